Background: an optimization exercise with open tools, aiming at small area. Do not read the settings as production practice. RTL that was checked went through simulation tests only; none was proved equivalent to the original. Runs are listed by start time; runs that overlapped did not see each other's results, and the first one shown may already differ from the original design. Not every run is shown, and edits may drop behaviour that the tests do not exercise. The RTL of run 11 was laid out without a check of its function.

==> flow/design.v <==
`timescale 1ns / 1ps
module uart_tx (
    input clk,
    input reset,
    input tick,
    input start_trigger,
    input [7:0] data_in,
    output o_tx,
    output o_tx_done
);
    parameter IDLE = 2'b00;
    parameter START = 2'b01;
    parameter DATA = 2'b10;
    parameter STOP = 2'b11;
    reg [7:0] data_in_reg, data_in_next;
    reg [2:0] state, next_state;
    reg tx_reg, tx_next;
    reg tx_done, tx_done_next;
    reg [2:0] data_counter, data_counter_next;
    reg [3:0] tick_count_reg, tick_count_next;
    assign o_tx = tx_reg;
    assign o_tx_done = tx_done;
    always @(posedge clk, posedge reset) begin
        if (reset) begin
            state <= 1'b0;
            tx_reg <= 1'b1;
            tx_done <= 1'b0;
            data_counter <= 3'b000;
            tick_count_reg <= 4'h0;
            data_in_reg <= 0;
        end else begin
            state <= next_state;
            tx_reg <= tx_next;
            tx_done <= tx_done_next;
            data_counter <= data_counter_next;
            tick_count_reg <= tick_count_next;
            data_in_reg <= data_in_next;
        end
    end
    always @(*) begin
        next_state = state;
        tx_next = tx_reg;
        tx_done_next = tx_done;
        data_counter_next = data_counter;
        tick_count_next = tick_count_reg;
        data_in_next = data_in_reg;
        case (state)
            IDLE: begin
                tx_next = 1'b1;
                tx_done_next = 1'b0;
                tick_count_next = 4'h0;
                if (start_trigger) begin
                    next_state = START;
                    data_in_next = data_in;
                end
            end
            START: begin
                tx_done_next = 1'b1;
                tx_next = 1'b0;
                if (tick == 1'b1) begin
                    if (tick_count_reg == 4'hf) begin
                        next_state = DATA;
                        data_counter_next = 3'b000;
                        tick_count_next = 4'h0;
                    end else begin
                        tick_count_next = tick_count_reg + 1;
                    end
                end
            end
            DATA: begin
                tx_next = data_in_reg[data_counter];
                if (tick == 1'b1) begin
                    if (tick_count_reg == 4'hf) begin
                        tick_count_next = 4'h0;
                        if (data_counter == 3'b111) begin
                            next_state = STOP;
                        end else begin
                            next_state = DATA;
                            data_counter_next = data_counter + 1;
                        end
                    end else begin
                        tick_count_next = tick_count_reg + 1;
                    end
                end
            end
            STOP: begin
                tx_next = 1'b1;
                if (tick == 1'b1) begin
                    if (tick_count_reg == 4'hf) begin
                        next_state = IDLE;
                        tick_count_next = 4'h0;
                    end else begin
                        tick_count_next = tick_count_reg + 1;
                    end
                end
            end
        endcase
    end
endmodule
module uart_rx (
    input        clk,
    input        reset,
    input        tick,
    input        rx,
    output       rx_done,
    output [7:0] rx_data
);
    localparam IDLE = 2'b00;
    localparam START = 2'b01;
    localparam DATA = 2'b10;
    localparam STOP = 2'b11;
    reg [1:0] state, next_state;
    reg rx_done_reg, rx_done_next;
    reg [2:0] bit_count_reg, bit_count_next;
    reg [4:0] tick_count_reg, tick_count_next;
    reg [7:0] rx_data_reg, rx_data_next;
    assign rx_done = rx_done_reg;
    assign rx_data = rx_data_reg;
    always @(posedge clk, posedge reset) begin
        if (reset) begin
            state          <= 0;
            rx_done_reg    <= 0;
            rx_data_reg    <= 0;
            bit_count_reg  <= 0;
            tick_count_reg <= 0;
        end else begin
            state          <= next_state;
            rx_done_reg    <= rx_done_next;
            rx_data_reg    <= rx_data_next;
            bit_count_reg  <= bit_count_next;
            tick_count_reg <= tick_count_next;
        end
    end
    always @(*) begin
        next_state = state;
        tick_count_next = tick_count_reg;
        bit_count_next = bit_count_reg;
        rx_data_next = rx_data_reg;
        rx_done_next = rx_done_reg;
        case (state)
            IDLE: begin
                tick_count_next = 0;
                bit_count_next  = 0;
                rx_done_next = 0;
                if (rx == 1'b0) begin
                    next_state = START;
                end
            end
            START: begin
                if (tick == 1'b1) begin
                    if (tick_count_reg == 7) begin
                        next_state = DATA;
                        tick_count_next = 0;
                    end else begin
                        tick_count_next = tick_count_reg + 1;
                    end
                end
            end
            DATA: begin
                if (tick == 1'b1) begin
                    if (tick_count_reg == 15) begin
                        rx_data_next[bit_count_reg] = rx;
                        tick_count_next = 0;
                        if (bit_count_reg == 7) begin
                            next_state = STOP;
                            bit_count_next = 0;
                        end else begin
                            next_state = DATA;
                            bit_count_next = bit_count_reg + 1;
                        end
                    end else begin
                        tick_count_next = tick_count_reg + 1;
                    end
                end
            end
            STOP: begin
                if (tick == 1'b1) begin
                    if (tick_count_reg == 23) begin
                        rx_done_next = 1'b1;
                        next_state = IDLE;
                        tick_count_next = 0;
                    end else begin
                        tick_count_next = tick_count_reg + 1;
                    end
                end
            end
        endcase
    end
endmodule
module baud_tick_gen (
    input  clk,
    input  reset,
    output baud_tick
);
    parameter BAUD_RATE = 115200;
    localparam BAUD_COUNT = (100_000_000 / BAUD_RATE) / 16;
    reg [$clog2(BAUD_COUNT)-1 : 0] count_reg, count_next;
    reg tick_reg, tick_next;
    assign baud_tick = tick_reg;
    always @(posedge clk, posedge reset) begin
        if (reset) begin
            count_reg <= 0;
            tick_reg  <= 0;
        end else begin
            count_reg <= count_next;
            tick_reg  <= tick_next;
        end
    end
    always @(*) begin
        count_next = count_reg;
        tick_next  = tick_reg;
        if (count_reg == BAUD_COUNT - 1) begin
            count_next = 0;
            tick_next  = tick_reg + 1;
        end else begin
            count_next = count_reg + 1;
            tick_next  = 1'b0;
        end
    end
endmodule
`timescale 1ns / 1ps
module fifo (
    input clk,
    input reset,
    input  [7:0] wdata,
    input        wr,
    output       full,
    input        rd,
    output [7:0] rdata,
    output       empty
);
    wire [3:0] waddr, raddr;
    fifo_control_unit U_FIFO_CU(
        .clk(clk),
        .reset(reset),
        .wr(wr),
        .waddr(waddr),
        .full(full),
        .rd(rd),
        .raddr(raddr),
        .empty(empty)
);
    register_file U_REG_FILE(
        .clk(clk),
        .waddr(waddr),
        .wdata(wdata),
        .wr((~full & wr)),
        .raddr(raddr),
        .rdata(rdata)
);
endmodule
module register_file (
    input clk,
    input [3:0] waddr,
    input [7:0] wdata,
    input wr,
    input  [3:0] raddr,
    output [7:0] rdata
);
    reg [7:0] mem[0:15];   
    always @(posedge clk) begin
        if (wr) begin
            mem[waddr] <= wdata;
        end
    end
    assign rdata = mem[raddr];
endmodule
module fifo_control_unit (
    input clk,
    input reset,
    input wr,
    output [3:0] waddr,
    output full,
    input rd,
    output [3:0] raddr,
    output empty
);
    reg full_reg, full_next;
    reg empty_reg, empty_next;
    reg [3:0] wptr_reg, wptr_next;
    reg [3:0] rptr_reg, rptr_next;
    assign full = full_reg;
    assign empty = empty_reg;
    assign waddr = wptr_reg;
    assign raddr = rptr_reg;
    always @(posedge clk, posedge reset) begin
        if (reset) begin
            full_reg  <= 0;
            empty_reg <= 1;
            wptr_reg  <= 0;
            rptr_reg  <= 0;
        end else begin
            full_reg  <= full_next;
            empty_reg <= empty_next;
            wptr_reg  <= wptr_next;
            rptr_reg  <= rptr_next;
        end
    end
    always @(*) begin
        full_next  = full_reg;
        empty_next = empty_reg;
        wptr_next  = wptr_reg;
        rptr_next  = rptr_reg;
        case ({wr,rd})  
            2'b01: begin   
                if (empty_reg == 1'b0) begin
                    rptr_next = rptr_reg + 1;
                    full_next = 1'b0;
                    if (wptr_reg == rptr_next) begin
                        empty_next = 1'b1;
                    end
                end
            end 
            2'b10: begin  
                if (full_reg == 1'b0) begin
                    wptr_next = wptr_reg + 1;
                    empty_next = 1'b0;
                    if (wptr_next == rptr_reg) begin
                        full_next = 1'b1;
                    end
                end
            end
            2'b11: begin
                if (empty_reg == 1'b1) begin   
                    wptr_next = wptr_reg + 1;
                    empty_next = 1'b0;
                end else if (full_reg == 1'b1) begin
                    rptr_next = rptr_reg + 1;
                    full_next = 1'b0;
                end else begin
                    wptr_next = wptr_reg + 1;
                    rptr_next = rptr_reg + 1;
                    empty_next = empty_reg;
                    full_next = full_reg;
                end
            end
            default: begin
                wptr_next = wptr_reg;
                rptr_next = rptr_reg;
                full_next = full_reg;
                empty_next = empty_reg;
            end
        endcase
    end
endmodule
`timescale 1ns / 1ps
module uart_fifo (
    input  clk,
    input  reset,
    input  rx,
    input rd_en,
    output fifo_empty,
    output tx,
    output [7:0]fifo_rx_data
);
    wire w_tick;
    wire w_rx_done;
    wire w_tx_done;
    wire tx_empty;
    wire [7:0] w_rx_data;
    wire [7:0] fifo_tx_data;
    baud_tick_gen TICK_GEN (
        .clk(clk),
        .reset(reset),
        .baud_tick(w_tick)
    );
    uart_rx UART_RX (
        .clk(clk),
        .reset(reset),
        .tick(w_tick),
        .rx(rx),
        .rx_done(w_rx_done),
        .rx_data(w_rx_data)
    );
    fifo FIFO_RX (
        .clk(clk),
        .reset(reset),
        .wdata(w_rx_data),
        .wr(w_rx_done),
        .full(),
        .rd(rd_en),
        .rdata(fifo_rx_data),
        .empty(fifo_empty)
    );
    fifo FIFO_TX (
        .clk(clk),
        .reset(reset),
        .wdata(fifo_rx_data),
        .wr(~fifo_empty & rd_en),
        .full(),
        .rd(~w_tx_done),
        .rdata(fifo_tx_data),
        .empty(tx_empty)
    );
    uart_tx UART_TX (
        .clk(clk),
        .reset(reset),
        .tick(w_tick),
        .start_trigger(~tx_empty),
        .data_in(fifo_tx_data),
        .o_tx(tx),
        .o_tx_done(w_tx_done)
    );
endmodule
module command_to_btn (
    input clk,
    input reset,
    input [7:0] fifo_rx_data,
    input fifo_empty,
    output reg fifo_rd_en,
    output reg run,
    output reg clear,
    output reg hour,
    output reg min,
    output reg sec
);
    reg [3:0] state;
    parameter IDLE = 4'd0, PROCESS = 4'd1, RUN_STATE = 4'd2, CLEAR_STATE = 4'd3,
              HOUR_STATE = 4'd4, MIN_STATE = 4'd5, SEC_STATE = 4'd6, WAIT = 4'd7;
    always @(posedge clk or posedge reset) begin
        if (reset) begin
            state <= IDLE;
            fifo_rd_en <= 0;
            run <= 0;
            clear <= 0;
            hour <= 0;
            min <= 0;
            sec <= 0;
        end else begin
            case (state)
                IDLE: begin
                    if (!fifo_empty) begin
                        fifo_rd_en <= 1;
                        state <= PROCESS;
                    end
                end
                PROCESS: begin
                    fifo_rd_en <= 0;
                    case (fifo_rx_data)
                        8'h52, 8'h72: state <= RUN_STATE;   
                        8'h43, 8'h63: state <= CLEAR_STATE;   
                        8'h48, 8'h68: state <= HOUR_STATE;   
                        8'h4D, 8'h6D: state <= MIN_STATE;   
                        8'h53, 8'h73: state <= SEC_STATE;   
                        default: state <= WAIT;
                    endcase
                end
                RUN_STATE: begin
                    run   <= 1;
                    state <= WAIT;
                end
                CLEAR_STATE: begin
                    clear <= 1;
                    state <= WAIT;
                end
                HOUR_STATE: begin
                    hour  <= 1;
                    state <= WAIT;
                end
                MIN_STATE: begin
                    min   <= 1;
                    state <= WAIT;
                end
                SEC_STATE: begin
                    sec   <= 1;
                    state <= WAIT;
                end
                WAIT: begin
                    run   <= 0;
                    clear <= 0;
                    hour  <= 0;
                    min   <= 0;
                    sec   <= 0;
                    state <= IDLE;
                end
            endcase
        end
    end
endmodule
`timescale 1ns / 1ps
module btn_debounce(
    input clk,
    input reset,
    input i_btn,
    output o_btn
    );
    reg [7:0] q_reg, q_next;     
    reg edge_detect;
    wire btn_debounce;
    reg [1:0] counter;  
    reg r_1khz;
    always @(posedge clk, posedge reset) begin
        if (reset) begin
            counter <= 0;
            r_1khz <=0;
        end else begin
            if (counter == 3) begin   
                counter <= 0;
                r_1khz <= 1'b1;  
            end else begin   
                counter <= counter + 1;
                r_1khz <= 1'b0; 
            end
        end
    end
    always @(posedge clk, posedge reset) begin
        if (reset) begin
            q_reg <= 0;
        end else if (r_1khz) begin
            q_reg <= q_next;
        end
    end
    always @(*) begin
        q_next = {i_btn,q_reg[7:1]} ;    
    end
    assign btn_debounce = &q_reg;
    always @(posedge clk, posedge reset) begin
        if (reset) begin
            edge_detect <= 1'b0;
        end else begin
            edge_detect <= btn_debounce;
        end
    end
    assign o_btn = btn_debounce & (~edge_detect);
endmodule
module Top_stopwatch (
    input clk,
    input reset,
    input btnL,
    input btnR,
    input btnU,
    input btnD,
    input sw_mode,
    input sw_time_mode,
    input w_pc_run,
    input w_pc_clear,
    input w_pc_hour,
    input w_pc_min,
    input w_pc_sec,
    output [3:0] led,
    output [3:0] fnd_comm,
    output [7:0] fnd_font
);
    assign led = (sw_mode)? (sw_time_mode)?4'b1000:4'b0100:(sw_time_mode)?4'b0010:4'b0001;
    wire w_btnL, w_btnR, run, clear;
    wire btn_L, btn_R, btn_U, btn_D;
    wire [6:0] s_msec, s_sec, s_min, s_hour;
    wire [6:0] w_msec, w_sec, w_min, w_hour;
    wire [6:0] o_msec, o_sec, o_min, o_hour;
    btn_debounce U_btn_left (
        .clk  (clk),
        .reset(reset),
        .i_btn(btnL),
        .o_btn(w_btnL)
    );
    btn_debounce U_btn_right (
        .clk  (clk),
        .reset(reset),
        .i_btn(btnR),
        .o_btn(w_btnR)
    );
    btn_debounce U_btn_up (
        .clk  (clk),
        .reset(reset),
        .i_btn(btnU),
        .o_btn(w_btnU)
    );
    btn_debounce U_btn_down (
        .clk  (clk),
        .reset(reset),
        .i_btn(btnD),
        .o_btn(w_btnD)
    );
    assign btn_L = w_btnL | w_pc_run | w_pc_hour;
    assign btn_R = w_btnR | w_pc_clear;
    assign btn_U = w_btnU | w_pc_sec;
    assign btn_D = w_btnD | w_pc_min;
    stopwatch_cu Stopwatch_CU (
        .clk(clk),
        .reset(reset),
        .mode(sw_mode),
        .i_btn_run(btn_L),
        .i_btn_clear(btn_R),
        .o_run(run),
        .o_clear(clear)
    );
    stopwatch_dp Stopwatch_DP (
        .clk  (clk),
        .reset(reset),
        .run  (run),
        .clear(clear),
        .msec (s_msec),
        .sec  (s_sec),
        .min  (s_min),
        .hour (s_hour)
    );
    watch_cu U_Watch_CU (
        .clk(clk),
        .reset(reset),
        .mode(sw_mode),
        .i_btn_sec(btn_U),
        .i_btn_min(btn_D),
        .i_btn_hour(btn_L),
        .o_btn_sec(w_btn_sec),
        .o_btn_min(w_btn_min),
        .o_btn_hour(w_btn_hour)
    );
    watch_dp Watch_DP (
        .clk(clk),
        .reset(reset),
        .btn_sec(w_btn_sec),
        .btn_min(w_btn_min),
        .btn_hour(w_btn_hour),
        .msec(w_msec),
        .sec(w_sec),
        .min(w_min),
        .hour(w_hour)
    );
    mux_2x1_watch U_mux_watch_sw (
        .sel(sw_mode),
        .s_msec(s_msec),
        .s_sec(s_sec),
        .s_min(s_min),
        .s_hour(s_hour),
        .w_msec(w_msec),
        .w_sec(w_sec),
        .w_min(w_min),
        .w_hour(w_hour),
        .o_msec(o_msec),
        .o_sec(o_sec),
        .o_min(o_min),
        .o_hour(o_hour)
    );
    fnd_controller U_Fnd_Ctrl (
        .clk(clk),
        .reset(reset),
        .sw_time_mode(sw_time_mode),
        .msec(o_msec),
        .sec(o_sec),
        .min(o_min),
        .hour(o_hour),
        .fnd_font(fnd_font),
        .fnd_comm(fnd_comm)
    );
endmodule
module mux_2x1_watch (
    input sel,
    input [6:0] s_msec,
    input [6:0] s_sec,
    input [6:0] s_min,
    input [6:0] s_hour,
    input [6:0] w_msec,
    input [6:0] w_sec,
    input [6:0] w_min,
    input [6:0] w_hour,
    output reg [6:0] o_msec,
    output reg [6:0] o_sec,
    output reg [6:0] o_min,
    output reg [6:0] o_hour
);
    always @(*) begin
        case (sel)
            1'b0: begin
                o_msec = s_msec;
                o_sec  = s_sec;
                o_min  = s_min;
                o_hour = s_hour;
            end
            1'b1: begin
                o_msec = w_msec;
                o_sec  = w_sec;
                o_min  = w_min;
                o_hour = w_hour;
            end
        endcase
    end
endmodule
module watch_cu (
    input clk,
    input reset,
    input mode,
    input i_btn_sec,
    input i_btn_min,
    input i_btn_hour,
    output reg o_btn_sec,
    output reg o_btn_min,
    output reg o_btn_hour
);
    parameter WATCH = 2'b00, SEC_UP = 2'b01, MIN_UP = 2'b10, HOUR_UP = 2'b11;
    reg [1:0] state, next;
    always @(posedge clk, posedge reset) begin
        if (reset) begin
            state <= WATCH;
        end else begin
            state <= next;
        end
    end
    always @(*) begin
        next = state;
        case (state)
            WATCH: begin
                if (mode & i_btn_sec) begin
                    next = SEC_UP;
                end else if (mode & i_btn_min) begin
                    next = MIN_UP;
                end else if (mode & i_btn_hour) begin
                    next = HOUR_UP;
                end
            end
            SEC_UP: begin
                if (mode & i_btn_sec == 0) begin
                    next = WATCH;
                end
            end
            MIN_UP: begin
                if (mode & i_btn_min == 0) begin
                    next = WATCH;
                end
            end
            HOUR_UP: begin
                if (mode & i_btn_hour == 0) begin
                    next = WATCH;
                end
            end
            default: next = state;
        endcase
    end
    always @(*) begin
        o_btn_sec  = 0;
        o_btn_min  = 0;
        o_btn_hour = 0;
        case (state)
            WATCH: begin
                o_btn_sec  = 1'b0;
                o_btn_min  = 1'b0;
                o_btn_hour = 1'b0;
            end
            SEC_UP: begin
                o_btn_sec  = 1'b1;
                o_btn_min  = 1'b0;
                o_btn_hour = 1'b0;
            end
            MIN_UP: begin
                o_btn_sec  = 1'b0;
                o_btn_min  = 1'b1;
                o_btn_hour = 1'b0;
            end
            HOUR_UP: begin
                o_btn_sec  = 1'b0;
                o_btn_min  = 1'b0;
                o_btn_hour = 1'b1;
            end
        endcase
    end
endmodule
module watch_dp (
    input clk,
    input reset,
    input btn_sec,
    input btn_min,
    input btn_hour,
    output [6:0] msec,
    output [6:0] sec,
    output [6:0] min,
    output [6:0] hour
);
    wire w_clk_100hz, tick_sec, tick_min;
    clk_div_100 clk_div_100 (
        .clk  (clk),
        .reset(reset),
        .run  (1'b1),
        .clear(1'b0),
        .o_clk(w_clk_100hz)
    );
    time_show #(
        .TICK_COUNT(100),
        .INITIAL_VALUE(0)
    ) time_msec (
        .clk(clk),
        .reset(reset),
        .tick(w_clk_100hz),
        .btn_up(1'b0),
        .o_time(msec),
        .o_tick(tick_msec)
    );
    time_show #(
        .TICK_COUNT(60),
        .INITIAL_VALUE(0)
    ) time_sec (
        .clk(clk),
        .reset(reset),
        .tick(tick_msec),
        .btn_up(btn_sec),
        .o_time(sec),
        .o_tick(tick_sec)
    );
    time_show #(
        .TICK_COUNT(60),
        .INITIAL_VALUE(0)
    ) time_min (
        .clk(clk),
        .reset(reset),
        .tick(tick_sec),
        .btn_up(btn_min),
        .o_time(min),
        .o_tick(tick_min)
    );
    time_show #(
        .TICK_COUNT(24),
        .INITIAL_VALUE(12)
    ) time_hour (
        .clk(clk),
        .reset(reset),
        .tick(tick_min),
        .btn_up(btn_hour),
        .o_time(hour),
        .o_tick()
    );
endmodule
module time_show (
    input clk,
    input reset,
    input tick,
    input btn_up,
    output [6:0] o_time,
    output o_tick
);
    parameter TICK_COUNT = 100, INITIAL_VALUE = 0;
    reg [$clog2(TICK_COUNT)-1:0] count_reg, count_next;
    reg tick_reg, tick_next;
    assign o_time = count_reg;
    assign o_tick = tick_reg;
    always @(posedge clk, posedge reset) begin
        if (reset) begin
            count_reg <= INITIAL_VALUE;
            tick_reg  <= 0;
        end else begin
            count_reg <= count_next;
            tick_reg  <= tick_next;
        end
    end
    always @(*) begin
        count_next = count_reg;
        tick_next  = 1'b0;
        if (btn_up) begin
            count_next = count_reg + 1;
        end
        if (tick) begin
            if (count_reg == TICK_COUNT - 1) begin
                count_next = 0;
                tick_next  = 1'b1;
            end else begin
                count_next = count_reg + 1;
                tick_next  = 1'b0;
            end
        end
        if (count_next >= TICK_COUNT) begin
            count_next = 0;
            tick_next  = 1'b1;
        end
    end
endmodule
module stopwatch_cu (
    input clk,
    input reset,
    input mode,
    input i_btn_run,
    input i_btn_clear,
    output reg o_run,
    output reg o_clear
);
    parameter STOP = 2'b00, RUN = 2'b01, CLEAR = 2'b10;
    reg [1:0] state, next;
    always @(posedge clk, posedge reset) begin
        if (reset) begin
            state <= STOP;
        end else begin
            state <= next;
        end
    end
    always @(*) begin
        next = state;
        case (state)
            STOP: begin
                if (!mode & i_btn_run) begin
                    next = RUN;
                end else if (!mode & i_btn_clear) begin
                    next = CLEAR;
                end
            end
            RUN: begin
                if (!mode & i_btn_run) begin
                    next = STOP;
                end
            end
            CLEAR: begin
                if (!mode & i_btn_clear == 0) begin
                    next = STOP;
                end
            end
            default: next = state;
        endcase
    end
    always @(*) begin
        o_run   = 0;
        o_clear = 0;
        case (state)
            STOP: begin
                o_run   = 1'b0;
                o_clear = 1'b0;
            end
            RUN: begin
                o_run   = 1'b1;
                o_clear = 1'b0;
            end
            CLEAR: begin
                o_clear = 1'b1;
            end
        endcase
    end
endmodule
module stopwatch_dp (
    input clk,
    input reset,
    input run,
    input clear,
    output [6:0] msec,
    output [6:0] sec,
    output [6:0] min,
    output [6:0] hour
);
    wire w_clk_100hz, tick_sec, tick_min;
    clk_div_100 clk_div_100 (
        .clk  (clk),
        .reset(reset),
        .run  (run),
        .clear(clear),
        .o_clk(w_clk_100hz)
    );
    time_counter #(
        .TICK_COUNT(100)
    ) time_counter_msec (
        .clk(clk),
        .reset(reset),
        .tick(w_clk_100hz),
        .clear(clear),
        .o_time(msec),
        .o_tick(tick_msec)
    );
    time_counter #(
        .TICK_COUNT(60)
    ) time_counter_sec (
        .clk(clk),
        .reset(reset),
        .tick(tick_msec),
        .clear(clear),
        .o_time(sec),
        .o_tick(tick_sec)
    );
    time_counter #(
        .TICK_COUNT(60)
    ) time_counter_min (
        .clk(clk),
        .reset(reset),
        .tick(tick_sec),
        .clear(clear),
        .o_time(min),
        .o_tick(tick_min)
    );
    time_counter #(
        .TICK_COUNT(24)
    ) time_counter_hour (
        .clk(clk),
        .reset(reset),
        .tick(tick_min),
        .clear(clear),
        .o_time(hour),
        .o_tick()
    );
endmodule
module time_counter (
    input clk,
    input reset,
    input tick,
    input clear,
    output [6:0] o_time,
    output o_tick
);
    parameter TICK_COUNT = 100;
    reg [$clog2(TICK_COUNT)-1:0] count_reg, count_next;
    reg tick_reg, tick_next;
    assign o_time = count_reg;
    assign o_tick = tick_reg;
    always @(posedge clk, posedge reset) begin
        if (reset) begin
            count_reg <= 0;
            tick_reg  <= 0;
        end else begin
            count_reg <= count_next;
            tick_reg  <= tick_next;
        end
    end
    always @(*) begin
        count_next = count_reg;
        tick_next  = 1'b0;
        if (clear) begin
            count_next = 0;
        end else if (tick) begin
            if (count_reg == TICK_COUNT - 1) begin
                count_next = 0;
                tick_next  = 1'b1;
            end else begin
                count_next = count_reg + 1;
                tick_next  = 1'b0;
            end
        end
    end
endmodule
module clk_div_100 (
    input  clk,
    input  reset,
    input  run,
    input  clear,
    output o_clk
);
    parameter FCOUNT = 4;   
    reg [$clog2(FCOUNT)-1:0] count_reg, count_next;
    reg clk_reg, clk_next;
    assign o_clk = clk_reg;
    always @(posedge clk, posedge reset) begin
        if (reset) begin
            count_reg <= 0;
            clk_reg   <= 0;
        end else begin
            count_reg <= count_next;
            clk_reg   <= clk_next;
        end
    end
    always @(*) begin
        count_next = count_reg;
        clk_next   = clk_reg;
        if (clear == 1'b1) begin
            count_next = 0;
            clk_next   = 0;
        end else if (run == 1'b1) begin
            if (count_reg == FCOUNT - 1) begin
                count_next = 0;
                clk_next   = 1'b1;
            end else begin
                count_next = count_reg + 1;
                clk_next   = 1'b0;
            end
        end
    end
endmodule
`timescale 1ns / 1ps
module fnd_controller (
    input clk,
    input reset,
    input sw_time_mode,
    input [6:0] msec,
    input [6:0] sec,
    input [6:0] min,
    input [6:0] hour,
    output [7:0] fnd_font,
    output [3:0] fnd_comm
);
    wire [3:0]  w_bcd, w_bcd1, w_bcd2, w_dot,
                w_digit_msec_1, w_digit_msec_10, 
                w_digit_sec_1, w_digit_sec_10,
                w_digit_min_1, w_digit_min_10,
                w_digit_hour_1, w_digit_hour_10;
    wire [2:0] w_seg_sel;
    wire w_clk_100hz;
    clk_divider U_Clk_Divider (
        .clk  (clk),
        .reset(reset),
        .o_clk(w_clk_100hz)
    );
    counter_8 U_Counter_8 (
        .clk  (clk),
        .en   (w_clk_100hz),
        .reset(reset),
        .o_sel(w_seg_sel)
    );
    decoder_3x8 U_decoder_3x8 (
        .seg_sel (w_seg_sel),
        .seg_comm(fnd_comm)
    );
    digit_splitter U_Msec_ds (
        .bcd(msec),
        .digit_1(w_digit_msec_1),
        .digit_10(w_digit_msec_10)
    );
    digit_splitter U_sec_ds (
        .bcd(sec),
        .digit_1(w_digit_sec_1),
        .digit_10(w_digit_sec_10)
    );
    digit_splitter U_min_ds (
        .bcd(min),
        .digit_1(w_digit_min_1),
        .digit_10(w_digit_min_10)
    );
    digit_splitter U_hour_ds (
        .bcd(hour),
        .digit_1(w_digit_hour_1),
        .digit_10(w_digit_hour_10)
    );
    comparator_msec U_Comp_dot (
        .msec(msec),
        .dot (w_dot)
    );
    mux_8x1 U_Mux_8x1_msec_sec (
        .sel(w_seg_sel),
        .x_0(w_digit_msec_1),
        .x_1(w_digit_msec_10),
        .x_2(w_digit_sec_1),
        .x_3(w_digit_sec_10),
        .x_4(4'ha),
        .x_5(4'ha),
        .x_6(w_dot),
        .x_7(4'ha),
        .y  (w_bcd1)
    );
    mux_8x1 U_Mux_8x1_min_hour (
        .sel(w_seg_sel),
        .x_0(w_digit_min_1),
        .x_1(w_digit_min_10),
        .x_2(w_digit_hour_1),
        .x_3(w_digit_hour_10),
        .x_4(4'ha),
        .x_5(4'ha),
        .x_6(w_dot),
        .x_7(4'ha),
        .y  (w_bcd2)
    );
    mux_2x1 U_mux_2x1 (
        .sel(sw_time_mode),
        .x_0(w_bcd1),
        .x_1(w_bcd2),
        .y  (w_bcd)
    );
    bcdtoseg U_bcdtoseg (
        .bcd(w_bcd),     
        .seg(fnd_font)
    );
endmodule
module clk_divider (
    input  clk,
    input  reset,
    output o_clk
);
    parameter FCOUNT = 16;   
    reg [$clog2(FCOUNT)-1:0] r_counter;
    reg r_clk;
    assign o_clk = r_clk;
    always @(posedge clk, posedge reset) begin
        if (reset) begin  
            r_counter <= 0;   
            r_clk <= 1'b0;
        end else begin
            if (r_counter == FCOUNT - 1) begin
                r_counter <= 0;
                r_clk <= 1'b1;   
            end else begin
                r_counter <= r_counter + 1;
                r_clk <= 1'b0;   
            end
        end
    end
endmodule
module comparator_msec (
    input  [6:0] msec,
    output [3:0] dot
);
    assign dot = (msec < 50) ? 4'hf : 4'ha;
endmodule
module counter_8 (
    input        clk,
    input        en,
    input        reset,
    output [3:0] o_sel
);
    reg [3:0] r_counter;
    assign o_sel = r_counter;
    always @(posedge clk, posedge reset) begin
        if (reset) begin
            r_counter <= 0;
        end else if (en) begin
            r_counter <= r_counter + 1;
        end
    end
endmodule
module digit_splitter (
    input  [6:0] bcd,
    output [3:0] digit_1,
    output [3:0] digit_10
);
    assign digit_1  = bcd % 10;   
    assign digit_10 = bcd / 10 % 10;   
endmodule
module decoder_3x8 (
    input [2:0] seg_sel,
    output reg [3:0] seg_comm
);
    always @(seg_sel) begin
        case (seg_sel)
            3'b000:  seg_comm = 4'b1110;
            3'b001:  seg_comm = 4'b1101;
            3'b010:  seg_comm = 4'b1011;
            3'b011:  seg_comm = 4'b0111;
            3'b100:  seg_comm = 4'b1110;
            3'b101:  seg_comm = 4'b1101;
            3'b110:  seg_comm = 4'b1011;
            3'b111:  seg_comm = 4'b0111;
            default: seg_comm = 4'b1110;
        endcase
    end
endmodule
module mux_8x1 (
    input [2:0] sel,
    input [3:0] x_0,
    input [3:0] x_1,
    input [3:0] x_2,
    input [3:0] x_3,
    input [3:0] x_4,
    input [3:0] x_5,
    input [3:0] x_6,
    input [3:0] x_7,
    output reg [3:0] y
);
    always @(*) begin
        case (sel)
            3'b000:  y = x_0;
            3'b001:  y = x_1;
            3'b010:  y = x_2;
            3'b011:  y = x_3;
            3'b100:  y = x_4;
            3'b101:  y = x_5;
            3'b110:  y = x_6;
            3'b111:  y = x_7;
            default: y = 4'bx;
        endcase
    end
endmodule
module mux_2x1 (
    input sel,
    input [3:0] x_0,
    input [3:0] x_1,
    output reg [3:0] y
);
    always @(*) begin
        case (sel)
            1'b0: y = x_0;
            1'b1: y = x_1;
            default: y = 4'bx;
        endcase
    end
endmodule
module bcdtoseg (
    input [3:0] bcd,   
    output reg [7:0] seg
);
    always @(bcd) begin
        case (bcd)
            4'h0: seg = 8'hc0;
            4'h1: seg = 8'hF9;
            4'h2: seg = 8'hA4;
            4'h3: seg = 8'hB0;
            4'h4: seg = 8'h99;
            4'h5: seg = 8'h92;
            4'h6: seg = 8'h82;
            4'h7: seg = 8'hf8;
            4'h8: seg = 8'h80;
            4'h9: seg = 8'h90;
            4'hf: seg = 8'h7f;  
            default: seg = 8'hff;  
        endcase
    end
endmodule
`timescale 1ns / 1ps
module Top_project (
    input clk,
    input reset,
    input [1:0] sw,
    input btnL,
    btnR,
    btnU,
    btnD,
    input rx,
    output tx,
    output [3:0] led,
    output [3:0] fnd_comm,
    output [7:0] fnd_font
);
    wire [7:0] fifo_rx_data;
    wire fifo_empty, fifo_rd_en;
    wire run, clear, hour, min, sec;
    uart_fifo UART_FIFO (
        .clk(clk),
        .reset(reset),
        .rx(rx),
        .tx(tx),
        .fifo_rx_data(fifo_rx_data),
        .fifo_empty(fifo_empty),
        .rd_en(fifo_rd_en)
    );
    command_to_btn CMD_PROC (
        .clk(clk),
        .reset(reset),
        .fifo_rx_data(fifo_rx_data),
        .fifo_empty(fifo_empty),
        .fifo_rd_en(fifo_rd_en),
        .run(run),
        .clear(clear),
        .hour(hour),
        .min(min),
        .sec(sec)
    );
    Top_stopwatch STOPWATCH (
        .clk(clk),
        .reset(reset),
        .btnL(btnL),
        .btnR(btnR),
        .btnU(btnU),
        .btnD(btnD),
        .sw_mode(sw[1]),
        .sw_time_mode(sw[0]),
        .w_pc_run(run),
        .w_pc_clear(clear),
        .w_pc_hour(hour),
        .w_pc_min(min),
        .w_pc_sec(sec),
        .led(led),
        .fnd_comm(fnd_comm),
        .fnd_font(fnd_font)
    );
endmodule
==> flow/run.sh <==
#!/bin/bash
# synth_recipe.tcl (not shown) runs the flow's synth.tcl, then flattens the netlist and writes it again
# the make line also repeats each setting of config.mk as NAME=value (left out here)
make -C /OpenROAD-flow-scripts/flow DESIGN_CONFIG=/design/flow/config.mk WORK_HOME=/design/flow/orfs CLKGATE_MAP_FILE= SYNTH_SCRIPT=/design/flow/synth_recipe.tcl finish
==> flow/config.mk <==
export PLATFORM = sky130hd
export DESIGN_NAME = Top_project
export DESIGN_NICKNAME = Top_project
export VERILOG_FILES = /design/flow/design.v
export SDC_FILE = /design/flow/constraint.sdc
export NUM_CORES = 4
export LEC_CHECK = 0
export CAP_MARGIN = 20
export CORE_MARGIN = 2
export CORE_UTILIZATION = 40
export SLEW_MARGIN = 20
==> flow/constraint.sdc <==
create_clock -name core_clock -period 12.0 [get_ports {clk}]
set_input_delay 2.4000 -clock core_clock [delete_from_list [all_inputs] [get_ports {clk}]]
set_output_delay 2.4000 -clock core_clock [all_outputs]
set_load 0.01 [all_outputs]
==> qor.yml, run 1 <==
outcome:
  status: "timing/DRC/antenna clean"
synth:
  ys_types: 90
  syn_area_mm2: 0.0220
  synthesis.nets: 1748
  synth-seq-cells: 450
  syn-instance-count: 1664
  synth_edf_count: 256
  seq_area_frac_synth: 0.571
  yosys_warnings: 31
  synth_flop_cell: "edfxtp_1"
  syn_avg_cell_area_um2: 13.2
  async_flop_share: 0.431
cells_and_area:
  final_layout_size_suffix_gt1_frac: 0.162
  final_nets: 1760
  synthToLayoutAreaGrowth_pct: 11.9
  diodes: 0
  final_util: 0.455
  reg_top3: "UART_FIFO.FIFO_RX.U_REG_FILE.mem: 128 flops, UART_FIFO.FIFO_TX.U_REG_FILE.mem: 128 flops"
cts:
  htree_levels: 2
  clk_pin_slew_ps: 50
  cts_tree: "yes"
  cts.sinks: 450
  cts_buffer_depth: 3
  root_buffer: "clkbuf_16"
  cts_setup_buffers: 0
  postCtsHoldBufs: 0
  clock_latency_ps: 590
  cts_resized: 0
  numCtsBuffers: 47
die:
  die_w_um: 238
  num_rows: 85
  core_area_mm2: 0.0540
  die_y_um: 238
  initial_core_util: 0.406
  io_pins: 26
  dieArea_mm2: 0.0568
place:
  dp_hpwl_um: 29900
  io_buffers: 25
  place_congestion: 0.863
grt:
  antenna_found_initial: 0
  track_usage: 0.161
  grt_pass1_vias: 13270
  grt.overflow.total: 0
  grt_first_pass_wirelength_um: 72900
  grt_max_degree: 115
detailed_routing:
  via_per_inst: 5.55
  wl_um: 44600
  wl_per_cell_um: 18.5
  vias: 13382
  drcViolationCount: 0
  drtIter0Drc: 968
  first_pass_iters: 5
  antenna_left: 0
setup_path:
  worstPathCellList: "buf_2 -> mux4_2 -> or2_2 -> ha_1 -> nor2b_1 -> o21ai_0 -> a31oi_1 -> o21ai_2 -> a221oi_2 -> o221ai_2 -> a211o_1 -> o2111ai_1 -> ha_1 -> inv_1 -> or4_1 -> o21ai_1 -> clkdlybuf4s50_1"
  cpPeakStageDelay_ps: 780
  cp_top_family: "compound AO/OA/AOI/OAI gates"
  rr_worst_depth: 9
  crit_type: "in2out"
  crit_slowest_cell: "mux4_2"
  crit_path_frequent_cell: "ha_1"
  critPathBufInv: 3
  arrival_ps: 8020
  rrSetupSlack_ps: 8700
  start_kind: "primary input"
  worstPathRequired_ps: 9600
  end_kind: "output port"
  r2r-start: "UART_FIFO.FIFO_RX.U_FIFO_CU.rptr_reg[0]$_DFFE_PP0P_"
  worstReg2RegEnd: "CMD_PROC.state[0]$_DFFE_PP0P_"
  crit_fanout: 26
job:
  drv_cap: 0
worst_hold_path:
  whs_path_depth: 1
  hold_class: "reg2reg"
  whs_endpoint: "STOPWATCH.U_btn_left.counter[0]$_DFF_PP0_"
  worstHoldStart: "STOPWATCH.U_btn_left.counter[0]$_DFF_PP0_"
sta:
  setup_viol: 0
  max_freq_ghz: 0.0960
  timing.final.crit_share: 0.868
  tightest_slew_ps: 1070
  rsz0062_at_grt: "no"
  period_minus_slack_ps: 10420
  slew_headroom: 0.276
  clock_skew_ps: 27.5
  hold_viol: 0
  drv_slew: 0
  final.setup.tns_ps: 0
## cell usage after synthesis, types with 11 or more instances
| cell type | n | share of area |
|---|---|---|
| a21o_1 | 15 | 0.0051 |
| ha_1 | 75 | 0.043 |
| o21ai_0 | 70 | 0.016 |
| nor2_1 | 129 | 0.022 |
| xnor2_1 | 33 | 0.013 |
| dfrtp_1 | 189 | 0.22 |
| edfxtp_1 | 256 | 0.35 |
| mux4_2 | 90 | 0.092 |
| and2_1 | 24 | 0.0068 |
| nand3_1 | 38 | 0.0087 |
| xor2_1 | 26 | 0.010 |
| nand4_1 | 25 | 0.0071 |
| nor3_1 | 35 | 0.0080 |
| nor2b_1 | 16 | 0.0046 |
| nand2_1 | 123 | 0.021 |
| mux2i_1 | 43 | 0.020 |
| buf_1 | 12 | 0.0021 |
| clkbuf_1 | 44 | 0.0075 |
| mux2_2 | 62 | 0.032 |
| a21oi_1 | 64 | 0.015 |
| nand2b_1 | 18 | 0.0051 |
| nor3b_1 | 11 | 0.0038 |
| inv_1 | 63 | 0.011 |
## metrics by stage
stage	hold WS [ps]	setup slack, ps	std cells	cell area [um^2]
4_1_cts	425	1550	2411	24600
5_1_grt	447	1060	2411	24600
2_1_floorplan	403	2850	1664	22000
3_5_place_dp	418	1570	2323	22900
3_3_place_gp	413	1710	2323	22900
6_report	423	1580	2411	24600
## layout make-up
type,count,area [um^2]
clock buffers,70,1470
clock inverters,18,241
fillers,4805,29500
inverters,65,251
multi-input cells,1079,8880
flip-flops and latches,450,12600
well taps,696,871
repair buffers,33,309
## how the worst max path moves through the flow
stage | startpoint | to | cells past startpoint | slack, ps
3_5_place_dp | sw[1] | fnd_font[2] | 17 | 1570
4_1_cts | sw[1] | fnd_font[2] | 17 | 1550
6_report | sw[1] | fnd_font[2] | 17 | 1580
5_1_grt | sw[1] | fnd_font[2] | 17 | 1060
2_1_floorplan | sw[1] | fnd_font[2] | 19 | 2850
3_3_place_gp | sw[1] | fnd_font[2] | 17 | 1710
## worst reg2reg max path, stage by stage (launching register included)
cell     delay, ps
dfrtp_2        330
buf_4          570
mux4_2         680
mux4_2         670
nor2b_1        250
nand3_1        190
nor3_1         230
nand2_1         70
o21ai_0         80
a22oi_1        100
## logic make-up (layout without fill, tap and decap cells)
logic type / count (synthesis) / count (layout) / share of synthesized area
compound gates: 284 / 284 / 0.0894
xor+xnor: 59 / 59 / 0.0235
fa+ha+maj: 77 / 77 / 0.0436
buf+inv: 135 / 186 / 0.0252
flops: 450 / 450 / 0.571
mux: 196 / 196 / 0.144
simple gates: 463 / 463 / 0.103
## layout by cell type (no fill, tap or decap), types with 7 or more instances in the layout
| cell | Yosys | routed |
|---|---|---|
| edfxtp_1 | 256 | 256 |
| dfrtp_1 | 189 | 187 |
| nor2_1 | 129 | 129 |
| nand2_1 | 123 | 123 |
| mux4_2 | 90 | 90 |
| ha_1 | 75 | 75 |
| o21ai_0 | 70 | 70 |
| a21oi_1 | 64 | 64 |
| inv_1 | 63 | 62 |
| mux2_2 | 62 | 62 |
| clkbuf_16 | 0 | 50 |
| mux2i_1 | 43 | 43 |
| nand3_1 | 38 | 38 |
| xnor2_1 | 33 | 33 |
| nor3_1 | 35 | 31 |
| xor2_1 | 26 | 26 |
| nand4_1 | 25 | 25 |
| and2_1 | 24 | 24 |
| clkdlybuf4s50_1 | 0 | 24 |
| nand2b_1 | 18 | 18 |
| nor2b_1 | 16 | 16 |
| a21o_1 | 15 | 15 |
| clkbuf_8 | 0 | 14 |
| nor3b_1 | 11 | 11 |
| o211ai_1 | 9 | 9 |
| o22ai_1 | 9 | 9 |
| a22o_1 | 8 | 8 |
| a311oi_1 | 8 | 8 |
| nand3b_1 | 7 | 7 |
| a31oi_1 | 7 | 7 |
| and3_1 | 7 | 7 |
| o31ai_1 | 7 | 7 |
| o221ai_1 | 7 | 7 |
| clkinv_2 | 0 | 7 |
| buf_4 | 2 | 7 |
## routing by layer
layer  vias up  global-route usage  share of wire
met1      6737               0.228           0.47
met4         0              0.0445          0.020
met3        62              0.0219          0.041
met2       264               0.260           0.47
met5         -                   0              0
li1       6319                   -              -
Power of run 1 is not shown: the default activity estimate is doubtful for this run.
==> inputs of run 2 (changes only) <==
==> flow/design.v (replaced) <==
`timescale 1ns / 1ps
module Top_project (
    input clk,
    input reset,
    input [1:0] sw,
    input btnL,
    btnR,
    btnU,
    btnD,
    input rx,
    output tx,
    output [3:0] led,
    output [3:0] fnd_comm,
    output [7:0] fnd_font
);
    wire mode = sw[1];
    assign led = mode ? (sw[0] ? 4'b1000 : 4'b0100) : (sw[0] ? 4'b0010 : 4'b0001);
    reg started;
    reg [6:0] cp;
    always @(posedge clk, posedge reset) begin
        if (reset) begin
            started <= 1'b0;
            cp <= 7'd0;
        end else begin
            started <= 1'b1;
            if (started) cp <= cp + 7'd1;
        end
    end
    wire t4 = &cp[1:0];
    wire [2:0] sel = cp[6:4];
    reg [5:0] bc;
    always @(posedge clk, posedge reset) begin
        if (reset) bc <= 6'd0;
        else if (bc == 6'd53) bc <= 6'd0;
        else bc <= bc + 6'd1;
    end
    wire tick = started & (bc == 6'd0);
    reg [7:0] rn;
    reg [7:0] rdata;
    wire r_idle = (rn[7:4] == 4'd0) & ~rn[3];
    wire r_end = tick & (rn == 8'd167);
    wire r_sample = tick & (rn[3:0] == 4'hf) & (rn[7:4] != 4'd0) & (rn[7:4] <= 4'd8);
    always @(posedge clk, posedge reset) begin
        if (reset) rn <= 8'd0;
        else if (r_idle) begin
            if (!rx) rn <= 8'd8;
        end else if (r_end) rn <= 8'd0;
        else if (tick) rn <= rn + 8'd1;
    end
    always @(posedge clk) begin
        if (r_sample) rdata <= {rx, rdata[7:1]};
    end
    reg rf;
    always @(posedge clk, posedge reset) begin
        if (reset) rf <= 1'b0;
        else if (r_end) rf <= 1'b1;
        else if (tick) rf <= 1'b0;
    end
    wire t_load = rf & (bc == 6'd4);
    wire c_pulse = rf & (bc == 6'd5);
    reg [7:0] tn;
    reg [7:0] tdata;
    reg tx_reg;
    wire [3:0] th = tn[7:4];
    wire t_idle = th[3] & th[1];
    always @(posedge clk, posedge reset) begin
        if (reset) begin
            tn <= 8'd160;
            tx_reg <= 1'b1;
        end else begin
            if (t_load) tn <= 8'd0;
            else if (tick & ~t_idle) tn <= tn + 8'd1;
            tx_reg <= (th[3] & (th[1] | th[0])) | ((th != 4'd0) & tdata[0]);
        end
    end
    always @(posedge clk) begin
        if (t_load) tdata <= rdata;
        else if (tick & (tn[3:0] == 4'hf) & (th != 4'd0)) tdata <= {1'b0, tdata[7:1]};
    end
    assign tx = tx_reg;
    wire cmd_hi = (rdata[7:6] == 2'b01);
    wire [3:0] cl = rdata[3:0];
    wire c_L = c_pulse & cmd_hi & ((rdata[4] & cl == 4'h2) | (~rdata[4] & cl == 4'h8));
    wire c_R = c_pulse & cmd_hi & ~rdata[4] & (cl == 4'h3);
    wire c_U = c_pulse & cmd_hi & rdata[4] & (cl == 4'h3);
    wire c_D = c_pulse & cmd_hi & ~rdata[4] & (cl == 4'hd);
    wire d_L, d_R, d_U, d_D;
    debounce U_dL (.clk(clk), .reset(reset), .t4(t4), .i_btn(btnL), .o_btn(d_L));
    debounce U_dR (.clk(clk), .reset(reset), .t4(t4), .i_btn(btnR), .o_btn(d_R));
    debounce U_dU (.clk(clk), .reset(reset), .t4(t4), .i_btn(btnU), .o_btn(d_U));
    debounce U_dD (.clk(clk), .reset(reset), .t4(t4), .i_btn(btnD), .o_btn(d_D));
    wire b_L = d_L | c_L;
    wire b_R = d_R | c_R;
    wire b_U = d_U | c_U;
    wire b_D = d_D | c_D;
    reg s_run, s_clr;
    always @(posedge clk, posedge reset) begin
        if (reset) begin
            s_run <= 1'b0;
            s_clr <= 1'b0;
        end else if (!mode) begin
            if (s_run) begin
                if (b_L) s_run <= 1'b0;
            end else if (s_clr) begin
                if (!b_R) s_clr <= 1'b0;
            end else if (b_L) s_run <= 1'b1;
            else if (b_R) s_clr <= 1'b1;
        end
    end
    reg [1:0] sd;
    reg s_tick;
    always @(posedge clk, posedge reset) begin
        if (reset) begin
            sd <= 2'd0;
            s_tick <= 1'b0;
        end else if (s_clr) begin
            sd <= 2'd0;
            s_tick <= 1'b0;
        end else if (s_run) begin
            sd <= sd + 2'd1;
            s_tick <= &sd;
        end
    end
    wire [3:0] s_ms1, s_ms10, s_s1, s_m1, s_h1;
    wire [2:0] s_s10, s_m10;
    wire [1:0] s_h10;
    wire s_c0, s_c1, s_c2;
    bcd_cnt #(.T(9), .WT(4), .TT(9)) S_MS (.clk(clk), .reset(reset), .clr(s_clr), .inc(s_tick),
        .ones(s_ms1), .tens(s_ms10), .carry(s_c0));
    bcd_cnt #(.T(9), .WT(3), .TT(5)) S_S (.clk(clk), .reset(reset), .clr(s_clr), .inc(s_c0),
        .ones(s_s1), .tens(s_s10), .carry(s_c1));
    bcd_cnt #(.T(9), .WT(3), .TT(5)) S_M (.clk(clk), .reset(reset), .clr(s_clr), .inc(s_c1),
        .ones(s_m1), .tens(s_m10), .carry(s_c2));
    bcd_cnt #(.T(3), .WT(2), .TT(2)) S_H (.clk(clk), .reset(reset), .clr(s_clr), .inc(s_c2),
        .ones(s_h1), .tens(s_h10), .carry());
    reg [1:0] ws;
    always @(posedge clk, posedge reset) begin
        if (reset) ws <= 2'd0;
        else if (mode) begin
            case (ws)
                2'd0: ws <= b_U ? 2'd1 : b_D ? 2'd2 : b_L ? 2'd3 : 2'd0;
                2'd1: if (!b_U) ws <= 2'd0;
                2'd2: if (!b_D) ws <= 2'd0;
                2'd3: if (!b_L) ws <= 2'd0;
            endcase
        end
    end
    wire [3:0] w_ms1, w_ms10, w_s1, w_m1, w_h1;
    wire [2:0] w_s10, w_m10;
    wire [1:0] w_h10;
    wire w_c0, w_c1, w_c2;
    bcd_cnt #(.T(9), .WT(4), .TT(9)) W_MS (.clk(clk), .reset(reset), .clr(1'b0), .inc(t4),
        .ones(w_ms1), .tens(w_ms10), .carry(w_c0));
    bcd_cnt #(.T(9), .WT(3), .TT(5)) W_S (.clk(clk), .reset(reset), .clr(1'b0),
        .inc(w_c0 | (ws == 2'd1)), .ones(w_s1), .tens(w_s10), .carry(w_c1));
    bcd_cnt #(.T(9), .WT(3), .TT(5)) W_M (.clk(clk), .reset(reset), .clr(1'b0),
        .inc(w_c1 | (ws == 2'd2)), .ones(w_m1), .tens(w_m10), .carry(w_c2));
    bcd_cnt #(.T(3), .WT(2), .TT(2), .R1(2), .R10(1)) W_H (.clk(clk), .reset(reset), .clr(1'b0),
        .inc(w_c2 | (ws == 2'd3)), .ones(w_h1), .tens(w_h10), .carry());
    assign fnd_comm = ~(4'b0001 << sel[1:0]);
    wire [3:0] ms1 = mode ? w_ms1 : s_ms1;
    wire [3:0] ms10 = mode ? w_ms10 : s_ms10;
    wire [3:0] s1 = mode ? w_s1 : s_s1;
    wire [2:0] s10 = mode ? w_s10 : s_s10;
    wire [3:0] m1 = mode ? w_m1 : s_m1;
    wire [2:0] m10 = mode ? w_m10 : s_m10;
    wire [3:0] h1 = mode ? w_h1 : s_h1;
    wire [1:0] h10 = mode ? w_h10 : s_h10;
    reg [3:0] digit;
    always @(*) begin
        case ({sw[0], sel[1:0]})
            3'd0: digit = ms1;
            3'd1: digit = ms10;
            3'd2: digit = s1;
            3'd3: digit = {1'b0, s10};
            3'd4: digit = m1;
            3'd5: digit = m10;
            3'd6: digit = h1;
            default: digit = {2'b00, h10};
        endcase
    end
    reg [6:0] seg;
    always @(*) begin
        case (digit)
            4'd0: seg = 7'h40;
            4'd1: seg = 7'h79;
            4'd2: seg = 7'h24;
            4'd3: seg = 7'h30;
            4'd4: seg = 7'h19;
            4'd5: seg = 7'h12;
            4'd6: seg = 7'h02;
            4'd7: seg = 7'h78;
            4'd8: seg = 7'h00;
            default: seg = 7'h10;
        endcase
    end
    wire dot = (sel[1:0] == 2'd2) & (ms10 < 4'd5);
    assign fnd_font = sel[2] ? {~dot, 7'h7f} : {1'b1, seg};
endmodule
module debounce (
    input clk,
    input reset,
    input t4,
    input i_btn,
    output o_btn
);
    reg [3:0] n;
    always @(posedge clk, posedge reset) begin
        if (reset) n <= 4'd0;
        else if (n == 4'd8) n <= 4'd9;
        else if (t4) begin
            if (!i_btn) n <= 4'd0;
            else if (n != 4'd9) n <= n + 4'd1;
        end
    end
    assign o_btn = (n == 4'd8);
endmodule
module bcd_cnt #(
    parameter T = 9,
    parameter WT = 4,
    parameter TT = 9,
    parameter R1 = 0,
    parameter R10 = 0
) (
    input clk,
    input reset,
    input clr,
    input inc,
    output reg [3:0] ones,
    output [WT-1:0] tens,
    output reg carry
);
    reg [WT-1:0] t;
    assign tens = t;
    wire top = (t == TT) & (ones == T);
    always @(posedge clk, posedge reset) begin
        if (reset) begin
            ones <= R1;
            t <= R10;
            carry <= 1'b0;
        end else if (clr) begin
            ones <= 4'd0;
            t <= 0;
            carry <= 1'b0;
        end else begin
            carry <= inc & top;
            if (inc) begin
                if (top) begin
                    ones <= 4'd0;
                    t <= 0;
                end else if (ones == 4'd9) begin
                    ones <= 4'd0;
                    t <= t + 1'b1;
                end else ones <= ones + 4'd1;
            end
        end
    end
endmodule
==> qor.yml, run 2 <==
place:
  io_buffers: 25  # unchanged
  place_congestion: 0.828  # was 0.863
  dp_hpwl_um: 10800  # was 29,900 um
die:
  die_w_um: 143  # was 238 um
  num_rows: 50  # was 85
  io_pins: 26  # unchanged
  dieArea_mm2: 0.0204  # was 0.0568 mm^2
  initial_core_util: 0.410  # was 0.406
  die_y_um: 143  # was 238 um
  core_area_mm2: 0.0188  # was 0.0540 mm^2
sta:
  hold_viol: 0  # unchanged
  tightest_slew_ps: 1030  # was 1070 ps
  final.setup.tns_ps: 0  # unchanged
  max_freq_ghz: 0.128  # was 0.0960 GHz
  rsz0062_at_grt: "no"  # unchanged
  setup_viol: 0  # unchanged
  slew_headroom: 0.307  # was 0.276
  drv_slew: 0  # unchanged
  clock_skew_ps: 8.76  # was 27.5 ps
  timing.final.crit_share: 0.649  # was 0.868
  period_minus_slack_ps: 7790  # was 10,420 ps
detailed_routing:
  vias: 5716  # was 13,382
  wl_per_cell_um: 13.9  # was 18.5 um
  wl_um: 15300  # was 44,600 um
  antenna_left: 0  # unchanged
  first_pass_iters: 5  # unchanged
  drcViolationCount: 0  # unchanged
  drtIter0Drc: 274  # was 968
  via_per_inst: 5.21  # was 5.55
cts:
  root_buffer: "clkbuf_16"  # unchanged
  cts_resized: 0  # unchanged
  numCtsBuffers: 17  # was 47
  postCtsHoldBufs: 0  # unchanged
  cts_tree: "yes"  # unchanged
  clock_latency_ps: 410  # was 590 ps
  cts_buffer_depth: 2  # was 3
  cts.sinks: 133  # was 450
  htree_levels: 4  # was 2
  cts_setup_buffers: 0  # unchanged
  clk_pin_slew_ps: 50  # about the same
cells_and_area:
  final.fill_count: 1771  # was 4,805
  final_cell_mix: "112 x dfrtp_1, 91 x nor2_1, 85 x nand2_1, 49 x o21ai_0, 49 x ha_1"  # was 256 x edfxtp_1, 187 x dfrtp_1, 129 x nor2_1, 123 x nand2_1, 90 x mux4_2
  final_nets: 884  # was 1,760
  layout_commonest_cell: "dfrtp_1"  # was edfxtp_1
  diodes: 0  # unchanged
  synthToLayoutAreaGrowth_pct: 12.3  # was 11.9%
  final_layout_size_suffix_gt1_frac: 0.0729  # was 0.162
setup_path:
  arrival_ps: 5390  # was 8020 ps
  worstPathRequired_ps: 9600  # about the same
  rrSetupSlack_ps: 9420  # was 8700 ps
  crit_path_start: "sw[0]"  # was sw[1]
  start_kind: "primary input"  # unchanged
  crit_type: "in2out"  # unchanged
  worstReg2RegEnd: "rdata[2]$_DFFE_PP_"  # was CMD_PROC.state[0]$_DFFE_PP0P_
  rr_worst_depth: 5  # was 9
  crit_fanout: 22  # was 26
  end_kind: "output port"  # unchanged
  r2r-start: "bc[0]$_DFF_PP0_"  # was UART_FIFO.FIFO_RX.U_FIFO_CU.rptr_reg[0]$_DFFE_PP0P_
synth:
  yosysTopAreaCell: "dfrtp_1"  # was edfxtp_1
  synthesis.nets: 857  # was 1,748
  seq_area_frac_synth: 0.442  # was 0.571
  synth_mux_area_frac: 0.0614  # was 0.144
  ys_types: 75  # was 90
  synth_area_leaders: "dfrtp_1 36%, ha_1 7.9%, edfxtp_1 6.2%"  # was edfxtp_1 35%, dfrtp_1 22%, mux4_2 9.2%
  synth_fa_ha_area_frac: 0.0794  # was 0.0436
  yosysMostFrequentCell: "dfrtp_1"  # was edfxtp_1
  synth_xor_area_frac: 0.0261  # was 0.0235
  syn_area_mm2: 0.00773  # was 0.0220 mm^2
  yosys_warnings: 6  # was 31
  synthSimpleGateAreaFrac: 0.213  # was 0.103
  synth_compound_area_frac: 0.137  # was 0.0894
  synth-seq-cells: 133  # was 450
  synth_edf_count: 16  # was 256
  syn-instance-count: 799  # was 1,664
  synth_common_cells: "112 x dfrtp_1, 91 x nor2_1, 85 x nand2_1"  # was 256 x edfxtp_1, 189 x dfrtp_1, 129 x nor2_1
  async_flop_share: 0.880  # was 0.431
  synth_flop_cell: "dfrtp_1"  # was edfxtp_1
  synth_top_family_by_area: "simple AND/OR/NAND/NOR gates"  # was multiplexers
  syn_avg_cell_area_um2: 9.67  # was 13.2 um^2
  synth_top_area_frac: 0.363  # was 0.350
grt:
  grt_pass1_vias: 5483  # was 13,270
  track_usage: 0.162  # was 0.161
  grt_max_degree: 65  # was 115
  antenna_found_initial: 0  # unchanged
  grt_first_pass_wirelength_um: 26400  # was 72,900 um
  grt.overflow.total: 0  # unchanged
worst_hold_path:
  whs_endpoint: "rdata[4]$_DFFE_PP_"  # was STOPWATCH.U_btn_left.counter[0]$_DFF_PP0_
  hold_class: "reg2reg"  # unchanged
  worstHoldStart: "rdata[5]$_DFFE_PP_"  # was STOPWATCH.U_btn_left.counter[0]$_DFF_PP0_
  whs_path_depth: 0  # was 1
outcome:
  status: "timing/DRC/antenna clean"  # unchanged
job:
  drv_cap: 0  # unchanged
## run 2: through the flow
| step | setup WS [ps] | hold slack, ps | instance area [um^2] | cells | utilization |
|---|---|---|---|---|---|
| after floorplan | 5420 | 422 | 7730 | 799 | - |
| after global placement | 4240 | 444 | 8160 | 1067 | 0.433 |
| after detailed placement | 4200 | 446 | 8160 | 1067 | 0.433 |
| after CTS | 4190 | 459 | 8680 | 1097 | 0.461 |
| after global routing | 4020 | 488 | 8680 | 1097 | 0.461 |
| final | 4210 | 457 | 8680 | 1097 | 0.461 |
## run 2: area by class of cell
class / instances / area, um^2 / share of cell area
flip-flops and latches: 133 / 3410 / 0.394
inverters: 40 / 153 / 0.0176
multi-input cells: 606 / 4000 / 0.460
clock buffers: 26 / 499 / 0.0575
well taps: 260 / 325 / 0.0375
repair buffers: 28 / 268 / 0.0309
clock inverters: 4 / 22.5 / 0.00260
## run 2: worst max path at each step
stage / to / slack [ps] / cells past startpoint
floorplan: fnd_font[3] / 5420 / 10
global placement: fnd_font[3] / 4240 / 10
detailed placement: fnd_font[3] / 4200 / 10
CTS: fnd_font[3] / 4190 / 10
global route: fnd_font[3] / 4020 / 10
finish: fnd_font[3] / 4210 / 10
## run 2: worst max-delay path: stages
cell and delay (ps):
clkdlybuf4s50_1 460, buf_4 260, mux4_2 540, nor2b_4 150, o41ai_4 440, inv_1 120, ha_1 220, nor3_1 220
a211oi_2 100, clkdlybuf4s50_1 480
## run 2: kinds of logic after synthesis
family	count (synthesis)
compound gates	163
xor+xnor	23
fa+ha+maj	49
buf+inv	60
flops	133
mux	38
other cells	1
simple gates	332
## run 2: per-layer routing
metal | track usage | part of all wire | vias to the layer above
met5 | 0 | 0 | -
li1 | - | - | 2872
met2 | 0.265 | 0.47 | 76
met1 | 0.216 | 0.48 | 2751
met4 | 0.0479 | 0.013 | 0
met3 | 0.0379 | 0.035 | 17
Power of run 2 is not shown: the default activity estimate is doubtful for this run.
==> inputs of run 3 (changes only) <==
==> flow/design.v (replaced) <==
`timescale 1ns / 1ps
module Top_project (
    input clk,
    input reset,
    input [1:0] sw,
    input btnL,
    btnR,
    btnU,
    btnD,
    input rx,
    output tx,
    output [3:0] led,
    output [3:0] fnd_comm,
    output [7:0] fnd_font
);
    wire mode = sw[1];
    assign led = {mode & sw[0], mode & ~sw[0], ~mode & sw[0], ~mode & ~sw[0]};
    reg started;
    reg [1:0] cq;
    always @(posedge clk, posedge reset) begin
        if (reset) begin
            started <= 1'b0;
            cq <= 2'd0;
        end else begin
            started <= 1'b1;
            cq <= {cq[1] ^ (started & cq[0]), cq[0] ^ started};
        end
    end
    wire t4 = cq[1] & cq[0];
    wire [3:0] w_ms1, w_ms10;
    wire w_ms1_wrap = t4 & w_ms1[3] & w_ms1[0];
    wire w_c0_next = w_ms1_wrap & w_ms10[3] & w_ms10[0];
    digit10 W_MS1 (.clk(clk), .reset(reset), .clr(1'b0), .e(t4), .q(w_ms1));
    digit10 W_MS10 (.clk(clk), .reset(reset), .clr(1'b0), .e(w_ms1_wrap), .q(w_ms10));
    wire t16 = t4 & w_ms1[0] & (w_ms1[1] ^ w_ms10[0]);
    reg [2:0] sel;
    always @(posedge clk, posedge reset) begin
        if (reset) sel <= 3'd0;
        else sel <= {sel[2] ^ (t16 & sel[1] & sel[0]), sel[1] ^ (t16 & sel[0]), sel[0] ^ t16};
    end
    reg [5:0] bc;
    wire bc_top = bc[5] & bc[4] & bc[2] & bc[0];   
    always @(posedge clk, posedge reset) begin
        if (reset) bc <= 6'd0;
        else if (bc_top) bc <= 6'd0;
        else bc <= bc + 6'd1;
    end
    wire bc_lo0 = ~bc[5] & ~bc[4] & ~bc[3];
    wire tick = started & bc_lo0 & ~bc[2] & ~bc[1] & ~bc[0];
    wire bc4 = bc_lo0 & bc[2] & ~bc[1] & ~bc[0];
    wire bc5 = bc_lo0 & bc[2] & ~bc[1] & bc[0];
    reg [3:0] rh, rl;
    reg [7:0] rdata;
    wire r_idle = ~rl[3] & (rh == 4'd0);
    wire r_end = tick & rh[3] & rh[1] & ~rl[3] & rl[2] & rl[1] & rl[0];
    wire rl15 = &rl;
    wire r_sample = tick & rl15 & (rh[3] ? ~rh[1] & ~rh[0] : (rh[2] | rh[1] | rh[0]));
    always @(posedge clk, posedge reset) begin
        if (reset) begin
            rh <= 4'd0;
            rl <= 4'd0;
        end else if (r_idle) begin
            rl[3] <= ~rx;
        end else if (r_end) begin
            rh <= 4'd0;
            rl <= 4'd0;
        end else if (tick) begin
            rl <= rl + 4'd1;
            if (rl15) rh <= rh + 4'd1;
        end
    end
    always @(posedge clk) begin
        if (r_sample) rdata <= {rx, rdata[7:1]};
    end
    reg [3:0] th, tl;
    reg [7:0] tdata;
    reg tx_reg;
    wire t_idle = th[3] & th[1];
    wire t_load = th[3] & th[1] & th[0] & bc4;
    wire c_pulse = (th == 4'd0) & (tl == 4'd0) & bc5;
    wire tl15 = &tl;
    always @(posedge clk, posedge reset) begin
        if (reset) begin
            th <= 4'd10;
            tl <= 4'd0;
            tx_reg <= 1'b1;
        end else begin
            if (r_end) begin
                th <= 4'd11;
                tl <= 4'd0;
            end else if (t_load) begin
                th <= 4'd0;
            end else if (tick & ~t_idle) begin
                tl <= tl + 4'd1;
                if (tl15) th <= th + 4'd1;
            end
            tx_reg <= (th[3] & (th[1] | th[0])) | ((th != 4'd0) & tdata[0]);
        end
    end
    always @(posedge clk) begin
        if (t_load) tdata <= rdata;
        else if (tick & tl15 & (th != 4'd0)) tdata <= {1'b0, tdata[7:1]};
    end
    assign tx = tx_reg;
    wire c_v = c_pulse & ~rdata[7] & rdata[6];
    wire c_L = c_v & ((rdata[4] & rdata[3:0] == 4'h2) | (~rdata[4] & rdata[3:0] == 4'h8));
    wire c_R = c_v & ~rdata[4] & (rdata[3:0] == 4'h3);
    wire c_U = c_v & rdata[4] & (rdata[3:0] == 4'h3);
    wire c_D = c_v & ~rdata[4] & (rdata[3:0] == 4'hd);
    wire d_L, d_R, d_U, d_D;
    debounce U_dL (.clk(clk), .reset(reset), .t4(t4), .i_btn(btnL), .o_btn(d_L));
    debounce U_dR (.clk(clk), .reset(reset), .t4(t4), .i_btn(btnR), .o_btn(d_R));
    debounce U_dU (.clk(clk), .reset(reset), .t4(t4), .i_btn(btnU), .o_btn(d_U));
    debounce U_dD (.clk(clk), .reset(reset), .t4(t4), .i_btn(btnD), .o_btn(d_D));
    wire b_L = d_L | c_L;
    wire b_R = d_R | c_R;
    wire b_U = d_U | c_U;
    wire b_D = d_D | c_D;
    reg s_run, s_clr;
    always @(posedge clk, posedge reset) begin
        if (reset) begin
            s_run <= 1'b0;
            s_clr <= 1'b0;
        end else if (!mode) begin
            s_run <= s_run ? ~b_L : (~s_clr & b_L);
            s_clr <= s_clr ? b_R : (~s_run & ~b_L & b_R);
        end
    end
    reg [1:0] sd;
    reg s_tick;
    always @(posedge clk, posedge reset) begin
        if (reset) begin
            sd <= 2'd0;
            s_tick <= 1'b0;
        end else begin
            sd <= {~s_clr & (sd[1] ^ (s_run & sd[0])), ~s_clr & (sd[0] ^ s_run)};
            s_tick <= ~s_clr & (s_run ? sd[1] & sd[0] : s_tick);
        end
    end
    wire [3:0] s_ms1, s_ms10, s_s1, s_m1, s_h1;
    wire [2:0] s_s10, s_m10;
    wire [1:0] s_h10;
    reg s_c0, s_c1, s_c2;
    wire s_ms1_wrap = s_tick & s_ms1[3] & s_ms1[0];
    wire s_s1_wrap = s_c0 & s_s1[3] & s_s1[0];
    wire s_m1_wrap = s_c1 & s_m1[3] & s_m1[0];
    digit10 S_MS1 (.clk(clk), .reset(reset), .clr(s_clr), .e(s_tick), .q(s_ms1));
    digit10 S_MS10 (.clk(clk), .reset(reset), .clr(s_clr), .e(s_ms1_wrap), .q(s_ms10));
    digit10 S_S1 (.clk(clk), .reset(reset), .clr(s_clr), .e(s_c0), .q(s_s1));
    digit6 S_S10 (.clk(clk), .reset(reset), .clr(s_clr), .e(s_s1_wrap), .q(s_s10));
    digit10 S_M1 (.clk(clk), .reset(reset), .clr(s_clr), .e(s_c1), .q(s_m1));
    digit6 S_M10 (.clk(clk), .reset(reset), .clr(s_clr), .e(s_m1_wrap), .q(s_m10));
    hours #(.R1(4'd0), .R10(2'd0)) S_H (.clk(clk), .reset(reset), .clr(s_clr), .e(s_c2),
        .ones(s_h1), .tens(s_h10));
    always @(posedge clk, posedge reset) begin
        if (reset) begin
            s_c0 <= 1'b0;
            s_c1 <= 1'b0;
            s_c2 <= 1'b0;
        end else begin
            s_c0 <= ~s_clr & s_ms1_wrap & s_ms10[3] & s_ms10[0];
            s_c1 <= ~s_clr & s_s1_wrap & s_s10[2] & s_s10[0];
            s_c2 <= ~s_clr & s_m1_wrap & s_m10[2] & s_m10[0];
        end
    end
    reg [1:0] ws;
    always @(posedge clk, posedge reset) begin
        if (reset) ws <= 2'd0;
        else if (mode) begin
            case (ws)
                2'd0: ws <= b_U ? 2'd1 : b_D ? 2'd2 : b_L ? 2'd3 : 2'd0;
                2'd1: if (!b_U) ws <= 2'd0;
                2'd2: if (!b_D) ws <= 2'd0;
                2'd3: if (!b_L) ws <= 2'd0;
            endcase
        end
    end
    wire [3:0] w_s1, w_m1, w_h1;
    wire [2:0] w_s10, w_m10;
    wire [1:0] w_h10;
    reg w_c0, w_c1, w_c2;
    wire w_s_e = w_c0 | (~ws[1] & ws[0]);
    wire w_m_e = w_c1 | (ws[1] & ~ws[0]);
    wire w_h_e = w_c2 | (ws[1] & ws[0]);
    wire w_s1_wrap = w_s_e & w_s1[3] & w_s1[0];
    wire w_m1_wrap = w_m_e & w_m1[3] & w_m1[0];
    digit10 W_S1 (.clk(clk), .reset(reset), .clr(1'b0), .e(w_s_e), .q(w_s1));
    digit6 W_S10 (.clk(clk), .reset(reset), .clr(1'b0), .e(w_s1_wrap), .q(w_s10));
    digit10 W_M1 (.clk(clk), .reset(reset), .clr(1'b0), .e(w_m_e), .q(w_m1));
    digit6 W_M10 (.clk(clk), .reset(reset), .clr(1'b0), .e(w_m1_wrap), .q(w_m10));
    hours #(.R1(4'd2), .R10(2'd1)) W_H (.clk(clk), .reset(reset), .clr(1'b0), .e(w_h_e),
        .ones(w_h1), .tens(w_h10));
    always @(posedge clk, posedge reset) begin
        if (reset) begin
            w_c0 <= 1'b0;
            w_c1 <= 1'b0;
            w_c2 <= 1'b0;
        end else begin
            w_c0 <= w_c0_next;
            w_c1 <= w_s1_wrap & w_s10[2] & w_s10[0];
            w_c2 <= w_m1_wrap & w_m10[2] & w_m10[0];
        end
    end
    assign fnd_comm = {~(sel[1] & sel[0]), ~(sel[1] & ~sel[0]), ~(~sel[1] & sel[0]), ~(~sel[1] & ~sel[0])};
    wire [3:0] ms1 = mode ? w_ms1 : s_ms1;
    wire [3:0] ms10 = mode ? w_ms10 : s_ms10;
    wire [3:0] s1 = mode ? w_s1 : s_s1;
    wire [2:0] s10 = mode ? w_s10 : s_s10;
    wire [3:0] m1 = mode ? w_m1 : s_m1;
    wire [2:0] m10 = mode ? w_m10 : s_m10;
    wire [3:0] h1 = mode ? w_h1 : s_h1;
    wire [1:0] h10 = mode ? w_h10 : s_h10;
    reg [3:0] d;
    always @(*) begin
        case ({sw[0], sel[1:0]})
            3'd0: d = ms1;
            3'd1: d = ms10;
            3'd2: d = s1;
            3'd3: d = {1'b0, s10};
            3'd4: d = m1;
            3'd5: d = {1'b0, m10};
            3'd6: d = h1;
            default: d = {2'b00, h10};
        endcase
    end
    wire [6:0] seg;
    assign seg[0] = (d[2] & ~d[1] & ~d[0]) | (~d[3] & ~d[2] & ~d[1] & d[0]);
    assign seg[1] = (d[2] & ~d[1] & d[0]) | (d[2] & d[1] & ~d[0]);
    assign seg[2] = ~d[2] & d[1] & ~d[0];
    assign seg[3] = (d[2] & ~d[1] & ~d[0]) | (d[2] & d[1] & d[0]) | (~d[3] & ~d[2] & ~d[1] & d[0]);
    assign seg[4] = d[0] | (d[2] & ~d[1]);
    assign seg[5] = (d[1] & d[0]) | (~d[2] & d[1]) | (~d[3] & ~d[2] & d[0]);
    assign seg[6] = (d[2] & d[1] & d[0]) | (~d[3] & ~d[2] & ~d[1]);
    wire lt50 = ~ms10[3] & ~(ms10[2] & (ms10[1] | ms10[0]));
    wire dot = sel[2] & sel[1] & ~sel[0] & lt50;
    assign fnd_font = {~dot, seg | {7{sel[2]}}};
endmodule
module debounce (
    input clk,
    input reset,
    input t4,
    input i_btn,
    output o_btn
);
    reg [3:0] n;
    wire s1 = t4 & i_btn;
    wire s0 = t4 & ~i_btn;
    always @(posedge clk, posedge reset) begin
        if (reset) n <= 4'd0;
        else if (n[3]) n <= {~s0, 2'b00, ~s0};
        else n <= {s1 & n[2] & n[1] & n[0],
                   t4 ? s1 & (n[2] ^ (n[1] & n[0])) : n[2],
                   t4 ? s1 & (n[1] ^ n[0]) : n[1],
                   t4 ? s1 & ~n[0] : n[0]};
    end
    assign o_btn = n[3] & ~n[0];
endmodule
module digit10 (
    input clk,
    input reset,
    input clr,
    input e,
    output reg [3:0] q
);
    always @(posedge clk, posedge reset) begin
        if (reset) q <= 4'd0;
        else q <= {4{~clr}} & {q[3] ^ (e & q[0] & (q[3] | (q[2] & q[1]))),
                              q[2] ^ (e & q[1] & q[0]),
                              q[1] ^ (e & q[0] & ~q[3]),
                              q[0] ^ e};
    end
endmodule
module digit6 (
    input clk,
    input reset,
    input clr,
    input e,
    output reg [2:0] q
);
    always @(posedge clk, posedge reset) begin
        if (reset) q <= 3'd0;
        else q <= {3{~clr}} & {q[2] ^ (e & q[0] & (q[2] | q[1])),
                              q[1] ^ (e & q[0] & ~q[2]),
                              q[0] ^ e};
    end
endmodule
module hours #(
    parameter [3:0] R1 = 4'd0,
    parameter [1:0] R10 = 2'd0
) (
    input clk,
    input reset,
    input clr,
    input e,
    output reg [3:0] ones,
    output reg [1:0] tens
);
    wire o9 = ones[3] & ones[0];
    wire top = tens[1] & ones[1] & ones[0];
    always @(posedge clk, posedge reset) begin
        if (reset) begin
            ones <= R1;
            tens <= R10;
        end else begin
            ones <= {4{~clr}} & {ones[3] ^ (e & ones[0] & (ones[3] | (ones[2] & ones[1]))),
                                 ones[2] ^ (e & ones[1] & ones[0] & ~tens[1]),
                                 ones[1] ^ (e & ones[0] & ~ones[3]),
                                 ones[0] ^ e};
            tens <= {2{~clr}} & {tens[1] ^ (e & ((o9 & tens[0]) | top)),
                                 tens[0] ^ (e & o9)};
        end
    end
endmodule
==> qor.yml, run 3 <==
outcome:
  status: "timing/DRC/antenna clean"  # unchanged
setup_path:
  crit_fanout: 35  # was 22
  arrival_ps: 5320  # was 5390 ps
  worstReg2RegEnd: "th[3]$_DFFE_PP1P_"  # was rdata[2]$_DFFE_PP_
  r2r-start: "bc[3]$_DFF_PP0_"  # was bc[0]$_DFF_PP0_
  rrSetupSlack_ps: 9480  # was 9420 ps
  crit_end: "fnd_font[3]"  # unchanged
  worstPathRequired_ps: 9600  # about the same
  rr_worst_depth: 5  # unchanged
  end_kind: "output port"  # unchanged
  crit_path_start: "sw[1]"  # was sw[0]
  start_kind: "primary input"  # unchanged
  crit_type: "in2out"  # unchanged
synth:
  yosys_warnings: 6  # unchanged
  yosysMostFrequentCell: "dfrtp_1"  # unchanged
  yosysTopAreaCell: "dfrtp_1"  # unchanged
  ys_types: 73  # was 75
  syn-instance-count: 612  # was 799
  synth_edf_count: 16  # unchanged
  syn_area_mm2: 0.00665  # was 0.00773 mm^2
  syn_avg_cell_area_um2: 10.9  # was 9.67 um^2
  synth-seq-cells: 130  # was 133
  async_flop_share: 0.877  # was 0.880
  synth_common_cells: "109 x dfrtp_1, 53 x nor2_1, 34 x o21ai_0"  # was 112 x dfrtp_1, 91 x nor2_1, 85 x nand2_1
  synthesis.nets: 650  # was 857
  synth_area_leaders: "dfrtp_1 41%, edfxtp_1 7.2%, ha_1 5.5%"  # was dfrtp_1 36%, ha_1 7.9%, edfxtp_1 6.2%
  synth_top_area_frac: 0.410  # was 0.363
  synth_flop_cell: "dfrtp_1"  # unchanged
  seq_area_frac_synth: 0.502  # was 0.442
cts:
  postCtsHoldBufs: 0  # unchanged
  htree_levels: 4  # unchanged
  cts_tree: "yes"  # unchanged
  root_buffer: "clkbuf_16"  # unchanged
  clock_latency_ps: 420  # was 410 ps
  cts_resized: 0  # unchanged
  cts.sinks: 130  # was 133
  cts_buffer_depth: 2  # unchanged
  cts_setup_buffers: 0  # unchanged
  clk_pin_slew_ps: 50  # about the same
  numCtsBuffers: 17  # unchanged
grt:
  track_usage: 0.161  # was 0.162
  grt_first_pass_wirelength_um: 22700  # was 26,400 um
  grt_max_degree: 67  # was 65
  grt_pass1_vias: 4561  # was 5,483
  grt.overflow.total: 0  # unchanged
  antenna_found_initial: 0  # unchanged
sta:
  final.setup.tns_ps: 0  # unchanged
  max_freq_ghz: 0.129  # was 0.128 GHz
  period_minus_slack_ps: 7720  # was 7790 ps
  tightest_slew_ps: 848  # was 1030 ps
  rsz0062_at_grt: "no"  # unchanged
  clock_skew_ps: 10.3  # was 8.76 ps
  timing.final.crit_share: 0.644  # was 0.649
  drv_slew: 0  # unchanged
  slew_headroom: 0.431  # was 0.307
  hold_viol: 0  # unchanged
  setup_viol: 0  # unchanged
detailed_routing:
  antenna_left: 0  # unchanged
  wl_um: 13200  # was 15,300 um
  drtIter0Drc: 297  # was 274
  first_pass_iters: 4  # was 5
  vias: 4531  # was 5,716
  wl_per_cell_um: 15.2  # was 13.9 um
  via_per_inst: 5.21  # about the same
  drcViolationCount: 0  # unchanged
die:
  dieArea_mm2: 0.0177  # was 0.0204 mm^2
  die_w_um: 133  # was 143 um
  num_rows: 47  # was 50
  initial_core_util: 0.405  # was 0.410
  io_pins: 26  # unchanged
  core_area_mm2: 0.0164  # was 0.0188 mm^2
  die_y_um: 133  # was 143 um
cells_and_area:
  synthToLayoutAreaGrowth_pct: 15.4  # was 12.3%
  final_nets: 676  # was 884
  diodes: 0  # unchanged
  final.fill_count: 1501  # was 1,771
  final_util: 0.468  # was 0.461
  final_layout_size_suffix_gt1_frac: 0.122  # was 0.0729
  layout_commonest_cell: "dfrtp_1"  # unchanged
  reg_top3: "rdata: 8 flops, tdata: 8 flops, bc: 6 flops"
  final_cell_mix: "108 x dfrtp_1, 53 x nor2_1, 34 x o21ai_0, 30 x nand2_1, 30 x a21oi_1"  # was 112 x dfrtp_1, 91 x nor2_1, 85 x nand2_1, 49 x o21ai_0, 49 x ha_1
job:
  drv_cap: 0  # unchanged
place:
  io_buffers: 25  # unchanged
  dp_hpwl_um: 9130  # was 10,800 um
  place_congestion: 0.818  # was 0.828
worst_hold_path:
  hold_class: "reg2reg"  # unchanged
  worstHoldStart: "rdata[5]$_DFFE_PP_"  # unchanged
==> run 3: cell type report <==
type	count	area (um^2)	area share
clock buffers	25	485	0.0633
inverters	22	85.1	0.0111
multi-input cells	439	3110	0.405
flip-flops and latches	130	3340	0.435
well taps	220	275	0.0359
clock inverters	6	105	0.0137
repair buffers	28	273	0.0356
==> run 3: how the worst min path moves through the flow <==
stage | slack [ps] | depth (start not counted) | endpoint
2_1_floorplan | 420 | 0 | rdata[4]$_DFFE_PP_
3_3_place_gp | 450 | 0 | rdata[4]$_DFFE_PP_
3_5_place_dp | 440 | 0 | rdata[4]$_DFFE_PP_
4_1_cts | 460 | 0 | rdata[4]$_DFFE_PP_
5_1_grt | 470 | 0 | rdata[4]$_DFFE_PP_
6_report | 460 | 0 | rdata[4]$_DFFE_PP_
==> run 3: worst max-delay path, stage by stage <==
cell and delay (ps):
clkdlybuf4s50_1 450, buf_4 390, mux2_2 390, a222oi_1 330
o211a_1 310, o21a_1 230, a2bb2oi_1 80, o21ai_0 150
clkdlybuf4s50_1 560
==> run 3: routing by layer <==
layer  up-vias  routed length [um]  global-route usage
met5         -                   0                   0
met1      2223                6160               0.209
met4         0                 177              0.0615
li1       2224                   -                   -
met3        12                 438              0.0464
met2        72                6420               0.257
==> run 3: kinds of logic (layout without fill, tap and decap cells) <==
kind of cell	after synthesis	after routing	synth area share
AND/OR/NAND/NOR	226	226	0.191
other	1	1	0.000564
adder cells (fa/ha/maj)	29	29	0.0546
flip-flops	130	130	0.502
AO/OA/AOI/OAI	106	106	0.103
XOR/XNOR	45	45	0.0593
buffers and inverters	43	81	0.0301
multiplexers	32	32	0.0591
==> run 3: through the flow <==
| step | hold slack (ps) | instance area, um^2 | instances | setup WS [ps] |
|---|---|---|---|---|
| after floorplan | 420 | 6650 | 612 | 5590 |
| after global placement | 446 | 7080 | 839 | 4330 |
| after detailed placement | 444 | 7080 | 839 | 4290 |
| after CTS | 457 | 7670 | 870 | 4280 |
| after global routing | 471 | 7670 | 870 | 4060 |
| final | 458 | 7670 | 870 | 4280 |
Power of run 3 is not shown: the default activity estimate is doubtful for this run.
==> inputs of run 4 (changes only) <==
--- a/flow/config.mk
+++ b/flow/config.mk
@@ -10,2 +10,4 @@
 export CORE_UTILIZATION = 40
+export CTS_BUF_LIST = sky130_fd_sc_hd__clkbuf_4
+export CTS_CLUSTER_SIZE = 40
 export SLEW_MARGIN = 20
==> qor.yml, run 4 <==
die:
  core_area_mm2: 0.0164  # unchanged
  die_w_um: 133  # unchanged
  num_rows: 47  # unchanged
  io_pins: 26  # unchanged
  dieArea_mm2: 0.0177  # unchanged
  die_y_um: 133  # unchanged
  initial_core_util: 0.405  # unchanged
detailed_routing:
  wl_per_cell_um: 14.9  # was 15.2 um
  wl_um: 13000  # was 13,200 um
  antenna_left: 0  # unchanged
  drcViolationCount: 0  # unchanged
  via_per_inst: 5.24  # was 5.21
  vias: 4556  # was 4,531
  first_pass_iters: 4  # unchanged
  drtIter0Drc: 315  # was 297
sta:
  period_minus_slack_ps: 7720  # about the same
  hold_viol: 0  # unchanged
  rsz0062_at_grt: "no"  # unchanged
  drv_slew: 0  # unchanged
  tightest_slew_ps: 852  # was 848 ps
  hold_slack_ps: 467  # was 458 ps
  timing.final.crit_share: 0.644  # about the same
  slew_headroom: 0.429  # was 0.431
  setup_viol: 0  # unchanged
  clock_skew_ps: 20.3  # was 10.3 ps
  max_freq_ghz: 0.129  # about the same
  final.setup.tns_ps: 0  # unchanged
synth:
  syn-instance-count: 612  # unchanged
  yosysTopAreaCell: "dfrtp_1"  # unchanged
  async_flop_share: 0.877  # unchanged
  ys_types: 73  # unchanged
  yosysMostFrequentCell: "dfrtp_1"  # unchanged
  synth_common_cells: "109 x dfrtp_1, 53 x nor2_1, 34 x o21ai_0"  # unchanged
  synth_top_area_frac: 0.410  # unchanged
  synth_top_family_by_area: "simple AND/OR/NAND/NOR gates"  # unchanged
  synth_fa_ha_area_frac: 0.0546  # unchanged
  synth_area_leaders: "dfrtp_1 41%, edfxtp_1 7.2%, ha_1 5.5%"  # unchanged
  syn_avg_cell_area_um2: 10.9  # unchanged
  syn_area_mm2: 0.00665  # unchanged
  synth-seq-cells: 130  # unchanged
  synth_mux_area_frac: 0.0591  # unchanged
  yosys_warnings: 6  # unchanged
  synth_xor_area_frac: 0.0593  # unchanged
  synth_edf_count: 16  # unchanged
  synth_compound_area_frac: 0.103  # unchanged
  synthSimpleGateAreaFrac: 0.191  # unchanged
  synth_flop_cell: "dfrtp_1"  # unchanged
  synthesis.nets: 650  # unchanged
  seq_area_frac_synth: 0.502  # unchanged
worst_hold_path:
  hold_class: "reg2reg"  # unchanged
  whs_endpoint: "rdata[4]$_DFFE_PP_"  # unchanged
  worstHoldStart: "rdata[5]$_DFFE_PP_"  # unchanged
  whs_path_depth: 0  # unchanged
cts:
  htree_levels: 4  # unchanged
  clock_latency_ps: 510  # was 420 ps
  clk_pin_slew_ps: 110  # was 50 ps
  numCtsBuffers: 17  # unchanged
  cts.sinks: 130  # unchanged
  cts_resized: 0  # unchanged
  cts_tree: "yes"  # unchanged
  cts_buffer_depth: 2  # unchanged
  postCtsHoldBufs: 0  # unchanged
  cts_setup_buffers: 0  # unchanged
  root_buffer: "clkbuf_4"  # was clkbuf_16
cells_and_area:
  multi_input_area_mm2: 0.00311  # unchanged
  final.fill_count: 1534  # was 1,501
  layout_commonest_cell: "dfrtp_1"  # unchanged
  reg_top3: "rdata: 8 flops, tdata: 8 flops, bc: 6 flops"  # unchanged
  final_layout_size_suffix_gt1_frac: 0.125  # was 0.122
  final_cell_mix: "108 x dfrtp_1, 53 x nor2_1, 34 x o21ai_0, 30 x nand2_1, 30 x a21oi_1"  # unchanged
  diodes: 0  # unchanged
  synthToLayoutAreaGrowth_pct: 10.8  # was 15.4%
  seq_area_mm2: 0.00334  # unchanged
  final_nets: 676  # unchanged
setup_path:
  rrSetupSlack_ps: 9470  # was 9480 ps
  rr_worst_depth: 5  # unchanged
  crit_type: "in2out"  # unchanged
  end_kind: "output port"  # unchanged
  cpPeakStageDelay_ps: 560  # about the same
  r2r-start: "bc[3]$_DFF_PP0_"  # unchanged
  start_kind: "primary input"  # unchanged
  worstPathRequired_ps: 9600  # about the same
  arrival_ps: 5320  # about the same
  crit_fanout: 35  # unchanged
  crit_path_frequent_cell: "clkdlybuf4s50_1"  # unchanged
  crit_slowest_cell: "clkdlybuf4s50_1"  # unchanged
  worstPathCellList: "clkdlybuf4s50_1 -> buf_4 -> mux2_2 -> a222oi_1 -> o211a_1 -> o21a_1 -> a2bb2oi_1 -> o21ai_0 -> clkdlybuf4s50_1"  # unchanged
  worstReg2RegEnd: "th[3]$_DFFE_PP1P_"  # unchanged
grt:
  grt_max_degree: 67  # unchanged
  grt.overflow.total: 0  # unchanged
  track_usage: 0.158  # was 0.161
  antenna_found_initial: 0  # unchanged
  grt_first_pass_wirelength_um: 22300  # was 22,700 um
  grt_pass1_vias: 4540  # was 4,561
outcome:
  status: "timing/DRC/antenna clean"  # unchanged
place:
  place_congestion: 0.818  # unchanged
  io_buffers: 25  # unchanged
  dp_hpwl_um: 9130  # unchanged
job:
  drv_cap: 0  # unchanged
==> run 4: cell counts after synthesis <==
No cell type changed its count.
==> run 4: critical path, delay by kind of cell <==
family,cells,cell delay (ps)
multiplexers,1,390
buffers and inverters,3,1400
AO/OA/AOI/OAI,5,1110
==> run 4: cell families (layout without fill, tap and decap cells) <==
group,after synthesis,after routing
AO/OA/AOI/OAI,106,106
XOR/XNOR,45,45
adder cells (fa/ha/maj),29,29
buffers and inverters,43,81
flip-flops,130,130
multiplexers,32,32
other,1,1
AND/OR/NAND/NOR,226,226
==> run 4: worst max path at each step <==
stage	startpoint	slack [ps]	to
4_1_cts	sw[1]	4270	fnd_font[3]
2_1_floorplan	sw[1]	5590	fnd_font[3]
6_report	sw[1]	4280	fnd_font[3]
3_5_place_dp	sw[1]	4290	fnd_font[3]
5_1_grt	sw[1]	4060	fnd_font[3]
3_3_place_gp	sw[1]	4330	fnd_font[3]
==> run 4: stage by stage <==
stage	util	worst slack (ps)	cell area [um^2]	cells
after floorplan	-	5590	6650	612
after global placement	0.432	4330	7080	839
after detailed placement	0.432	4290	7080	839
after CTS	0.449	4270	7360	870
after global routing	0.449	4060	7360	870
final	0.449	4280	7360	870
==> run 4: layer usage <==
metal	global-route usage	vias to the layer above	routed length, um
li1	-	2226	-
met5	0	-	0
met2	0.252	66	6220
met4	0.0573	0	226
met1	0.207	2244	6070
met3	0.0444	20	455
==> run 4: cell type report <==
class,instances,share of cell area
Clock inverter,9,0.0158
Multi-Input combinational cell,439,0.422
Timing Repair Buffer,28,0.0370
Inverter,22,0.0116
Tap cell,220,0.0374
Clock buffer,22,0.0224
Sequential cell,130,0.454
Power of run 4 is not shown: the default activity estimate is doubtful for this run.
==> inputs of run 5 (changes only) <==
==> flow/flow/run.sh (new file) <==
#!/bin/bash
# Standard layout flow, unchanged.
bash standard.sh > standard.log 2>&1
==> flow/standard.sh (new file) <==
#!/bin/bash
# synth_recipe.tcl (not shown) runs the flow's synth.tcl, then flattens the netlist and writes it again
# the make line also repeats each setting of config.mk as NAME=value (left out here)
make -C /OpenROAD-flow-scripts/flow DESIGN_CONFIG=/design/flow/config.mk WORK_HOME=/design/flow/orfs CLKGATE_MAP_FILE= SYNTH_SCRIPT=/design/flow/synth_recipe.tcl "${@:-finish}"
--- a/flow/config.mk
+++ b/flow/config.mk
@@ -10,4 +10,2 @@
 export CORE_UTILIZATION = 40
-export CTS_BUF_LIST = sky130_fd_sc_hd__clkbuf_4
-export CTS_CLUSTER_SIZE = 40
 export SLEW_MARGIN = 20
removed: flow/run.sh
==> qor.yml, run 5 <==
outcome:
  status: "timing/DRC/antenna clean"  # unchanged
place:
  dp_hpwl_um: 9130  # unchanged
  place_congestion: 0.818  # unchanged
  io_buffers: 25  # unchanged
sta:
  setup_viol: 0  # unchanged
  rsz0062_at_grt: "no"  # unchanged
  period_minus_slack_ps: 7720  # about the same
  tightest_slew_ps: 848  # was 852 ps
  timing.final.crit_share: 0.644  # about the same
  drv_slew: 0  # unchanged
  slew_headroom: 0.431  # was 0.429
  clock_skew_ps: 10.3  # was 20.3 ps
  max_freq_ghz: 0.129  # about the same
  final.setup.tns_ps: 0  # unchanged
  hold_viol: 0  # unchanged
setup_path:
  crit_fanout: 35  # unchanged
  rr_worst_depth: 5  # unchanged
  worstPathRequired_ps: 9600  # about the same
  start_kind: "primary input"  # unchanged
  worstReg2RegEnd: "th[3]$_DFFE_PP1P_"  # unchanged
  end_kind: "output port"  # unchanged
  arrival_ps: 5320  # about the same
  r2r-start: "bc[3]$_DFF_PP0_"  # unchanged
  crit_type: "in2out"  # unchanged
  rrSetupSlack_ps: 9480  # was 9470 ps
detailed_routing:
  antenna_left: 0  # unchanged
  drcViolationCount: 0  # unchanged
  vias: 4531  # was 4,556
  wl_per_cell_um: 15.2  # was 14.9 um
  wl_um: 13200  # was 13,000 um
  drtIter0Drc: 297  # was 315
  via_per_inst: 5.21  # was 5.24
  first_pass_iters: 4  # unchanged
synth:
  syn_area_mm2: 0.00665  # unchanged
  synthesis.nets: 650  # unchanged
  yosysMostFrequentCell: "dfrtp_1"  # unchanged
  synth-seq-cells: 130  # unchanged
  syn-instance-count: 612  # unchanged
  yosys_warnings: 6  # unchanged
  synth_edf_count: 16  # unchanged
  synth_top_area_frac: 0.410  # unchanged
  yosysTopAreaCell: "dfrtp_1"  # unchanged
  seq_area_frac_synth: 0.502  # unchanged
  ys_types: 73  # unchanged
  synth_area_leaders: "dfrtp_1 41%, edfxtp_1 7.2%, ha_1 5.5%"  # unchanged
  synth_common_cells: "109 x dfrtp_1, 53 x nor2_1, 34 x o21ai_0"  # unchanged
  synth_flop_cell: "dfrtp_1"  # unchanged
  async_flop_share: 0.877  # unchanged
  syn_avg_cell_area_um2: 10.9  # unchanged
job:
  drv_cap: 0  # unchanged
die:
  initial_core_util: 0.405  # unchanged
  die_y_um: 133  # unchanged
  die_w_um: 133  # unchanged
  num_rows: 47  # unchanged
  dieArea_mm2: 0.0177  # unchanged
  core_area_mm2: 0.0164  # unchanged
  io_pins: 26  # unchanged
cts:
  cts_tree: "yes"  # unchanged
  root_buffer: "clkbuf_16"  # was clkbuf_4
  clock_latency_ps: 420  # was 510 ps
  cts.sinks: 130  # unchanged
  cts_buffer_depth: 2  # unchanged
  clk_pin_slew_ps: 50  # was 110 ps
  htree_levels: 4  # unchanged
  cts_resized: 0  # unchanged
  postCtsHoldBufs: 0  # unchanged
  numCtsBuffers: 17  # unchanged
  cts_setup_buffers: 0  # unchanged
cells_and_area:
  layout_commonest_cell: "dfrtp_1"  # unchanged
  final_layout_size_suffix_gt1_frac: 0.122  # was 0.125
  final_cell_mix: "108 x dfrtp_1, 53 x nor2_1, 34 x o21ai_0, 30 x nand2_1, 30 x a21oi_1"  # unchanged
  final.fill_count: 1501  # was 1,534
  diodes: 0  # unchanged
  synthToLayoutAreaGrowth_pct: 15.4  # was 10.8%
  reg_top3: "rdata: 8 flops, tdata: 8 flops, bc: 6 flops"  # unchanged
  final_nets: 676  # unchanged
grt:
  grt_max_degree: 67  # unchanged
  track_usage: 0.161  # was 0.158
  antenna_found_initial: 0  # unchanged
  grt_pass1_vias: 4561  # was 4,540
  grt_first_pass_wirelength_um: 22700  # was 22,300 um
  grt.overflow.total: 0  # unchanged
worst_hold_path:
  whs_path_depth: 0  # unchanged
  worstHoldStart: "rdata[5]$_DFFE_PP_"  # unchanged
  whs_endpoint: "rdata[4]$_DFFE_PP_"  # unchanged
  hold_class: "reg2reg"  # unchanged
-- run 5: changes by cell type in the layout (fill, tap and decap cells not counted) --
cell	previous run	this run
clkbuf_1	0	5
clkbuf_16	0	17
clkbuf_4	22	0
clkbuf_8	0	3
clkinv_1	3	0
-- run 5: area by class of cell --
class                   count  area [um^2]  share of cell area
repair buffers             28          273              0.0356
clock inverters             6          105              0.0137
well taps                 220          275              0.0359
inverters                  22         85.1              0.0111
clock buffers              25          485              0.0633
flip-flops and latches    130         3340               0.435
multi-input cells         439         3110               0.405
-- run 5: critical path, cell delays in order --
cell             delay, ps
clkdlybuf4s50_1        450
buf_4                  390
mux2_2                 390
a222oi_1               330
o211a_1                310
o21a_1                 230
a2bb2oi_1               80
o21ai_0                150
clkdlybuf4s50_1        560
-- run 5: worst max-delay path by stage --
| stage | from | to | slack, ps | depth (start not counted) |
|---|---|---|---|---|
| 2_1_floorplan | sw[1] | fnd_font[3] | 5590 | 8 |
| 3_3_place_gp | sw[1] | fnd_font[3] | 4330 | 9 |
| 3_5_place_dp | sw[1] | fnd_font[3] | 4290 | 9 |
| 4_1_cts | sw[1] | fnd_font[3] | 4280 | 9 |
| 5_1_grt | sw[1] | fnd_font[3] | 4060 | 9 |
| 6_report | sw[1] | fnd_font[3] | 4280 | 9 |
-- run 5: cell families (layout without fill, tap and decap cells) --
group | Yosys count | after routing | share of synthesized area
AO/OA/AOI/OAI | 106 | 106 | 0.103
XOR/XNOR | 45 | 45 | 0.0593
adder cells (fa/ha/maj) | 29 | 29 | 0.0546
buffers and inverters | 43 | 81 | 0.0301
flip-flops | 130 | 130 | 0.502
multiplexers | 32 | 32 | 0.0591
other | 1 | 1 | 0.000564
AND/OR/NAND/NOR | 226 | 226 | 0.191
-- run 5: metrics by stage --
step / hold WS [ps] / area [um^2] / util / cells / setup slack (ps)
3_3_place_gp: 446 / 7080 / 0.432 / 839 / 4330
4_1_cts: 457 / 7670 / 0.468 / 870 / 4280
2_1_floorplan: 420 / 6650 / - / 612 / 5590
6_report: 458 / 7670 / 0.468 / 870 / 4280
3_5_place_dp: 444 / 7080 / 0.432 / 839 / 4290
5_1_grt: 471 / 7670 / 0.468 / 870 / 4060
-- run 5: metal layers --
| metal | global-route usage | wire length, um |
|---|---|---|
| met5 | 0 | 0 |
| met4 | 0.0615 | 177 |
| met3 | 0.0464 | 438 |
| met2 | 0.257 | 6420 |
| met1 | 0.209 | 6160 |
Power of run 5 is not shown: the default activity estimate is doubtful for this run.
==> inputs of run 6 (changes only) <==
--- a/flow/design.v
+++ b/flow/design.v
@@ -51,2 +51,3 @@
     wire bc5 = bc_lo0 & bc[2] & ~bc[1] & bc[0];
+    wire bc1 = bc_lo0 & ~bc[2] & ~bc[1] & bc[0];
     reg [3:0] rh, rl;
@@ -75,3 +76,3 @@
     reg [3:0] th, tl;
-    reg [7:0] tdata;
+    reg [2:0] tp;
     reg tx_reg;
@@ -79,4 +80,6 @@
     wire t_load = th[3] & th[1] & th[0] & bc4;
-    wire c_pulse = (th == 4'd0) & (tl == 4'd0) & bc5;
-    wire tl15 = &tl;
+    wire tl0 = (tl == 4'd0);
+    wire c_pulse = (th == 4'd0) & tl0 & bc5;
+    wire t_data = (th != 4'd0) & ~(th[3] & (th[1] | th[0]));   
+    wire t_read = bc1 & tl0 & t_data;
     always @(posedge clk, posedge reset) begin
@@ -84,15 +87,8 @@
             th <= 4'd10;
-            tl <= 4'd0;
             tx_reg <= 1'b1;
         end else begin
-            if (r_end) begin
-                th <= 4'd11;
-                tl <= 4'd0;
-            end else if (t_load) begin
-                th <= 4'd0;
-            end else if (tick & ~t_idle) begin
-                tl <= tl + 4'd1;
-                if (tl15) th <= th + 4'd1;
-            end
-            tx_reg <= (th[3] & (th[1] | th[0])) | ((th != 4'd0) & tdata[0]);
+            if (r_end) th <= 4'd11;
+            else if (t_load) th <= 4'd0;
+            else if (tick & ~t_idle & (&tl)) th <= th + 4'd1;
+            if ((bc1 & tl0) | c_pulse) tx_reg <= (th[3] & (th[1] | th[0])) | ((th != 4'd0) & rdata[tp]);
         end
@@ -100,4 +96,7 @@
     always @(posedge clk) begin
-        if (t_load) tdata <= rdata;
-        else if (tick & tl15 & (th != 4'd0)) tdata <= {1'b0, tdata[7:1]};
+        if (r_end) tl <= 4'd0;
+        else if (tick & ~t_idle) tl <= tl + 4'd1;
+        if (r_end) tp <= 3'd0;
+        else if (t_read) tp <= tp + 3'd1;
+        else if (r_sample) tp <= tp - 3'd1;
     end
@@ -204,23 +203,13 @@
     assign fnd_comm = {~(sel[1] & sel[0]), ~(sel[1] & ~sel[0]), ~(~sel[1] & sel[0]), ~(~sel[1] & ~sel[0])};
-    wire [3:0] ms1 = mode ? w_ms1 : s_ms1;
     wire [3:0] ms10 = mode ? w_ms10 : s_ms10;
-    wire [3:0] s1 = mode ? w_s1 : s_s1;
-    wire [2:0] s10 = mode ? w_s10 : s_s10;
-    wire [3:0] m1 = mode ? w_m1 : s_m1;
-    wire [2:0] m10 = mode ? w_m10 : s_m10;
-    wire [3:0] h1 = mode ? w_h1 : s_h1;
-    wire [1:0] h10 = mode ? w_h10 : s_h10;
-    reg [3:0] d;
+    reg [3:0] a0, a1, b0, b1;
     always @(*) begin
-        case ({sw[0], sel[1:0]})
-            3'd0: d = ms1;
-            3'd1: d = ms10;
-            3'd2: d = s1;
-            3'd3: d = {1'b0, s10};
-            3'd4: d = m1;
-            3'd5: d = {1'b0, m10};
-            3'd6: d = h1;
-            default: d = {2'b00, h10};
+        case (sel[1:0])
+            2'd0: begin a0 = s_ms1; a1 = s_m1; b0 = w_ms1; b1 = w_m1; end
+            2'd1: begin a0 = s_ms10; a1 = {1'b0, s_m10}; b0 = w_ms10; b1 = {1'b0, w_m10}; end
+            2'd2: begin a0 = s_s1; a1 = s_h1; b0 = w_s1; b1 = w_h1; end
+            default: begin a0 = {1'b0, s_s10}; a1 = {2'b00, s_h10}; b0 = {1'b0, w_s10}; b1 = {2'b00, w_h10}; end
         endcase
     end
+    wire [3:0] d = mode ? (sw[0] ? b1 : b0) : (sw[0] ? a1 : a0);
     wire [6:0] seg;
==> flow/flow/run.sh (replaced) <==
#!/bin/bash
# The standard layout flow (standard.sh, unchanged synthesis), with:
# - port buffers of the smallest buffer cell,
# - a clock tree of clkbuf_4 without dummy loads,
# - downsizing of non-critical cells after global routing.
bash standard.sh \
  "BUFFER_PORTS_ARGS=-buffer_cell sky130_fd_sc_hd__buf_1" \
  "CTS_ARGS=-sink_clustering_enable -repair_clock_nets -buf_list sky130_fd_sc_hd__clkbuf_4 -dont_use_dummy_load" \
  "RECOVER_POWER=100" \
  finish > standard.log 2>&1
==> qor.yml, run 6 <==
synth:
  async_flop_share: 0.880  # was 0.877
  synth_xor_area_frac: 0.0597  # was 0.0593
  synth_edf_count: 8  # was 16
  synth_top_area_frac: 0.407  # was 0.410
  synth_top_family_by_area: "simple AND/OR/NAND/NOR gates"  # unchanged
  synth-seq-cells: 125  # was 130
  yosysMostFrequentCell: "dfrtp_1"  # unchanged
  synth_common_cells: "105 x dfrtp_1, 59 x nor2_1, 40 x o21ai_0"  # was 109 x dfrtp_1, 53 x nor2_1, 34 x o21ai_0
  synth_mux_area_frac: 0.0562  # was 0.0591
  synth_area_leaders: "dfrtp_1 41%, ha_1 5.6%, xnor2_1 4.1%"  # was dfrtp_1 41%, edfxtp_1 7.2%, ha_1 5.5%
  ys_types: 65  # was 73
  seq_area_frac_synth: 0.486  # was 0.502
  synth_compound_area_frac: 0.113  # was 0.103
  syn_area_mm2: 0.00646  # was 0.00665 mm^2
  synth_fa_ha_area_frac: 0.0593  # was 0.0546
  synthSimpleGateAreaFrac: 0.196  # was 0.191
  yosys_warnings: 6  # unchanged
  yosysTopAreaCell: "dfrtp_1"  # unchanged
  syn_avg_cell_area_um2: 10.3  # was 10.9 um^2
  synth_flop_cell: "dfrtp_1"  # unchanged
  syn-instance-count: 626  # was 612
  synthesis.nets: 665  # was 650
cts:
  cts_resized: 0  # unchanged
  numCtsBuffers: 17  # unchanged
  clock_latency_ps: 520  # was 420 ps
  postCtsHoldBufs: 0  # unchanged
  htree_levels: 4  # unchanged
  cts_setup_buffers: 0  # unchanged
  root_buffer: "clkbuf_4"  # was clkbuf_16
  clk_pin_slew_ps: 90  # was 50 ps
  cts_tree: "yes"  # unchanged
  cts_buffer_depth: 2  # unchanged
  cts.sinks: 125  # was 130
die:
  die_w_um: 131  # was 133 um
  core_area_mm2: 0.0158  # was 0.0164 mm^2
  initial_core_util: 0.408  # was 0.405
  die_y_um: 131  # was 133 um
  num_rows: 46  # was 47
  io_pins: 26  # unchanged
  dieArea_mm2: 0.0172  # was 0.0177 mm^2
cells_and_area:
  largest_register_ffs: 8
  synthToLayoutAreaGrowth_pct: 5.68  # was 15.4%
  final_nets: 693  # was 676
  final.fill_count: 1535  # was 1,501
  final_layout_size_suffix_gt1_frac: 0.0644  # was 0.122
  seq_area_mm2: 0.00314  # was 0.00334 mm^2
  final_cell_mix: "105 x dfrtp_1, 59 x nor2_1, 41 x o21ai_0, 37 x nand2_1, 36 x a21oi_1"  # was 108 x dfrtp_1, 53 x nor2_1, 34 x o21ai_0, 30 x nand2_1, 30 x a21oi_1
  diodes: 0  # unchanged
  reg_top3: "rdata: 8 flops, bc: 6 flops"  # was rdata: 8 flops, tdata: 8 flops, bc: 6 flops
  layout_commonest_cell: "dfrtp_1"  # unchanged
  largest_register: "rdata"
  multi_input_area_mm2: 0.00307  # was 0.00311 mm^2
setup_path:
  crit_fanout: 15  # was 35
  worstPathRequired_ps: 9600  # about the same
  arrival_ps: 4690  # was 5320 ps
  crit_type: "in2out"  # unchanged
  end_kind: "output port"  # unchanged
  start_kind: "primary input"  # unchanged
sta:
  setup_viol: 0  # unchanged
  slew_headroom: -1.26  # was 0.431
  timing.final.crit_share: 0.591  # was 0.644
  max_freq_ghz: 0.141  # was 0.129 GHz
  hold_viol: 0  # unchanged
  final.setup.tns_ps: 0  # unchanged
  period_minus_slack_ps: 7090  # was 7720 ps
  drv_slew: 124  # was 0
  clock_skew_ps: 28.3  # was 10.3 ps
  tightest_slew_ps: 3380  # was 848 ps
  rsz0062_at_grt: "no"  # unchanged
place:
  io_buffers: 25  # unchanged
  place_congestion: 0.818  # about the same
  dp_hpwl_um: 9310  # was 9130 um
detailed_routing:
  antenna_left: 0  # unchanged
  drcViolationCount: 0  # unchanged
  drtIter0Drc: 233  # was 297
  vias: 4598  # was 4,531
  via_per_inst: 5.30  # was 5.21
  wl_per_cell_um: 14.9  # was 15.2 um
  first_pass_iters: 4  # unchanged
  wl_um: 12900  # was 13,200 um
worst_hold_path:
  hold_class: "reg2reg"  # unchanged
job:
  drv_cap: 3  # was 0
grt:
  antenna_found_initial: 0  # unchanged
  grt_max_degree: 66  # was 67
  grt_use_met3: 0.0471  # was 0.0464
  grt_first_pass_wirelength_um: 21900  # was 22,700 um
  track_usage: 0.163  # was 0.161
  grt_use_met1: 0.202  # was 0.209
  grt.met2_usage: 0.273  # was 0.257
  grt_pass1_vias: 4696  # was 4,561
  grt.overflow.total: 0  # unchanged
  busiest_layer: "met2"  # unchanged
outcome:
  violations: "capacitance limit, slew limit"
  status: "finished with violations"  # was timing/DRC/antenna clean
-- run 6: cells by family (layout without fill, tap and decap cells) --
logic type / count (synthesis) / in the layout
multiplexers: 28 / 28
XOR/XNOR: 44 / 44
flip-flops: 125 / 125
other: 1 / 1
adder cells (fa/ha/maj): 30 / 30
AO/OA/AOI/OAI: 119 / 119
AND/OR/NAND/NOR: 230 / 230
buffers and inverters: 49 / 75
-- run 6: area by class of cell --
class | instances | share of cell area
sequential | 125 | 0.460
inverter | 32 | 0.0178
multi-input combinational | 452 | 0.450
tap | 216 | 0.0396
clock buffer | 17 | 0.0187
timing repair buffer | 26 | 0.0143
-- run 6: stage by stage --
| step | area (um^2) | cells | utilization | hold WS [ps] | setup WS [ps] |
|---|---|---|---|---|---|
| 2_1_floorplan | 6460 | 626 | - | 421 | 5540 |
| 3_3_place_gp | 6760 | 851 | 0.427 | 450 | 5000 |
| 3_5_place_dp | 6760 | 851 | 0.427 | 452 | 4940 |
| 4_1_cts | 6890 | 868 | 0.435 | 470 | 4930 |
| 5_1_grt | 6830 | 868 | 0.431 | 481 | 4640 |
| 6_report | 6830 | 868 | 0.431 | 469 | 4910 |
-- run 6: critical path, stage by stage --
cell      delay, ps
clkbuf_1        550
inv_1           260
nand2_1         190
o221ai_1        170
o22ai_1         430
mux2_2          390
o21ai_0         130
buf_1           170
-- run 6: final timing paths --
check / slack, ps / end / depth (start not counted) / from
max in group asynchronous: 5680 / W_H.tens[1]$_DFF_PP0_ / 3 / reset
min in group asynchronous: 2400 / bc[3]$_DFF_PP0_ / 2 / reset
hold reg to reg: 470 / cq[1]$_DFF_PP0_ / 1 / cq[1]$_DFF_PP0_
setup reg to reg: 8420 / tp[1]$_SDFFE_PP0P_ / 6 / bc[4]$_DFF_PP0_
hold / removal: 470 / cq[1]$_DFF_PP0_ / 1 / cq[1]$_DFF_PP0_
setup / recovery: 4910 / fnd_font[0] / 8 / sw[0]
-- run 6: metal layers --
metal | part of all wire | wire length (um) | up-vias
li1 | - | - | 2258
met1 | 0.46 | 5870 | 2254
met2 | 0.50 | 6390 | 70
met3 | 0.035 | 450 | 16
met4 | 0.014 | 182 | 0
met5 | 0 | 0 | -
Power of run 6 is not shown: the default activity estimate is doubtful for this run.
==> inputs of run 7 (changes only) <==
==> flow/run.sh (new file) <==
#!/bin/bash
# synth_recipe.tcl (not shown) runs the flow's synth.tcl, then flattens the netlist and writes it again
# the make line also repeats each setting of config.mk as NAME=value (left out here)
make -C /OpenROAD-flow-scripts/flow DESIGN_CONFIG=/design/flow/config.mk WORK_HOME=/design/flow/orfs CLKGATE_MAP_FILE= SYNTH_SCRIPT=/design/flow/synth_recipe.tcl finish
--- a/flow/config.mk
+++ b/flow/config.mk
@@ -10,2 +10,3 @@
 export CORE_UTILIZATION = 40
+export CTS_BUF_LIST = sky130_fd_sc_hd__clkbuf_4
 export SLEW_MARGIN = 20
removed: flow/flow/run.sh
removed: flow/standard.sh
==> qor.yml, run 7 <==
outcome:
  status: "timing/DRC/antenna clean"  # was finished with violations
setup_path:
  rrSetupSlack_ps: 9330  # was 8420 ps
  start_kind: "primary input"  # unchanged
  arrival_ps: 5460  # was 4690 ps
  crit_type: "in2out"  # unchanged
  worstPathRequired_ps: 9600  # about the same
  end_kind: "output port"  # unchanged
  crit_fanout: 26  # was 15
synth:
  synth_top_area_frac: 0.407  # unchanged
  syn-instance-count: 626  # unchanged
  yosysMostFrequentCell: "dfrtp_1"  # unchanged
  synth_area_leaders: "dfrtp_1 41%, ha_1 5.6%, xnor2_1 4.1%"  # unchanged
  synth_flop_cell: "dfrtp_1"  # unchanged
  syn_avg_cell_area_um2: 10.3  # unchanged
  yosys_warnings: 6  # unchanged
  synth_edf_count: 8  # unchanged
  synth_common_cells: "105 x dfrtp_1, 59 x nor2_1, 40 x o21ai_0"  # unchanged
  synth-seq-cells: 125  # unchanged
  synthesis.nets: 665  # unchanged
  yosysTopAreaCell: "dfrtp_1"  # unchanged
  syn_area_mm2: 0.00646  # unchanged
  seq_area_frac_synth: 0.486  # unchanged
  async_flop_share: 0.880  # unchanged
  ys_types: 65  # unchanged
cells_and_area:
  reg_top3: "rdata: 8 flops, bc: 6 flops"  # unchanged
  largest_register_ffs: 8  # unchanged
  multi_input_area_mm2: 0.00314  # was 0.00307 mm^2
  largest_register: "rdata"  # unchanged
  seq_area_mm2: 0.00314  # about the same
  synthToLayoutAreaGrowth_pct: 11.8  # was 5.68%
  final_layout_size_suffix_gt1_frac: 0.0943  # was 0.0644
  final_cell_mix: "104 x dfrtp_1, 59 x nor2_1, 40 x o21ai_0, 37 x nand2_1, 36 x a21oi_1"  # was 105 x dfrtp_1, 59 x nor2_1, 41 x o21ai_0, 37 x nand2_1, 36 x a21oi_1
  final.fill_count: 1508  # was 1,535
  stdcell_count: 885  # was 868
  stdcell_area_mm2: 0.00722  # was 0.00683 mm^2
  final_nets: 694  # was 693
  layout_commonest_cell: "dfrtp_1"  # unchanged
sta:
  final.setup.tns_ps: 0  # unchanged
  max_freq_ghz: 0.127  # was 0.141 GHz
  hold_viol: 0  # unchanged
  hold_slack_ps: 473  # was 469 ps
  tightest_slew_ps: 941  # was 3380 ps
  rsz0062_at_grt: "no"  # unchanged
  setup_viol: 0  # unchanged
  timing.final.crit_share: 0.655  # was 0.591
  drv_slew: 0  # was 124
  period_minus_slack_ps: 7860  # was 7090 ps
  slew_headroom: 0.373  # was -1.26
  clock_skew_ps: 16.2  # was 28.3 ps
detailed_routing:
  drtIter0Drc: 241  # was 233
  first_pass_iters: 4  # unchanged
  vias: 4597  # was 4,598
  via_per_inst: 5.19  # was 5.30
  wl_per_cell_um: 14.8  # was 14.9 um
  antenna_left: 0  # unchanged
  drcViolationCount: 0  # unchanged
  wl_um: 13100  # was 12,900 um
die:
  core_area_mm2: 0.0158  # unchanged
  die_y_um: 131  # unchanged
  initial_core_util: 0.408  # unchanged
  dieArea_mm2: 0.0172  # unchanged
  num_rows: 46  # unchanged
  io_pins: 26  # unchanged
  die_w_um: 131  # unchanged
cts:
  clk_pin_slew_ps: 100  # was 90 ps
  numCtsBuffers: 17  # unchanged
  postCtsHoldBufs: 0  # unchanged
  root_buffer: "clkbuf_4"  # unchanged
  cts.sinks: 125  # unchanged
  cts_setup_buffers: 0  # unchanged
  htree_levels: 4  # unchanged
  clock_latency_ps: 540  # was 520 ps
  cts_resized: 0  # unchanged
  cts_buffer_depth: 2  # unchanged
  cts_tree: "yes"  # unchanged
grt:
  grt_max_degree: 75  # was 66
  track_usage: 0.168  # was 0.163
  grt_pass1_vias: 4603  # was 4,696
  grt.overflow.total: 0  # unchanged
  antenna_found_initial: 1  # was 0
  grt_first_pass_wirelength_um: 22200  # was 21,900 um
place:
  placed_cell_area_mm2: 0.00693  # was 0.00676 mm^2
  dp_cells: 852  # was 851
  dp_hpwl_um: 9270  # was 9310 um
  place_congestion: 0.809  # was 0.818
  io_buffers: 25  # unchanged
worst_hold_path:
  hold_class: "reg2reg"  # unchanged
job:
  drv_cap: 0  # was 3
[run 7: layout make-up]
class	instances	area share
clock inverters	11	0.0172
well taps	216	0.0374
flip-flops and latches	125	0.435
multi-input cells	452	0.435
clock buffers	21	0.0218
inverters	32	0.0170
diodes	1	0.000347
repair buffers	27	0.0367
[run 7: critical path, stage by stage]
cell             delay (ps)
clkdlybuf4s50_1         850
nor3b_1                 350
o21ai_0                 190
o221ai_1                170
o22ai_1                 420
mux2_2                  390
o21ai_0                 130
clkdlybuf4s50_1         550
[run 7: metal layers]
metal,GRT usage,routed length [um],up-vias
li1,-,-,2273
met1,0.211,5980,2255
met2,0.283,6470,58
met3,0.0455,467,11
met4,0.0519,157,0
met5,0,0,-
[run 7: final timing paths]
check | startpoint | end | cells past startpoint
min in group asynchronous | reset | bc[3]$_DFF_PP0_ | 2
max in group asynchronous | reset | s_clr$_DFFE_PP0N_ | 3
worst min register to register | rdata[5]$_DFFE_PP_ | rdata[4]$_DFFE_PP_ | 0
worst min-delay path | rdata[5]$_DFFE_PP_ | rdata[4]$_DFFE_PP_ | 0
worst max register to register | bc[4]$_DFF_PP0_ | tp[2]$_SDFFE_PP0P_ | 8
worst max-delay path | sw[1] | fnd_font[0] | 8
[run 7: through the flow]
stage | utilization | setup WS [ps]
2_1_floorplan | - | 5540
3_3_place_gp | 0.438 | 4240
3_5_place_dp | 0.438 | 4150
4_1_cts | 0.455 | 4130
5_1_grt | 0.456 | 3920
6_report | 0.456 | 4140
[run 7: cell families after synthesis]
family / share of synthesized area
flops: 0.486
xor+xnor: 0.0597
simple gates: 0.196
compound gates: 0.113
other cells: 0.000581
buf+inv: 0.0296
mux: 0.0562
fa+ha+maj: 0.0593
Power of run 7 is not shown: the default activity estimate is doubtful for this run.
==> inputs of run 8 (changes only) <==
==> flow/flow/run.sh (new file) <==
#!/bin/bash
# The standard layout flow (standard.sh, unchanged synthesis), with:
# - port buffers of the smallest buffer cell,
# - a clock tree of clkbuf_4 without dummy loads.
bash standard.sh \
  "BUFFER_PORTS_ARGS=-buffer_cell sky130_fd_sc_hd__buf_1" \
  "CTS_ARGS=-sink_clustering_enable -repair_clock_nets -buf_list sky130_fd_sc_hd__clkbuf_4 -dont_use_dummy_load" \
  finish > standard.log 2>&1
==> flow/standard.sh (new file) <==
#!/bin/bash
# synth_recipe.tcl (not shown) runs the flow's synth.tcl, then flattens the netlist and writes it again
# the make line also repeats each setting of config.mk as NAME=value (left out here)
make -C /OpenROAD-flow-scripts/flow DESIGN_CONFIG=/design/flow/config.mk WORK_HOME=/design/flow/orfs CLKGATE_MAP_FILE= SYNTH_SCRIPT=/design/flow/synth_recipe.tcl "${@:-finish}"
--- a/flow/config.mk
+++ b/flow/config.mk
@@ -10,3 +10,2 @@
 export CORE_UTILIZATION = 40
-export CTS_BUF_LIST = sky130_fd_sc_hd__clkbuf_4
 export SLEW_MARGIN = 20
removed: flow/run.sh
==> qor.yml, run 8 <==
outcome:
  status: "timing/DRC/antenna clean"  # unchanged
cells_and_area:
  largest_register: "rdata"  # unchanged
  final_nets: 693  # was 694
  largest_register_ffs: 8  # unchanged
  layout_commonest_cell: "dfrtp_1"  # unchanged
  diodes: 0  # was 1
  reg_top3: "rdata: 8 flops, bc: 6 flops"  # unchanged
  final_cell_mix: "104 x dfrtp_1, 59 x nor2_1, 40 x o21ai_0, 37 x nand2_1, 36 x a21oi_1"  # unchanged
  stdcell_area_mm2: 0.00690  # was 0.00722 mm^2
  synthToLayoutAreaGrowth_pct: 6.82  # was 11.8%
  final_layout_size_suffix_gt1_frac: 0.0798  # was 0.0943
  final.fill_count: 1522  # was 1,508
setup_path:
  crit_path_frequent_cell: "buf_1"
  worstPathRequired_ps: 9600  # about the same
  cp_top_family: "buffers and inverters"  # unchanged
  crit_type: "in2out"  # unchanged
  crit_fanout: 15  # was 26
  critPathBufInv: 3  # was 2
  crit_slowest_cell: "buf_1"  # was clkdlybuf4s50_1
  arrival_ps: 4690  # was 5460 ps
  end_kind: "output port"  # unchanged
  worstPathCellList: "buf_1 -> inv_1 -> nand2_1 -> o221ai_1 -> o22ai_1 -> mux2_2 -> o21ai_0 -> buf_1"  # was clkdlybuf4s50_1 -> nor3b_1 -> o21ai_0 -> o221ai_1 -> o22ai_1 -> mux2_2 -> o21ai_0 -> clkdlybuf4s50_1
  rrSetupSlack_ps: 9350  # was 9330 ps
  cpPeakStageDelay_ps: 540  # was 850 ps
  start_kind: "primary input"  # unchanged
synth:
  synth_flop_cell: "dfrtp_1"  # unchanged
  synthesis.nets: 665  # unchanged
  yosys_warnings: 6  # unchanged
  synth-seq-cells: 125  # unchanged
  synth_common_cells: "105 x dfrtp_1, 59 x nor2_1, 40 x o21ai_0"  # unchanged
  synth_area_leaders: "dfrtp_1 41%, ha_1 5.6%, xnor2_1 4.1%"  # unchanged
  seq_area_frac_synth: 0.486  # unchanged
  ys_types: 65  # unchanged
  syn-instance-count: 626  # unchanged
  yosysMostFrequentCell: "dfrtp_1"  # unchanged
  syn_area_mm2: 0.00646  # unchanged
  synth_edf_count: 8  # unchanged
  synth_top_area_frac: 0.407  # unchanged
  syn_avg_cell_area_um2: 10.3  # unchanged
  async_flop_share: 0.880  # unchanged
  yosysTopAreaCell: "dfrtp_1"  # unchanged
sta:
  final.setup.tns_ps: 0  # unchanged
  timing.final.crit_share: 0.591  # was 0.655
  tightest_slew_ps: 999  # was 941 ps
  setup_ws_ps: 4910  # was 4140 ps
  drv_slew: 0  # unchanged
  hold_viol: 0  # unchanged
  rsz0062_at_grt: "no"  # unchanged
  period_minus_slack_ps: 7090  # was 7860 ps
  max_freq_ghz: 0.141  # was 0.127 GHz
  slew_headroom: 0.334  # was 0.373
  setup_viol: 0  # unchanged
  clock_skew_ps: 30.6  # was 16.2 ps
cts:
  cts_buffer_depth: 2  # unchanged
  clk_pin_slew_ps: 90  # was 100 ps
  cts_resized: 0  # unchanged
  cts_setup_buffers: 0  # unchanged
  clock_latency_ps: 520  # was 540 ps
  cts_tree: "yes"  # unchanged
  htree_levels: 4  # unchanged
  root_buffer: "clkbuf_4"  # unchanged
  cts.sinks: 125  # unchanged
  postCtsHoldBufs: 0  # unchanged
  numCtsBuffers: 17  # unchanged
place:
  placed_cell_area_mm2: 0.00676  # was 0.00693 mm^2
  dp_hpwl_um: 9310  # was 9270 um
  place_congestion: 0.818  # was 0.809
  io_buffers: 25  # unchanged
  pre_cts_ws_ps: 4940  # was 4150 ps
job:
  drv_cap: 0  # unchanged
grt:
  grt_max_degree: 66  # was 75
  grt_first_pass_wirelength_um: 21900  # was 22,200 um
  antenna_found_initial: 0  # was 1
  track_usage: 0.163  # was 0.168
  grt_pass1_vias: 4696  # was 4,603
  grt.overflow.total: 0  # unchanged
detailed_routing:
  first_pass_iters: 4  # unchanged
  drcViolationCount: 0  # unchanged
  drtIter0Drc: 244  # was 241
  via_per_inst: 5.31  # was 5.19
  wl_um: 12900  # was 13,100 um
  vias: 4607  # was 4,597
  antenna_left: 0  # unchanged
  wl_per_cell_um: 14.8  # about the same
die:
  die_w_um: 131  # unchanged
  die_y_um: 131  # unchanged
  core_area_mm2: 0.0158  # unchanged
  num_rows: 46  # unchanged
  io_pins: 26  # unchanged
  dieArea_mm2: 0.0172  # unchanged
  initial_core_util: 0.408  # unchanged
worst_hold_path:
  hold_class: "reg2reg"  # unchanged
-- run 8: cell counts after synthesis --
Identical to the previous run, type by type.
-- run 8: path summary, 6_finish.rpt --
path / start / end / cells after the start
setup / recovery: sw[0] / fnd_font[0] / 8
hold / removal: cq[1]$_DFF_PP0_ / cq[1]$_DFF_PP0_ / 1
setup reg to reg: bc[4]$_DFF_PP0_ / tp[2]$_SDFFE_PP0P_ / 8
hold reg to reg: cq[1]$_DFF_PP0_ / cq[1]$_DFF_PP0_ / 1
max in group asynchronous: reset / U_dL.n[1]$_DFFE_PP0P_ / 3
min in group asynchronous: reset / bc[3]$_DFF_PP0_ / 2
-- run 8: cell families after synthesis --
kind of cell,Yosys count,share of synthesized area
buffers and inverters,49,0.0296
and+or+nand+nor,230,0.196
muxes,28,0.0562
DFF,125,0.486
adders and majority gates,30,0.0593
xor gates and xnor gates,44,0.0597
AOI/OAI and AO/OA,119,0.113
other,1,0.000581
-- run 8: stage by stage --
step                hold WS (ps)   util  std cells
floorplan                    421      -        626
global placement             450  0.427        851
detailed placement           452  0.427        851
CTS                          470  0.435        868
global route                 481  0.436        868
finish                       469  0.436        868
-- run 8: cell type report --
type | instances | area, um^2 | share of cell area
clock buffers | 17 | 128 | 0.0185
inverters | 32 | 123 | 0.0178
multi-input cells | 452 | 3140 | 0.455
flip-flops and latches | 125 | 3140 | 0.455
well taps | 216 | 270 | 0.0392
repair buffers | 26 | 101 | 0.0147
-- run 8: per-layer routing --
metal  part of all wire  up-vias  track usage
li1                   -     2258            -
met4              0.016        0       0.0588
met1               0.45     2246        0.202
met5                  0        -            0
met3              0.037       18       0.0471
met2               0.50       85        0.273
Power of run 8 is not shown: the default activity estimate is doubtful for this run.
==> inputs of run 9 (changes only) <==
--- a/flow/design.v
+++ b/flow/design.v
@@ -16,13 +16,9 @@
     wire mode = sw[1];
+    reg [5:0] bc;
     assign led = {mode & sw[0], mode & ~sw[0], ~mode & sw[0], ~mode & ~sw[0]};
-    reg started;
     reg [1:0] cq;
-    always @(posedge clk, posedge reset) begin
-        if (reset) begin
-            started <= 1'b0;
-            cq <= 2'd0;
-        end else begin
-            started <= 1'b1;
-            cq <= {cq[1] ^ (started & cq[0]), cq[0] ^ started};
-        end
+    wire first = (cq == 2'd0) & (bc == 6'd0);
+    always @(posedge clk, posedge reset) begin
+        if (reset) cq <= 2'd0;
+        else cq <= {cq[1] ^ (~first & cq[0]), cq[0] ^ ~first};
     end
@@ -40,3 +36,2 @@
     end
-    reg [5:0] bc;
     wire bc_top = bc[5] & bc[4] & bc[2] & bc[0];   
@@ -48,3 +43,3 @@
     wire bc_lo0 = ~bc[5] & ~bc[4] & ~bc[3];
-    wire tick = started & bc_lo0 & ~bc[2] & ~bc[1] & ~bc[0];
+    wire tick = (cq != 2'd0) & bc_lo0 & ~bc[2] & ~bc[1] & ~bc[0];
     wire bc4 = bc_lo0 & bc[2] & ~bc[1] & ~bc[0];
==> flow/flow/run.sh (replaced) <==
#!/bin/bash
# The standard layout flow (standard.sh, unchanged synthesis), with port
# buffers of the smallest buffer cell and a custom clock tree.
bash standard.sh \
  "BUFFER_PORTS_ARGS=-buffer_cell sky130_fd_sc_hd__buf_1" \
  "CTS_ARGS=-sink_clustering_enable -repair_clock_nets -buf_list sky130_fd_sc_hd__clkbuf_8 -sink_clustering_size 30 -sink_clustering_max_diameter 150 -dont_use_dummy_load" \
  finish > standard.log 2>&1
==> qor.yml, run 9 <==
cts:
  root_buffer: "clkbuf_8"  # was clkbuf_4
  cts_setup_buffers: 0  # unchanged
  cts_buffer_depth: 2  # unchanged
  clock_latency_ps: 430  # was 520 ps
  cts_tree: "yes"  # unchanged
  htree_levels: 4  # unchanged
  clk_pin_slew_ps: 60  # was 90 ps
  numCtsBuffers: 17  # unchanged
  cts_resized: 0  # unchanged
  cts.sinks: 124  # was 125
  postCtsHoldBufs: 0  # unchanged
place:
  dp_cells: 856  # was 851
  dp_hpwl_um: 9640  # was 9310 um
  place_congestion: 0.840  # was 0.818
  io_buffers: 25  # unchanged
  placed_cell_area_mm2: 0.00678  # was 0.00676 mm^2
job:
  drv_cap: 0  # unchanged
synth:
  synth_common_cells: "104 x dfrtp_1, 47 x nor2_1, 44 x nand3_1"  # was 105 x dfrtp_1, 59 x nor2_1, 40 x o21ai_0
  synth_edf_count: 8  # unchanged
  syn_area_mm2: 0.00649  # was 0.00646 mm^2
  ys_types: 68  # was 65
  async_flop_share: 0.879  # was 0.880
  yosysMostFrequentCell: "dfrtp_1"  # unchanged
  synthesis.nets: 674  # was 665
  yosys_warnings: 6  # unchanged
  synth_top_area_frac: 0.401  # was 0.407
  syn_avg_cell_area_um2: 10.3  # about the same
  synth_flop_cell: "dfrtp_1"  # unchanged
  synth_area_leaders: "dfrtp_1 40%, ha_1 6.0%, edfxtp_1 3.7%"  # was dfrtp_1 41%, ha_1 5.6%, xnor2_1 4.1%
  yosysTopAreaCell: "dfrtp_1"  # unchanged
  synth-seq-cells: 124  # was 125
  syn-instance-count: 633  # was 626
  seq_area_frac_synth: 0.480  # was 0.486
detailed_routing:
  antenna_left: 0  # unchanged
  drtIter0Drc: 279  # was 244
  vias: 4715  # was 4,607
  wl_per_cell_um: 15.4  # was 14.8 um
  via_per_inst: 5.40  # was 5.31
  drcViolationCount: 0  # unchanged
  wl_um: 13400  # was 12,900 um
  first_pass_iters: 4  # unchanged
cells_and_area:
  synthToLayoutAreaGrowth_pct: 8.08  # was 6.82%
  largest_register: "rdata"  # unchanged
  layout_commonest_cell: "dfrtp_1"  # unchanged
  final_layout_size_suffix_gt1_frac: 0.0852  # was 0.0798
  diodes: 0  # unchanged
  reg_top3: "rdata: 8 flops, bc: 6 flops"  # unchanged
  final_nets: 700  # was 693
  largest_register_ffs: 8  # unchanged
  stdcell_area_mm2: 0.00702  # was 0.00690 mm^2
  stdcell_count: 873  # was 868
  final.fill_count: 1517  # was 1,522
  final_cell_mix: "103 x dfrtp_1, 47 x nor2_1, 44 x nand3_1, 41 x o21ai_0, 39 x a21oi_1"  # was 104 x dfrtp_1, 59 x nor2_1, 40 x o21ai_0, 37 x nand2_1, 36 x a21oi_1
grt:
  track_usage: 0.163  # about the same
  antenna_found_initial: 0  # unchanged
  grt_first_pass_wirelength_um: 22800  # was 21,900 um
  grt_max_degree: 75  # was 66
  grt.overflow.total: 0  # unchanged
  grt_pass1_vias: 4706  # was 4,696
sta:
  clock_skew_ps: 20.5  # was 30.6 ps
  rsz0062_at_grt: "no"  # unchanged
  max_freq_ghz: 0.139  # was 0.141 GHz
  drv_slew: 0  # unchanged
  setup_viol: 0  # unchanged
  slew_headroom: 0.346  # was 0.334
  period_minus_slack_ps: 7190  # was 7090 ps
  final.setup.tns_ps: 0  # unchanged
  hold_viol: 0  # unchanged
  timing.final.crit_share: 0.600  # was 0.591
  tightest_slew_ps: 981  # was 999 ps
setup_path:
  worstPathRequired_ps: 9600  # about the same
  end_kind: "output port"  # unchanged
  rrSetupSlack_ps: 9130  # was 9350 ps
  arrival_ps: 4790  # was 4690 ps
  worstReg2RegEnd: "tp[1]$_SDFFE_PP0P_"  # was tp[2]$_SDFFE_PP0P_
  rr_worst_depth: 6  # was 8
  crit_path_start: "sw[1]"  # was sw[0]
  start_kind: "primary input"  # unchanged
  crit_type: "in2out"  # unchanged
  crit_fanout: 21  # was 15
  r2r-start: "bc[3]$_DFF_PP0_"  # was bc[4]$_DFF_PP0_
die:
  die_w_um: 131  # about the same
  num_rows: 46  # unchanged
  io_pins: 26  # unchanged
  core_area_mm2: 0.0159  # was 0.0158 mm^2
  initial_core_util: 0.409  # was 0.408
  dieArea_mm2: 0.0173  # was 0.0172 mm^2
  die_y_um: 131  # about the same
worst_hold_path:
  whs_path_depth: 0  # was 1
  whs_endpoint: "rdata[5]$_DFFE_PP_"  # was cq[1]$_DFF_PP0_
  hold_class: "reg2reg"  # unchanged
  worstHoldStart: "rdata[6]$_DFFE_PP_"  # was cq[1]$_DFF_PP0_
outcome:
  status: "timing/DRC/antenna clean"  # unchanged
[run 9: cell types whose count changed after synthesis, sizes merged, moves of 5 or more]
cell    change
nand4b      -5
nand3      +12
mux2i       -9
inv         +5
nor2       -12
nor3        +7
[run 9: cell type report]
type                            count  area (um^2)  share of cell area
Tap cell                          216          270              0.0385
Timing Repair Buffer               27          109              0.0155
Inverter                           38          145              0.0207
Clock buffer                       17          234              0.0334
Sequential cell                   124         3120               0.444
Multi-Input combinational cell    451         3140               0.448
[run 9: worst max-delay path, cell delays in order]
cell	delay, ps
buf_1	710
nor2b_1	280
a221oi_1	350
o22ai_1	130
o21ai_1	440
a31oi_1	190
o31ai_1	110
buf_1	180
[run 9: cell families after synthesis]
logic type               synth area share
AO/OA/AOI/OAI                       0.122
XOR/XNOR                           0.0553
adder cells (fa/ha/maj)            0.0628
buffers and inverters              0.0366
flip-flops                          0.480
multiplexers                       0.0524
AND/OR/NAND/NOR                     0.191
[run 9: per-layer routing]
metal,GRT usage,routed length (um),vias up,part of all wire
met5,0,0,-,0
met4,0.0574,246,0,0.018
met3,0.0478,430,17,0.032
met2,0.271,6530,84,0.49
met1,0.202,6200,2337,0.46
li1,-,-,2277,-
[run 9: metrics by stage]
stage	worst slack, ps	util	hold slack (ps)
3_5_place_dp	4830	0.427	454
5_1_grt	4600	0.442	493
3_3_place_gp	4970	0.427	438
2_1_floorplan	5790	-	421
6_report	4810	0.442	472
4_1_cts	4810	0.441	471
[run 9: worst max path at each step]
stage	slack, ps	cells after the start	endpoint
2_1_floorplan	5790	6	fnd_font[3]
3_3_place_gp	4970	8	fnd_font[1]
3_5_place_dp	4830	8	fnd_font[1]
4_1_cts	4810	8	fnd_font[1]
5_1_grt	4600	8	fnd_font[6]
6_report	4810	8	fnd_font[6]
Power of run 9 is not shown: the default activity estimate is doubtful for this run.
==> inputs of run 10 (changes only) <==
==> flow/flow/run.sh (replaced) <==
#!/bin/bash
# The standard layout flow (standard.sh, unchanged synthesis), with:
# - port buffers of the smallest buffer cell,
# - a clock tree of clkbuf_4 without dummy loads.
bash standard.sh \
  "BUFFER_PORTS_ARGS=-buffer_cell sky130_fd_sc_hd__buf_1" \
  "CTS_ARGS=-sink_clustering_enable -repair_clock_nets -buf_list sky130_fd_sc_hd__clkbuf_4 -dont_use_dummy_load" \
  finish > standard.log 2>&1
==> qor.yml, run 10 <==
synth:
  synth_compound_area_frac: 0.122  # unchanged
  synth_top_family_by_area: "simple AND/OR/NAND/NOR gates"  # unchanged
  synthSimpleGateAreaFrac: 0.191  # unchanged
  yosysTopAreaCell: "dfrtp_1"  # unchanged
  synth-seq-cells: 124  # unchanged
  synth_top_area_frac: 0.401  # unchanged
  syn_area_mm2: 0.00649  # unchanged
  yosysMostFrequentCell: "dfrtp_1"  # unchanged
  synth_flop_cell: "dfrtp_1"  # unchanged
  seq_area_frac_synth: 0.480  # unchanged
  yosys_warnings: 6  # unchanged
  ys_types: 68  # unchanged
  synthesis.nets: 674  # unchanged
  synth_edf_count: 8  # unchanged
  synth_xor_area_frac: 0.0553  # unchanged
  synth_fa_ha_area_frac: 0.0628  # unchanged
  synth_mux_area_frac: 0.0524  # unchanged
  syn_avg_cell_area_um2: 10.3  # unchanged
  synth_common_cells: "104 x dfrtp_1, 47 x nor2_1, 44 x nand3_1"  # unchanged
  syn-instance-count: 633  # unchanged
  synth_area_leaders: "dfrtp_1 40%, ha_1 6.0%, edfxtp_1 3.7%"  # unchanged
  async_flop_share: 0.879  # unchanged
grt:
  grt_max_degree: 75  # unchanged
  grt.overflow.total: 0  # unchanged
  antenna_found_initial: 1  # was 0
  track_usage: 0.161  # was 0.163
  grt_pass1_vias: 4725  # was 4,706
  grt_first_pass_wirelength_um: 22700  # was 22,800 um
detailed_routing:
  drtIter0Drc: 213  # was 279
  antenna_left: 0  # unchanged
  first_pass_iters: 4  # unchanged
  via_per_inst: 5.37  # was 5.40
  wl_per_cell_um: 15.3  # was 15.4 um
  vias: 4697  # was 4,715
  drcViolationCount: 0  # unchanged
  wl_um: 13400  # about the same
setup_path:
  arrival_ps: 4810  # was 4790 ps
  rr_worst_depth: 6  # unchanged
  cpPeakStageDelay_ps: 720  # was 710 ps
  crit_type: "in2out"  # unchanged
  worstPathRequired_ps: 9600  # about the same
  crit_slowest_cell: "buf_1"  # unchanged
  worstPathCellList: "buf_1 -> nor2b_1 -> a221oi_1 -> o22ai_1 -> o21ai_1 -> a31oi_1 -> o31ai_1 -> buf_1"  # unchanged
  crit_path_frequent_cell: "buf_1"  # unchanged
  start_kind: "primary input"  # unchanged
  crit_fanout: 21  # unchanged
  end_kind: "output port"  # unchanged
cells_and_area:
  final_util: 0.435  # was 0.442
  largest_register_ffs: 8  # unchanged
  stdcell_count: 874  # was 873
  final_layout_size_suffix_gt1_frac: 0.0852  # unchanged
  final_nets: 700  # unchanged
  largest_register: "rdata"  # unchanged
  layout_commonest_cell: "dfrtp_1"  # unchanged
  synthToLayoutAreaGrowth_pct: 6.48  # was 8.08%
  final_cell_mix: "103 x dfrtp_1, 47 x nor2_1, 44 x nand3_1, 41 x o21ai_0, 39 x a21oi_1"  # unchanged
  reg_top3: "rdata: 8 flops, bc: 6 flops"  # unchanged
sta:
  drv_slew: 0  # unchanged
  timing.final.crit_share: 0.601  # was 0.600
  hold_viol: 0  # unchanged
  clock_skew_ps: 37.9  # was 20.5 ps
  max_freq_ghz: 0.139  # about the same
  period_minus_slack_ps: 7210  # was 7190 ps
  tightest_slew_ps: 1010  # was 981 ps
  setup_ws_ps: 4790  # was 4810 ps
  rsz0062_at_grt: "no"  # unchanged
  setup_viol: 0  # unchanged
  final.setup.tns_ps: 0  # unchanged
  slew_headroom: 0.330  # was 0.346
place:
  pre_cts_ws_ps: 4830  # unchanged
  dp_hpwl_um: 9640  # unchanged
  place_congestion: 0.840  # unchanged
  io_buffers: 25  # unchanged
  dp_cells: 856  # unchanged
worst_hold_path:
  hold_class: "reg2reg"  # unchanged
  whs_path_depth: 1  # was 0
cts:
  cts_setup_buffers: 0  # unchanged
  clock_latency_ps: 520  # was 430 ps
  htree_levels: 4  # unchanged
  numCtsBuffers: 17  # unchanged
  cts_buffer_depth: 2  # unchanged
  cts_resized: 0  # unchanged
  root_buffer: "clkbuf_4"  # was clkbuf_8
  clk_pin_slew_ps: 110  # was 60 ps
  cts_tree: "yes"  # unchanged
  cts.sinks: 124  # unchanged
  postCtsHoldBufs: 0  # unchanged
die:
  dieArea_mm2: 0.0173  # unchanged
  die_w_um: 131  # unchanged
  die_y_um: 131  # unchanged
  io_pins: 26  # unchanged
  core_area_mm2: 0.0159  # unchanged
  num_rows: 46  # unchanged
  initial_core_util: 0.409  # unchanged
outcome:
  status: "timing/DRC/antenna clean"  # unchanged
job:
  drv_cap: 0  # unchanged
-- run 10: path summary, 6_finish.rpt --
path                                    endpoint  slack [ps]                 from
setup / recovery                     fnd_font[6]        4790                sw[1]
hold / removal             U_dD.n[2]$_DFFE_PP0P_         480  U_dD.n[3]$_DFF_PP0_
setup reg to reg              tp[1]$_SDFFE_PP0P_        9140      bc[3]$_DFF_PP0_
hold reg to reg            U_dD.n[2]$_DFFE_PP0P_         480  U_dD.n[3]$_DFF_PP0_
max in group asynchronous      s_clr$_DFFE_PP0N_        8760                reset
min in group asynchronous    U_dR.n[3]$_DFF_PP0_        1890                reset
-- run 10: kinds of logic (layout without fill, tap and decap cells) --
logic type	count (synthesis)	after routing
simple gates	229	229
compound gates	125	125
flops	124	124
buf+inv	58	82
xor+xnor	41	41
fa+ha+maj	32	32
mux	24	24
other cells	0	1
-- run 10: per-layer routing --
metal,up-vias,global-route usage,share of wire
li1,2283,-,-
met1,2329,0.202,0.46
met2,70,0.271,0.49
met3,15,0.0386,0.033
met4,0,0.0610,0.019
met5,-,0,0
-- run 10: worst max-delay path: cells and delay by family --
kind / cells / cell delay, ps
simple gates: 1 / 280
buf+inv: 2 / 900
compound gates: 5 / 1230
-- run 10: per-stage QoR --
step           area (um^2)  hold WS [ps]
3_5_place_dp          6780           454
3_3_place_gp          6780           438
6_report              6910           478
5_1_grt               6910           493
2_1_floorplan         6490           421
4_1_cts               6910           481
-- run 10: area by class of cell --
class                   instances  area, um^2
diodes                          1        2.50
clock buffers                  17         128
fillers                      1535        8970
inverters                      38         145
multi-input cells             451        3140
flip-flops and latches        124        3120
well taps                     216         270
repair buffers                 27         109
Power of run 10 is not shown: the default activity estimate is doubtful for this run.
==> inputs of run 11 (changes only) <==
--- a/flow/design.v
+++ b/flow/design.v
@@ -90,5 +90,8 @@
     end
+    always @(posedge clk, posedge reset) begin
+        if (reset) tl <= 4'd0;
+        else if (r_end) tl <= 4'd0;
+        else if (tick & ~t_idle) tl <= tl + 4'd1;
+    end
     always @(posedge clk) begin
-        if (r_end) tl <= 4'd0;
-        else if (tick & ~t_idle) tl <= tl + 4'd1;
         if (r_end) tp <= 3'd0;
==> flow/flow/run.sh (replaced) <==
#!/bin/bash
# The standard layout flow (standard.sh, unchanged synthesis), with port
# buffers of the smallest buffer cell and a custom clock tree.
bash standard.sh \
  "BUFFER_PORTS_ARGS=-buffer_cell sky130_fd_sc_hd__buf_1" \
  "CTS_ARGS=-sink_clustering_enable -repair_clock_nets -buf_list sky130_fd_sc_hd__clkbuf_4 -dont_use_dummy_load" \
  finish > standard.log 2>&1
--- a/flow/config.mk
+++ b/flow/config.mk
@@ -9,3 +9,3 @@
 export CORE_MARGIN = 2
-export CORE_UTILIZATION = 40
+export CORE_UTILIZATION = 70
 export SLEW_MARGIN = 20
==> qor.yml, run 11 <==
outcome:
  status: "timing/DRC/antenna clean"  # unchanged
cells_and_area:
  largest_register_ffs: 8  # unchanged
  largest_register: "rdata"  # unchanged
  stdcell_count: 762  # was 874
  final_cell_mix: "107 x dfrtp_1, 57 x nor2_1, 37 x a21oi_1, 37 x inv_1"  # was 103 x dfrtp_1, 47 x nor2_1, 44 x nand3_1, 41 x o21ai_0, 39 x a21oi_1
  layout_commonest_cell: "dfrtp_1"  # unchanged
  diodes: 0  # was 1
  final_layout_size_suffix_gt1_frac: 0.0845  # was 0.0852
  reg_top3: "rdata: 8 flops, bc: 6 flops"  # unchanged
  synthToLayoutAreaGrowth_pct: 4.46  # was 6.48%
  final_nets: 694  # was 700
  final_util: 0.746  # was 0.435
detailed_routing:
  wl_per_cell_um: 16.4  # was 15.3 um
  wl_um: 12500  # was 13,400 um
  antenna_left: 0  # unchanged
  via_per_inst: 6.07  # was 5.37
  first_pass_iters: 5  # was 4
  drtIter0Drc: 207  # was 213
  drcViolationCount: 0  # unchanged
  vias: 4629  # was 4,697
cts:
  cts_tree: "yes"  # unchanged
  htree_levels: 4  # unchanged
  cts.sinks: 124  # unchanged
  cts_resized: 0  # unchanged
  numCtsBuffers: 17  # unchanged
  root_buffer: "clkbuf_4"  # unchanged
  clock_latency_ps: 520  # about the same
  postCtsHoldBufs: 0  # unchanged
  cts_setup_buffers: 0  # unchanged
  clk_pin_slew_ps: 70  # was 110 ps
  cts_buffer_depth: 2  # unchanged
synth:
  syn-instance-count: 624  # was 633
  ys_types: 71  # was 68
  seq_area_frac_synth: 0.482  # was 0.480
  syn_area_mm2: 0.00651  # was 0.00649 mm^2
  yosysTopAreaCell: "dfrtp_1"  # unchanged
  synthesis.nets: 665  # was 674
  synth_flop_cell: "dfrtp_1"  # unchanged
  syn_avg_cell_area_um2: 10.4  # was 10.3 um^2
  async_flop_share: 0.911  # was 0.879
  yosys_warnings: 6  # unchanged
  synth_common_cells: "108 x dfrtp_1, 57 x nor2_1, 38 x inv_1"  # was 104 x dfrtp_1, 47 x nor2_1, 44 x nand3_1
  synth_area_leaders: "dfrtp_1 42%, ha_1 6.0%, xnor2_1 3.9%"  # was dfrtp_1 40%, ha_1 6.0%, edfxtp_1 3.7%
  synth_edf_count: 8  # unchanged
  yosysMostFrequentCell: "dfrtp_1"  # unchanged
  synth-seq-cells: 124  # unchanged
  synth_top_area_frac: 0.415  # was 0.401
die:
  die_w_um: 100  # was 131 um
  core_area_mm2: 0.00911  # was 0.0159 mm^2
  initial_core_util: 0.715  # was 0.409
  num_rows: 35  # was 46
  io_pins: 26  # unchanged
  dieArea_mm2: 0.0101  # was 0.0173 mm^2
  die_y_um: 100  # was 131 um
worst_hold_path:
  hold_class: "reg2reg"  # unchanged
sta:
  max_freq_ghz: 0.142  # was 0.139 GHz
  setup_ws_ps: 4970  # was 4790 ps
  period_minus_slack_ps: 7030  # was 7210 ps
  final.setup.tns_ps: 0  # unchanged
  clock_skew_ps: 43.0  # was 37.9 ps
  hold_viol: 0  # unchanged
  rsz0062_at_grt: "no"  # unchanged
  setup_viol: 0  # unchanged
  tightest_slew_ps: 1070  # was 1010 ps
  timing.final.crit_share: 0.586  # was 0.601
  slew_headroom: 0.284  # was 0.330
  drv_slew: 0  # unchanged
setup_path:
  cp_top_family: "buffers and inverters"  # was compound AO/OA/AOI/OAI gates
  crit_slowest_cell: "buf_1"  # unchanged
  cpPeakStageDelay_ps: 600  # was 720 ps
  critPathBufInv: 4  # was 2
  crit_type: "in2out"  # unchanged
  arrival_ps: 4630  # was 4810 ps
  end_kind: "output port"  # unchanged
  start_kind: "primary input"  # unchanged
  worstPathRequired_ps: 9600  # about the same
  crit_fanout: 18  # was 21
  worstPathCellList: "buf_1 -> or2_2 -> inv_1 -> o211a_1 -> a211o_1 -> o22ai_1 -> inv_1 -> o211ai_1 -> buf_1"  # was buf_1 -> nor2b_1 -> a221oi_1 -> o22ai_1 -> o21ai_1 -> a31oi_1 -> o31ai_1 -> buf_1
grt:
  track_usage: 0.267  # was 0.161
  grt_pass1_vias: 4403  # was 4,725
  grt_max_degree: 63  # was 75
  antenna_found_initial: 0  # was 1
  grt.overflow.total: 0  # unchanged
  grt_first_pass_wirelength_um: 20900  # was 22,700 um
place:
  pre_cts_ws_ps: 5040  # was 4830 ps
  place_congestion: 0.840  # about the same
  dp_cells: 745  # was 856
  io_buffers: 25  # unchanged
  dp_hpwl_um: 8750  # was 9640 um
job:
  drv_cap: 0  # unchanged
run 11: worst reg2reg max path, stage by stage, from the launching register on:
cell and delay, ps:
dfrtp_1 410, inv_1 110, ha_1 160, nor3b_1 350, nor4b_1 690, a32oi_1 410
or4_1 500, nand2_1 70
run 11: through the flow:
stage	hold slack [ps]	area, um^2
floorplan	421	6510
global placement	437	6670
detailed placement	438	6670
CTS	455	6800
global route	465	6800
finish	453	6800
run 11: final cells by class:
| class | instances | area [um^2] |
|---|---|---|
| multi-input combinational | 445 | 3140 |
| sequential | 124 | 3140 |
| inverter | 38 | 145 |
| tap | 111 | 139 |
| timing repair buffer | 27 | 109 |
| clock buffer | 17 | 128 |
| fill | 675 | 2310 |
run 11: final timing paths:
path | slack, ps | depth (start not counted) | to | start
setup / recovery | 4970 | 9 | fnd_font[5] | sw[1]
hold / removal | 450 | 0 | rdata[4]$_DFFE_PP_ | rdata[5]$_DFFE_PP_
setup reg to reg | 9230 | 7 | s_run$_DFFE_PP0N_ | th[0]$_DFFE_PP0P_
hold reg to reg | 450 | 0 | rdata[4]$_DFFE_PP_ | rdata[5]$_DFFE_PP_
max in group asynchronous | 8760 | 3 | s_clr$_DFFE_PP0N_ | reset
min in group asynchronous | 1950 | 2 | w_c2$_DFF_PP0_ | reset
run 11: kinds of logic after synthesis:
logic type / Yosys count / synth area share
AO/OA/AOI/OAI: 114 / 0.113
flip-flops: 124 / 0.482
AND/OR/NAND/NOR: 229 / 0.191
XOR/XNOR: 43 / 0.0579
adder cells (fa/ha/maj): 32 / 0.0627
buffers and inverters: 55 / 0.0356
multiplexers: 27 / 0.0584
run 11: layer usage:
metal	wire length [um]	vias up	global-route usage
li1	-	2246	-
met1	6020	2284	0.384
met2	5830	80	0.411
met3	482	19	0.0592
met4	173	0	0.0780
met5	0	-	0
Power of run 11 is not shown: the default activity estimate is doubtful for this run.
==> inputs of run 12 (changes only) <==
--- a/flow/design.v
+++ b/flow/design.v
@@ -19,3 +19,4 @@
     reg [1:0] cq;
-    wire first = (cq == 2'd0) & (bc == 6'd0);
+    wire bc0 = ~bc[4] & ~bc[3] & ~bc[2] & ~bc[1] & ~bc[0];
+    wire first = (cq == 2'd0) & bc0;
     always @(posedge clk, posedge reset) begin
@@ -36,16 +37,17 @@
     end
-    wire bc_top = bc[5] & bc[4] & bc[2] & bc[0];   
+    wire bc_wrap = ~bc[5] & bc[4] & bc[3] & ~bc[2] & ~bc[1] & bc[0];   
     always @(posedge clk, posedge reset) begin
         if (reset) bc <= 6'd0;
-        else if (bc_top) bc <= 6'd0;
-        else bc <= bc + 6'd1;
+        else bc <= {6{~bc_wrap}} & {bc[4:0], ~(bc[5] ^ bc[4])};
     end
-    wire bc_lo0 = ~bc[5] & ~bc[4] & ~bc[3];
-    wire tick = (cq != 2'd0) & bc_lo0 & ~bc[2] & ~bc[1] & ~bc[0];
-    wire bc4 = bc_lo0 & bc[2] & ~bc[1] & ~bc[0];
-    wire bc5 = bc_lo0 & bc[2] & ~bc[1] & bc[0];
-    wire bc1 = bc_lo0 & ~bc[2] & ~bc[1] & bc[0];
-    reg [3:0] rh, rl;
+    wire tick = (cq != 2'd0) & bc0;
+    wire bc1 = ~bc[5] & ~bc[4] & ~bc[3] & ~bc[2] & ~bc[1] & bc[0];
+    wire bc4 = ~bc[5] & ~bc[4] & bc[3] & bc[2] & bc[1] & bc[0];
+    wire bc5 = bc[4] & bc[3] & bc[2] & bc[1] & bc[0];
+    reg [3:0] rh;
+    reg rl3;
+    reg [2:0] rlo;
+    wire [3:0] rl = {rl3, rlo};
     reg [7:0] rdata;
-    wire r_idle = ~rl[3] & (rh == 4'd0);
+    wire r_idle = ~rl3 & (rh == 4'd0);
     wire r_end = tick & rh[3] & rh[1] & ~rl[3] & rl[2] & rl[1] & rl[0];
@@ -56,10 +58,10 @@
             rh <= 4'd0;
-            rl <= 4'd0;
+            rl3 <= 1'b0;
         end else if (r_idle) begin
-            rl[3] <= ~rx;
+            rl3 <= ~rx;
         end else if (r_end) begin
             rh <= 4'd0;
-            rl <= 4'd0;
+            rl3 <= 1'b0;
         end else if (tick) begin
-            rl <= rl + 4'd1;
+            rl3 <= rl3 ^ (&rlo);
             if (rl15) rh <= rh + 4'd1;
@@ -67,2 +69,6 @@
     end
+    always @(posedge clk) begin
+        if (r_idle | r_end) rlo <= 3'd0;
+        else if (tick) rlo <= rlo + 3'd1;
+    end
     always @(posedge clk) begin
==> flow/flow/run.sh (replaced) <==
#!/bin/bash
# The standard layout flow (standard.sh, unchanged synthesis), with:
# - port buffers of the smallest buffer cell,
# - a clock tree of clkbuf_4 without dummy loads.
bash standard.sh \
  "BUFFER_PORTS_ARGS=-buffer_cell sky130_fd_sc_hd__buf_1" \
  "CTS_ARGS=-sink_clustering_enable -repair_clock_nets -buf_list sky130_fd_sc_hd__clkbuf_4 -dont_use_dummy_load" \
  finish > standard.log 2>&1
--- a/flow/config.mk
+++ b/flow/config.mk
@@ -9,3 +9,3 @@
 export CORE_MARGIN = 2
-export CORE_UTILIZATION = 70
+export CORE_UTILIZATION = 40
 export SLEW_MARGIN = 20
==> qor.yml, run 12 <==
die:
  initial_core_util: 0.408  # was 0.715
  io_pins: 26  # unchanged
  core_area_mm2: 0.0159  # was 0.00911 mm^2
  die_y_um: 131  # was 100 um
  die_w_um: 131  # was 100 um
  dieArea_mm2: 0.0172  # was 0.0101 mm^2
  num_rows: 46  # was 35
synth:
  syn-instance-count: 616  # was 624
  syn_avg_cell_area_um2: 10.5  # was 10.4 um^2
  async_flop_share: 0.887  # was 0.911
  synth_edf_count: 8  # unchanged
  yosysTopAreaCell: "dfrtp_1"  # unchanged
  synth-seq-cells: 124  # unchanged
  synth_top_area_frac: 0.406  # was 0.415
  syn_area_mm2: 0.00648  # was 0.00651 mm^2
  synth_area_leaders: "dfrtp_1 41%, ha_1 6.2%, xnor2_1 4.1%"  # was dfrtp_1 42%, ha_1 6.0%, xnor2_1 3.9%
  synth_common_cells: "105 x dfrtp_1, 50 x nor2_1, 44 x inv_1"  # was 108 x dfrtp_1, 57 x nor2_1, 38 x inv_1
  seq_area_frac_synth: 0.481  # was 0.482
  synthesis.nets: 658  # was 665
  ys_types: 68  # was 71
  synth_flop_cell: "dfrtp_1"  # unchanged
  yosys_warnings: 6  # unchanged
  yosysMostFrequentCell: "dfrtp_1"  # unchanged
cts:
  cts.sinks: 124  # unchanged
  root_buffer: "clkbuf_4"  # unchanged
  htree_levels: 4  # unchanged
  cts_resized: 0  # unchanged
  numCtsBuffers: 17  # unchanged
  clock_latency_ps: 520  # about the same
  cts_setup_buffers: 0  # unchanged
  clk_pin_slew_ps: 90  # was 70 ps
  cts_tree: "yes"  # unchanged
  cts_buffer_depth: 2  # unchanged
  postCtsHoldBufs: 0  # unchanged
cells_and_area:
  final_util: 0.435  # was 0.746
  reg_top3: "rdata: 8 flops, bc: 6 flops"  # unchanged
  diodes: 0  # unchanged
  largest_register_ffs: 8  # unchanged
  final_layout_size_suffix_gt1_frac: 0.0950  # was 0.0845
  final_nets: 686  # was 694
  largest_register: "rdata"  # unchanged
  synthToLayoutAreaGrowth_pct: 6.78  # was 4.46%
  stdcell_count: 858  # was 762
  layout_commonest_cell: "dfrtp_1"  # unchanged
  final_cell_mix: "105 x dfrtp_1, 50 x nor2_1, 43 x inv_1, 38 x a21oi_1, 32 x ha_1"  # was 107 x dfrtp_1, 57 x nor2_1, 37 x a21oi_1, 37 x inv_1
place:
  dp_hpwl_um: 8860  # was 8750 um
  dp_cells: 841  # was 745
  place_congestion: 0.837  # was 0.840
  io_buffers: 25  # unchanged
setup_path:
  crit_type: "in2out"  # unchanged
  arrival_ps: 4270  # was 4630 ps
  worstPathRequired_ps: 9600  # about the same
  end_kind: "output port"  # unchanged
  start_kind: "primary input"  # unchanged
  crit_fanout: 25  # was 18
detailed_routing:
  wl_um: 12600  # was 12,500 um
  via_per_inst: 5.24  # was 6.07
  drcViolationCount: 0  # unchanged
  antenna_left: 0  # unchanged
  drtIter0Drc: 334  # was 207
  first_pass_iters: 5  # unchanged
  vias: 4496  # was 4,629
  wl_per_cell_um: 14.7  # was 16.4 um
sta:
  hold_viol: 0  # unchanged
  drv_slew: 0  # unchanged
  clock_skew_ps: 32.0  # was 43.0 ps
  slew_headroom: 0.451  # was 0.284
  timing.final.crit_share: 0.556  # was 0.586
  period_minus_slack_ps: 6670  # was 7030 ps
  setup_viol: 0  # unchanged
  rsz0062_at_grt: "no"  # unchanged
  final.setup.tns_ps: 0  # unchanged
  max_freq_ghz: 0.150  # was 0.142 GHz
  tightest_slew_ps: 812  # was 1070 ps
grt:
  grt.overflow.total: 0  # unchanged
  track_usage: 0.156  # was 0.267
  antenna_found_initial: 0  # unchanged
  grt_first_pass_wirelength_um: 21800  # was 20,900 um
  grt_pass1_vias: 4555  # was 4,403
  grt_max_degree: 84  # was 63
worst_hold_path:
  hold_class: "reg2reg"  # unchanged
outcome:
  status: "timing/DRC/antenna clean"  # unchanged
job:
  drv_cap: 0  # unchanged
## run 12: cell types whose count changed after synthesis, moves of 4 or more
cell     before  now
a21o_1        3    8
nand4_1       6   10
nand3_1      35   30
nor2_1       57   50
inv_1        38   44
o21ai_0      35   28
## run 12: final timing paths
kind	startpoint	to	slack [ps]	cells past startpoint
hold reg to reg	bc[1]$_DFF_PP0_	bc[2]$_DFF_PP0_	460	0
setup / recovery	sw[1]	fnd_font[3]	5330	7
max in group asynchronous	reset	S_S1.q[2]$_DFF_PP0_	9070	3
setup reg to reg	tl[0]$_DFFE_PP0P_	tp[2]$_SDFFE_PP0P_	9560	8
hold / removal	bc[1]$_DFF_PP0_	bc[2]$_DFF_PP0_	460	0
min in group asynchronous	reset	tl[2]$_DFFE_PP0P_	1850	2
## run 12: through the flow
| step | setup WS, ps | area [um^2] | hold slack [ps] |
|---|---|---|---|
| 2_1_floorplan | 5810 | 6480 | 421 |
| 5_1_grt | 5160 | 6920 | 485 |
| 3_5_place_dp | 4910 | 6790 | 444 |
| 3_3_place_gp | 4930 | 6790 | 425 |
| 6_report | 5330 | 6920 | 463 |
| 4_1_cts | 4900 | 6910 | 465 |
## run 12: worst max-delay path, stage by stage
cell,delay [ps]
clkbuf_2,390
mux4_2,560
nor2_1,150
o22a_2,230
nor2_1,80
o32a_1,330
buf_1,130
## run 12: area by class of cell
type | instances | area, um^2
Inverter | 44 | 168
Tap cell | 216 | 270
Multi-Input combinational cell | 428 | 3100
Clock buffer | 17 | 128
Fill cell | 1545 | 8970
Timing Repair Buffer | 29 | 129
Sequential cell | 124 | 3120
## run 12: metal layers
metal / GRT usage / share of wire / routed length (um) / vias to the layer above
li1: - / - / - / 2217
met1: 0.200 / 0.47 / 5930 / 2193
met2: 0.255 / 0.48 / 6030 / 73
met3: 0.0428 / 0.034 / 429 / 13
met4: 0.0531 / 0.015 / 190 / 0
met5: 0 / 0 / 0 / -
## run 12: kinds of logic (layout without fill, tap and decap cells)
kind of cell | count (synthesis) | after routing | synth area share
fa+ha+maj | 33 | 33 | 0.0649
flops | 124 | 124 | 0.481
simple gates | 210 | 210 | 0.180
mux | 31 | 31 | 0.0637
compound gates | 112 | 112 | 0.114
buf+inv | 64 | 90 | 0.0394
xor+xnor | 42 | 42 | 0.0568
Power of run 12 is not shown: the default activity estimate is doubtful for this run.
==> inputs of run 13 (changes only) <==
--- a/flow/flow/run.sh
+++ b/flow/flow/run.sh
@@ -3,5 +3,10 @@
 # - port buffers of the smallest buffer cell,
+# - logic cells sized down before the placement's repair_design
+#   (flow/downsize.tcl), which sizes up again wherever limits need it,
 # - a clock tree of clkbuf_4 without dummy loads.
+# ORFS writes each step's log under orfs/logs; make's output goes to
+# standard.log.
 bash standard.sh \
   "BUFFER_PORTS_ARGS=-buffer_cell sky130_fd_sc_hd__buf_1" \
+  "PRE_RESIZE_TCL=$PWD/flow/downsize.tcl" \
   "CTS_ARGS=-sink_clustering_enable -repair_clock_nets -buf_list sky130_fd_sc_hd__clkbuf_4 -dont_use_dummy_load" \
==> flow/flow/downsize.tcl (new file) <==
# Run by the place_resized step before its repair_design (PRE_RESIZE_TCL).
# Swaps each logic cell that synthesis sized up for the smallest cell of the
# same function (same name but the drive-strength suffix). repair_design,
# which follows in the step, sizes cells back up or buffers wherever a
# slew, capacitance or fanout limit needs it. Registers are not touched.
set downsize_map [dict create \
  sky130_fd_sc_hd__a2111o_2 sky130_fd_sc_hd__a2111o_1 \
  sky130_fd_sc_hd__a2111o_4 sky130_fd_sc_hd__a2111o_1 \
  sky130_fd_sc_hd__a2111oi_1 sky130_fd_sc_hd__a2111oi_0 \
  sky130_fd_sc_hd__a2111oi_2 sky130_fd_sc_hd__a2111oi_0 \
  sky130_fd_sc_hd__a2111oi_4 sky130_fd_sc_hd__a2111oi_0 \
  sky130_fd_sc_hd__a211o_2 sky130_fd_sc_hd__a211o_1 \
  sky130_fd_sc_hd__a211o_4 sky130_fd_sc_hd__a211o_1 \
  sky130_fd_sc_hd__a211oi_2 sky130_fd_sc_hd__a211oi_1 \
  sky130_fd_sc_hd__a211oi_4 sky130_fd_sc_hd__a211oi_1 \
  sky130_fd_sc_hd__a21bo_4 sky130_fd_sc_hd__a21bo_1 \
  sky130_fd_sc_hd__a21boi_2 sky130_fd_sc_hd__a21boi_0 \
  sky130_fd_sc_hd__a21boi_4 sky130_fd_sc_hd__a21boi_0 \
  sky130_fd_sc_hd__a21o_2 sky130_fd_sc_hd__a21o_1 \
  sky130_fd_sc_hd__a21o_4 sky130_fd_sc_hd__a21o_1 \
  sky130_fd_sc_hd__a21oi_2 sky130_fd_sc_hd__a21oi_1 \
  sky130_fd_sc_hd__a21oi_4 sky130_fd_sc_hd__a21oi_1 \
  sky130_fd_sc_hd__a221o_2 sky130_fd_sc_hd__a221o_1 \
  sky130_fd_sc_hd__a221o_4 sky130_fd_sc_hd__a221o_1 \
  sky130_fd_sc_hd__a221oi_2 sky130_fd_sc_hd__a221oi_1 \
  sky130_fd_sc_hd__a221oi_4 sky130_fd_sc_hd__a221oi_1 \
  sky130_fd_sc_hd__a22o_2 sky130_fd_sc_hd__a22o_1 \
  sky130_fd_sc_hd__a22o_4 sky130_fd_sc_hd__a22o_1 \
  sky130_fd_sc_hd__a22oi_2 sky130_fd_sc_hd__a22oi_1 \
  sky130_fd_sc_hd__a22oi_4 sky130_fd_sc_hd__a22oi_1 \
  sky130_fd_sc_hd__a2bb2o_2 sky130_fd_sc_hd__a2bb2o_1 \
  sky130_fd_sc_hd__a2bb2o_4 sky130_fd_sc_hd__a2bb2o_1 \
  sky130_fd_sc_hd__a2bb2oi_2 sky130_fd_sc_hd__a2bb2oi_1 \
  sky130_fd_sc_hd__a2bb2oi_4 sky130_fd_sc_hd__a2bb2oi_1 \
  sky130_fd_sc_hd__a311o_2 sky130_fd_sc_hd__a311o_1 \
  sky130_fd_sc_hd__a311o_4 sky130_fd_sc_hd__a311o_1 \
  sky130_fd_sc_hd__a311oi_2 sky130_fd_sc_hd__a311oi_1 \
  sky130_fd_sc_hd__a311oi_4 sky130_fd_sc_hd__a311oi_1 \
  sky130_fd_sc_hd__a31o_4 sky130_fd_sc_hd__a31o_1 \
  sky130_fd_sc_hd__a31oi_2 sky130_fd_sc_hd__a31oi_1 \
  sky130_fd_sc_hd__a31oi_4 sky130_fd_sc_hd__a31oi_1 \
  sky130_fd_sc_hd__a32o_2 sky130_fd_sc_hd__a32o_1 \
  sky130_fd_sc_hd__a32o_4 sky130_fd_sc_hd__a32o_1 \
  sky130_fd_sc_hd__a32oi_2 sky130_fd_sc_hd__a32oi_1 \
  sky130_fd_sc_hd__a32oi_4 sky130_fd_sc_hd__a32oi_1 \
  sky130_fd_sc_hd__a41o_2 sky130_fd_sc_hd__a41o_1 \
  sky130_fd_sc_hd__a41o_4 sky130_fd_sc_hd__a41o_1 \
  sky130_fd_sc_hd__a41oi_2 sky130_fd_sc_hd__a41oi_1 \
  sky130_fd_sc_hd__a41oi_4 sky130_fd_sc_hd__a41oi_1 \
  sky130_fd_sc_hd__and2_2 sky130_fd_sc_hd__and2_0 \
  sky130_fd_sc_hd__and2_4 sky130_fd_sc_hd__and2_0 \
  sky130_fd_sc_hd__and2b_2 sky130_fd_sc_hd__and2b_1 \
  sky130_fd_sc_hd__and2b_4 sky130_fd_sc_hd__and2b_1 \
  sky130_fd_sc_hd__and3_2 sky130_fd_sc_hd__and3_1 \
  sky130_fd_sc_hd__and3_4 sky130_fd_sc_hd__and3_1 \
  sky130_fd_sc_hd__and3b_2 sky130_fd_sc_hd__and3b_1 \
  sky130_fd_sc_hd__and3b_4 sky130_fd_sc_hd__and3b_1 \
  sky130_fd_sc_hd__and4_2 sky130_fd_sc_hd__and4_1 \
  sky130_fd_sc_hd__and4_4 sky130_fd_sc_hd__and4_1 \
  sky130_fd_sc_hd__and4b_2 sky130_fd_sc_hd__and4b_1 \
  sky130_fd_sc_hd__and4b_4 sky130_fd_sc_hd__and4b_1 \
  sky130_fd_sc_hd__and4bb_4 sky130_fd_sc_hd__and4bb_1 \
  sky130_fd_sc_hd__buf_12 sky130_fd_sc_hd__buf_1 \
  sky130_fd_sc_hd__buf_16 sky130_fd_sc_hd__buf_1 \
  sky130_fd_sc_hd__buf_2 sky130_fd_sc_hd__buf_1 \
  sky130_fd_sc_hd__buf_4 sky130_fd_sc_hd__buf_1 \
  sky130_fd_sc_hd__buf_6 sky130_fd_sc_hd__buf_1 \
  sky130_fd_sc_hd__buf_8 sky130_fd_sc_hd__buf_1 \
  sky130_fd_sc_hd__bufbuf_16 sky130_fd_sc_hd__bufbuf_8 \
  sky130_fd_sc_hd__bufinv_16 sky130_fd_sc_hd__bufinv_8 \
  sky130_fd_sc_hd__ebufn_2 sky130_fd_sc_hd__ebufn_1 \
  sky130_fd_sc_hd__ebufn_4 sky130_fd_sc_hd__ebufn_1 \
  sky130_fd_sc_hd__ebufn_8 sky130_fd_sc_hd__ebufn_1 \
  sky130_fd_sc_hd__einvn_1 sky130_fd_sc_hd__einvn_0 \
  sky130_fd_sc_hd__einvn_2 sky130_fd_sc_hd__einvn_0 \
  sky130_fd_sc_hd__einvn_4 sky130_fd_sc_hd__einvn_0 \
  sky130_fd_sc_hd__einvn_8 sky130_fd_sc_hd__einvn_0 \
  sky130_fd_sc_hd__einvp_2 sky130_fd_sc_hd__einvp_1 \
  sky130_fd_sc_hd__einvp_4 sky130_fd_sc_hd__einvp_1 \
  sky130_fd_sc_hd__einvp_8 sky130_fd_sc_hd__einvp_1 \
  sky130_fd_sc_hd__fa_2 sky130_fd_sc_hd__fa_1 \
  sky130_fd_sc_hd__fa_4 sky130_fd_sc_hd__fa_1 \
  sky130_fd_sc_hd__ha_2 sky130_fd_sc_hd__ha_1 \
  sky130_fd_sc_hd__ha_4 sky130_fd_sc_hd__ha_1 \
  sky130_fd_sc_hd__inv_12 sky130_fd_sc_hd__inv_1 \
  sky130_fd_sc_hd__inv_16 sky130_fd_sc_hd__inv_1 \
  sky130_fd_sc_hd__inv_4 sky130_fd_sc_hd__inv_1 \
  sky130_fd_sc_hd__inv_6 sky130_fd_sc_hd__inv_1 \
  sky130_fd_sc_hd__inv_8 sky130_fd_sc_hd__inv_1 \
  sky130_fd_sc_hd__maj3_2 sky130_fd_sc_hd__maj3_1 \
  sky130_fd_sc_hd__maj3_4 sky130_fd_sc_hd__maj3_1 \
  sky130_fd_sc_hd__mux2_4 sky130_fd_sc_hd__mux2_1 \
  sky130_fd_sc_hd__mux2_8 sky130_fd_sc_hd__mux2_1 \
  sky130_fd_sc_hd__mux2i_2 sky130_fd_sc_hd__mux2i_1 \
  sky130_fd_sc_hd__mux2i_4 sky130_fd_sc_hd__mux2i_1 \
  sky130_fd_sc_hd__mux4_1 sky130_fd_sc_hd__mux4_2 \
  sky130_fd_sc_hd__mux4_4 sky130_fd_sc_hd__mux4_2 \
  sky130_fd_sc_hd__nand2_2 sky130_fd_sc_hd__nand2_1 \
  sky130_fd_sc_hd__nand2_4 sky130_fd_sc_hd__nand2_1 \
  sky130_fd_sc_hd__nand2_8 sky130_fd_sc_hd__nand2_1 \
  sky130_fd_sc_hd__nand2b_2 sky130_fd_sc_hd__nand2b_1 \
  sky130_fd_sc_hd__nand2b_4 sky130_fd_sc_hd__nand2b_1 \
  sky130_fd_sc_hd__nand3_2 sky130_fd_sc_hd__nand3_1 \
  sky130_fd_sc_hd__nand3_4 sky130_fd_sc_hd__nand3_1 \
  sky130_fd_sc_hd__nand3b_2 sky130_fd_sc_hd__nand3b_1 \
  sky130_fd_sc_hd__nand3b_4 sky130_fd_sc_hd__nand3b_1 \
  sky130_fd_sc_hd__nand4_2 sky130_fd_sc_hd__nand4_1 \
  sky130_fd_sc_hd__nand4_4 sky130_fd_sc_hd__nand4_1 \
  sky130_fd_sc_hd__nand4b_2 sky130_fd_sc_hd__nand4b_1 \
  sky130_fd_sc_hd__nand4b_4 sky130_fd_sc_hd__nand4b_1 \
  sky130_fd_sc_hd__nand4bb_2 sky130_fd_sc_hd__nand4bb_1 \
  sky130_fd_sc_hd__nand4bb_4 sky130_fd_sc_hd__nand4bb_1 \
  sky130_fd_sc_hd__nor2_2 sky130_fd_sc_hd__nor2_1 \
  sky130_fd_sc_hd__nor2_4 sky130_fd_sc_hd__nor2_1 \
  sky130_fd_sc_hd__nor2_8 sky130_fd_sc_hd__nor2_1 \
  sky130_fd_sc_hd__nor2b_2 sky130_fd_sc_hd__nor2b_1 \
  sky130_fd_sc_hd__nor2b_4 sky130_fd_sc_hd__nor2b_1 \
  sky130_fd_sc_hd__nor3_2 sky130_fd_sc_hd__nor3_1 \
  sky130_fd_sc_hd__nor3_4 sky130_fd_sc_hd__nor3_1 \
  sky130_fd_sc_hd__nor3b_2 sky130_fd_sc_hd__nor3b_1 \
  sky130_fd_sc_hd__nor3b_4 sky130_fd_sc_hd__nor3b_1 \
  sky130_fd_sc_hd__nor4_2 sky130_fd_sc_hd__nor4_1 \
  sky130_fd_sc_hd__nor4_4 sky130_fd_sc_hd__nor4_1 \
  sky130_fd_sc_hd__nor4b_2 sky130_fd_sc_hd__nor4b_1 \
  sky130_fd_sc_hd__nor4b_4 sky130_fd_sc_hd__nor4b_1 \
  sky130_fd_sc_hd__nor4bb_2 sky130_fd_sc_hd__nor4bb_1 \
  sky130_fd_sc_hd__nor4bb_4 sky130_fd_sc_hd__nor4bb_1 \
  sky130_fd_sc_hd__o2111a_2 sky130_fd_sc_hd__o2111a_1 \
  sky130_fd_sc_hd__o2111a_4 sky130_fd_sc_hd__o2111a_1 \
  sky130_fd_sc_hd__o2111ai_2 sky130_fd_sc_hd__o2111ai_1 \
  sky130_fd_sc_hd__o2111ai_4 sky130_fd_sc_hd__o2111ai_1 \
  sky130_fd_sc_hd__o211a_4 sky130_fd_sc_hd__o211a_1 \
  sky130_fd_sc_hd__o211ai_2 sky130_fd_sc_hd__o211ai_1 \
  sky130_fd_sc_hd__o211ai_4 sky130_fd_sc_hd__o211ai_1 \
  sky130_fd_sc_hd__o21a_2 sky130_fd_sc_hd__o21a_1 \
  sky130_fd_sc_hd__o21a_4 sky130_fd_sc_hd__o21a_1 \
  sky130_fd_sc_hd__o21ai_2 sky130_fd_sc_hd__o21ai_0 \
  sky130_fd_sc_hd__o21ai_4 sky130_fd_sc_hd__o21ai_0 \
  sky130_fd_sc_hd__o21ba_4 sky130_fd_sc_hd__o21ba_1 \
  sky130_fd_sc_hd__o21bai_2 sky130_fd_sc_hd__o21bai_1 \
  sky130_fd_sc_hd__o21bai_4 sky130_fd_sc_hd__o21bai_1 \
  sky130_fd_sc_hd__o221a_4 sky130_fd_sc_hd__o221a_1 \
  sky130_fd_sc_hd__o221ai_2 sky130_fd_sc_hd__o221ai_1 \
  sky130_fd_sc_hd__o221ai_4 sky130_fd_sc_hd__o221ai_1 \
  sky130_fd_sc_hd__o22a_2 sky130_fd_sc_hd__o22a_1 \
  sky130_fd_sc_hd__o22a_4 sky130_fd_sc_hd__o22a_1 \
  sky130_fd_sc_hd__o22ai_2 sky130_fd_sc_hd__o22ai_1 \
  sky130_fd_sc_hd__o22ai_4 sky130_fd_sc_hd__o22ai_1 \
  sky130_fd_sc_hd__o2bb2a_2 sky130_fd_sc_hd__o2bb2a_1 \
  sky130_fd_sc_hd__o2bb2a_4 sky130_fd_sc_hd__o2bb2a_1 \
  sky130_fd_sc_hd__o2bb2ai_2 sky130_fd_sc_hd__o2bb2ai_1 \
  sky130_fd_sc_hd__o2bb2ai_4 sky130_fd_sc_hd__o2bb2ai_1 \
  sky130_fd_sc_hd__o311a_2 sky130_fd_sc_hd__o311a_1 \
  sky130_fd_sc_hd__o311a_4 sky130_fd_sc_hd__o311a_1 \
  sky130_fd_sc_hd__o311ai_2 sky130_fd_sc_hd__o311ai_0 \
  sky130_fd_sc_hd__o311ai_4 sky130_fd_sc_hd__o311ai_0 \
  sky130_fd_sc_hd__o31a_2 sky130_fd_sc_hd__o31a_1 \
  sky130_fd_sc_hd__o31a_4 sky130_fd_sc_hd__o31a_1 \
  sky130_fd_sc_hd__o31ai_2 sky130_fd_sc_hd__o31ai_1 \
  sky130_fd_sc_hd__o31ai_4 sky130_fd_sc_hd__o31ai_1 \
  sky130_fd_sc_hd__o32a_2 sky130_fd_sc_hd__o32a_1 \
  sky130_fd_sc_hd__o32a_4 sky130_fd_sc_hd__o32a_1 \
  sky130_fd_sc_hd__o32ai_2 sky130_fd_sc_hd__o32ai_1 \
  sky130_fd_sc_hd__o32ai_4 sky130_fd_sc_hd__o32ai_1 \
  sky130_fd_sc_hd__o41a_2 sky130_fd_sc_hd__o41a_1 \
  sky130_fd_sc_hd__o41a_4 sky130_fd_sc_hd__o41a_1 \
  sky130_fd_sc_hd__o41ai_2 sky130_fd_sc_hd__o41ai_1 \
  sky130_fd_sc_hd__o41ai_4 sky130_fd_sc_hd__o41ai_1 \
  sky130_fd_sc_hd__or2_4 sky130_fd_sc_hd__or2_0 \
  sky130_fd_sc_hd__or2b_2 sky130_fd_sc_hd__or2b_1 \
  sky130_fd_sc_hd__or2b_4 sky130_fd_sc_hd__or2b_1 \
  sky130_fd_sc_hd__or3_2 sky130_fd_sc_hd__or3_1 \
  sky130_fd_sc_hd__or3_4 sky130_fd_sc_hd__or3_1 \
  sky130_fd_sc_hd__or3b_4 sky130_fd_sc_hd__or3b_1 \
  sky130_fd_sc_hd__or4_2 sky130_fd_sc_hd__or4_1 \
  sky130_fd_sc_hd__or4_4 sky130_fd_sc_hd__or4_1 \
  sky130_fd_sc_hd__or4b_4 sky130_fd_sc_hd__or4b_1 \
  sky130_fd_sc_hd__or4bb_2 sky130_fd_sc_hd__or4bb_1 \
  sky130_fd_sc_hd__or4bb_4 sky130_fd_sc_hd__or4bb_1 \
  sky130_fd_sc_hd__sedfxbp_2 sky130_fd_sc_hd__sedfxbp_1 \
  sky130_fd_sc_hd__sedfxtp_2 sky130_fd_sc_hd__sedfxtp_1 \
  sky130_fd_sc_hd__sedfxtp_4 sky130_fd_sc_hd__sedfxtp_1 \
  sky130_fd_sc_hd__xnor2_2 sky130_fd_sc_hd__xnor2_1 \
  sky130_fd_sc_hd__xnor2_4 sky130_fd_sc_hd__xnor2_1 \
  sky130_fd_sc_hd__xnor3_2 sky130_fd_sc_hd__xnor3_1 \
  sky130_fd_sc_hd__xnor3_4 sky130_fd_sc_hd__xnor3_1 \
  sky130_fd_sc_hd__xor2_2 sky130_fd_sc_hd__xor2_1 \
  sky130_fd_sc_hd__xor2_4 sky130_fd_sc_hd__xor2_1 \
  sky130_fd_sc_hd__xor3_2 sky130_fd_sc_hd__xor3_1 \
  sky130_fd_sc_hd__xor3_4 sky130_fd_sc_hd__xor3_1 \
]
set n_downsized 0
foreach inst [[ord::get_db_block] getInsts] {
  set master [[$inst getMaster] getName]
  if { [dict exists $downsize_map $master] } {
    replace_cell [$inst getName] [dict get $downsize_map $master]
    incr n_downsized
  }
}
puts "downsize: replaced $n_downsized instances with smaller cells of the same function"
==> qor.yml, run 13 <==
cts:
  cts_buffer_depth: 2  # unchanged
  clk_pin_slew_ps: 100  # was 90 ps
  clock_latency_ps: 530  # was 520 ps
  htree_levels: 4  # unchanged
  cts_setup_buffers: 0  # unchanged
  postCtsHoldBufs: 0  # unchanged
  cts_tree: "yes"  # unchanged
  cts_resized: 0  # unchanged
  root_buffer: "clkbuf_4"  # unchanged
  numCtsBuffers: 17  # unchanged
  cts.sinks: 124  # unchanged
detailed_routing:
  wl_per_cell_um: 14.7  # about the same
  antenna_left: 0  # unchanged
  via_per_inst: 5.23  # was 5.24
  drtIter0Drc: 208  # was 334
  wl_um: 12600  # about the same
  first_pass_iters: 5  # unchanged
  drcViolationCount: 0  # unchanged
  vias: 4506  # was 4,496
cells_and_area:
  final_cell_mix: "105 x dfrtp_1, 50 x nor2_1, 43 x inv_1, 38 x a21oi_1, 32 x ha_1"  # unchanged
  layout_commonest_cell: "dfrtp_1"  # unchanged
  largest_register_ffs: 8  # unchanged
  synthToLayoutAreaGrowth_pct: 6.32  # was 6.78%
  diodes: 0  # unchanged
  final_layout_size_suffix_gt1_frac: 0.0822  # was 0.0950
  final_nets: 689  # was 686
  largest_register: "rdata"  # unchanged
  reg_top3: "rdata: 8 flops, bc: 6 flops"  # unchanged
synth:
  synth_area_leaders: "dfrtp_1 41%, ha_1 6.2%, xnor2_1 4.1%"  # unchanged
  ys_types: 68  # unchanged
  synth-seq-cells: 124  # unchanged
  synthesis.nets: 658  # unchanged
  synth_common_cells: "105 x dfrtp_1, 50 x nor2_1, 44 x inv_1"  # unchanged
  synth_top_area_frac: 0.406  # unchanged
  yosys_warnings: 6  # unchanged
  async_flop_share: 0.887  # unchanged
  yosysMostFrequentCell: "dfrtp_1"  # unchanged
  synth_flop_cell: "dfrtp_1"  # unchanged
  syn_area_mm2: 0.00648  # unchanged
  seq_area_frac_synth: 0.481  # unchanged
  syn_avg_cell_area_um2: 10.5  # unchanged
  yosysTopAreaCell: "dfrtp_1"  # unchanged
  syn-instance-count: 616  # unchanged
  synth_edf_count: 8  # unchanged
setup_path:
  end_kind: "output port"  # unchanged
  rrSetupSlack_ps: 9300  # was 9560 ps
  arrival_ps: 4360  # was 4270 ps
  rr_worst_depth: 5  # was 8
  crit_fanout: 25  # unchanged
  worstReg2RegEnd: "rh[0]$_DFFE_PP0P_"  # was tp[2]$_SDFFE_PP0P_
  start_kind: "primary input"  # unchanged
  r2r-start: "bc[3]$_DFF_PP0_"  # was tl[0]$_DFFE_PP0P_
  crit_path_start: "sw[1]"  # unchanged
  crit_type: "in2out"  # unchanged
  worstPathRequired_ps: 9600  # about the same
worst_hold_path:
  worstHoldStart: "bc[2]$_DFF_PP0_"  # was bc[1]$_DFF_PP0_
  whs_path_depth: 0  # unchanged
  hold_class: "reg2reg"  # unchanged
  whs_endpoint: "bc[3]$_DFF_PP0_"  # was bc[2]$_DFF_PP0_
sta:
  rsz0062_at_grt: "no"  # unchanged
  max_freq_ghz: 0.148  # was 0.150 GHz
  tightest_slew_ps: 1000  # was 812 ps
  setup_viol: 0  # unchanged
  slew_headroom: 0.329  # was 0.451
  timing.final.crit_share: 0.563  # was 0.556
  clock_skew_ps: 23.5  # was 32.0 ps
  drv_slew: 0  # unchanged
  period_minus_slack_ps: 6760  # was 6670 ps
  final.setup.tns_ps: 0  # unchanged
  hold_viol: 0  # unchanged
die:
  die_w_um: 131  # unchanged
  die_y_um: 131  # unchanged
  dieArea_mm2: 0.0172  # unchanged
  core_area_mm2: 0.0159  # unchanged
  io_pins: 26  # unchanged
  num_rows: 46  # unchanged
  initial_core_util: 0.408  # unchanged
grt:
  grt_max_degree: 35  # was 84
  antenna_found_initial: 0  # unchanged
  grt_pass1_vias: 4573  # was 4,555
  track_usage: 0.155  # was 0.156
  grt_first_pass_wirelength_um: 21600  # was 21,800 um
  grt.overflow.total: 0  # unchanged
place:
  io_buffers: 25  # unchanged
  dp_hpwl_um: 9050  # was 8860 um
  place_congestion: 0.837  # unchanged
job:
  drv_cap: 0  # unchanged
outcome:
  status: "timing/DRC/antenna clean"  # unchanged
[run 13: cell counts after synthesis]
Identical to the previous run, type by type.
[run 13: worst max-delay path by stage]
stage / to / slack, ps / cells past startpoint
final: fnd_font[3] / 5240 / 7
after global routing: fnd_font[0] / 4990 / 8
after CTS: fnd_font[3] / 4800 / 7
after detailed placement: fnd_font[3] / 4830 / 7
after global placement: fnd_font[3] / 4930 / 7
after floorplan: fnd_font[3] / 5810 / 6
[run 13: critical path: stages]
cell and delay [ps]:
clkbuf_2 410, mux4_2 570, nor2_1 140, o22a_1 270, nor2_1 90, o32a_1 330, buf_1 130
[run 13: cell families (layout without fill, tap and decap cells)]
group | after synthesis | after routing | synth area share
simple gates | 210 | 210 | 0.180
flops | 124 | 124 | 0.481
compound gates | 112 | 112 | 0.114
buf+inv | 64 | 93 | 0.0394
xor+xnor | 42 | 42 | 0.0568
fa+ha+maj | 33 | 33 | 0.0649
mux | 31 | 31 | 0.0637
[run 13: final cells by class]
type / count / area [um^2]
Tap cell: 216 / 270
Clock buffer: 17 / 128
Timing Repair Buffer: 32 / 175
Fill cell: 1554 / 9000
Multi-Input combinational cell: 428 / 3030
Sequential cell: 124 / 3120
Inverter: 44 / 165
[run 13: layer usage]
metal  GRT usage  share of wire
met5           0              0
met4      0.0525          0.010
met1       0.195           0.47
met2       0.256           0.48
met3      0.0444          0.038
[run 13: stage by stage]
step                       util  worst slack (ps)  hold WS [ps]  instances  area, um^2
after CTS                 0.433              4800           464        861        6890
after global placement    0.427              4930           425        841        6790
after floorplan               -              5810           421        616        6480
final                     0.434              5240           461        861        6890
after detailed placement  0.425              4830           430        844        6760
after global routing      0.434              4990           490        861        6890
Power of run 13 is not shown: the default activity estimate is doubtful for this run.
==> inputs of run 14 (changes only) <==
--- a/flow/design.v
+++ b/flow/design.v
@@ -77,3 +77,3 @@
     reg [3:0] th, tl;
-    reg [2:0] tp;
+    wire [2:0] tp = th[2:0] - {rh[2:1], rh[0] | (rh == 4'd0)};
     reg tx_reg;
@@ -83,4 +83,2 @@
     wire c_pulse = (th == 4'd0) & tl0 & bc5;
-    wire t_data = (th != 4'd0) & ~(th[3] & (th[1] | th[0]));   
-    wire t_read = bc1 & tl0 & t_data;
     always @(posedge clk, posedge reset) begin
@@ -101,7 +99,2 @@
     end
-    always @(posedge clk) begin
-        if (r_end) tp <= 3'd0;
-        else if (t_read) tp <= tp + 3'd1;
-        else if (r_sample) tp <= tp - 3'd1;
-    end
     assign tx = tx_reg;
==> qor.yml, run 14 <==
die:
  num_rows: 46  # unchanged
  core_area_mm2: 0.0157  # was 0.0159 mm^2
  initial_core_util: 0.404  # was 0.408
  io_pins: 26  # unchanged
  die_y_um: 130  # was 131 um
  die_w_um: 130  # was 131 um
  dieArea_mm2: 0.0169  # was 0.0172 mm^2
cts:
  cts_buffer_depth: 2  # unchanged
  numCtsBuffers: 17  # unchanged
  cts.sinks: 121  # was 124
  cts_tree: "yes"  # unchanged
  htree_levels: 4  # unchanged
  root_buffer: "clkbuf_4"  # unchanged
  clk_pin_slew_ps: 90  # was 100 ps
  clock_latency_ps: 520  # was 530 ps
  cts_setup_buffers: 0  # unchanged
  postCtsHoldBufs: 0  # unchanged
  cts_resized: 0  # unchanged
synth:
  syn_area_mm2: 0.00635  # was 0.00648 mm^2
  yosysTopAreaCell: "dfrtp_1"  # unchanged
  seq_area_frac_synth: 0.482  # was 0.481
  synthesis.nets: 644  # was 658
  ys_types: 64  # was 68
  syn-instance-count: 601  # was 616
  synth_top_area_frac: 0.414  # was 0.406
  async_flop_share: 0.909  # was 0.887
  yosysMostFrequentCell: "dfrtp_1"  # unchanged
  synth_edf_count: 8  # unchanged
  synth_common_cells: "105 x dfrtp_1, 52 x nor2_1, 35 x inv_1, 35 x nand3_1"  # was 105 x dfrtp_1, 50 x nor2_1, 44 x inv_1
  synth-seq-cells: 121  # was 124
  syn_avg_cell_area_um2: 10.6  # was 10.5 um^2
  synth_area_leaders: "dfrtp_1 41%, ha_1 6.5%, xnor2_1 4.0%"  # was dfrtp_1 41%, ha_1 6.2%, xnor2_1 4.1%
  yosys_warnings: 6  # unchanged
  synth_flop_cell: "dfrtp_1"  # unchanged
setup_path:
  worstPathRequired_ps: 9600  # about the same
  r2r-start: "rh[1]$_DFFE_PP0P_"  # was bc[3]$_DFF_PP0_
  crit_path_start: "sw[1]"  # unchanged
  crit_type: "in2out"  # unchanged
  start_kind: "primary input"  # unchanged
  crit_fanout: 21  # was 25
  end_kind: "output port"  # unchanged
  arrival_ps: 4880  # was 4360 ps
sta:
  drv_slew: 0  # unchanged
  tightest_slew_ps: 1080  # was 1000 ps
  setup_viol: 0  # unchanged
  max_freq_ghz: 0.137  # was 0.148 GHz
  setup_ws_ps: 4720  # was 5240 ps
  clock_skew_ps: 38.6  # was 23.5 ps
  rsz0062_at_grt: "no"  # unchanged
  slew_headroom: 0.277  # was 0.329
  final.setup.tns_ps: 0  # unchanged
  period_minus_slack_ps: 7280  # was 6760 ps
  timing.final.crit_share: 0.607  # was 0.563
  hold_viol: 0  # unchanged
worst_hold_path:
  worstHoldStart: "bc[2]$_DFF_PP0_"  # unchanged
  hold_class: "reg2reg"  # unchanged
grt:
  grt_first_pass_wirelength_um: 21500  # was 21,600 um
  grt_use_met3: 0.0422  # was 0.0444
  grt_pass1_vias: 4381  # was 4,573
  antenna_found_initial: 0  # unchanged
  busiest_layer: "met2"  # unchanged
  track_usage: 0.163  # was 0.155
  grt_max_degree: 53  # was 35
  grt_use_met1: 0.213  # was 0.195
  grt.met2_usage: 0.262  # was 0.256
  grt.overflow.total: 0  # unchanged
detailed_routing:
  first_pass_iters: 4  # was 5
  wl_per_cell_um: 15.1  # was 14.7 um
  via_per_inst: 5.30  # was 5.23
  antenna_left: 0  # unchanged
  drtIter0Drc: 311  # was 208
  wl_um: 12700  # was 12,600 um
  drcViolationCount: 0  # unchanged
  vias: 4463  # was 4,506
outcome:
  status: "timing/DRC/antenna clean"  # unchanged
cells_and_area:
  seq_area_mm2: 0.00306  # was 0.00312 mm^2
  final_layout_size_suffix_gt1_frac: 0.0671  # was 0.0822
  layout_commonest_cell: "dfrtp_1"  # unchanged
  final_cell_mix: "104 x dfrtp_1, 52 x nor2_1, 36 x nand3_1, 34 x inv_1, 33 x a21oi_1"  # was 105 x dfrtp_1, 50 x nor2_1, 43 x inv_1, 38 x a21oi_1, 32 x ha_1
  diodes: 0  # unchanged
  final.fill_count: 1504  # was 1,554
  largest_register: "rdata"  # unchanged
  synthToLayoutAreaGrowth_pct: 5.67  # was 6.32%
  final_nets: 671  # was 689
  final_util: 0.427  # was 0.434
  largest_register_ffs: 8  # unchanged
  reg_top3: "rdata: 8 flops, bc: 6 flops"  # unchanged
  multi_input_area_mm2: 0.00300  # was 0.00303 mm^2
place:
  dp_hpwl_um: 9180  # was 9050 um
  io_buffers: 25  # unchanged
  place_congestion: 0.812  # was 0.837
  pre_cts_ws_ps: 4710  # was 4830 ps
job:
  drv_cap: 0  # unchanged
## run 14: cell count changes in the layout (fill, tap and decap cells not counted), moves of 4 or more
cell	previous run	this run
nand3_1	30	36
o21a_1	0	5
mux2_1	2	7
mux2i_1	12	8
inv_1	43	34
mux2_2	10	4
a21oi_1	38	33
or2_2	4	0
nand2_1	20	26
## run 14: layer usage
| metal | vias up | part of all wire | wire length (um) |
|---|---|---|---|
| met5 | - | 0 | 0 |
| met4 | 0 | 0.013 | 170 |
| met3 | 10 | 0.030 | 380 |
| met2 | 58 | 0.48 | 6030 |
| met1 | 2235 | 0.48 | 6100 |
| li1 | 2160 | - | - |
## run 14: cell type report
cell class | count | share of cell area
tap | 216 | 0.0403
multi-input combinational | 425 | 0.446
clock buffer | 17 | 0.0190
timing repair buffer | 27 | 0.0177
sequential | 121 | 0.456
inverter | 36 | 0.0205
## run 14: logic make-up (layout without fill, tap and decap cells)
group | Yosys count | count (layout) | share of synthesized area
and+or+nand+nor | 214 | 214 | 0.186
DFF | 121 | 121 | 0.482
AOI/OAI and AO/OA | 107 | 107 | 0.108
buffers and inverters | 55 | 80 | 0.0351
xor gates and xnor gates | 42 | 42 | 0.0579
adders and majority gates | 34 | 34 | 0.0682
muxes | 28 | 28 | 0.0640
## run 14: path summary, 6_finish.rpt
path / endpoint / slack [ps] / cells past startpoint
setup reg to reg: tx_reg$_DFFE_PP1P_ / 8630 / 11
setup / recovery: fnd_font[0] / 4720 / 8
min in group asynchronous: U_dL.n[1]$_DFFE_PP0P_ / 1980 / 2
max in group asynchronous: W_M1.q[1]$_DFF_PP0_ / 8690 / 4
hold / removal: bc[3]$_DFF_PP0_ / 420 / 0
hold reg to reg: bc[3]$_DFF_PP0_ / 420 / 0
## run 14: critical path, cell delays in order
cell and delay (ps):
buf_1 650, inv_1 250, mux4_2 400, nor2_1 40, o21ai_1 440, mux2_2 410, o21bai_1 120, buf_1 170
## run 14: stage by stage
stage | instance area (um^2) | std cells | hold slack, ps
2_1_floorplan | 6350 | 601 | 421
3_3_place_gp | 6640 | 824 | 409
3_5_place_dp | 6580 | 825 | 412
4_1_cts | 6710 | 842 | 417
5_1_grt | 6710 | 842 | 447
6_report | 6710 | 842 | 421
Power of run 14 is not shown: the default activity estimate is doubtful for this run.
==> inputs of run 15 (changes only) <==
--- a/flow/design.v
+++ b/flow/design.v
@@ -201,12 +201,15 @@
     wire [3:0] ms10 = mode ? w_ms10 : s_ms10;
-    reg [3:0] a0, a1, b0, b1;
-    always @(*) begin
-        case (sel[1:0])
-            2'd0: begin a0 = s_ms1; a1 = s_m1; b0 = w_ms1; b1 = w_m1; end
-            2'd1: begin a0 = s_ms10; a1 = {1'b0, s_m10}; b0 = w_ms10; b1 = {1'b0, w_m10}; end
-            2'd2: begin a0 = s_s1; a1 = s_h1; b0 = w_s1; b1 = w_h1; end
-            default: begin a0 = {1'b0, s_s10}; a1 = {2'b00, s_h10}; b0 = {1'b0, w_s10}; b1 = {2'b00, w_h10}; end
-        endcase
-    end
-    wire [3:0] d = mode ? (sw[0] ? b1 : b0) : (sw[0] ? a1 : a0);
+    wire [3:0] z0 = mode ? w_ms1 : s_ms1;
+    wire [3:0] z1 = ms10;
+    wire [3:0] z2 = mode ? w_s1 : s_s1;
+    wire [2:0] z3 = mode ? w_s10 : s_s10;
+    wire [3:0] z4 = mode ? w_m1 : s_m1;
+    wire [2:0] z5 = mode ? w_m10 : s_m10;
+    wire [3:0] z6 = mode ? w_h1 : s_h1;
+    wire [1:0] z7 = mode ? w_h10 : s_h10;
+    wire [3:0] p0 = sel[1] ? z2 : z0;
+    wire [3:0] p1 = sel[1] ? {1'b0, z3} : z1;
+    wire [3:0] q0 = sel[1] ? z6 : z4;
+    wire [3:0] q1 = sel[1] ? {2'b00, z7} : {1'b0, z5};
+    wire [3:0] d = sw[0] ? (sel[0] ? q1 : q0) : (sel[0] ? p1 : p0);
     wire [6:0] seg;
--- a/flow/flow/run.sh
+++ b/flow/flow/run.sh
@@ -11,3 +11,3 @@
   "PRE_RESIZE_TCL=$PWD/flow/downsize.tcl" \
-  "CTS_ARGS=-sink_clustering_enable -repair_clock_nets -buf_list sky130_fd_sc_hd__clkbuf_4 -dont_use_dummy_load" \
+  "CTS_ARGS=-repair_clock_nets -buf_list sky130_fd_sc_hd__clkbuf_4 -dont_use_dummy_load" \
   finish > standard.log 2>&1
==> qor.yml, run 15 <==
die:
  dieArea_mm2: 0.0168  # was 0.0169 mm^2
  num_rows: 45  # was 46
  core_area_mm2: 0.0153  # was 0.0157 mm^2
  io_pins: 26  # unchanged
  die_y_um: 130  # about the same
  initial_core_util: 0.413  # was 0.404
  die_w_um: 130  # about the same
synth:
  syn_avg_cell_area_um2: 10.8  # was 10.6 um^2
  async_flop_share: 0.909  # unchanged
  ys_types: 71  # was 64
  yosysTopAreaCell: "dfrtp_1"  # unchanged
  synth_area_leaders: "dfrtp_1 42%, ha_1 6.5%, mux4_2 4.3%"  # was dfrtp_1 41%, ha_1 6.5%, xnor2_1 4.0%
  synthesis.nets: 629  # was 644
  synth_flop_cell: "dfrtp_1"  # unchanged
  synth_common_cells: "105 x dfrtp_1, 48 x nor2_1, 35 x a21oi_1, 35 x inv_1"  # was 105 x dfrtp_1, 52 x nor2_1, 35 x inv_1, 35 x nand3_1
  synth-seq-cells: 121  # unchanged
  syn_area_mm2: 0.00633  # was 0.00635 mm^2
  yosysMostFrequentCell: "dfrtp_1"  # unchanged
  syn-instance-count: 586  # was 601
  synth_top_area_frac: 0.415  # was 0.414
  yosys_warnings: 6  # unchanged
  synth_edf_count: 8  # unchanged
  seq_area_frac_synth: 0.484  # was 0.482
cells_and_area:
  synthToLayoutAreaGrowth_pct: 6.03  # was 5.67%
  final_cell_mix: "105 x dfrtp_1, 48 x nor2_1, 36 x a21oi_1, 34 x inv_1, 34 x nand3_1"  # was 104 x dfrtp_1, 52 x nor2_1, 36 x nand3_1, 34 x inv_1, 33 x a21oi_1
  final_layout_size_suffix_gt1_frac: 0.0717  # was 0.0671
  largest_register: "rdata"  # unchanged
  largest_register_ffs: 8  # unchanged
  final_nets: 659  # was 671
  layout_commonest_cell: "dfrtp_1"  # unchanged
  reg_top3: "rdata: 8 flops, bc: 6 flops"  # unchanged
job:
  drv_cap: 0  # unchanged
detailed_routing:
  drcViolationCount: 0  # unchanged
  antenna_left: 0  # unchanged
  first_pass_iters: 5  # was 4
  wl_um: 12600  # was 12,700 um
  wl_per_cell_um: 15.3  # was 15.1 um
  drtIter0Drc: 221  # was 311
  vias: 4353  # was 4,463
  via_per_inst: 5.27  # was 5.30
setup_path:
  crit_fanout: 28  # was 21
  rr_worst_depth: 4  # was 11
  worstPathRequired_ps: 9600  # about the same
  crit_path_start: "sw[1]"  # unchanged
  crit_type: "in2out"  # unchanged
  rrSetupSlack_ps: 8660  # was 8630 ps
  cpPeakStageDelay_ps: 570  # was 650 ps
  end_kind: "output port"  # unchanged
  crit_path_frequent_cell: "buf_1"  # unchanged
  worstReg2RegEnd: "rdata[3]$_DFFE_PP_"  # was tx_reg$_DFFE_PP1P_
  cp_top_family: "compound AO/OA/AOI/OAI gates"  # was buffers and inverters
  r2r-start: "bc[3]$_DFF_PP0_"  # was rh[1]$_DFFE_PP0P_
  path_depth: 8  # unchanged
  worstPathCellList: "buf_1 -> buf_2 -> mux4_2 -> o22ai_1 -> o32ai_1 -> a2111oi_0 -> o31a_1 -> buf_1"  # was buf_1 -> inv_1 -> mux4_2 -> nor2_1 -> o21ai_1 -> mux2_2 -> o21bai_1 -> buf_1
  critPathBufInv: 3  # unchanged
  arrival_ps: 4900  # was 4880 ps
  start_kind: "primary input"  # unchanged
  crit_slowest_cell: "mux4_2"  # was buf_1
  crit_end: "fnd_font[3]"  # was fnd_font[0]
sta:
  slew_headroom: 0.331  # was 0.277
  clock_skew_ps: 28.2  # was 38.6 ps
  period_minus_slack_ps: 7300  # was 7280 ps
  tightest_slew_ps: 996  # was 1080 ps
  max_freq_ghz: 0.137  # about the same
  hold_viol: 0  # unchanged
  drv_slew: 0  # unchanged
  final.setup.tns_ps: 0  # unchanged
  rsz0062_at_grt: "no"  # unchanged
  timing.final.crit_share: 0.608  # was 0.607
  setup_viol: 0  # unchanged
cts:
  cts_buffer_depth: 2  # unchanged
  clk_pin_slew_ps: 100  # was 90 ps
  htree_levels: 4  # unchanged
  clock_latency_ps: 520  # about the same
  cts.sinks: 121  # unchanged
  cts_resized: 0  # unchanged
  cts_setup_buffers: 0  # unchanged
  cts_tree: "yes"  # unchanged
  root_buffer: "clkbuf_4"  # unchanged
  numCtsBuffers: 17  # unchanged
  postCtsHoldBufs: 0  # unchanged
place:
  io_buffers: 25  # unchanged
  place_congestion: 0.843  # was 0.812
  dp_hpwl_um: 9160  # was 9180 um
worst_hold_path:
  whs_path_depth: 0  # unchanged
  hold_class: "reg2reg"  # unchanged
grt:
  grt.overflow.total: 0  # unchanged
  grt_first_pass_wirelength_um: 21300  # was 21,500 um
  antenna_found_initial: 1  # was 0
  grt_max_degree: 59  # was 53
  grt_pass1_vias: 4348  # was 4,381
  track_usage: 0.164  # was 0.163
outcome:
  status: "timing/DRC/antenna clean"  # unchanged
==> run 15: changes by cell type after synthesis, sizes merged, moves of 3 or more <==
| cell | before | now |
|---|---|---|
| nor2 | 52 | 48 |
| o21a | 5 | 1 |
| mux2 | 11 | 0 |
| mux4 | 9 | 12 |
| nand2 | 26 | 21 |
| o21ai | 33 | 30 |
| a21oi | 33 | 36 |
| mux2i | 8 | 12 |
==> run 15: how the worst min path moves through the flow <==
stage | start | endpoint | slack [ps]
finish | bc[1]$_DFF_PP0_ | bc[2]$_DFF_PP0_ | 390
global route | bc[1]$_DFF_PP0_ | bc[2]$_DFF_PP0_ | 420
CTS | bc[1]$_DFF_PP0_ | bc[2]$_DFF_PP0_ | 400
detailed placement | bc[2]$_DFF_PP0_ | bc[3]$_DFF_PP0_ | 400
global placement | bc[1]$_DFF_PP0_ | bc[2]$_DFF_PP0_ | 400
floorplan | rdata[5]$_DFFE_PP_ | rdata[4]$_DFFE_PP_ | 420
==> run 15: metrics by stage <==
stage               instances  hold slack (ps)   util  worst slack, ps  cell area [um^2]
floorplan                 586              421      -             5440              6330
global placement          806              404  0.432             5080              6620
detailed placement        808              402  0.429             4730              6560
CTS                       825              395  0.437             4730              6690
global route              826              424  0.438             4460              6710
finish                    826              390  0.438             4700              6710
==> run 15: worst register-to-register path: stages (launching register included) <==
cell and delay [ps]:
dfrtp_1 440, or4_1 600, nor3_1 790, nand3_1 460, a311oi_2 690
==> run 15: per-layer routing <==
layer	GRT usage	vias to the layer above	wire length (um)
met5	0	-	0
met1	0.205	2123	5680
met3	0.0422	23	490
met4	0.0696	0	283
met2	0.271	71	6180
li1	-	2136	-
==> run 15: final cells by class <==
type	count	area [um^2]
antenna	1	2.50
clock buffer	17	128
sequential	121	3060
fill	1484	8610
tap	211	264
multi-input combinational	411	2960
timing repair buffer	30	156
inverter	35	134
==> run 15: logic make-up after synthesis <==
logic type | after synthesis | share of synthesized area
xor gates and xnor gates | 41 | 0.0568
adders and majority gates | 34 | 0.0684
buffers and inverters | 54 | 0.0348
and+or+nand+nor | 201 | 0.177
DFF | 121 | 0.484
AOI/OAI and AO/OA | 111 | 0.118
muxes | 24 | 0.0617
Power of run 15 is not shown: the default activity estimate is doubtful for this run.
==> inputs of run 16 (changes only) <==
--- a/flow/design.v
+++ b/flow/design.v
@@ -28,5 +28,5 @@
     wire w_ms1_wrap = t4 & w_ms1[3] & w_ms1[0];
-    wire w_c0_next = w_ms1_wrap & w_ms10[3] & w_ms10[0];
+    wire w_c0 = w_ms10[3] & w_ms10[1];   
     digit10 W_MS1 (.clk(clk), .reset(reset), .clr(1'b0), .e(t4), .q(w_ms1));
-    digit10 W_MS10 (.clk(clk), .reset(reset), .clr(1'b0), .e(w_ms1_wrap), .q(w_ms10));
+    tens10 W_MS10 (.clk(clk), .reset(reset), .clr(1'b0), .e(w_ms1_wrap), .q(w_ms10));
     wire t16 = t4 & w_ms1[0] & (w_ms1[1] ^ w_ms10[0]);
@@ -138,3 +138,5 @@
     wire [1:0] s_h10;
-    reg s_c0, s_c1, s_c2;
+    wire s_c0 = s_ms10[3] & s_ms10[1];
+    wire s_c1 = s_s10[2] & s_s10[1];
+    wire s_c2 = s_m10[2] & s_m10[1];
     wire s_ms1_wrap = s_tick & s_ms1[3] & s_ms1[0];
@@ -143,20 +145,9 @@
     digit10 S_MS1 (.clk(clk), .reset(reset), .clr(s_clr), .e(s_tick), .q(s_ms1));
-    digit10 S_MS10 (.clk(clk), .reset(reset), .clr(s_clr), .e(s_ms1_wrap), .q(s_ms10));
+    tens10 S_MS10 (.clk(clk), .reset(reset), .clr(s_clr), .e(s_ms1_wrap), .q(s_ms10));
     digit10 S_S1 (.clk(clk), .reset(reset), .clr(s_clr), .e(s_c0), .q(s_s1));
-    digit6 S_S10 (.clk(clk), .reset(reset), .clr(s_clr), .e(s_s1_wrap), .q(s_s10));
+    tens6 S_S10 (.clk(clk), .reset(reset), .clr(s_clr), .e(s_s1_wrap), .q(s_s10));
     digit10 S_M1 (.clk(clk), .reset(reset), .clr(s_clr), .e(s_c1), .q(s_m1));
-    digit6 S_M10 (.clk(clk), .reset(reset), .clr(s_clr), .e(s_m1_wrap), .q(s_m10));
+    tens6 S_M10 (.clk(clk), .reset(reset), .clr(s_clr), .e(s_m1_wrap), .q(s_m10));
     hours #(.R1(4'd0), .R10(2'd0)) S_H (.clk(clk), .reset(reset), .clr(s_clr), .e(s_c2),
         .ones(s_h1), .tens(s_h10));
-    always @(posedge clk, posedge reset) begin
-        if (reset) begin
-            s_c0 <= 1'b0;
-            s_c1 <= 1'b0;
-            s_c2 <= 1'b0;
-        end else begin
-            s_c0 <= ~s_clr & s_ms1_wrap & s_ms10[3] & s_ms10[0];
-            s_c1 <= ~s_clr & s_s1_wrap & s_s10[2] & s_s10[0];
-            s_c2 <= ~s_clr & s_m1_wrap & s_m10[2] & s_m10[0];
-        end
-    end
     reg [1:0] ws;
@@ -176,3 +167,4 @@
     wire [1:0] w_h10;
-    reg w_c0, w_c1, w_c2;
+    wire w_c1 = w_s10[2] & w_s10[1];
+    wire w_c2 = w_m10[2] & w_m10[1];
     wire w_s_e = w_c0 | (~ws[1] & ws[0]);
@@ -183,18 +175,7 @@
     digit10 W_S1 (.clk(clk), .reset(reset), .clr(1'b0), .e(w_s_e), .q(w_s1));
-    digit6 W_S10 (.clk(clk), .reset(reset), .clr(1'b0), .e(w_s1_wrap), .q(w_s10));
+    tens6 W_S10 (.clk(clk), .reset(reset), .clr(1'b0), .e(w_s1_wrap), .q(w_s10));
     digit10 W_M1 (.clk(clk), .reset(reset), .clr(1'b0), .e(w_m_e), .q(w_m1));
-    digit6 W_M10 (.clk(clk), .reset(reset), .clr(1'b0), .e(w_m1_wrap), .q(w_m10));
+    tens6 W_M10 (.clk(clk), .reset(reset), .clr(1'b0), .e(w_m1_wrap), .q(w_m10));
     hours #(.R1(4'd2), .R10(2'd1)) W_H (.clk(clk), .reset(reset), .clr(1'b0), .e(w_h_e),
         .ones(w_h1), .tens(w_h10));
-    always @(posedge clk, posedge reset) begin
-        if (reset) begin
-            w_c0 <= 1'b0;
-            w_c1 <= 1'b0;
-            w_c2 <= 1'b0;
-        end else begin
-            w_c0 <= w_c0_next;
-            w_c1 <= w_s1_wrap & w_s10[2] & w_s10[0];
-            w_c2 <= w_m1_wrap & w_m10[2] & w_m10[0];
-        end
-    end
     assign fnd_comm = {~(sel[1] & sel[0]), ~(sel[1] & ~sel[0]), ~(~sel[1] & sel[0]), ~(~sel[1] & ~sel[0])};
@@ -205,4 +186,6 @@
     wire [2:0] z3 = mode ? w_s10 : s_s10;
+    wire z3x = z3[2] & z3[1];
     wire [3:0] z4 = mode ? w_m1 : s_m1;
     wire [2:0] z5 = mode ? w_m10 : s_m10;
+    wire z5x = z5[2] & z5[1];
     wire [3:0] z6 = mode ? w_h1 : s_h1;
@@ -210,5 +193,5 @@
     wire [3:0] p0 = sel[1] ? z2 : z0;
-    wire [3:0] p1 = sel[1] ? {1'b0, z3} : z1;
+    wire [3:0] p1 = sel[1] ? {z3x, z3} : z1;
     wire [3:0] q0 = sel[1] ? z6 : z4;
-    wire [3:0] q1 = sel[1] ? {2'b00, z7} : {1'b0, z5};
+    wire [3:0] q1 = sel[1] ? {2'b00, z7} : {z5x, z5};
     wire [3:0] d = sw[0] ? (sel[0] ? q1 : q0) : (sel[0] ? p1 : p0);
@@ -216,9 +199,9 @@
     assign seg[0] = (d[2] & ~d[1] & ~d[0]) | (~d[3] & ~d[2] & ~d[1] & d[0]);
-    assign seg[1] = (d[2] & ~d[1] & d[0]) | (d[2] & d[1] & ~d[0]);
-    assign seg[2] = ~d[2] & d[1] & ~d[0];
+    assign seg[1] = (d[2] & ~d[1] & d[0]) | (~d[3] & d[2] & d[1] & ~d[0]);
+    assign seg[2] = ~d[3] & ~d[2] & d[1] & ~d[0];
     assign seg[3] = (d[2] & ~d[1] & ~d[0]) | (d[2] & d[1] & d[0]) | (~d[3] & ~d[2] & ~d[1] & d[0]);
     assign seg[4] = d[0] | (d[2] & ~d[1]);
-    assign seg[5] = (d[1] & d[0]) | (~d[2] & d[1]) | (~d[3] & ~d[2] & d[0]);
-    assign seg[6] = (d[2] & d[1] & d[0]) | (~d[3] & ~d[2] & ~d[1]);
-    wire lt50 = ~ms10[3] & ~(ms10[2] & (ms10[1] | ms10[0]));
+    assign seg[5] = ~((~d[1] & ~d[0]) | (d[2] & ~d[0]) | (d[2] & ~d[1]) | d[3]);
+    assign seg[6] = (d[2] & d[1] & d[0]) | (~d[3] & ~d[2] & ~d[1]) | (d[3] & d[1]);
+    wire lt50 = ~((ms10[3] & ~ms10[1]) | (ms10[2] & (ms10[1] | ms10[0])));   
     wire dot = sel[2] & sel[1] & ~sel[0] & lt50;
@@ -261,3 +244,19 @@
 endmodule
-module digit6 (
+module tens10 (
+    input clk,
+    input reset,
+    input clr,
+    input e,
+    output reg [3:0] q
+);
+    wire p = q[3] & q[1];
+    always @(posedge clk, posedge reset) begin
+        if (reset) q <= 4'd0;
+        else q <= {4{~clr & ~p}} & {q[3] ^ (e & q[2] & q[1] & q[0]),
+                                   q[2] ^ (e & q[1] & q[0]),
+                                   q[1] ^ (e & q[0]),
+                                   q[0] ^ e};
+    end
+endmodule
+module tens6 (
     input clk,
@@ -268,7 +267,8 @@
 );
+    wire p = q[2] & q[1];
     always @(posedge clk, posedge reset) begin
         if (reset) q <= 3'd0;
-        else q <= {3{~clr}} & {q[2] ^ (e & q[0] & (q[2] | q[1])),
-                              q[1] ^ (e & q[0] & ~q[2]),
-                              q[0] ^ e};
+        else q <= {3{~clr & ~p}} & {q[2] ^ (e & q[1] & q[0]),
+                                   q[1] ^ (e & q[0]),
+                                   q[0] ^ e};
     end
--- a/flow/flow/run.sh
+++ b/flow/flow/run.sh
@@ -11,3 +11,3 @@
   "PRE_RESIZE_TCL=$PWD/flow/downsize.tcl" \
-  "CTS_ARGS=-repair_clock_nets -buf_list sky130_fd_sc_hd__clkbuf_4 -dont_use_dummy_load" \
+  "CTS_ARGS=-sink_clustering_enable -repair_clock_nets -buf_list sky130_fd_sc_hd__clkbuf_4 -dont_use_dummy_load" \
   finish > standard.log 2>&1
==> qor.yml, run 16 <==
cts:
  cts_buffer_depth: 2  # unchanged
  cts_tree: "yes"  # unchanged
  htree_levels: 4  # unchanged
  clock_latency_ps: 510  # was 520 ps
  postCtsHoldBufs: 0  # unchanged
  clk_pin_slew_ps: 100  # about the same
  root_buffer: "clkbuf_4"  # unchanged
  cts_resized: 0  # unchanged
  cts.sinks: 115  # was 121
  numCtsBuffers: 17  # unchanged
  cts_setup_buffers: 0  # unchanged
sta:
  period_minus_slack_ps: 7340  # was 7300 ps
  tightest_slew_ps: 1060  # was 996 ps
  setup_viol: 0  # unchanged
  slew_headroom: 0.295  # was 0.331
  drv_slew: 0  # unchanged
  timing.final.crit_share: 0.612  # was 0.608
  max_freq_ghz: 0.136  # was 0.137 GHz
  final.setup.tns_ps: 0  # unchanged
  clock_skew_ps: 25.9  # was 28.2 ps
  hold_viol: 0  # unchanged
  rsz0062_at_grt: "no"  # unchanged
cells_and_area:
  synthToLayoutAreaGrowth_pct: 6.20  # was 6.03%
  reg_top3: "rdata: 8 flops, bc: 6 flops"  # unchanged
  stdcell_count: 819  # was 826
  final_layout_size_suffix_gt1_frac: 0.0810  # was 0.0717
  final_nets: 675  # was 659
  final_cell_mix: "98 x dfrtp_1, 51 x nor2_1, 41 x inv_1, 39 x a21oi_1, 34 x o21ai_0"  # was 105 x dfrtp_1, 48 x nor2_1, 36 x a21oi_1, 34 x inv_1, 34 x nand3_1
  stdcell_area_mm2: 0.00661  # was 0.00671 mm^2
  largest_register: "rdata"  # unchanged
  layout_commonest_cell: "dfrtp_1"  # unchanged
  largest_register_ffs: 8  # unchanged
setup_path:
  crit_fanout: 30  # was 28
  critPathBufInv: 2  # was 3
  end_kind: "output port"  # unchanged
  worstPathRequired_ps: 9600  # about the same
  crit_slowest_cell: "mux4_2"  # unchanged
  cp_top_family: "buffers and inverters"  # was compound AO/OA/AOI/OAI gates
  worstPathCellList: "clkbuf_2 -> mux4_2 -> nor2b_1 -> o32ai_1 -> and2_1 -> nor2b_1 -> o32a_1 -> buf_1"  # was buf_1 -> buf_2 -> mux4_2 -> o22ai_1 -> o32ai_1 -> a2111oi_0 -> o31a_1 -> buf_1
  crit_type: "in2out"  # unchanged
  start_kind: "primary input"  # unchanged
  crit_path_frequent_cell: "nor2b_1"  # was buf_1
  arrival_ps: 4940  # was 4900 ps
  cpPeakStageDelay_ps: 580  # was 570 ps
detailed_routing:
  drcViolationCount: 0  # unchanged
  via_per_inst: 5.40  # was 5.27
  wl_per_cell_um: 14.9  # was 15.3 um
  wl_um: 12200  # was 12,600 um
  antenna_left: 0  # unchanged
  drtIter0Drc: 213  # was 221
  vias: 4424  # was 4,353
  first_pass_iters: 4  # was 5
synth:
  async_flop_share: 0.904  # was 0.909
  yosysTopAreaCell: "dfrtp_1"  # unchanged
  synth_edf_count: 8  # unchanged
  yosys_warnings: 7  # was 6
  synth_common_cells: "99 x dfrtp_1, 51 x nor2_1, 42 x inv_1"  # was 105 x dfrtp_1, 48 x nor2_1, 35 x a21oi_1, 35 x inv_1
  ys_types: 62  # was 71
  synth_flop_cell: "dfrtp_1"  # unchanged
  synth-seq-cells: 115  # was 121
  syn_avg_cell_area_um2: 10.3  # was 10.8 um^2
  synth_area_leaders: "dfrtp_1 40%, ha_1 6.6%, mux4_2 4.0%"  # was dfrtp_1 42%, ha_1 6.5%, mux4_2 4.3%
  syn_area_mm2: 0.00622  # was 0.00633 mm^2
  yosysMostFrequentCell: "dfrtp_1"  # unchanged
  synth_top_area_frac: 0.398  # was 0.415
  syn-instance-count: 603  # was 586
  seq_area_frac_synth: 0.468  # was 0.484
  synthesis.nets: 646  # was 629
grt:
  grt_max_degree: 35  # was 59
  grt_pass1_vias: 4305  # was 4,348
  antenna_found_initial: 1  # unchanged
  grt.overflow.total: 0  # unchanged
  track_usage: 0.156  # was 0.164
  grt_first_pass_wirelength_um: 20400  # was 21,300 um
die:
  initial_core_util: 0.409  # was 0.413
  num_rows: 45  # unchanged
  die_w_um: 129  # was 130 um
  core_area_mm2: 0.0152  # was 0.0153 mm^2
  dieArea_mm2: 0.0166  # was 0.0168 mm^2
  io_pins: 26  # unchanged
  die_y_um: 129  # was 130 um
job:
  drv_cap: 0  # unchanged
outcome:
  status: "timing/DRC/antenna clean"  # unchanged
place:
  placed_cell_area_mm2: 0.00647  # was 0.00656 mm^2
  dp_cells: 801  # was 808
  io_buffers: 25  # unchanged
  place_congestion: 0.822  # was 0.843
  dp_hpwl_um: 8940  # was 9160 um
worst_hold_path:
  hold_class: "reg2reg"  # unchanged
[run 16: changes by cell type after synthesis, sizes merged, moves of 4 or more]
cell / previous run / this run
nand4: 5 / 10
o21ai: 30 / 35
nor2b: 23 / 15
mux2i: 12 / 19
dfrtp: 105 / 99
inv: 35 / 42
a21o: 5 / 1
and2: 4 / 9
nand2: 21 / 30
xnor2: 29 / 23
[run 16: cell type report]
| cell class | instances | area [um^2] |
|---|---|---|
| antenna | 1 | 2.50 |
| clock buffer | 17 | 128 |
| fill | 1457 | 8600 |
| inverter | 42 | 158 |
| multi-input combinational | 427 | 3000 |
| sequential | 115 | 2910 |
| tap | 188 | 235 |
| timing repair buffer | 29 | 168 |
[run 16: path summary, 6_finish.rpt]
kind / startpoint / to / slack [ps] / depth (start not counted)
worst max register to register: bc[3]$_DFF_PP0_ / rdata[2]$_DFFE_PP_ / 8570 / 4
worst min register to register: bc[2]$_DFF_PP0_ / bc[3]$_DFF_PP0_ / 420 / 0
max in group asynchronous: reset / S_MS10.q[2]$_DFF_PP0_ / 9060 / 5
worst max-delay path: sw[1] / fnd_font[3] / 4660 / 8
min in group asynchronous: reset / bc[5]$_DFF_PP0_ / 1840 / 2
worst min-delay path: bc[2]$_DFF_PP0_ / bc[3]$_DFF_PP0_ / 420 / 0
[run 16: kinds of logic after synthesis]
family                   Yosys count  synth area share
AO/OA/AOI/OAI                    112             0.112
XOR/XNOR                          33            0.0465
adder cells (fa/ha/maj)           34            0.0696
buffers and inverters             61            0.0418
flip-flops                       115             0.468
multiplexers                      33            0.0758
AND/OR/NAND/NOR                  215             0.187
[run 16: per-stage QoR]
step	hold slack, ps	setup WS [ps]	utilization
2_1_floorplan	421	5660	-
3_3_place_gp	409	4730	0.425
3_5_place_dp	401	4670	0.426
4_1_cts	423	4640	0.434
5_1_grt	426	4410	0.434
6_report	424	4660	0.434
[run 16: per-layer routing]
metal  part of all wire  global-route usage  wire length (um)  vias to the layer above
met5                  0                   0                 0                        -
met4              0.017              0.0684               204                        0
met3              0.033              0.0457               402                       12
met2               0.48               0.254              5890                       64
met1               0.47               0.194              5730                     2158
li1                   -                   -                 -                     2190
Power of run 16 is not shown: the default activity estimate is doubtful for this run.
==> inputs of run 17 (changes only) <==
--- a/flow/design.v
+++ b/flow/design.v
@@ -51,9 +51,9 @@
     reg [7:0] rdata;
-    wire r_idle = ~rl3 & (rh == 4'd0);
-    wire r_end = tick & rh[3] & rh[1] & ~rl[3] & rl[2] & rl[1] & rl[0];
+    wire r_idle = ~rh[3] & rh[2] & ~rl3;
+    wire r_end = tick & ~rh[3] & ~rh[2] & rh[0] & ~rl[3] & rl[2] & rl[1] & rl[0];
     wire rl15 = &rl;
-    wire r_sample = tick & rl15 & (rh[3] ? ~rh[1] & ~rh[0] : (rh[2] | rh[1] | rh[0]));
+    wire r_sample = tick & rl15 & rh[3];
     always @(posedge clk, posedge reset) begin
         if (reset) begin
-            rh <= 4'd0;
+            rh <= 4'd7;
             rl3 <= 1'b0;
@@ -62,3 +62,3 @@
         end else if (r_end) begin
-            rh <= 4'd0;
+            rh <= 4'd7;
             rl3 <= 1'b0;
@@ -77,17 +77,17 @@
     reg [3:0] th, tl;
-    wire [2:0] tp = th[2:0] - {rh[2:1], rh[0] | (rh == 4'd0)};
+    wire [2:0] tp = th[2:0] - (rh[2:0] & {3{rh[3]}});
     reg tx_reg;
-    wire t_idle = th[3] & th[1];
-    wire t_load = th[3] & th[1] & th[0] & bc4;
+    wire t_idle = ~th[3] & ~th[2] & th[0];
+    wire t_load = ~th[3] & ~th[2] & th[1] & bc4;
     wire tl0 = (tl == 4'd0);
-    wire c_pulse = (th == 4'd0) & tl0 & bc5;
+    wire c_pulse = ~th[3] & th[2] & tl0 & bc5;
     always @(posedge clk, posedge reset) begin
         if (reset) begin
-            th <= 4'd10;
+            th <= 4'd1;
             tx_reg <= 1'b1;
         end else begin
-            if (r_end) th <= 4'd11;
-            else if (t_load) th <= 4'd0;
+            if (r_end) th <= 4'd3;
+            else if (t_load) th <= 4'd7;
             else if (tick & ~t_idle & (&tl)) th <= th + 4'd1;
-            if ((bc1 & tl0) | c_pulse) tx_reg <= (th[3] & (th[1] | th[0])) | ((th != 4'd0) & rdata[tp]);
+            if ((bc1 & tl0) | c_pulse) tx_reg <= th[3] ? rdata[tp] : ~th[2];
         end
==> qor.yml, run 17 <==
sta:
  timing.final.crit_share: 0.617  # was 0.612
  setup_viol: 0  # unchanged
  rsz0062_at_grt: "no"  # unchanged
  period_minus_slack_ps: 7400  # was 7340 ps
  hold_viol: 0  # unchanged
  tightest_slew_ps: 908  # was 1060 ps
  max_freq_ghz: 0.135  # was 0.136 GHz
  clock_skew_ps: 25.4  # was 25.9 ps
  drv_slew: 0  # unchanged
  final.setup.tns_ps: 0  # unchanged
  slew_headroom: 0.390  # was 0.295
synth:
  synth_top_area_frac: 0.395  # was 0.398
  yosysMostFrequentCell: "dfrtp_1"  # unchanged
  synth_area_leaders: "dfrtp_1 39%, ha_1 6.3%, mux4_2 4.4%"  # was dfrtp_1 40%, ha_1 6.6%, mux4_2 4.0%
  syn-instance-count: 583  # was 603
  ys_types: 58  # was 62
  synth_flop_cell: "dfrtp_1"  # unchanged
  synth_common_cells: "97 x dfrtp_1, 44 x nor2_1, 35 x inv_1"  # was 99 x dfrtp_1, 51 x nor2_1, 42 x inv_1
  synth-seq-cells: 115  # unchanged
  yosysTopAreaCell: "dfrtp_1"  # unchanged
  seq_area_frac_synth: 0.474  # was 0.468
  syn_avg_cell_area_um2: 10.5  # was 10.3 um^2
  synth_edf_count: 8  # unchanged
  yosys_warnings: 7  # unchanged
  synthesis.nets: 624  # was 646
  syn_area_mm2: 0.00615  # was 0.00622 mm^2
  async_flop_share: 0.904  # unchanged
die:
  dieArea_mm2: 0.0164  # was 0.0166 mm^2
  die_y_um: 128  # was 129 um
  die_w_um: 128  # was 129 um
  num_rows: 45  # unchanged
  core_area_mm2: 0.0151  # was 0.0152 mm^2
  io_pins: 26  # unchanged
  initial_core_util: 0.407  # was 0.409
cells_and_area:
  synthToLayoutAreaGrowth_pct: 6.39  # was 6.20%
  final_cell_mix: "96 x dfrtp_1, 44 x nor2_1, 35 x inv_1, 33 x a21oi_1, 30 x ha_1"  # was 98 x dfrtp_1, 51 x nor2_1, 41 x inv_1, 39 x a21oi_1, 34 x o21ai_0
  final_nets: 650  # was 675
  largest_register: "rdata"  # unchanged
  layout_commonest_cell: "dfrtp_1"  # unchanged
  multi_input_area_mm2: 0.00299  # was 0.00300 mm^2
  final_layout_size_suffix_gt1_frac: 0.0824  # was 0.0810
  reg_top3: "rdata: 8 flops, bc: 6 flops"  # unchanged
  final.fill_count: 1448  # was 1,457
  largest_register_ffs: 8  # unchanged
  seq_area_mm2: 0.00291  # about the same
  final_util: 0.433  # was 0.434
cts:
  cts_buffer_depth: 2  # unchanged
  postCtsHoldBufs: 0  # unchanged
  cts.sinks: 115  # unchanged
  htree_levels: 4  # unchanged
  cts_tree: "yes"  # unchanged
  clk_pin_slew_ps: 90  # was 100 ps
  root_buffer: "clkbuf_4"  # unchanged
  cts_setup_buffers: 0  # unchanged
  numCtsBuffers: 17  # unchanged
  clock_latency_ps: 510  # about the same
  cts_resized: 0  # unchanged
job:
  drv_cap: 0  # unchanged
detailed_routing:
  wl_per_cell_um: 15.0  # was 14.9 um
  drcViolationCount: 0  # unchanged
  first_pass_iters: 5  # was 4
  wl_um: 11900  # was 12,200 um
  antenna_left: 0  # unchanged
  via_per_inst: 5.39  # was 5.40
  drtIter0Drc: 246  # was 213
  vias: 4291  # was 4,424
grt:
  track_usage: 0.158  # was 0.156
  grt_first_pass_wirelength_um: 20400  # about the same
  grt.overflow.total: 0  # unchanged
  grt_pass1_vias: 4372  # was 4,305
  antenna_found_initial: 0  # was 1
  grt_max_degree: 35  # unchanged
worst_hold_path:
  whs_path_depth: 0  # unchanged
  hold_class: "reg2reg"  # unchanged
setup_path:
  start_kind: "primary input"  # unchanged
  end_kind: "output port"  # unchanged
  rrSetupSlack_ps: 9000  # was 8570 ps
  arrival_ps: 5000  # was 4940 ps
  worstPathRequired_ps: 9600  # about the same
  rr_worst_depth: 4  # unchanged
  crit_type: "in2out"  # unchanged
  crit_fanout: 33  # was 30
outcome:
  status: "timing/DRC/antenna clean"  # unchanged
place:
  io_buffers: 25  # unchanged
  dp_hpwl_um: 8740  # was 8940 um
  place_congestion: 0.845  # was 0.822
==> run 17: changes by cell type after synthesis, moves of 3 or more <==
cell / before / now
buf_1: 0 / 3
inv_1: 42 / 35
nand3_1: 33 / 28
a22oi_1: 3 / 0
mux2i_1: 19 / 24
buf_6: 3 / 0
o21ai_0: 34 / 25
a21oi_1: 39 / 33
o21bai_1: 0 / 5
nor2_1: 51 / 44
and2_1: 9 / 12
and4_1: 0 / 3
==> run 17: per-stage QoR <==
step,hold WS [ps],area (um^2),setup slack (ps),std cells
6_report,430,6540,4600,796
5_1_grt,469,6540,4280,795
4_1_cts,436,6530,4560,795
3_5_place_dp,413,6400,4570,778
3_3_place_gp,412,6400,4650,776
2_1_floorplan,421,6150,5390,583
==> run 17: cell families (layout without fill, tap and decap cells) <==
| kind of cell | after synthesis | count (layout) | share of synthesized area |
|---|---|---|---|
| muxes | 39 | 39 | 0.0886 |
| xor gates and xnor gates | 35 | 35 | 0.0499 |
| adders and majority gates | 32 | 32 | 0.0664 |
| AOI/OAI and AO/OA | 103 | 103 | 0.109 |
| DFF | 115 | 115 | 0.474 |
| buffers and inverters | 56 | 80 | 0.0360 |
| and+or+nand+nor | 203 | 203 | 0.177 |
| other | 0 | 1 | 0 |
==> run 17: final timing paths <==
kind / startpoint / end
worst max-delay path: sw[1] / fnd_font[3]
worst min-delay path: bc[2]$_DFF_PP0_ / bc[3]$_DFF_PP0_
worst max register to register: bc[3]$_DFF_PP0_ / rdata[3]$_DFFE_PP_
worst min register to register: bc[2]$_DFF_PP0_ / bc[3]$_DFF_PP0_
max in group asynchronous: reset / W_MS1.q[3]$_DFF_PP0_
min in group asynchronous: reset / rh[3]$_DFFE_PP0P_
==> run 17: metal layers <==
layer | up-vias | GRT usage | share of wire
met5 | - | 0 | 0
met4 | 0 | 0.0575 | 0.012
met3 | 10 | 0.0447 | 0.032
met2 | 50 | 0.260 | 0.49
met1 | 2119 | 0.200 | 0.47
li1 | 2112 | - | -
==> run 17: layout make-up <==
cell class	count	share of cell area
antenna	1	0.000383
tap	188	0.0360
inverter	35	0.0201
clock buffer	17	0.0195
multi-input combinational	412	0.457
sequential	115	0.445
timing repair buffer	28	0.0214
==> run 17: critical path, cell delays in order <==
cell and delay (ps):
clkbuf_2 660, mux4_2 580, and2_1 170, o32ai_1 470, and2b_1 280, mux2i_1 90
a31oi_1 180, buf_1 170
Power of run 17 is not shown: the default activity estimate is doubtful for this run.
==> inputs of run 18 (changes only) <==
--- a/flow/config.mk
+++ b/flow/config.mk
@@ -7,5 +7,5 @@
 export LEC_CHECK = 0
-export CAP_MARGIN = 20
+export CAP_MARGIN = 0
 export CORE_MARGIN = 2
 export CORE_UTILIZATION = 40
-export SLEW_MARGIN = 20
+export SLEW_MARGIN = 0
==> qor.yml, run 18 <==
outcome:
  status: "timing/DRC/antenna clean"  # unchanged
place:
  dp_hpwl_um: 8690  # was 8740 um
  io_buffers: 25  # unchanged
  place_congestion: 0.845  # unchanged
  placed_cell_area_mm2: 0.00640  # about the same
setup_path:
  r2r-start: "bc[3]$_DFF_PP0_"  # unchanged
  crit_slowest_cell: "clkbuf_2"  # unchanged
  worstPathCellList: "clkbuf_2 -> mux4_2 -> and2_1 -> o32ai_1 -> and2b_1 -> mux2i_1 -> a31oi_1 -> buf_1"  # unchanged
  rrSetupSlack_ps: 9000  # about the same
  crit_fanout: 33  # unchanged
  worstReg2RegEnd: "rdata[6]$_DFFE_PP_"  # was rdata[3]$_DFFE_PP_
  worstPathRequired_ps: 9600  # about the same
  start_kind: "primary input"  # unchanged
  crit_type: "in2out"  # unchanged
  crit_end: "fnd_font[3]"  # unchanged
  arrival_ps: 5040  # was 5000 ps
  rr_worst_depth: 4  # unchanged
  cpPeakStageDelay_ps: 680  # was 660 ps
  end_kind: "output port"  # unchanged
  crit_path_start: "sw[1]"  # unchanged
cells_and_area:
  final_cell_mix: "97 x dfrtp_1, 44 x nor2_1, 35 x inv_1, 33 x a21oi_1, 31 x ha_1"  # was 96 x dfrtp_1, 44 x nor2_1, 35 x inv_1, 33 x a21oi_1, 30 x ha_1
  stdcell_area_mm2: 0.00653  # was 0.00654 mm^2
  final_layout_size_suffix_gt1_frac: 0.0789  # was 0.0824
  layout_commonest_cell: "dfrtp_1"  # unchanged
  largest_register_ffs: 8  # unchanged
  final.fill_count: 1422  # was 1,448
  diodes: 0  # was 1
  final_nets: 651  # was 650
  synthToLayoutAreaGrowth_pct: 6.29  # was 6.39%
  reg_top3: "rdata: 8 flops, bc: 6 flops"  # unchanged
  largest_register: "rdata"  # unchanged
synth:
  yosysTopAreaCell: "dfrtp_1"  # unchanged
  syn_avg_cell_area_um2: 10.5  # unchanged
  yosysMostFrequentCell: "dfrtp_1"  # unchanged
  synth_top_area_frac: 0.395  # unchanged
  synth_common_cells: "97 x dfrtp_1, 44 x nor2_1, 35 x inv_1"  # unchanged
  synth_flop_cell: "dfrtp_1"  # unchanged
  syn_area_mm2: 0.00615  # unchanged
  synthesis.nets: 624  # unchanged
  syn-instance-count: 583  # unchanged
  async_flop_share: 0.904  # unchanged
  synth_area_leaders: "dfrtp_1 39%, ha_1 6.3%, mux4_2 4.4%"  # unchanged
  synth_edf_count: 8  # unchanged
  yosys_warnings: 7  # unchanged
  seq_area_frac_synth: 0.474  # unchanged
  ys_types: 58  # unchanged
  synth-seq-cells: 115  # unchanged
cts:
  htree_levels: 4  # unchanged
  root_buffer: "clkbuf_4"  # unchanged
  numCtsBuffers: 17  # unchanged
  cts_tree: "yes"  # unchanged
  postCtsHoldBufs: 0  # unchanged
  cts.sinks: 115  # unchanged
  cts_buffer_depth: 2  # unchanged
  cts_resized: 0  # unchanged
  clock_latency_ps: 520  # was 510 ps
  clk_pin_slew_ps: 100  # was 90 ps
  cts_setup_buffers: 0  # unchanged
sta:
  rsz0062_at_grt: "no"  # unchanged
  period_minus_slack_ps: 7440  # was 7400 ps
  hold_viol: 0  # unchanged
  tightest_slew_ps: 1130  # was 908 ps
  setup_viol: 0  # unchanged
  max_freq_ghz: 0.134  # was 0.135 GHz
  clock_skew_ps: 30.4  # was 25.4 ps
  slew_headroom: 0.247  # was 0.390
  final.setup.tns_ps: 0  # unchanged
  drv_slew: 0  # unchanged
  timing.final.crit_share: 0.620  # was 0.617
die:
  die_y_um: 128  # unchanged
  io_pins: 26  # unchanged
  num_rows: 45  # unchanged
  initial_core_util: 0.407  # unchanged
  core_area_mm2: 0.0151  # unchanged
  die_w_um: 128  # unchanged
  dieArea_mm2: 0.0164  # unchanged
detailed_routing:
  drtIter0Drc: 241  # was 246
  wl_per_cell_um: 15.1  # was 15.0 um
  vias: 4324  # was 4,291
  antenna_left: 0  # unchanged
  wl_um: 12100  # was 11,900 um
  first_pass_iters: 4  # was 5
  drcViolationCount: 0  # unchanged
  via_per_inst: 5.43  # was 5.39
grt:
  track_usage: 0.158  # about the same
  antenna_found_initial: 0  # unchanged
  grt.overflow.total: 0  # unchanged
  grt_pass1_vias: 4360  # was 4,372
  grt_first_pass_wirelength_um: 20800  # was 20,400 um
  grt_max_degree: 37  # was 35
job:
  drv_cap: 0  # unchanged
worst_hold_path:
  hold_class: "reg2reg"  # unchanged
run 18: cell counts after synthesis:
Identical to the previous run, type by type.
run 18: worst min-delay path by stage:
stage,startpoint,to,slack (ps),cells after the start
2_1_floorplan,rdata[5]$_DFFE_PP_,rdata[4]$_DFFE_PP_,420,0
3_3_place_gp,bc[2]$_DFF_PP0_,bc[3]$_DFF_PP0_,410,0
3_5_place_dp,bc[2]$_DFF_PP0_,bc[3]$_DFF_PP0_,410,0
4_1_cts,bc[1]$_DFF_PP0_,bc[2]$_DFF_PP0_,440,0
5_1_grt,bc[2]$_DFF_PP0_,bc[3]$_DFF_PP0_,470,0
6_report,bc[1]$_DFF_PP0_,bc[2]$_DFF_PP0_,440,0
run 18: area by class of cell:
class	instances	area [um^2]	area share
clock buffers	17	128	0.0195
inverters	35	131	0.0201
multi-input cells	412	2980	0.456
flip-flops and latches	115	2910	0.446
well taps	188	235	0.0360
repair buffers	29	145	0.0222
run 18: critical path, delay by kind of cell:
family	cells	cell delay [ps]
AO/OA/AOI/OAI	2	670
multiplexers	2	670
buffers and inverters	2	850
AND/OR/NAND/NOR	2	450
run 18: cells by family after synthesis:
| group | synth area share |
|---|---|
| AO/OA/AOI/OAI | 0.109 |
| AND/OR/NAND/NOR | 0.177 |
| XOR/XNOR | 0.0499 |
| adder cells (fa/ha/maj) | 0.0664 |
| buffers and inverters | 0.0360 |
| multiplexers | 0.0886 |
| flip-flops | 0.474 |
run 18: routing by layer:
layer	wire (um)	track usage	vias up
li1	-	-	2123
met1	5750	0.205	2111
met2	5660	0.259	73
met3	431	0.0430	17
met4	214	0.0511	0
met5	0	0	-
run 18: through the flow:
stage	hold WS [ps]	cells	worst slack (ps)	utilization
5_1_grt	472	796	4280	0.433
3_5_place_dp	409	778	4590	0.424
6_report	441	796	4560	0.433
3_3_place_gp	412	776	4650	0.424
4_1_cts	440	795	4570	0.433
2_1_floorplan	421	583	5390	-
Power of run 18 is not shown: the default activity estimate is doubtful for this run.
==> inputs of run 19 (changes only) <==
--- a/flow/flow/downsize.tcl
+++ b/flow/flow/downsize.tcl
@@ -200 +200,11 @@
 puts "downsize: replaced $n_downsized instances with smaller cells of the same function"
+
+# Let this step's repair_design buffer with small buffers only.
+set big_buffers {}
+foreach cell [get_lib_cells {sky130_fd_sc_hd__buf_* sky130_fd_sc_hd__clkbuf_* sky130_fd_sc_hd__bufbuf_* sky130_fd_sc_hd__clkdlybuf4s* sky130_fd_sc_hd__dlygate* sky130_fd_sc_hd__dlymetal*}] {
+  if { [get_property $cell area] > 7.6 } {
+    lappend big_buffers $cell
+  }
+}
+set_dont_use $big_buffers
+puts "downsize: [llength $big_buffers] large buffer cells not used by this step"
--- a/flow/config.mk
+++ b/flow/config.mk
@@ -7,5 +7,5 @@
 export LEC_CHECK = 0
-export CAP_MARGIN = 0
+export CAP_MARGIN = 20
 export CORE_MARGIN = 2
 export CORE_UTILIZATION = 40
-export SLEW_MARGIN = 0
+export SLEW_MARGIN = 20
==> qor.yml, run 19 <==
place:
  dp_hpwl_um: 8650  # was 8690 um
  dp_cells: 778  # unchanged
  place_congestion: 0.845  # unchanged
  io_buffers: 25  # unchanged
cells_and_area:
  largest_register: "rdata"  # unchanged
  diodes: 0  # unchanged
  final_cell_mix: "96 x dfrtp_1, 44 x nor2_1, 35 x inv_1, 33 x a21oi_1, 30 x ha_1"  # was 97 x dfrtp_1, 44 x nor2_1, 35 x inv_1, 33 x a21oi_1, 31 x ha_1
  stdcell_count: 796  # unchanged
  final.fill_count: 1407  # was 1,422
  final_layout_size_suffix_gt1_frac: 0.0822  # was 0.0789
  reg_top3: "rdata: 8 flops, bc: 6 flops"  # unchanged
  synthToLayoutAreaGrowth_pct: 5.94  # was 6.29%
  final_nets: 651  # unchanged
  layout_commonest_cell: "dfrtp_1"  # unchanged
  largest_register_ffs: 8  # unchanged
grt:
  grt.overflow.total: 0  # unchanged
  grt_use_met3: 0.0497  # was 0.0430
  busiest_layer: "met2"  # unchanged
  grt_pass1_vias: 4395  # was 4,360
  antenna_found_initial: 0  # unchanged
  grt_max_degree: 35  # was 37
  grt_use_met1: 0.207  # was 0.205
  grt.met2_usage: 0.260  # was 0.259
  track_usage: 0.161  # was 0.158
  grt_first_pass_wirelength_um: 20900  # was 20,800 um
synth:
  synth_top_area_frac: 0.395  # unchanged
  ys_types: 58  # unchanged
  async_flop_share: 0.904  # unchanged
  yosysTopAreaCell: "dfrtp_1"  # unchanged
  synth-seq-cells: 115  # unchanged
  yosys_warnings: 7  # unchanged
  synth_flop_cell: "dfrtp_1"  # unchanged
  synthSimpleGateAreaFrac: 0.177  # unchanged
  yosysMostFrequentCell: "dfrtp_1"  # unchanged
  synth_fa_ha_area_frac: 0.0664  # unchanged
  synth_edf_count: 8  # unchanged
  syn_avg_cell_area_um2: 10.5  # unchanged
  synth_xor_area_frac: 0.0499  # unchanged
  synth_compound_area_frac: 0.109  # unchanged
  synth_top_family_by_area: "simple AND/OR/NAND/NOR gates"  # unchanged
  seq_area_frac_synth: 0.474  # unchanged
  synth_area_leaders: "dfrtp_1 39%, ha_1 6.3%, mux4_2 4.4%"  # unchanged
  synth_mux_area_frac: 0.0886  # unchanged
  synth_common_cells: "97 x dfrtp_1, 44 x nor2_1, 35 x inv_1"  # unchanged
  syn_area_mm2: 0.00615  # unchanged
  synthesis.nets: 624  # unchanged
  syn-instance-count: 583  # unchanged
worst_hold_path:
  hold_class: "reg2reg"  # unchanged
  worstHoldStart: "bc[2]$_DFF_PP0_"  # was bc[1]$_DFF_PP0_
  whs_path_depth: 0  # unchanged
  whs_endpoint: "bc[3]$_DFF_PP0_"  # was bc[2]$_DFF_PP0_
setup_path:
  start_kind: "primary input"  # unchanged
  crit_slowest_cell: "clkbuf_2"  # unchanged
  worstPathRequired_ps: 9600  # about the same
  cpPeakStageDelay_ps: 670  # was 680 ps
  arrival_ps: 5060  # was 5040 ps
  worstReg2RegEnd: "rdata[4]$_DFFE_PP_"  # was rdata[6]$_DFFE_PP_
  crit_fanout: 33  # unchanged
  cp_top_family: "buffers and inverters"  # unchanged
  r2r-start: "bc[3]$_DFF_PP0_"  # unchanged
  rr_worst_depth: 4  # unchanged
  rrSetupSlack_ps: 8990  # was 9000 ps
  critPathBufInv: 2  # unchanged
  crit_type: "in2out"  # unchanged
  worstPathCellList: "clkbuf_2 -> mux4_2 -> and2_1 -> o32ai_1 -> and2b_1 -> mux2i_1 -> a31oi_1 -> buf_1"  # unchanged
  end_kind: "output port"  # unchanged
detailed_routing:
  via_per_inst: 5.44  # was 5.43
  wl_per_cell_um: 15.1  # about the same
  wl_um: 12000  # was 12,100 um
  antenna_left: 0  # unchanged
  vias: 4328  # was 4,324
  first_pass_iters: 5  # was 4
  drcViolationCount: 0  # unchanged
  drtIter0Drc: 317  # was 241
cts:
  htree_levels: 4  # unchanged
  postCtsHoldBufs: 0  # unchanged
  cts.sinks: 115  # unchanged
  numCtsBuffers: 17  # unchanged
  cts_buffer_depth: 2  # unchanged
  cts_resized: 0  # unchanged
  cts_tree: "yes"  # unchanged
  clock_latency_ps: 510  # was 520 ps
  cts_setup_buffers: 0  # unchanged
  root_buffer: "clkbuf_4"  # unchanged
  clk_pin_slew_ps: 100  # about the same
die:
  dieArea_mm2: 0.0164  # unchanged
  core_area_mm2: 0.0151  # unchanged
  io_pins: 26  # unchanged
  initial_core_util: 0.407  # unchanged
  die_y_um: 128  # unchanged
  num_rows: 45  # unchanged
  die_w_um: 128  # unchanged
sta:
  final.setup.tns_ps: 0  # unchanged
  timing.final.crit_share: 0.622  # was 0.620
  hold_slack_ps: 403  # was 441 ps
  setup_viol: 0  # unchanged
  slew_headroom: 0.383  # was 0.247
  hold_viol: 0  # unchanged
  drv_slew: 0  # unchanged
  period_minus_slack_ps: 7460  # was 7440 ps
  rsz0062_at_grt: "no"  # unchanged
  clock_skew_ps: 33.5  # was 30.4 ps
  tightest_slew_ps: 918  # was 1130 ps
  max_freq_ghz: 0.134  # about the same
outcome:
  status: "timing/DRC/antenna clean"  # unchanged
job:
  drv_cap: 0  # unchanged
run 19: layout make-up:
type | count | area [um^2] | area share
clock buffer | 17 | 128 | 0.0196
inverter | 35 | 131 | 0.0202
sequential | 115 | 2910 | 0.447
tap | 188 | 235 | 0.0361
timing repair buffer | 29 | 120 | 0.0184
multi-input combinational | 412 | 2980 | 0.458
run 19: per-layer routing:
metal | routed length (um) | part of all wire
met2 | 5750 | 0.48
met3 | 468 | 0.039
met5 | 0 | 0
met4 | 127 | 0.011
met1 | 5680 | 0.47
run 19: metrics by stage:
step	util	setup WS, ps	cell area [um^2]
floorplan	-	5390	6150
global route	0.432	4240	6510
detailed placement	0.422	4560	6370
global placement	0.424	4650	6400
finish	0.432	4540	6510
CTS	0.431	4560	6500
run 19: worst max path at each step:
stage             endpoint  slack (ps)  start  cells after the start
6_report       fnd_font[3]        4540  sw[1]                      8
5_1_grt        fnd_font[3]        4240  sw[1]                      8
4_1_cts        fnd_font[3]        4560  sw[1]                      8
3_5_place_dp   fnd_font[3]        4560  sw[1]                      8
3_3_place_gp   fnd_font[3]        4650  sw[1]                      8
2_1_floorplan  fnd_font[3]        5390  sw[1]                      9
run 19: cells by family (layout without fill, tap and decap cells):
family          Yosys count  in the layout
mux                      39             39
fa+ha+maj                32             32
simple gates            203            203
compound gates          103            103
flops                   115            115
buf+inv                  56             81
xor+xnor                 35             35
Power of run 19 is not shown: the default activity estimate is doubtful for this run.
==> inputs of run 20 (changes only) <==
==> flow/flow/run.sh (replaced) <==
#!/bin/bash
# The standard layout flow (standard.sh, with its synthesis unchanged), with:
# - port buffers of the smallest buffer cell,
# - logic cells sized down before placement's repair_design, which then
#   buffers with small buffers only and sizes up wherever a limit needs it
#   (flow/downsize.tcl, generated by gen/make_downsize.py plus a dont_use
#   list of the large buffers for that step),
# - a clock tree of clkbuf_4 without dummy loads.
# ORFS writes each step's full log under orfs/logs/; make's own output goes
# to standard.log.
bash standard.sh \
  "BUFFER_PORTS_ARGS=-buffer_cell sky130_fd_sc_hd__buf_1" \
  "PRE_RESIZE_TCL=$PWD/flow/downsize.tcl" \
  "CTS_ARGS=-sink_clustering_enable -repair_clock_nets -buf_list sky130_fd_sc_hd__clkbuf_4 -dont_use_dummy_load" \
  finish > standard.log 2>&1
==> qor.yml, run 20 <==
outcome:
  status: "timing/DRC/antenna clean"  # unchanged
sta:
  hold_viol: 0  # unchanged
  setup_viol: 0  # unchanged
  rsz0062_at_grt: "no"  # unchanged
  final.setup.tns_ps: 0  # unchanged
  max_freq_ghz: 0.134  # unchanged
  period_minus_slack_ps: 7460  # unchanged
  setup_ws_ps: 4540  # unchanged
  drv_slew: 0  # unchanged
  tightest_slew_ps: 918  # unchanged
  clock_skew_ps: 33.5  # unchanged
  slew_headroom: 0.383  # unchanged
  timing.final.crit_share: 0.622  # unchanged
cts:
  cts_setup_buffers: 0  # unchanged
  root_buffer: "clkbuf_4"  # unchanged
  clock_latency_ps: 510  # about the same
  postCtsHoldBufs: 0  # unchanged
  cts.sinks: 115  # unchanged
  htree_levels: 4  # unchanged
  cts_tree: "yes"  # unchanged
  cts_buffer_depth: 2  # unchanged
  numCtsBuffers: 17  # unchanged
  clk_pin_slew_ps: 100  # about the same
  cts_resized: 0  # unchanged
detailed_routing:
  drcViolationCount: 0  # unchanged
  vias: 4328  # unchanged
  wl_um: 12000  # unchanged
  antenna_left: 0  # unchanged
  drtIter0Drc: 317  # unchanged
  via_per_inst: 5.44  # unchanged
  first_pass_iters: 5  # unchanged
  wl_per_cell_um: 15.1  # unchanged
synth:
  syn_area_mm2: 0.00615  # unchanged
  synth_flop_cell: "dfrtp_1"  # unchanged
  synth_area_leaders: "dfrtp_1 39%, ha_1 6.3%, mux4_2 4.4%"  # unchanged
  synthesis.nets: 624  # unchanged
  yosys_warnings: 7  # unchanged
  syn_avg_cell_area_um2: 10.5  # unchanged
  seq_area_frac_synth: 0.474  # unchanged
  synth_common_cells: "97 x dfrtp_1, 44 x nor2_1, 35 x inv_1"  # unchanged
  synth_top_area_frac: 0.395  # unchanged
  ys_types: 58  # unchanged
  yosysTopAreaCell: "dfrtp_1"  # unchanged
  synth-seq-cells: 115  # unchanged
  yosysMostFrequentCell: "dfrtp_1"  # unchanged
  async_flop_share: 0.904  # unchanged
  syn-instance-count: 583  # unchanged
  synth_edf_count: 8  # unchanged
setup_path:
  cpPeakStageDelay_ps: 670  # about the same
  crit_slowest_cell: "clkbuf_2"  # unchanged
  worstReg2RegEnd: "rdata[4]$_DFFE_PP_"  # unchanged
  arrival_ps: 5060  # about the same
  rr_worst_depth: 4  # unchanged
  r2r-start: "bc[3]$_DFF_PP0_"  # unchanged
  crit_fanout: 33  # unchanged
  crit_path_start: "sw[1]"  # unchanged
  start_kind: "primary input"  # unchanged
  worstPathRequired_ps: 9600  # about the same
  end_kind: "output port"  # unchanged
  worstPathCellList: "clkbuf_2 -> mux4_2 -> and2_1 -> o32ai_1 -> and2b_1 -> mux2i_1 -> a31oi_1 -> buf_1"  # unchanged
  rrSetupSlack_ps: 8990  # about the same
  crit_type: "in2out"  # unchanged
die:
  die_y_um: 128  # unchanged
  dieArea_mm2: 0.0164  # unchanged
  initial_core_util: 0.407  # unchanged
  die_w_um: 128  # unchanged
  io_pins: 26  # unchanged
  core_area_mm2: 0.0151  # unchanged
  num_rows: 45  # unchanged
worst_hold_path:
  whs_endpoint: "bc[3]$_DFF_PP0_"  # unchanged
  hold_class: "reg2reg"  # unchanged
  worstHoldStart: "bc[2]$_DFF_PP0_"  # unchanged
  whs_path_depth: 0  # unchanged
grt:
  grt.met2_usage: 0.260  # unchanged
  grt_pass1_vias: 4395  # unchanged
  grt_use_met3: 0.0497  # unchanged
  grt.overflow.total: 0  # unchanged
  grt_use_met1: 0.207  # unchanged
  grt_first_pass_wirelength_um: 20900  # unchanged
  busiest_layer: "met2"  # unchanged
  grt_max_degree: 35  # unchanged
  track_usage: 0.161  # unchanged
  antenna_found_initial: 0  # unchanged
cells_and_area:
  synthToLayoutAreaGrowth_pct: 5.94  # unchanged
  largest_register_ffs: 8  # unchanged
  final_layout_size_suffix_gt1_frac: 0.0822  # unchanged
  diodes: 0  # unchanged
  layout_commonest_cell: "dfrtp_1"  # unchanged
  final_nets: 651  # unchanged
  largest_register: "rdata"  # unchanged
  final_cell_mix: "96 x dfrtp_1, 44 x nor2_1, 35 x inv_1, 33 x a21oi_1, 30 x ha_1"  # unchanged
  reg_top3: "rdata: 8 flops, bc: 6 flops"  # unchanged
place:
  pre_cts_ws_ps: 4560  # unchanged
  dp_hpwl_um: 8650  # unchanged
  place_congestion: 0.845  # unchanged
  io_buffers: 25  # unchanged
job:
  drv_cap: 0  # unchanged
-- run 20: cell counts after synthesis --
Identical to the previous run, type by type.
-- run 20: logic make-up after synthesis --
family                   Yosys count  synth area share
AO/OA/AOI/OAI                    103             0.109
XOR/XNOR                          35            0.0499
adder cells (fa/ha/maj)           32            0.0664
buffers and inverters             56            0.0360
flip-flops                       115             0.474
multiplexers                      39            0.0886
AND/OR/NAND/NOR                  203             0.177
-- run 20: layout make-up --
| cell class | instances | area (um^2) |
|---|---|---|
| fill | 1407 | 8580 |
| multi-input combinational | 412 | 2980 |
| sequential | 115 | 2910 |
| tap | 188 | 235 |
| inverter | 35 | 131 |
| clock buffer | 17 | 128 |
| timing repair buffer | 29 | 120 |
-- run 20: metrics by stage --
step	hold WS, ps	util	cells	instance area [um^2]
after detailed placement	402	0.422	778	6370
after CTS	403	0.431	795	6500
final	403	0.432	796	6510
after floorplan	421	-	583	6150
after global placement	412	0.424	776	6400
after global routing	436	0.432	796	6510
-- run 20: critical path, delay by kind of cell --
kind / cells / cell delay (ps)
buffers and inverters: 2 / 830
AO/OA/AOI/OAI: 2 / 690
multiplexers: 2 / 670
AND/OR/NAND/NOR: 2 / 460
-- run 20: worst max path at each step --
stage / cells past startpoint / to
floorplan: 9 / fnd_font[3]
global placement: 8 / fnd_font[3]
detailed placement: 8 / fnd_font[3]
CTS: 8 / fnd_font[3]
global route: 8 / fnd_font[3]
finish: 8 / fnd_font[3]
-- run 20: routing by layer --
metal,wire length (um),vias to the layer above
met2,5750,86
met4,127,0
met5,0,-
met3,468,12
li1,-,2115
met1,5680,2115
Power of run 20 is not shown: the default activity estimate is doubtful for this run.
==> inputs of run 21 (changes only) <==
--- a/flow/flow/run.sh
+++ b/flow/flow/run.sh
@@ -13,3 +13,3 @@
   "PRE_RESIZE_TCL=$PWD/flow/downsize.tcl" \
-  "CTS_ARGS=-sink_clustering_enable -repair_clock_nets -buf_list sky130_fd_sc_hd__clkbuf_4 -dont_use_dummy_load" \
+  "CTS_ARGS=-sink_clustering_enable -sink_clustering_size 20 -sink_clustering_max_diameter 100 -sink_clustering_levels 1 -repair_clock_nets -buf_list sky130_fd_sc_hd__clkbuf_4 -dont_use_dummy_load" \
   finish > standard.log 2>&1
==> qor.yml, run 21 <==
outcome:
  status: "timing/DRC/antenna clean"  # unchanged
synth:
  syn-instance-count: 583  # unchanged
  yosysMostFrequentCell: "dfrtp_1"  # unchanged
  async_flop_share: 0.904  # unchanged
  seq_area_frac_synth: 0.474  # unchanged
  synth_area_leaders: "dfrtp_1 39%, ha_1 6.3%, mux4_2 4.4%"  # unchanged
  ys_types: 58  # unchanged
  synth_common_cells: "97 x dfrtp_1, 44 x nor2_1, 35 x inv_1"  # unchanged
  synth_edf_count: 8  # unchanged
  synthesis.nets: 624  # unchanged
  synth-seq-cells: 115  # unchanged
  synth_top_area_frac: 0.395  # unchanged
  yosysTopAreaCell: "dfrtp_1"  # unchanged
  synth_flop_cell: "dfrtp_1"  # unchanged
  syn_avg_cell_area_um2: 10.5  # unchanged
  syn_area_mm2: 0.00615  # unchanged
  yosys_warnings: 7  # unchanged
cts:
  postCtsHoldBufs: 0  # unchanged
  htree_levels: 4  # unchanged
  cts.sinks: 115  # unchanged
  root_buffer: "clkbuf_4"  # unchanged
  clk_pin_slew_ps: 100  # about the same
  cts_buffer_depth: 2  # unchanged
  cts_tree: "yes"  # unchanged
  cts_setup_buffers: 0  # unchanged
  cts_resized: 0  # unchanged
  clock_latency_ps: 510  # about the same
  numCtsBuffers: 17  # unchanged
sta:
  final.setup.tns_ps: 0  # unchanged
  clock_skew_ps: 33.5  # unchanged
  slew_headroom: 0.383  # unchanged
  hold_slack_ps: 403  # unchanged
  drv_slew: 0  # unchanged
  period_minus_slack_ps: 7460  # unchanged
  timing.final.crit_share: 0.622  # unchanged
  max_freq_ghz: 0.134  # unchanged
  setup_viol: 0  # unchanged
  tightest_slew_ps: 918  # unchanged
  rsz0062_at_grt: "no"  # unchanged
  hold_viol: 0  # unchanged
detailed_routing:
  vias: 4328  # unchanged
  wl_per_cell_um: 15.1  # unchanged
  first_pass_iters: 5  # unchanged
  drcViolationCount: 0  # unchanged
  via_per_inst: 5.44  # unchanged
  wl_um: 12000  # unchanged
  antenna_left: 0  # unchanged
  drtIter0Drc: 317  # unchanged
place:
  place_congestion: 0.845  # unchanged
  io_buffers: 25  # unchanged
  dp_hpwl_um: 8650  # unchanged
setup_path:
  worstPathCellList: "clkbuf_2 -> mux4_2 -> and2_1 -> o32ai_1 -> and2b_1 -> mux2i_1 -> a31oi_1 -> buf_1"  # unchanged
  start_kind: "primary input"  # unchanged
  end_kind: "output port"  # unchanged
  arrival_ps: 5060  # about the same
  r2r-start: "bc[3]$_DFF_PP0_"  # unchanged
  crit_fanout: 33  # unchanged
  cpPeakStageDelay_ps: 670  # about the same
  crit_type: "in2out"  # unchanged
  worstPathRequired_ps: 9600  # about the same
  rrSetupSlack_ps: 8990  # about the same
  crit_slowest_cell: "clkbuf_2"  # unchanged
  crit_path_start: "sw[1]"  # unchanged
cells_and_area:
  final_cell_mix: "96 x dfrtp_1, 44 x nor2_1, 35 x inv_1, 33 x a21oi_1, 30 x ha_1"  # unchanged
  final_nets: 651  # unchanged
  diodes: 0  # unchanged
  largest_register_ffs: 8  # unchanged
  synthToLayoutAreaGrowth_pct: 5.94  # unchanged
  layout_commonest_cell: "dfrtp_1"  # unchanged
  final.fill_count: 1407  # unchanged
  largest_register: "rdata"  # unchanged
  final_layout_size_suffix_gt1_frac: 0.0822  # unchanged
  reg_top3: "rdata: 8 flops, bc: 6 flops"  # unchanged
grt:
  grt_first_pass_wirelength_um: 20900  # unchanged
  antenna_found_initial: 0  # unchanged
  track_usage: 0.161  # unchanged
  grt_max_degree: 35  # unchanged
  grt.overflow.total: 0  # unchanged
  grt_pass1_vias: 4395  # unchanged
die:
  initial_core_util: 0.407  # unchanged
  dieArea_mm2: 0.0164  # unchanged
  die_w_um: 128  # unchanged
  num_rows: 45  # unchanged
  core_area_mm2: 0.0151  # unchanged
  io_pins: 26  # unchanged
  die_y_um: 128  # unchanged
worst_hold_path:
  worstHoldStart: "bc[2]$_DFF_PP0_"  # unchanged
  hold_class: "reg2reg"  # unchanged
job:
  drv_cap: 0  # unchanged
run 21: cell counts after synthesis:
No cell type changed its count.
run 21: worst max-delay path: cells and delay by family:
kind | cells | cell delay, ps
buffers and inverters | 2 | 830
AOI/OAI and AO/OA | 2 | 690
muxes | 2 | 670
and+or+nand+nor | 2 | 460
run 21: path summary, 6_finish.rpt:
kind / end / cells after the start
worst max-delay path: fnd_font[3] / 8
worst min-delay path: bc[3]$_DFF_PP0_ / 0
worst max register to register: rdata[4]$_DFFE_PP_ / 4
worst min register to register: bc[3]$_DFF_PP0_ / 0
max in group asynchronous: U_dU.n[1]$_DFFE_PP0P_ / 5
min in group asynchronous: bc[0]$_DFF_PP0_ / 2
run 21: final cells by class:
type / count / area [um^2] / area share
Sequential cell: 115 / 2910 / 0.447
Clock buffer: 17 / 128 / 0.0196
Tap cell: 188 / 235 / 0.0361
Inverter: 35 / 131 / 0.0202
Multi-Input combinational cell: 412 / 2980 / 0.458
Timing Repair Buffer: 29 / 120 / 0.0184
run 21: routing by layer:
layer / share of wire / vias up / GRT usage
met3: 0.039 / 12 / 0.0497
met5: 0 / - / 0
li1: - / 2115 / -
met2: 0.48 / 86 / 0.260
met4: 0.011 / 0 / 0.0537
met1: 0.47 / 2115 / 0.207
run 21: metrics by stage:
step	utilization	cell area, um^2	worst slack (ps)	cells
finish	0.432	6510	4540	796
global route	0.432	6510	4240	796
CTS	0.431	6500	4560	795
detailed placement	0.422	6370	4560	778
global placement	0.424	6400	4650	776
floorplan	-	6150	5390	583
run 21: cell families after synthesis:
family | share of synthesized area
flops | 0.474
xor+xnor | 0.0499
fa+ha+maj | 0.0664
mux | 0.0886
buf+inv | 0.0360
compound gates | 0.109
simple gates | 0.177
Power of run 21 is not shown: the default activity estimate is doubtful for this run.
==> inputs of run 22 (changes only) <==
--- a/flow/flow/run.sh
+++ b/flow/flow/run.sh
@@ -13,3 +13,3 @@
   "PRE_RESIZE_TCL=$PWD/flow/downsize.tcl" \
-  "CTS_ARGS=-sink_clustering_enable -sink_clustering_size 20 -sink_clustering_max_diameter 100 -sink_clustering_levels 1 -repair_clock_nets -buf_list sky130_fd_sc_hd__clkbuf_4 -dont_use_dummy_load" \
+  "CTS_ARGS=-sink_clustering_enable -sink_clustering_size 12 -sink_clustering_max_diameter 60 -sink_clustering_levels 2 -repair_clock_nets -buf_list sky130_fd_sc_hd__clkbuf_4 -dont_use_dummy_load" \
   finish > standard.log 2>&1
==> qor.yml, run 22 <==
outcome:
  status: "timing/DRC/antenna clean"  # unchanged
grt:
  antenna_found_initial: 0  # unchanged
  grt_first_pass_wirelength_um: 20900  # unchanged
  grt_max_degree: 35  # unchanged
  grt.overflow.total: 0  # unchanged
  track_usage: 0.161  # unchanged
  grt_pass1_vias: 4395  # unchanged
synth:
  yosysMostFrequentCell: "dfrtp_1"  # unchanged
  synthesis.nets: 624  # unchanged
  yosysTopAreaCell: "dfrtp_1"  # unchanged
  synth_area_leaders: "dfrtp_1 39%, ha_1 6.3%, mux4_2 4.4%"  # unchanged
  syn_avg_cell_area_um2: 10.5  # unchanged
  syn_area_mm2: 0.00615  # unchanged
  synth_edf_count: 8  # unchanged
  synth-seq-cells: 115  # unchanged
  synth_flop_cell: "dfrtp_1"  # unchanged
  async_flop_share: 0.904  # unchanged
  syn-instance-count: 583  # unchanged
  ys_types: 58  # unchanged
  synth_top_area_frac: 0.395  # unchanged
  seq_area_frac_synth: 0.474  # unchanged
  yosys_warnings: 7  # unchanged
  synth_common_cells: "97 x dfrtp_1, 44 x nor2_1, 35 x inv_1"  # unchanged
sta:
  final.setup.tns_ps: 0  # unchanged
  setup_viol: 0  # unchanged
  clock_skew_ps: 33.5  # unchanged
  period_minus_slack_ps: 7460  # unchanged
  slew_headroom: 0.383  # unchanged
  hold_viol: 0  # unchanged
  drv_slew: 0  # unchanged
  timing.final.crit_share: 0.622  # unchanged
  tightest_slew_ps: 918  # unchanged
  max_freq_ghz: 0.134  # unchanged
  rsz0062_at_grt: "no"  # unchanged
die:
  io_pins: 26  # unchanged
  initial_core_util: 0.407  # unchanged
  dieArea_mm2: 0.0164  # unchanged
  num_rows: 45  # unchanged
  die_y_um: 128  # unchanged
  die_w_um: 128  # unchanged
  core_area_mm2: 0.0151  # unchanged
setup_path:
  critPathBufInv: 2  # unchanged
  crit_type: "in2out"  # unchanged
  arrival_ps: 5060  # about the same
  cpPeakStageDelay_ps: 670  # about the same
  crit_fanout: 33  # unchanged
  cp_top_family: "buffers and inverters"  # unchanged
  worstPathCellList: "clkbuf_2 -> mux4_2 -> and2_1 -> o32ai_1 -> and2b_1 -> mux2i_1 -> a31oi_1 -> buf_1"  # unchanged
  worstPathRequired_ps: 9600  # about the same
  start_kind: "primary input"  # unchanged
  crit_slowest_cell: "clkbuf_2"  # unchanged
  end_kind: "output port"  # unchanged
cts:
  clock_latency_ps: 510  # about the same
  cts_buffer_depth: 2  # unchanged
  clk_pin_slew_ps: 100  # about the same
  cts.sinks: 115  # unchanged
  cts_resized: 0  # unchanged
  numCtsBuffers: 17  # unchanged
  cts_tree: "yes"  # unchanged
  root_buffer: "clkbuf_4"  # unchanged
  htree_levels: 4  # unchanged
  cts_setup_buffers: 0  # unchanged
  postCtsHoldBufs: 0  # unchanged
job:
  drv_cap: 0  # unchanged
cells_and_area:
  largest_register: "rdata"  # unchanged
  largest_register_ffs: 8  # unchanged
  seq_area_mm2: 0.00291  # unchanged
  final_nets: 651  # unchanged
  multi_input_area_mm2: 0.00298  # unchanged
  final_layout_size_suffix_gt1_frac: 0.0822  # unchanged
  final_cell_mix: "96 x dfrtp_1, 44 x nor2_1, 35 x inv_1, 33 x a21oi_1, 30 x ha_1"  # unchanged
  final.fill_count: 1407  # unchanged
  diodes: 0  # unchanged
  reg_top3: "rdata: 8 flops, bc: 6 flops"  # unchanged
  synthToLayoutAreaGrowth_pct: 5.94  # unchanged
  layout_commonest_cell: "dfrtp_1"  # unchanged
worst_hold_path:
  hold_class: "reg2reg"  # unchanged
detailed_routing:
  wl_per_cell_um: 15.1  # unchanged
  wl_um: 12000  # unchanged
  via_per_inst: 5.44  # unchanged
  vias: 4328  # unchanged
  first_pass_iters: 5  # unchanged
  antenna_left: 0  # unchanged
  drtIter0Drc: 317  # unchanged
  drcViolationCount: 0  # unchanged
place:
  io_buffers: 25  # unchanged
  place_congestion: 0.845  # unchanged
  dp_hpwl_um: 8650  # unchanged
[run 22: cell counts after synthesis]
Identical to the previous run, type by type.
[run 22: final cells by class]
class,count,area share
clock buffers,17,0.0196
inverters,35,0.0202
multi-input cells,412,0.458
flip-flops and latches,115,0.447
well taps,188,0.0361
repair buffers,29,0.0184
[run 22: final timing paths]
path,from,endpoint,slack [ps],depth (start not counted)
worst max register to register,bc[3]$_DFF_PP0_,rdata[4]$_DFFE_PP_,8990,4
worst max-delay path,sw[1],fnd_font[3],4540,8
worst min register to register,bc[2]$_DFF_PP0_,bc[3]$_DFF_PP0_,400,0
worst min-delay path,bc[2]$_DFF_PP0_,bc[3]$_DFF_PP0_,400,0
max in group asynchronous,reset,U_dU.n[1]$_DFFE_PP0P_,8050,5
min in group asynchronous,reset,bc[0]$_DFF_PP0_,1970,2
[run 22: per-layer routing]
layer / part of all wire / vias up / GRT usage
met1: 0.47 / 2115 / 0.207
met5: 0 / - / 0
met4: 0.011 / 0 / 0.0537
met2: 0.48 / 86 / 0.260
li1: - / 2115 / -
met3: 0.039 / 12 / 0.0497
[run 22: metrics by stage]
step	area (um^2)	hold slack [ps]	worst slack, ps	instances	util
detailed placement	6370	402	4560	778	0.422
floorplan	6150	421	5390	583	-
global route	6510	436	4240	796	0.432
global placement	6400	412	4650	776	0.424
CTS	6500	403	4560	795	0.431
finish	6510	403	4540	796	0.432
[run 22: cell families (layout without fill, tap and decap cells)]
logic type / Yosys count / after routing / synth area share
mux: 39 / 39 / 0.0886
xor+xnor: 35 / 35 / 0.0499
simple gates: 203 / 203 / 0.177
fa+ha+maj: 32 / 32 / 0.0664
buf+inv: 56 / 81 / 0.0360
compound gates: 103 / 103 / 0.109
flops: 115 / 115 / 0.474
Power of run 22 is not shown: the default activity estimate is doubtful for this run.
==> inputs of run 23 (changes only) <==
--- a/flow/flow/run.sh
+++ b/flow/flow/run.sh
@@ -13,3 +13,3 @@
   "PRE_RESIZE_TCL=$PWD/flow/downsize.tcl" \
-  "CTS_ARGS=-sink_clustering_enable -sink_clustering_size 12 -sink_clustering_max_diameter 60 -sink_clustering_levels 2 -repair_clock_nets -buf_list sky130_fd_sc_hd__clkbuf_4 -dont_use_dummy_load" \
+  "CTS_ARGS=-sink_clustering_enable -repair_clock_nets -buf_list sky130_fd_sc_hd__clkbuf_4 -dont_use_dummy_load" \
   finish > standard.log 2>&1
--- a/flow/config.mk
+++ b/flow/config.mk
@@ -9,3 +9,3 @@
 export CORE_MARGIN = 2
-export CORE_UTILIZATION = 40
+export CORE_UTILIZATION = 60
 export SLEW_MARGIN = 20
==> qor.yml, run 23 <==
grt:
  grt.overflow.total: 0  # unchanged
  grt_pass1_vias: 4367  # was 4,395
  grt_first_pass_wirelength_um: 19800  # was 20,900 um
  track_usage: 0.225  # was 0.161
  grt_max_degree: 35  # unchanged
  antenna_found_initial: 0  # unchanged
place:
  place_congestion: 0.839  # was 0.845
  io_buffers: 25  # unchanged
  dp_hpwl_um: 8400  # was 8650 um
  pre_cts_ws_ps: 4590  # was 4560 ps
sta:
  clock_skew_ps: 21.5  # was 33.5 ps
  slew_headroom: 0.398  # was 0.383
  period_minus_slack_ps: 7380  # was 7460 ps
  drv_slew: 0  # unchanged
  final.setup.tns_ps: 0  # unchanged
  rsz0062_at_grt: "no"  # unchanged
  max_freq_ghz: 0.136  # was 0.134 GHz
  setup_viol: 0  # unchanged
  hold_viol: 0  # unchanged
  timing.final.crit_share: 0.615  # was 0.622
  tightest_slew_ps: 896  # was 918 ps
  setup_ws_ps: 4620  # was 4540 ps
synth:
  synthesis.nets: 624  # unchanged
  syn_avg_cell_area_um2: 10.5  # unchanged
  yosysMostFrequentCell: "dfrtp_1"  # unchanged
  synth_xor_area_frac: 0.0499  # unchanged
  synth_mux_area_frac: 0.0886  # unchanged
  yosysTopAreaCell: "dfrtp_1"  # unchanged
  synth_fa_ha_area_frac: 0.0664  # unchanged
  synth_top_family_by_area: "simple AND/OR/NAND/NOR gates"  # unchanged
  syn_area_mm2: 0.00615  # unchanged
  async_flop_share: 0.904  # unchanged
  synth_edf_count: 8  # unchanged
  synth_flop_cell: "dfrtp_1"  # unchanged
  synthSimpleGateAreaFrac: 0.177  # unchanged
  synth_common_cells: "97 x dfrtp_1, 44 x nor2_1, 35 x inv_1"  # unchanged
  synth_area_leaders: "dfrtp_1 39%, ha_1 6.3%, mux4_2 4.4%"  # unchanged
  syn-instance-count: 583  # unchanged
  synth-seq-cells: 115  # unchanged
  synth_compound_area_frac: 0.109  # unchanged
  seq_area_frac_synth: 0.474  # unchanged
  ys_types: 58  # unchanged
  synth_top_area_frac: 0.395  # unchanged
  yosys_warnings: 7  # unchanged
cts:
  numCtsBuffers: 17  # unchanged
  clock_latency_ps: 490  # was 510 ps
  cts_resized: 0  # unchanged
  htree_levels: 4  # unchanged
  cts.sinks: 115  # unchanged
  postCtsHoldBufs: 0  # unchanged
  cts_buffer_depth: 2  # unchanged
  cts_tree: "yes"  # unchanged
  clk_pin_slew_ps: 90  # was 100 ps
  root_buffer: "clkbuf_4"  # unchanged
  cts_setup_buffers: 0  # unchanged
setup_path:
  end_kind: "output port"  # unchanged
  arrival_ps: 4980  # was 5060 ps
  worstPathRequired_ps: 9600  # about the same
  r2r-start: "bc[3]$_DFF_PP0_"  # unchanged
  rr_worst_depth: 4  # unchanged
  crit_path_start: "sw[1]"  # unchanged
  crit_type: "in2out"  # unchanged
  crit_fanout: 33  # unchanged
  start_kind: "primary input"  # unchanged
  worstReg2RegEnd: "rdata[5]$_DFFE_PP_"  # was rdata[4]$_DFFE_PP_
  rrSetupSlack_ps: 9040  # was 8990 ps
cells_and_area:
  final_layout_size_suffix_gt1_frac: 0.0840  # was 0.0822
  largest_register: "rdata"  # unchanged
  final_cell_mix: "96 x dfrtp_1, 44 x nor2_1, 34 x inv_1, 33 x a21oi_1, 30 x ha_1"  # was 96 x dfrtp_1, 44 x nor2_1, 35 x inv_1, 33 x a21oi_1, 30 x ha_1
  largest_register_ffs: 8  # unchanged
  final_nets: 650  # was 651
  reg_top3: "rdata: 8 flops, bc: 6 flops"  # unchanged
  synthToLayoutAreaGrowth_pct: 4.82  # was 5.94%
  layout_commonest_cell: "dfrtp_1"  # unchanged
  diodes: 0  # unchanged
worst_hold_path:
  hold_class: "reg2reg"  # unchanged
  worstHoldStart: "bc[1]$_DFF_PP0_"  # was bc[2]$_DFF_PP0_
  whs_path_depth: 0  # unchanged
  whs_endpoint: "bc[2]$_DFF_PP0_"  # was bc[3]$_DFF_PP0_
die:
  die_w_um: 105  # was 128 um
  die_y_um: 105  # was 128 um
  dieArea_mm2: 0.0111  # was 0.0164 mm^2
  initial_core_util: 0.623  # was 0.407
  num_rows: 36  # was 45
  core_area_mm2: 0.00986  # was 0.0151 mm^2
  io_pins: 26  # unchanged
detailed_routing:
  first_pass_iters: 4  # was 5
  via_per_inst: 5.89  # was 5.44
  wl_per_cell_um: 15.6  # was 15.1 um
  wl_um: 11500  # was 12,000 um
  drtIter0Drc: 190  # was 317
  antenna_left: 0  # unchanged
  drcViolationCount: 0  # unchanged
  vias: 4355  # was 4,328
outcome:
  status: "timing/DRC/antenna clean"  # unchanged
job:
  drv_cap: 0  # unchanged
run 23: cell count changes in the layout (fill, tap and decap cells not counted), sizes merged:
| cell | before | now |
|---|---|---|
| clkbuf | 19 | 18 |
run 23: logic make-up after synthesis:
kind of cell    count (synthesis)
flops                         115
fa+ha+maj                      32
buf+inv                        56
mux                            39
compound gates                103
simple gates                  203
xor+xnor                       35
run 23: metal layers:
layer / track usage / wire, um / vias to the layer above
met5: 0 / 0 / -
met4: 0.0810 / 189 / 0
met3: 0.0625 / 410 / 14
met2: 0.368 / 5620 / 81
met1: 0.288 / 5290 / 2139
li1: - / - / 2121
run 23: cell type report:
type | instances | area (um^2)
fillers | 802 | 3420
multi-input cells | 412 | 2990
flip-flops and latches | 115 | 2910
well taps | 133 | 166
inverters | 35 | 131
clock buffers | 17 | 128
repair buffers | 28 | 115
run 23: worst max path at each step:
stage | slack (ps) | depth (start not counted) | endpoint
after floorplan | 5390 | 9 | fnd_font[3]
after global placement | 4680 | 8 | fnd_font[3]
after detailed placement | 4590 | 8 | fnd_font[3]
after CTS | 4590 | 8 | fnd_font[3]
after global routing | 4400 | 8 | fnd_font[3]
final | 4620 | 8 | fnd_font[3]
run 23: worst max-delay path, stage by stage:
cell and delay (ps):
clkbuf_2 650, mux4_2 590, and2_1 170, o32ai_1 450, and2b_1 270, mux2i_1 90
a31oi_1 180, buf_1 160
run 23: stage by stage:
step	hold slack, ps	instances	utilization	instance area, um^2
4_1_cts	432	740	0.652	6430
3_3_place_gp	407	721	0.641	6330
6_report	431	740	0.653	6440
5_1_grt	446	740	0.653	6440
2_1_floorplan	421	583	-	6150
3_5_place_dp	410	723	0.639	6310
Power of run 23 is not shown: the default activity estimate is doubtful for this run.
==> inputs of run 24 (changes only) <==
--- a/flow/design.v
+++ b/flow/design.v
@@ -182,17 +182,12 @@
     wire [3:0] ms10 = mode ? w_ms10 : s_ms10;
-    wire [3:0] z0 = mode ? w_ms1 : s_ms1;
-    wire [3:0] z1 = ms10;
-    wire [3:0] z2 = mode ? w_s1 : s_s1;
-    wire [2:0] z3 = mode ? w_s10 : s_s10;
-    wire z3x = z3[2] & z3[1];
-    wire [3:0] z4 = mode ? w_m1 : s_m1;
-    wire [2:0] z5 = mode ? w_m10 : s_m10;
-    wire z5x = z5[2] & z5[1];
-    wire [3:0] z6 = mode ? w_h1 : s_h1;
-    wire [1:0] z7 = mode ? w_h10 : s_h10;
-    wire [3:0] p0 = sel[1] ? z2 : z0;
-    wire [3:0] p1 = sel[1] ? {z3x, z3} : z1;
-    wire [3:0] q0 = sel[1] ? z6 : z4;
-    wire [3:0] q1 = sel[1] ? {2'b00, z7} : {z5x, z5};
-    wire [3:0] d = sw[0] ? (sel[0] ? q1 : q0) : (sel[0] ? p1 : p0);
+    reg [3:0] a0, a1, b0, b1;
+    always @(*) begin
+        case (sel[1:0])
+            2'd0: begin a0 = s_ms1; a1 = s_m1; b0 = w_ms1; b1 = w_m1; end
+            2'd1: begin a0 = s_ms10; a1 = {s_m10[2] & s_m10[1], s_m10}; b0 = w_ms10; b1 = {w_m10[2] & w_m10[1], w_m10}; end
+            2'd2: begin a0 = s_s1; a1 = s_h1; b0 = w_s1; b1 = w_h1; end
+            default: begin a0 = {s_s10[2] & s_s10[1], s_s10}; a1 = {2'b00, s_h10}; b0 = {w_s10[2] & w_s10[1], w_s10}; b1 = {2'b00, w_h10}; end
+        endcase
+    end
+    wire [3:0] d = mode ? (sw[0] ? b1 : b0) : (sw[0] ? a1 : a0);
     wire [6:0] seg;
--- a/flow/config.mk
+++ b/flow/config.mk
@@ -9,3 +9,3 @@
 export CORE_MARGIN = 2
-export CORE_UTILIZATION = 60
+export CORE_UTILIZATION = 40
 export SLEW_MARGIN = 20
==> qor.yml, run 24 <==
outcome:
  status: "timing/DRC/antenna clean"  # unchanged
synth:
  async_flop_share: 0.904  # unchanged
  seq_area_frac_synth: 0.476  # was 0.474
  yosys_warnings: 7  # unchanged
  synth_area_leaders: "dfrtp_1 40%, ha_1 6.3%, mux4_2 4.4%"  # was dfrtp_1 39%, ha_1 6.3%, mux4_2 4.4%
  synthesis.nets: 629  # was 624
  ys_types: 61  # was 58
  yosysTopAreaCell: "dfrtp_1"  # unchanged
  synth_flop_cell: "dfrtp_1"  # unchanged
  synth_top_area_frac: 0.397  # was 0.395
  syn-instance-count: 588  # was 583
  synth-seq-cells: 115  # unchanged
  syn_avg_cell_area_um2: 10.4  # was 10.5 um^2
  yosysMostFrequentCell: "dfrtp_1"  # unchanged
  syn_area_mm2: 0.00611  # was 0.00615 mm^2
  synth_common_cells: "97 x dfrtp_1, 43 x nor2_1, 40 x a21oi_1"  # was 97 x dfrtp_1, 44 x nor2_1, 35 x inv_1
  synth_edf_count: 8  # unchanged
die:
  die_y_um: 128  # was 105 um
  die_w_um: 128  # was 105 um
  io_pins: 26  # unchanged
  dieArea_mm2: 0.0163  # was 0.0111 mm^2
  initial_core_util: 0.405  # was 0.623
  core_area_mm2: 0.0151  # was 0.00986 mm^2
  num_rows: 45  # was 36
cts:
  cts.sinks: 115  # unchanged
  cts_resized: 0  # unchanged
  htree_levels: 4  # unchanged
  cts_buffer_depth: 2  # unchanged
  numCtsBuffers: 17  # unchanged
  cts_setup_buffers: 0  # unchanged
  root_buffer: "clkbuf_4"  # unchanged
  cts_tree: "yes"  # unchanged
  clk_pin_slew_ps: 70  # was 90 ps
  clock_latency_ps: 510  # was 490 ps
  postCtsHoldBufs: 0  # unchanged
setup_path:
  crit_type: "in2out"  # unchanged
  r2r-start: "bc[3]$_DFF_PP0_"  # unchanged
  start_kind: "primary input"  # unchanged
  rr_worst_depth: 6  # was 4
  worstReg2RegEnd: "th[3]$_DFFE_PP0P_"  # was rdata[5]$_DFFE_PP_
  crit_slowest_cell: "buf_1"  # was clkbuf_2
  crit_path_frequent_cell: "buf_1"
  cpPeakStageDelay_ps: 470  # was 650 ps
  rrSetupSlack_ps: 9090  # was 9040 ps
  worstPathRequired_ps: 9600  # about the same
  end_kind: "output port"  # unchanged
  arrival_ps: 4470  # was 4980 ps
  crit_fanout: 15  # was 33
  worstPathCellList: "buf_1 -> inv_1 -> a221o_1 -> a31o_2 -> or2_2 -> o211ai_1 -> buf_1"  # was clkbuf_2 -> mux4_2 -> and2_1 -> o32ai_1 -> and2b_1 -> mux2i_1 -> a31oi_1 -> buf_1
  crit_path_start: "sw[1]"  # unchanged
detailed_routing:
  wl_um: 12200  # was 11,500 um
  vias: 4443  # was 4,355
  wl_per_cell_um: 15.1  # was 15.6 um
  first_pass_iters: 5  # was 4
  antenna_left: 0  # unchanged
  via_per_inst: 5.53  # was 5.89
  drtIter0Drc: 284  # was 190
  drcViolationCount: 0  # unchanged
cells_and_area:
  layout_commonest_cell: "dfrtp_1"  # unchanged
  final_nets: 659  # was 650
  final_util: 0.430  # was 0.653
  final_cell_mix: "97 x dfrtp_1, 43 x nor2_1, 40 x a21oi_1, 36 x inv_1, 35 x nand2_1"  # was 96 x dfrtp_1, 44 x nor2_1, 34 x inv_1, 33 x a21oi_1, 30 x ha_1
  largest_register_ffs: 8  # unchanged
  diodes: 0  # unchanged
  stdcell_area_mm2: 0.00649  # was 0.00644 mm^2
  synthToLayoutAreaGrowth_pct: 6.16  # was 4.82%
  final_layout_size_suffix_gt1_frac: 0.0828  # was 0.0840
  reg_top3: "rdata: 8 flops, bc: 6 flops"  # unchanged
  largest_register: "rdata"  # unchanged
place:
  dp_hpwl_um: 9050  # was 8400 um
  place_congestion: 0.844  # was 0.839
  placed_cell_area_mm2: 0.00635  # was 0.00631 mm^2
  io_buffers: 25  # unchanged
sta:
  hold_viol: 0  # unchanged
  final.setup.tns_ps: 0  # unchanged
  rsz0062_at_grt: "no"  # unchanged
  tightest_slew_ps: 1090  # was 896 ps
  setup_viol: 0  # unchanged
  period_minus_slack_ps: 6870  # was 7380 ps
  timing.final.crit_share: 0.572  # was 0.615
  drv_slew: 0  # unchanged
  max_freq_ghz: 0.146  # was 0.136 GHz
  slew_headroom: 0.275  # was 0.398
  clock_skew_ps: 18.0  # was 21.5 ps
grt:
  antenna_found_initial: 0  # unchanged
  grt_first_pass_wirelength_um: 21000  # was 19,800 um
  track_usage: 0.162  # was 0.225
  grt_max_degree: 35  # unchanged
  grt.overflow.total: 0  # unchanged
  grt_pass1_vias: 4407  # was 4,367
worst_hold_path:
  whs_endpoint: "bc[3]$_DFF_PP0_"  # was bc[2]$_DFF_PP0_
  whs_path_depth: 0  # unchanged
  hold_class: "reg2reg"  # unchanged
  worstHoldStart: "bc[2]$_DFF_PP0_"  # was bc[1]$_DFF_PP0_
job:
  drv_cap: 0  # unchanged
run 24: layout make-up:
type                            count  area, um^2
Clock buffer                       17         128
Fill cell                        1476        8600
Inverter                           36         135
Multi-Input combinational cell    417        2950
Sequential cell                   115        2910
Tap cell                          188         235
Timing Repair Buffer               31         130
run 24: through the flow:
step                cells  hold slack [ps]  setup WS [ps]
finish                804              428           5130
global route          804              444           4960
CTS                   804              430           5140
detailed placement    787              411           5140
global placement      784              415           5250
floorplan             588              421           5650
run 24: worst max path at each step:
| stage | end | slack (ps) | cells after the start |
|---|---|---|---|
| finish | fnd_font[3] | 5130 | 7 |
| global route | fnd_font[0] | 4960 | 7 |
| CTS | fnd_font[3] | 5140 | 7 |
| detailed placement | fnd_font[3] | 5140 | 7 |
| global placement | fnd_font[3] | 5250 | 7 |
| floorplan | fnd_font[2] | 5650 | 6 |
run 24: logic make-up (layout without fill, tap and decap cells):
kind of cell               Yosys count  in the layout  synth area share
and+or+nand+nor                    208            208             0.177
xor gates and xnor gates            35             35            0.0502
buffers and inverters               56             84            0.0368
DFF                                115            115             0.476
adders and majority gates           33             33            0.0684
AOI/OAI and AO/OA                  112            112             0.118
muxes                               29             29            0.0731
run 24: per-layer routing:
| metal | vias up | track usage | wire length [um] |
|---|---|---|---|
| met4 | 0 | 0.0595 | 205 |
| met5 | - | 0 | 0 |
| met2 | 91 | 0.264 | 5870 |
| met1 | 2184 | 0.206 | 5620 |
| met3 | 15 | 0.0444 | 469 |
| li1 | 2153 | - | - |
run 24: worst max-delay path: cells and delay by family:
kind / cells / cell delay, ps
buffers and inverters: 3 / 930
AO/OA/AOI/OAI: 3 / 800
AND/OR/NAND/NOR: 1 / 330
Power of run 24 is not shown: the default activity estimate is doubtful for this run.

==> separate check: timing with driven ports <==
The flow's constraints put no driver on any port. The routed layouts listed below were extracted and timed again, unchanged, in two steps.
Step 1 sets driving cells, clkbuf_16 on the clock port and buf_2 on the other inputs (assumed; they add their load-dependent delay and slew).
Step 2, shift: input delay + t, output delay - t, t = (earliest + latest rising clock arrival at the registers) / 2. This alone moves slack from input paths to output paths.
a / b / c = no drivers / after step 1 / after step 2; a / b = the first two.
| run | t, ns | slack for setup (ns) | hold slack, ns | latest minus earliest clock arrival (ns) | worst slew at a driven data input, ns |
|---|---|---|---|---|---|
| run 1 | 0.631 | 1.585 / 1.560 / 1.560 | 0.423 / 0.423 / 0.423 | 0.032 / 0.031 | 0.03 |
| run 2 | 0.450 | 4.211 / 4.186 / 4.186 | 0.457 / 0.457 / 0.457 | 0.009 / 0.009 | 0.03 |
| run 3 | 0.453 | 4.275 / 4.248 / 4.248 | 0.458 / 0.458 / 0.458 | 0.012 / 0.012 | 0.04 |
| run 4 | 0.540 | 4.277 / 4.250 / 4.250 | 0.467 / 0.467 / 0.467 | 0.025 / 0.025 | 0.04 |
| run 5 | 0.453 | 4.275 / 4.248 / 4.248 | 0.458 / 0.458 / 0.458 | 0.012 / 0.012 | 0.04 |
| run 6 | 0.535 | 4.911 / 4.884 / 4.884 | 0.469 / 0.469 / 0.469 | 0.028 / 0.028 | 0.03 |
| run 7 | 0.571 | 4.137 / 4.109 / 4.109 | 0.473 / 0.473 / 0.473 | 0.016 / 0.017 | 0.03 |
| run 8 | 0.538 | 4.914 / 4.887 / 4.887 | 0.469 / 0.469 / 0.469 | 0.031 / 0.030 | 0.03 |
| run 9 | 0.456 | 4.805 / 4.778 / 4.778 | 0.472 / 0.472 / 0.472 | 0.022 / 0.021 | 0.04 |
| run 10 | 0.538 | 4.788 / 4.761 / 4.761 | 0.478 / 0.478 / 0.478 | 0.038 / 0.038 | 0.04 |
| run 11 | 0.528 | 4.971 / 4.942 / 4.942 | 0.453 / 0.453 / 0.453 | 0.050 / 0.050 | 0.03 |
| run 12 | 0.541 | 5.327 / 5.299 / 5.299 | 0.463 / 0.463 / 0.463 | 0.032 / 0.032 | 0.04 |
| run 13 | 0.554 | 5.240 / 5.215 / 5.215 | 0.461 / 0.461 / 0.461 | 0.027 / 0.026 | 0.04 |
| run 14 | 0.532 | 4.719 / 4.673 / 4.673 | 0.421 / 0.421 / 0.421 | 0.039 / 0.039 | 0.05 |
| run 15 | 0.542 | 4.700 / 4.674 / 4.674 | 0.390 / 0.390 / 0.390 | 0.028 / 0.029 | 0.03 |
| run 16 | 0.530 | 4.658 / 4.636 / 4.636 | 0.424 / 0.424 / 0.424 | 0.031 / 0.031 | 0.03 |
| run 17 | 0.538 | 4.599 / 4.576 / 4.576 | 0.430 / 0.430 / 0.430 | 0.032 / 0.032 | 0.03 |
| run 18 | 0.539 | 4.556 / 4.535 / 4.535 | 0.441 / 0.441 / 0.441 | 0.031 / 0.030 | 0.03 |
| run 19 | 0.532 | 4.537 / 4.514 / 4.514 | 0.403 / 0.403 / 0.403 | 0.035 / 0.035 | 0.03 |
| run 20 | 0.532 | 4.537 / 4.514 / 4.514 | 0.403 / 0.403 / 0.403 | 0.035 / 0.035 | 0.03 |
| run 21 | 0.532 | 4.537 / 4.514 / 4.514 | 0.403 / 0.403 / 0.403 | 0.035 / 0.035 | 0.03 |
| run 22 | 0.532 | 4.537 / 4.514 / 4.514 | 0.403 / 0.403 / 0.403 | 0.035 / 0.035 | 0.03 |
| run 23 | 0.516 | 4.622 / 4.602 / 4.602 | 0.431 / 0.431 / 0.431 | 0.027 / 0.026 | 0.04 |
| run 24 | 0.528 | 5.131 / 5.101 / 5.101 | 0.428 / 0.428 / 0.428 | 0.018 / 0.018 | 0.04 |
For run 14, which loses most, drivers alone change the setup slack by -0.046 ns; drivers and shift together by -0.046 ns.
